This design comes from an exercise in tuning for a short achievable clock period and few clock cycles on the open sky130 flow, not from production work.
The RTL was checked by simulation tests, not by an equivalence proof against the original design.
Order is by start time. A run may have started before the one above it ended, and the first run may already hold edits.
Some runs may be left out. An edit can pass the tests and still lose a function that they never use.
Power and IR drop assume default switching activity.

==> design.v <==
package rv32i_types;
typedef enum bit [6:0] {
    op_lui   = 7'b0110111,  
    op_auipc = 7'b0010111,  
    op_jal   = 7'b1101111,  
    op_jalr  = 7'b1100111,  
    op_br    = 7'b1100011,  
    op_load  = 7'b0000011,  
    op_store = 7'b0100011,  
    op_imm   = 7'b0010011,  
    op_reg   = 7'b0110011,  
    op_csr   = 7'b1110011   
} rv32i_opcode;
typedef enum bit [2:0] {
    beq  = 3'b000,
    bne  = 3'b001,
    blt  = 3'b100,
    bge  = 3'b101,
    bltu = 3'b110,
    bgeu = 3'b111
} branch_funct3_t;
typedef enum bit [2:0] {
    lb  = 3'b000,
    lh  = 3'b001,
    lw  = 3'b010,
    lbu = 3'b100,
    lhu = 3'b101
} load_funct3_t;
typedef enum bit [2:0] {
    sb = 3'b000,
    sh = 3'b001,
    sw = 3'b010
} store_funct3_t;
typedef enum bit [2:0] {
    add  = 3'b000,  
    sll  = 3'b001,
    slt  = 3'b010,
    sltu = 3'b011,
    axor = 3'b100,
    sr   = 3'b101,  
    aor  = 3'b110,
    aand = 3'b111
} arith_funct3_t;
typedef enum bit [2:0] {
    alu_add = 3'b000,
    alu_sll = 3'b001,
    alu_sra = 3'b010,
    alu_sub = 3'b011,
    alu_xor = 3'b100,
    alu_srl = 3'b101,
    alu_or  = 3'b110,
    alu_and = 3'b111
} alu_ops;
typedef logic [31:0] rv32i_word;
typedef logic [4:0] rv32i_reg;
typedef logic [3:0] rv32i_mem_wmask;
typedef struct packed {
	rv32i_opcode opcode;
	alu_ops aluop;
	logic [2:0] regfilemux_sel;
	logic load_regfile;
	logic alumux1_sel; 
	logic [2:0] alumux2_sel;
	logic cmpmux_sel; 
	logic [1:0] memdatamux_sel;
	branch_funct3_t cmpop;
	rv32i_reg rd;
	logic [1:0] store_op;
	logic load_op;
	logic sign_sel;
	logic jalr_addr_sel;
	logic is_branch;
	logic is_jump;
	logic data_mem_read;
	logic data_mem_write;
	rv32i_reg rs1;
	rv32i_reg rs2;
	logic [7:0] bp_update_index;
} rv32i_control_word;
endpackage : rv32i_types
module register #(parameter width = 32)
(
    input clk,
    input rst,
    input load,
    input [width-1:0] in,
    output logic [width-1:0] out
);
logic [width-1:0] data;
always_ff @(posedge clk)
begin
    if (rst)
    begin
        data <= '0;
    end
    else if (load)
    begin
        data <= in;
    end
end
always_comb
begin
    out = data;
end
endmodule
module pc_register #(parameter width = 32)
(
    input clk,
    input rst,
    input load,
    input [width-1:0] in,
    output logic [width-1:0] out
);
logic [width-1:0] data;
always_ff @(posedge clk)
begin
    if (rst)
    begin
        data <= 32'h00000060;
    end
    else if (load)
    begin
        data <= in;
    end
end
always_comb
begin
    out = data;
end
endmodule
module regfile
(
    input clk,
    input load,
    input [31:0] in,
    input [4:0] src_a, src_b, dest,
    output logic [31:0] reg_a, reg_b
);
logic [31:0] data [32]  ;
always_ff @(posedge clk)
begin
    if (load && dest)
    begin
        data[dest] <= in;
    end
end
always_comb
begin
    reg_a = src_a ? data[src_a] : 0;
    reg_b = src_b ? data[src_b] : 0;
end
endmodule
module mux2 #(parameter width = 32)
(
	input sel,
	input [width-1:0] a, b,
	output logic [width-1:0] f
);
	always_comb
	begin
		if (sel == 0)
			f = a;
		else
			f = b;
	end
endmodule
module mux4 #(parameter width = 32)
(
	input logic [1:0] sel,
	input [width-1:0] a, b, c, d, 
	output logic [width-1:0] f
);
	always_comb
	begin
		if (sel == 0)
			f = a;
		else if (sel == 1)
			f = b;
		else if (sel == 2)
			f = c;
		else 
			f = d;		
	end
endmodule
module mux8 #(parameter width = 32)
(
	input logic [2:0] sel,
	input [width-1:0] a, b, c, d, aa, bb, cc, dd,
	output logic [width-1:0] f
);
	always_comb
	begin
		if (sel == 0)
			f = a;
		else if (sel == 1)
			f = b;
		else if (sel == 2)
			f = c;
		else if (sel == 3)
			f = d;
		else if (sel == 4)
			f = aa;
		else if (sel == 5)
			f = bb;
		else if (sel == 6)
			f = cc;
		else 
			f = dd;
	end
endmodule
import rv32i_types::*;
module alu
(
    input rv32i_types::alu_ops aluop,
    input [31:0] a, b,
    output logic [31:0] f
);
always_comb
begin
    case (aluop)
        alu_add:  f = a + b;
        alu_sll:  f = a << b[4:0];
        alu_sra:  f = $signed(a) >>> b[4:0];
        alu_sub:  f = a - b;
        alu_xor:  f = a ^ b;
        alu_srl:  f = a >> b[4:0];
        alu_or:   f = a | b;
        alu_and:  f = a & b;
    endcase
end
endmodule
import rv32i_types::*;
module cmp
(
	input rv32i_types::rv32i_word rs1,
	input rv32i_types::rv32i_word cmpmux,
	input rv32i_types::branch_funct3_t cmpop,
	output logic br_en
);
logic signed [31:0] rs1_signed;
logic signed [31:0] cmpmux_signed;
assign rs1_signed = $signed(rs1);
assign cmpmux_signed = $signed(cmpmux);
always_comb
begin
	br_en = 0;
	case(cmpop)
		beq: begin
			if (rs1 == cmpmux)
				br_en = 1;
		end
		bne: begin
			if (rs1 != cmpmux)
				br_en = 1;
		end
		blt: begin
			if (rs1_signed < cmpmux_signed)
				br_en = 1;
		end
		bge: begin
			if (rs1_signed >= cmpmux_signed)
				br_en = 1;
		end
		bltu: begin
			if (rs1 < cmpmux)
				br_en = 1;
		end
		bgeu: begin
			if (rs1 >= cmpmux)
				br_en = 1;
		end
	endcase
end
endmodule
import rv32i_types::*;
module forwarding_unit
(
	input rv32i_types::rv32i_reg rs1,
	input rv32i_types::rv32i_reg rs2,
	input rv32i_types::rv32i_reg mem_rd,
	input rv32i_types::rv32i_reg wb_rd,
	input rv32i_types::rv32i_reg decode_rs1,
	input rv32i_types::rv32i_reg decode_rs2,
	input rv32i_types::rv32i_opcode mem_opcode,
	input rv32i_types::rv32i_opcode wb_opcode,
	output logic [1:0] forwardA_sel,
	output logic [1:0] forwardB_sel,
	output logic decode_forwardA_sel,
	output logic decode_forwardB_sel
);
always_comb begin
	forwardA_sel = 2'b00;
	forwardB_sel = 2'b00;
	decode_forwardA_sel = 1'b0;
	decode_forwardB_sel = 1'b0;
	if( (wb_rd != 5'b0) && ((wb_opcode != op_store) && (wb_opcode != op_br)) ) begin
		forwardA_sel[1] = (rs1 == wb_rd);
		forwardB_sel[1] = (rs2 == wb_rd);
		decode_forwardA_sel = (decode_rs1 == wb_rd);
		decode_forwardB_sel = (decode_rs2 == wb_rd);
	end
	if( (mem_rd != 5'b0) && ((mem_opcode != op_store) && (mem_opcode != op_br)) ) begin
		forwardA_sel[0] = (rs1 == mem_rd);
		forwardB_sel[0] = (rs2 == mem_rd);
	end
end
endmodule
import rv32i_types::*;
module load_instr_block
(
	input rv32i_types::rv32i_word wb_mem_rdata,
	input rv32i_types::rv32i_word wb_alu_out,
	input logic wb_sign_sel,
	input logic wb_load_op,
	output rv32i_types::rv32i_word load_data_out
);
rv32i_types::rv32i_word lh_upper, lh_lower, lhu_upper, lhu_lower, lb_0, lb_1, lb_2, lb_3, lbu_0, lbu_1, lbu_2, lbu_3;
rv32i_types::rv32i_word load_half_signed_out, load_byte_signed_out, load_half_unsigned_out, load_byte_unsigned_out, load_signed_out, load_unsigned_out;
assign lh_upper = $signed(wb_mem_rdata[31:16]);
assign lh_lower = $signed(wb_mem_rdata[15:0]);
assign lhu_upper = {16'h0, wb_mem_rdata[31:16]};
assign lhu_lower = {16'h0, wb_mem_rdata[15:0]};	
assign lb_0 = $signed(wb_mem_rdata[7:0]);
assign lb_1 = $signed(wb_mem_rdata[15:8]);
assign lb_2 = $signed(wb_mem_rdata[23:16]);
assign lb_3 = $signed(wb_mem_rdata[31:24]);
assign lbu_0 = {24'h0, wb_mem_rdata[7:0]};
assign lbu_1 = {24'h0, wb_mem_rdata[15:8]};
assign lbu_2 = {24'h0, wb_mem_rdata[23:16]};
assign lbu_3 = {24'h0, wb_mem_rdata[31:24]};
mux2 load_half_signed
(
	.sel(wb_alu_out[1]),
	.a(lh_lower),
	.b(lh_upper),
	.f(load_half_signed_out)
);
mux4 load_byte_signed
(
	.sel(wb_alu_out[1:0]),
	.a(lb_0),
	.b(lb_1),
	.c(lb_2),
	.d(lb_3),
	.f(load_byte_signed_out)
);
mux2 load_half_unsigned
(
	.sel(wb_alu_out[1]),
	.a(lhu_lower),
	.b(lhu_upper),
	.f(load_half_unsigned_out)
);
mux4 load_byte_unsigned
(
	.sel(wb_alu_out[1:0]),
	.a(lbu_0),
	.b(lbu_1),
	.c(lbu_2),
	.d(lbu_3),
	.f(load_byte_unsigned_out)
);
mux2 load_signed
(
	.sel(wb_load_op),
	.a(load_half_signed_out),
	.b(load_byte_signed_out),
	.f(load_signed_out)
);
mux2 load_unsigned
(
	.sel(wb_load_op),
	.a(load_half_unsigned_out),
	.b(load_byte_unsigned_out),
	.f(load_unsigned_out)
);
mux2 load_instr_final
(
	.sel(wb_sign_sel),
	.a(load_signed_out),
	.b(load_unsigned_out),
	.f(load_data_out)
);
endmodule
import rv32i_types::*;
module mem_byte_enable_block
(
	input rv32i_types::rv32i_word mem_alu_out,
	input [1:0] mem_store_op,
	output logic [3:0] mem_byte_enable
);
logic [3:0] store_half_out;
logic [3:0] store_byte_out;
mux2 #(4) store_half
(
	.sel(mem_alu_out[1]),
	.a(4'b0011),
	.b(4'b1100),
	.f(store_half_out)
);
mux4 #(4) store_byte
(
	.sel(mem_alu_out[1:0]),
	.a(4'b0001),
	.b(4'b0010),
	.c(4'b0100),
	.d(4'b1000),
	.f(store_byte_out)
);
mux4 #(4) store_op
(
	.sel(mem_store_op),
	.a(4'b0000),
	.b(store_half_out),
	.c(store_byte_out),
	.d(4'b1111),
	.f(mem_byte_enable)
);
endmodule
import rv32i_types::*;
module control_rom
(
	input rv32i_types::rv32i_opcode opcode,
	input logic [2:0] funct3,
	input logic [6:0] funct7,
	input rv32i_types::rv32i_reg rd,
	input rv32i_types::rv32i_reg rs1,
	input rv32i_types::rv32i_reg rs2,
	input cache_hit,
	input rv32i_types::rv32i_opcode ex_opcode,
	input rv32i_types::rv32i_opcode mem_opcode,
	input rv32i_types::rv32i_reg prev_rd,
	input ex_br_en,
	input old_branch_hazard,
	input [7:0] bp_update_index,
	input [31:0] branch_target,
	input [31:0] id_pc,
	input [31:0] ex_pc,
	output rv32i_types::rv32i_control_word ctrl,
	output logic pipeline_continue ,
	output logic load_use_hazard,
	output logic branch_hazard,
	output logic pc_correction_sel
);
logic output_bubble;
logic [31:0] next_addr;
assign next_addr = ex_pc + 4;
always_comb begin
	output_bubble = 1'b0;
	branch_hazard = 1'b0;
	pc_correction_sel = 1'b0;
	if( ((ex_opcode == op_br) && (ex_br_en == 1'b1)) || (ex_opcode == op_jal) || (ex_opcode == op_jalr) ) begin
		if(id_pc != branch_target) begin
			output_bubble = 1'b1;
			branch_hazard = 1'b1;
		end
	end
	if( (ex_opcode == op_br) && (ex_br_en == 1'b0) ) begin
		if(id_pc != next_addr) begin
			output_bubble = 1'b1;
			branch_hazard = 1'b1;
			pc_correction_sel = 1'b1;
		end	
	end
	if(old_branch_hazard) begin
		output_bubble = 1'b1;
	end
end
always_comb
begin 
	pipeline_continue = cache_hit;
	load_use_hazard = 1'b1;
	ctrl.opcode = opcode;
	ctrl.load_regfile = 1'b0;
	ctrl.aluop = rv32i_types::alu_ops'(funct3);
	ctrl.cmpop = rv32i_types::branch_funct3_t'(funct3);
	ctrl.regfilemux_sel = 3'b0;
	ctrl.rd = rd;
	ctrl.rs1 = rs1;
	ctrl.rs2 = rs2;
	ctrl.alumux1_sel = 1'b0;
	ctrl.alumux2_sel = 3'b0;
	ctrl.cmpmux_sel = 1'b0;
	ctrl.memdatamux_sel = 2'b0;
	ctrl.store_op = 2'b0;
	ctrl.load_op = 1'b0;
	ctrl.sign_sel = 1'b0;
	ctrl.is_jump = 1'b0;
	ctrl.is_branch = 1'b0;
	ctrl.jalr_addr_sel = 1'b0;
	ctrl.data_mem_read = 1'b0;
	ctrl.data_mem_write = 1'b0;
	ctrl.bp_update_index = bp_update_index;
	case(opcode)
		op_lui: begin
			ctrl.regfilemux_sel = 3'b010;  
			ctrl.load_regfile = 1'b1;
		end 
		op_auipc: begin
			ctrl.aluop = alu_add;
			ctrl.alumux1_sel = 1'b1;
			ctrl.alumux2_sel = 3'b1;
			ctrl.load_regfile = 1'b1;  
		end
		op_jal: begin
			ctrl.aluop = alu_add;
			ctrl.is_jump = 1'b1;
			ctrl.alumux1_sel = 1'b1;
			ctrl.alumux2_sel = 3'b100;
			ctrl.regfilemux_sel = 3'b100;
			ctrl.load_regfile = 1'b1;
		end
		op_jalr: begin
			ctrl.aluop = alu_add;
			ctrl.is_jump = 1'b1;
			ctrl.regfilemux_sel = 3'b100;
			ctrl.load_regfile = 1'b1;
			ctrl.jalr_addr_sel = 1'b1;
		end
		op_br: begin
			ctrl.is_branch = 1'b1;
			ctrl.alumux1_sel = 1'b1;
			ctrl.alumux2_sel = 3'b010;
			ctrl.aluop = alu_add;
		end
		op_load: begin
			ctrl.data_mem_read = 1'b1;
			ctrl.aluop = alu_add;
			case(funct3)
				3'b000: begin
					ctrl.load_op = 1'b1; 
					ctrl.sign_sel = 1'b0;
					ctrl.regfilemux_sel = 3'b101;
				end 
				3'b001: begin
					ctrl.load_op = 1'b0;
					ctrl.sign_sel = 1'b0;
					ctrl.regfilemux_sel = 3'b101;
				end
				3'b010: begin
					ctrl.regfilemux_sel = 3'b011;
				end
				3'b100: begin
					ctrl.load_op = 1'b1;
					ctrl.sign_sel = 1'b1;
					ctrl.regfilemux_sel = 3'b101;
				end
				3'b101: begin
					ctrl.load_op = 1'b0;
					ctrl.sign_sel = 1'b1;
					ctrl.regfilemux_sel = 3'b101;
				end
				default: ;  
			endcase
			ctrl.load_regfile = 1'b1;
		end
		op_store: begin
			ctrl.data_mem_write = 1'b1;
			ctrl.aluop = alu_add;
			ctrl.alumux2_sel = 3'b011;
			case(funct3)
				3'b000: begin
					ctrl.memdatamux_sel = 2'b10;
					ctrl.store_op = 2'b10;
				end
				3'b001: begin
					ctrl.memdatamux_sel = 2'b01;
					ctrl.store_op = 2'b01;
				end
				3'b010: begin
					ctrl.store_op = 2'b11;
				end
				default: ;  
			endcase
		end
		op_imm: begin
			ctrl.load_regfile = 1'b1;
			case(funct3)
				3'b010: begin 
					ctrl.cmpop = blt;
					ctrl.cmpmux_sel = 1'b1;
					ctrl.regfilemux_sel = 3'b1;
				end
				3'b011: begin
					ctrl.cmpop = bltu;
					ctrl.cmpmux_sel = 1'b1;
					ctrl.regfilemux_sel = 3'b1;
				end
				3'b101: begin 
					case(funct7)
						7'b0000000: begin 
							ctrl.aluop = alu_srl;
						end
						7'b0100000: begin 
							ctrl.aluop = alu_sra;
						end 
						default:   ;
					endcase
				end
				default: ;   
			endcase
		end
		op_reg: begin
			ctrl.load_regfile = 1'b1;
			ctrl.alumux2_sel = 3'b101;
			case(funct3)
				3'b000: begin
					case(funct7)
						7'b0000000: begin 
							ctrl.aluop = alu_add;
						end 
						7'b0100000: begin 
							ctrl.aluop = alu_sub;
						end
						default:   ;
					endcase
				end 
				3'b010: begin 
					ctrl.cmpop = blt;
					ctrl.regfilemux_sel = 3'b1;
				end 
				3'b011: begin 	
					ctrl.cmpop = bltu;
					ctrl.regfilemux_sel = 3'b1;
				end 
				3'b101: begin 
					case(funct7) 
						7'b0000000: begin 
							ctrl.aluop = alu_srl;
						end 
						7'b0100000: begin
							ctrl.aluop = alu_sra;
						end 
						default:   ;
					endcase 
				end
				default: begin 
					ctrl.aluop = rv32i_types::alu_ops'(funct3);
				end 
			endcase
		end
		op_csr: ;  
		default: begin
			ctrl = 0;
		end 
	endcase
	if( (ex_opcode == op_load) && ((rs1 == prev_rd) || (rs2 == prev_rd)) ) begin
		load_use_hazard = 1'b0;
		ctrl.opcode = op_imm;
		ctrl.load_regfile = 1'b1;
		ctrl.aluop = alu_add;
		ctrl.cmpop = rv32i_types::branch_funct3_t'(3'b011);
		ctrl.regfilemux_sel = 3'b0;
		ctrl.rd = 5'b0;
		ctrl.rs1 = 5'b0;
		ctrl.rs2 = 5'b0;
		ctrl.alumux1_sel = 1'b0;
		ctrl.alumux2_sel = 3'b0;
		ctrl.cmpmux_sel = 1'b0;
		ctrl.memdatamux_sel = 2'b0;
		ctrl.store_op = 2'b0;
		ctrl.load_op = 1'b0;
		ctrl.sign_sel = 1'b0;
		ctrl.is_branch = 1'b0;
		ctrl.is_jump = 1'b0;
		ctrl.jalr_addr_sel = 1'b0;
		ctrl.data_mem_read = 1'b0;
		ctrl.data_mem_write = 1'b0;
	end
	if(output_bubble) begin
		ctrl.opcode = op_imm;
		ctrl.load_regfile = 1'b1;
		ctrl.aluop = alu_add;
		ctrl.cmpop = rv32i_types::branch_funct3_t'(3'b011);
		ctrl.regfilemux_sel = 3'b0;
		ctrl.rd = 5'b0;
		ctrl.rs1 = 5'b0;
		ctrl.rs2 = 5'b0;
		ctrl.alumux1_sel = 1'b0;
		ctrl.alumux2_sel = 3'b0;
		ctrl.cmpmux_sel = 1'b0;
		ctrl.memdatamux_sel = 2'b0;
		ctrl.store_op = 2'b0;
		ctrl.load_op = 1'b0;
		ctrl.sign_sel = 1'b0;
		ctrl.is_branch = 1'b0;
		ctrl.is_jump = 1'b0;
		ctrl.jalr_addr_sel = 1'b0;
		ctrl.data_mem_read = 1'b0;
		ctrl.data_mem_write = 1'b0;
	end
end
endmodule
module IF_ID_reg
(
	input clk,
	input rst,
	input logic load,
	input [31:0] if_pc_out,
	output logic [31:0] id_pc_out
);
register pc_out_reg
(	
	.clk(clk),
	.rst(rst),
	.load(load),
	.in(if_pc_out),
	.out(id_pc_out)
);
endmodule
import rv32i_types::*;
module ID_EX_reg
(
	input clk,
	input rst,
	input logic load,
	input logic hazard,
	input logic branch,
	input rv32i_types::rv32i_word id_pc_out,
	input rv32i_types::rv32i_control_word id_ctrl_word,
	input rv32i_types::rv32i_word id_rs1_out,
	input rv32i_types::rv32i_word id_rs2_out,
	input rv32i_types::rv32i_word id_i_imm,
	input rv32i_types::rv32i_word id_u_imm,
	input rv32i_types::rv32i_word id_b_imm,
	input rv32i_types::rv32i_word id_s_imm,
	input rv32i_types::rv32i_word id_j_imm,
	output rv32i_types::rv32i_word ex_pc_out, 
	output rv32i_types::rv32i_control_word ex_ctrl_word,
	output rv32i_types::rv32i_word ex_rs1_out,
	output rv32i_types::rv32i_word ex_rs2_out,
	output rv32i_types::rv32i_word ex_i_imm,
	output rv32i_types::rv32i_word ex_u_imm,
	output rv32i_types::rv32i_word ex_b_imm,
	output rv32i_types::rv32i_word ex_s_imm,
	output rv32i_types::rv32i_word ex_j_imm
);
logic [31:0] i_imm_out;
logic [31:0] pc_mux_out;
register pc_out_reg
(	
	.clk(clk),
	.rst(rst),
	.load(load),
	.in(pc_mux_out),
	.out(ex_pc_out)
);
register #(56) ctrl_word_reg  
(	
	.clk(clk),
	.rst(rst),
	.load(load),
	.in(id_ctrl_word),
	.out(ex_ctrl_word)
);
register rs1_out_reg
(	
	.clk(clk),
	.rst(rst),
	.load(load),
	.in(id_rs1_out),
	.out(ex_rs1_out)
);
register rs2_out_reg
(	
	.clk(clk),
	.rst(rst),
	.load(load),
	.in(id_rs2_out),
	.out(ex_rs2_out)
);
register i_imm_reg
(	
	.clk(clk),
	.rst(rst),
	.load(load),
	.in(i_imm_out),
	.out(ex_i_imm)
);
register u_imm_reg
(	
	.clk(clk),
	.rst(rst),
	.load(load),
	.in(id_u_imm),
	.out(ex_u_imm)
);
register b_imm_reg
(	
	.clk(clk),
	.rst(rst),
	.load(load),
	.in(id_b_imm),
	.out(ex_b_imm)
);
register s_imm_reg
(	
	.clk(clk),
	.rst(rst),
	.load(load),
	.in(id_s_imm),
	.out(ex_s_imm)
);
register j_imm_reg
(	
	.clk(clk),
	.rst(rst),
	.load(load),
	.in(id_j_imm),
	.out(ex_j_imm)
);
mux2 i_imm_mux
(
	.sel(hazard),
	.a(32'b0),
	.b(id_i_imm),
	.f(i_imm_out)
);
mux2 pc_mux
(
	.sel(~hazard | branch),
	.a(id_pc_out),
	.b(32'b0),
	.f(pc_mux_out)
);
endmodule
import rv32i_types::*;
module EX_MEM_reg
(
	input clk,
	input rst,
	input logic load,
	input rv32i_types::rv32i_word ex_pc_out,
	input rv32i_types::rv32i_control_word ex_ctrl_word,
	input rv32i_types::rv32i_word ex_alu_out,
	input logic ex_br_en,
	input rv32i_types::rv32i_word ex_mem_wdata,
	input rv32i_types::rv32i_word ex_u_imm,
	output rv32i_types::rv32i_word mem_pc_out, 
	output rv32i_types::rv32i_control_word mem_ctrl_word,
	output rv32i_types::rv32i_word mem_alu_out,
	output logic mem_br_en,
	output rv32i_types::rv32i_word mem_mem_wdata,
	output rv32i_types::rv32i_word mem_u_imm
);
register pc_out_reg
(	
	.clk(clk),
	.rst(rst),
	.load(load),
	.in(ex_pc_out),
	.out(mem_pc_out)
);
register #(56) ctrl_word_reg  
(	
	.clk(clk),
	.rst(rst),
	.load(load),
	.in(ex_ctrl_word),
	.out(mem_ctrl_word)
);
register alu_out_reg
(	
	.clk(clk),
	.rst(rst),
	.load(load),
	.in(ex_alu_out),
	.out(mem_alu_out)
);
register #(1) br_en_reg
(	
	.clk(clk),
	.rst(rst),
	.load(load),
	.in(ex_br_en),
	.out(mem_br_en)
);
register mem_wdata_reg
(	
	.clk(clk),
	.rst(rst),
	.load(load),
	.in(ex_mem_wdata),
	.out(mem_mem_wdata)
);
register u_imm_reg
(	
	.clk(clk),
	.rst(rst),
	.load(load),
	.in(ex_u_imm),
	.out(mem_u_imm)
);
endmodule
import rv32i_types::*;
module MEM_WB_reg
(
	input clk,
	input rst,
	input logic load,
	input rv32i_types::rv32i_word mem_pc_out,
	input rv32i_types::rv32i_control_word mem_ctrl_word,
	input rv32i_types::rv32i_word mem_alu_out,
	input logic mem_br_en,
	input rv32i_types::rv32i_word mem_u_imm,
	output rv32i_types::rv32i_word wb_pc_out, 
	output rv32i_types::rv32i_control_word wb_ctrl_word,
	output rv32i_types::rv32i_word wb_alu_out,
	output logic wb_br_en,
	output rv32i_types::rv32i_word wb_u_imm
);
register pc_out_reg
(	
	.clk(clk),
	.rst(rst),
	.load(load),
	.in(mem_pc_out),
	.out(wb_pc_out)
);
register #(56) ctrl_word_reg  
(	
	.clk(clk),
	.rst(rst),
	.load(load),
	.in(mem_ctrl_word),
	.out(wb_ctrl_word)
);
register alu_out_reg
(	
	.clk(clk),
	.rst(rst),
	.load(load),
	.in(mem_alu_out),
	.out(wb_alu_out)
);
register #(1) br_en_reg
(	
	.clk(clk),
	.rst(rst),
	.load(load),
	.in(mem_br_en),
	.out(wb_br_en)
);
register u_imm_reg
(	
	.clk(clk),
	.rst(rst),
	.load(load),
	.in(mem_u_imm),
	.out(wb_u_imm)
);
endmodule
import rv32i_types::*;
module mp3_datapath
(
	input clk,
	input rst,
	input rv32i_types::rv32i_word data_mem_rdata,
	input rv32i_types::rv32i_word instr_mem_rdata,
	input cache_hit,
	output rv32i_types::rv32i_word instr_mem_addr,
	output rv32i_types::rv32i_word data_mem_addr,
	output logic [3:0] data_mem_byte_en,
	output rv32i_types::rv32i_word data_mem_wdata,
	output logic data_mem_read,
	output logic data_mem_write
);
logic pipeline_continue;
rv32i_types::rv32i_word if_pcmux_out;
rv32i_types::rv32i_word if_pc_plus4_out;
logic pcmux_sel;
rv32i_types::rv32i_word if_pc_out;
rv32i_types::rv32i_word jalr_addr_mux_out;
rv32i_types::rv32i_word jalr_target;
rv32i_types::rv32i_control_word id_ctrl_word;
rv32i_types::rv32i_word id_pc_out;
rv32i_types::rv32i_opcode opcode;
logic [2:0] funct3;
logic [6:0] funct7;
rv32i_types::rv32i_reg rs1, rs2, rd;
rv32i_types::rv32i_word id_rs1_out, id_rs2_out;
rv32i_types::rv32i_word id_i_imm,id_u_imm, id_b_imm, id_s_imm, id_j_imm;
rv32i_types::rv32i_word decode_forwardA_out, decode_forwardB_out;
logic decode_forwardA_sel, decode_forwardB_sel;
logic load_use_hazard;
logic branch_hazard;
logic hazard_reg_out;
logic [31:0] instr_reg_out, instr_mux_out;
logic old_branch_hazard;
rv32i_types::rv32i_control_word ex_ctrl_word;
rv32i_types::rv32i_word ex_pc_out;
rv32i_types::rv32i_word ex_rs1_out, ex_rs2_out;
rv32i_types::rv32i_word ex_i_imm,ex_u_imm, ex_b_imm, ex_s_imm, ex_j_imm;
rv32i_types::rv32i_word ex_rs2_half, ex_rs2_byte;
rv32i_types::rv32i_word ex_alumux1_out, ex_alumux2_out;
rv32i_types::rv32i_word ex_forwardA, ex_forwardB;
rv32i_types::rv32i_word ex_cmpmux_out;
rv32i_types::rv32i_word ex_alu_out;
logic ex_br_en;
rv32i_types::rv32i_word ex_mem_wdata;
rv32i_types::rv32i_word wb_forward_out;
rv32i_types::rv32i_control_word mem_ctrl_word;
rv32i_types::rv32i_word mem_pc_out;
rv32i_types::rv32i_word mem_alu_out;
rv32i_types::rv32i_word mem_mem_wdata;
logic mem_br_en;
rv32i_types::rv32i_word mem_u_imm;
rv32i_types::rv32i_word mem_pc_plus_four;
rv32i_types::rv32i_control_word wb_ctrl_word;
rv32i_types::rv32i_word wb_pc_out;
rv32i_types::rv32i_word wb_alu_out;
logic wb_br_en;
rv32i_types::rv32i_word wb_u_imm;
rv32i_types::rv32i_word wb_mem_rdata;
rv32i_types::rv32i_word wb_pc_plus_four;
rv32i_types::rv32i_word wb_load_data_out;
rv32i_types::rv32i_word wb_regfilemux_out;
logic [1:0] forwardA_sel;
logic [1:0] forwardB_sel;
logic [31:0] mem_forward_out;
logic [7:0] bp_read_index;
logic bp_prediction;
logic BTB_match;
logic [31:0] BTB_target;
logic [31:0] BTB_mux_out;
logic pc_correction_sel;
logic [31:0] pc_correction_mux_out;
logic prediction_sel;
logic data_mem_read_temp;
logic data_mem_write_temp;
logic [31:0] data_mem_rdata_temp;
assign instr_mem_addr = BTB_mux_out;
assign opcode = rv32i_types::rv32i_opcode'(instr_mux_out[6:0]);
assign funct3 = instr_mux_out[14:12];
assign funct7 = instr_mux_out[31:25];
assign rs1 = instr_mux_out[19:15];
assign rs2 = instr_mux_out[24:20];
assign rd = instr_mux_out[11:7];
assign id_i_imm = {{21{instr_mux_out[31]}}, instr_mux_out[30:20]};
assign id_s_imm = {{21{instr_mux_out[31]}}, instr_mux_out[30:25], instr_mux_out[11:7]};
assign id_b_imm = {{20{instr_mux_out[31]}}, instr_mux_out[7], instr_mux_out[30:25], instr_mux_out[11:8], 1'b0};
assign id_u_imm = {instr_mux_out[31:12], 12'h000};
assign id_j_imm = {{12{instr_mux_out[31]}}, instr_mux_out[19:12], instr_mux_out[20], instr_mux_out[30:21], 1'b0};
assign wb_mem_rdata = data_mem_rdata_temp;
assign data_mem_read_temp = mem_ctrl_word.data_mem_read;
assign data_mem_write_temp = mem_ctrl_word.data_mem_write;
assign data_mem_addr= mem_alu_out;
assign data_mem_wdata = mem_mem_wdata;
assign if_pc_plus4_out = BTB_mux_out + 4;
assign pcmux_sel = branch_hazard;
assign jalr_target = (ex_alu_out & 32'hfffffffe);
assign ex_rs2_half = {ex_forwardB[15:0], ex_forwardB[15:0]};
assign ex_rs2_byte = {ex_forwardB[7:0], ex_forwardB[7:0], ex_forwardB[7:0], ex_forwardB[7:0]};
assign wb_pc_plus_four = wb_pc_out + 4;
assign mem_pc_plus_four = mem_pc_out + 4;
assign prediction_sel = 1'b0;
pc_register pc
(
	.clk(clk),
	.rst(rst),
	.load(pipeline_continue & load_use_hazard),
	.in(pc_correction_mux_out),
	.out(if_pc_out)
);
mux2 pcmux
(
	.sel(pcmux_sel),
	.a(if_pc_plus4_out),
	.b(jalr_addr_mux_out),
	.f(if_pcmux_out)
);
mux2 jalr_addr_mux 
(
	.sel(ex_ctrl_word.jalr_addr_sel),
	.a(ex_alu_out),
	.b(jalr_target),
	.f(jalr_addr_mux_out)
);
mux2 pc_correction_mux
(
	.sel(pc_correction_sel),
	.a(if_pcmux_out),
	.b(ex_pc_out + 4),
	.f(pc_correction_mux_out)
);
IF_ID_reg IF_ID_reg
(
	.clk(clk),
	.rst(rst),
	.load(pipeline_continue & load_use_hazard),
	.if_pc_out(BTB_mux_out),
	.id_pc_out(id_pc_out)
);
control_rom control_rom
(
	.opcode(opcode),
	.funct3(funct3),
	.funct7(funct7),
	.rd(rd),
	.rs1(rs1),
	.rs2(rs2),
	.cache_hit(cache_hit),
	.ex_opcode(ex_ctrl_word.opcode),
	.mem_opcode(mem_ctrl_word.opcode),
	.prev_rd(ex_ctrl_word.rd),
	.ex_br_en(ex_br_en),
	.old_branch_hazard(old_branch_hazard),
	.bp_update_index(bp_read_index),
	.branch_target(jalr_addr_mux_out),
	.id_pc(id_pc_out),
	.ex_pc(ex_pc_out),
	.ctrl(id_ctrl_word),
	.pipeline_continue(pipeline_continue),
	.load_use_hazard(load_use_hazard),
	.branch_hazard(branch_hazard),
	.pc_correction_sel(pc_correction_sel)
);
regfile regfile
(
	.clk(clk),
	.load(wb_ctrl_word.load_regfile),
	.in(wb_regfilemux_out),
	.src_a(rs1),
	.src_b(rs2),
	.dest(wb_ctrl_word.rd),
	.reg_a(id_rs1_out), 
	.reg_b(id_rs2_out)
);
mux2 decode_forwardA_mux
(
	.sel(decode_forwardA_sel),
	.a(id_rs1_out),
	.b(wb_regfilemux_out),
	.f(decode_forwardA_out)
);
mux2 decode_forwardB_mux
(
	.sel(decode_forwardB_sel),
	.a(id_rs2_out),
	.b(wb_regfilemux_out),
	.f(decode_forwardB_out)
);
register instr_reg
(
	.clk(clk),
	.rst(rst),
	.load(pipeline_continue),
	.in(instr_mem_rdata),
	.out(instr_reg_out)
);
register #(1) hazard_reg
(
	.clk(clk),
	.rst(rst),
	.load(pipeline_continue),
	.in(load_use_hazard),
	.out(hazard_reg_out)
);
mux2 instr_mux
(
	.sel(hazard_reg_out),
	.a(instr_reg_out),
	.b(instr_mem_rdata),
	.f(instr_mux_out)
);
register #(1) br_en_reg
(
	.clk(clk),
	.rst(rst),
	.load(pipeline_continue),
	.in(branch_hazard),
	.out(old_branch_hazard)
);
ID_EX_reg ID_EX_reg
(
	.clk(clk),
	.rst(rst),
	.load(pipeline_continue),
	.hazard(load_use_hazard),
	.branch(branch_hazard),
	.id_pc_out(id_pc_out),
	.id_ctrl_word(id_ctrl_word),
	.id_rs1_out(decode_forwardA_out),
	.id_rs2_out(decode_forwardB_out),
	.id_i_imm(id_i_imm),
	.id_u_imm(id_u_imm),
	.id_b_imm(id_b_imm),
	.id_s_imm(id_s_imm),
	.id_j_imm(id_j_imm),
	.ex_pc_out(ex_pc_out),
	.ex_ctrl_word(ex_ctrl_word),
	.ex_rs1_out(ex_rs1_out),
	.ex_rs2_out(ex_rs2_out),
	.ex_i_imm(ex_i_imm),
	.ex_u_imm(ex_u_imm),
	.ex_b_imm(ex_b_imm),
	.ex_s_imm(ex_s_imm),
	.ex_j_imm(ex_j_imm)
);
mux2 alumux1
(
	.sel(ex_ctrl_word.alumux1_sel),
	.a(ex_forwardA),
	.b(ex_pc_out),
	.f(ex_alumux1_out)
);
mux8 alumux2
(
	.sel(ex_ctrl_word.alumux2_sel),
	.a(ex_i_imm),
	.b(ex_u_imm),
	.c(ex_b_imm),
	.d(ex_s_imm),
	.aa(ex_j_imm),	
	.bb(ex_forwardB),				 
	.cc(32'b0),	 
	.dd(32'b0),	 
	.f(ex_alumux2_out)
);
mux2 cmpmux
(
	.sel(ex_ctrl_word.cmpmux_sel),
	.a(ex_forwardB),
	.b(ex_i_imm),
	.f(ex_cmpmux_out)
);
mux4 memdatamux
(
	.sel(ex_ctrl_word.memdatamux_sel),
	.a(ex_forwardB),
	.b(ex_rs2_half),
	.c(ex_rs2_byte),
	.d(32'b0),		 
	.f(ex_mem_wdata)
);
alu alu 
(
	.aluop(ex_ctrl_word.aluop),
	.a(ex_alumux1_out),
	.b(ex_alumux2_out),
	.f(ex_alu_out)
);
cmp cmp 
(
	.cmpop(ex_ctrl_word.cmpop),
	.rs1(ex_forwardA),
	.cmpmux(ex_cmpmux_out),
	.br_en(ex_br_en)
);
mux4 forwardA_mux
(
	.sel(forwardA_sel),
	.a(ex_rs1_out),
	.b(mem_forward_out),
	.c(wb_regfilemux_out),
	.d(mem_forward_out),
	.f(ex_forwardA)
);
mux4 forwardB_mux
(
	.sel(forwardB_sel),
	.a(ex_rs2_out),
	.b(mem_forward_out),
	.c(wb_regfilemux_out),
	.d(mem_forward_out),
	.f(ex_forwardB)
);
EX_MEM_reg EX_MEM_reg
(
	.clk(clk),
	.rst(rst),
	.load(pipeline_continue),
	.ex_pc_out(ex_pc_out),
	.ex_ctrl_word(ex_ctrl_word),
	.ex_alu_out(jalr_addr_mux_out),
	.ex_br_en(ex_br_en),
	.ex_mem_wdata(ex_mem_wdata),
	.ex_u_imm(ex_u_imm),
	.mem_pc_out(mem_pc_out),
	.mem_ctrl_word(mem_ctrl_word),
	.mem_alu_out(mem_alu_out),
	.mem_br_en(mem_br_en),
	.mem_mem_wdata(mem_mem_wdata),
	.mem_u_imm(mem_u_imm)
);
mem_byte_enable_block mbe_block 
(
	.mem_alu_out(mem_alu_out),
	.mem_store_op(mem_ctrl_word.store_op),
	.mem_byte_enable(data_mem_byte_en)
);
MEM_WB_reg MEM_WB_reg
(
	.clk(clk),
	.rst(rst),
	.load(pipeline_continue),
	.mem_pc_out(mem_pc_out),
	.mem_ctrl_word(mem_ctrl_word),
	.mem_alu_out(mem_alu_out),
	.mem_br_en(mem_br_en),
	.mem_u_imm(mem_u_imm),
	.wb_pc_out(wb_pc_out),
	.wb_ctrl_word(wb_ctrl_word),
	.wb_alu_out(wb_alu_out),
	.wb_br_en(wb_br_en),
	.wb_u_imm(wb_u_imm)
);
mux8 mem_forward_mux
(
	.sel(mem_ctrl_word.regfilemux_sel),
	.a(mem_alu_out),
	.b({31'h0, mem_br_en}),
	.c(mem_u_imm),
	.d(32'b0),
	.aa(mem_pc_plus_four),	
	.bb(32'b0),				 
	.cc(32'b0),	 
	.dd(32'b0),	 
	.f(mem_forward_out)
);
mux8 regfilemux
(
	.sel(wb_ctrl_word.regfilemux_sel),
	.a(wb_alu_out),
	.b({31'h0, wb_br_en}),
	.c(wb_u_imm),
	.d(wb_mem_rdata),
	.aa(wb_pc_plus_four),	
	.bb(wb_load_data_out),				 
	.cc(32'b0),	 
	.dd(32'b0),	 
	.f(wb_regfilemux_out)
);
load_instr_block load_instr_block
(
	.wb_mem_rdata(wb_mem_rdata),
	.wb_alu_out(wb_alu_out),
	.wb_sign_sel(wb_ctrl_word.sign_sel),
	.wb_load_op(wb_ctrl_word.load_op),
	.load_data_out(wb_load_data_out)
);
forwarding_unit forwarding_unit
(
	.rs1(ex_ctrl_word.rs1),
	.rs2(ex_ctrl_word.rs2),
	.mem_rd(mem_ctrl_word.rd),
	.wb_rd(wb_ctrl_word.rd),
	.decode_rs1(rs1),
	.decode_rs2(rs2),
	.mem_opcode(mem_ctrl_word.opcode),
	.wb_opcode(wb_ctrl_word.opcode),
	.forwardA_sel(forwardA_sel),
	.forwardB_sel(forwardB_sel),
	.decode_forwardA_sel(decode_forwardA_sel),
	.decode_forwardB_sel(decode_forwardB_sel)
);
assign bp_read_index = 8'b0;
assign bp_prediction = 1'b0;
assign BTB_match = 1'b0;
assign BTB_target = 32'b0;
mux2 #(32) BTB_mux
(
	.sel(prediction_sel),
	.a(if_pc_out),
	.b(BTB_target),
	.f(BTB_mux_out)
);
assign data_mem_read = data_mem_read_temp;
assign data_mem_write = data_mem_write_temp;
assign data_mem_rdata_temp = data_mem_rdata;
endmodule
==> run.sh <==
#!/bin/bash
# synth_recipe.tcl (not shown) runs the flow's synth.tcl, then flattens the netlist and writes it again
# the make line also repeats each setting of config.mk as NAME=value (left out here)
make -C /OpenROAD-flow-scripts/flow DESIGN_CONFIG=/design/flow/config.mk WORK_HOME=/design/flow/orfs CLKGATE_MAP_FILE= SYNTH_SCRIPT=/design/flow/synth_recipe.tcl finish
==> config.mk <==
export PLATFORM = sky130hd
export DESIGN_NAME = mp3_datapath
export DESIGN_NICKNAME = mp3_datapath
export VERILOG_FILES = /design/flow/design.v
export SDC_FILE = /design/flow/constraint.sdc
export NUM_CORES = 4
export LEC_CHECK = 0
export CAP_MARGIN = 20
export CORE_MARGIN = 2
export CORE_UTILIZATION = 40
export SLEW_MARGIN = 20
==> constraint.sdc <==
create_clock -name core_clock -period 15.0 [get_ports {clk}]
set_input_delay 3.0000 -clock core_clock [delete_from_list [all_inputs] [get_ports {clk}]]
set_output_delay 3.0000 -clock core_clock [all_outputs]
set_load 0.01 [all_outputs]
==> flow_summary.yaml, run 1 <==
run_status:
  outcome: "no timing/DRC/antenna violations"
finish:
  drive_above_1_share_pct: 16.0
  syn2layout_area_growth_pct: 12.9
  seq_area_sq_um: 41100
  final_cells: 11100
  fillCellCount: 20200
  final_common_cell: "edfxtp_1"
  layout.nets: 8247
  final_cell_mix: "1024 x edfxtp_1, 969 x nand2_1, 789 x nor2_1"
  multiInputGateArea_sq_um: 44300
routing:
  final_antenna_net_count: 0
  drtIter0Drc: 11300
  vias: 74800
  totalWireLength_microns: 431000
  drtPass1Iterations: 8
  avgViaCountPerCell: 6.77
  wl_per_cell_microns: 38.9
  drc_errors: 0
place:
  placed_cells: 10700
  placement.io_buffers: 168
  place_ws_ps: 1970
  hpwl_microns: 305000
  place.gp.congestion: 1.10
yosys:
  yosys.area_share.adder_pct: 2.03
  synth-edff-count: 1024
  synth-simple-area-share_pct: 14.1
  yosys_register_bits: 1541
  yosysWarnings: 15
  synth_ff_type: "edfxtp_1"
  netlist_instances: 7996
  synthXorXnorAreaFrac_pct: 1.91
  synth_top_family_by_area: "multiplexers"
  synth_area_leaders: "edfxtp_1 35%, mux4_2 13%, dfxtp_1 12%, mux2i_1 4.4%, nand2_1 4.1%"
  synth-compound-area-share_pct: 13.3
  synth_top_area_share_pct: 35.0
  async_reset_ff_share_pct: 0
  muxShareOfSynthArea_pct: 18.2
  seq_area_frac_synth_pct: 46.8
  avgSynthCellArea_sq_um: 11.0
  synth_area_leader_cell: "edfxtp_1"
  synth_cell_types: 123
  synth_area_sq_um: 87800
die:
  core_area_sq_um: 219000
  die_h_microns: 473
  io_pins: 169
  row_count: 172
  die_x_microns: 473
  design.die.area_sq_um: 223000
  start_util_pct: 40.1
clocking:
  htree_num_levels: 4
  cts_root_buf: "clkbuf_16"
  cts_buffers: 170
  post_cts_resized: 0
  clock_sinks: 1541
  cts_buffer_depth: 3
  post_cts_buffers: 0
  postCtsHoldBufs: 0
  tritoncts: "done"
  clkLatencyLatePin_ps: 860
  clk_pin_slew_ps: 60
timing:
  drv_slew: 0
  max_freq_mhz: 82.3
  tightest_slew_ps: 1250
  finalHoldViolCount: 0
  finalCritPeriodShare_pct: 81.0
  skew_ps: 83.0
  max_slew_margin_pct: 16.0
  min_period_ps: 12150
  setup_viol: 0
  fin_setup_tns_ps: 0
  rsz0062_at_grt: "false"
  finalWorstSetupSlack_ps: 2850
worst_hold_path:
  hp-class: "register to register"
  min_from: "ID_EX_reg.rs2_out_reg.data[17]$_SDFFE_PP0P_"
  hold_end: "ID_EX_reg.rs2_out_reg.data[17]$_SDFFE_PP0P_"
  min_path_cells: 2
global_routing:
  grt_max_degree: 128
  antenna_found_initial: 20
  grt_pass1_wl_microns: 585000
  grt_pass1_vias: 69700
  overflow: 0
  grt_usage_pct: 37.6
setup_path:
  r2r_slack_ps: 4400
  worst_setup_path_end_kind: "register"
  start_kind: "input port"
  cp.required_ps: 15730
  worst-setup-path-type: "input port to register"
  crit_slowest_cell: "o211ai_1"
  setup.worst_path.start: "data_mem_rdata[29]"
  critPathArrivalTime_ps: 12880
  reg2reg_to: "ID_EX_reg.ctrl_word_reg.data[27]$_SDFFE_PP0P_"
  r2r-start: "MEM_WB_reg.ctrl_word_reg.data[44]$_SDFFE_PP0P_"
  r2r_cells: 36
  max_stage_delay_ps: 730
  worstPathMaxFanout: 29
job:
  maxCapViolCount: 0
power_and_ir_drop:
  ir_drop_mv: 0.108
  finalPower_mw: 11.4
  p_leak_nw: 34.7
  p_per_area_nw_per_um2: 115
cell families after synthesis:
family	Yosys count
flip-flops	1541
other	1
AND/OR/NAND/NOR	2736
AO/OA/AOI/OAI	1642
XOR/XNOR	192
buffers and inverters	799
multiplexers	943
adder cells (fa/ha/maj)	142
stage by stage:
| stage | hold WS, ps | util, % | area (sq um) |
|---|---|---|---|
| 2_1_floorplan | 425 | - | 88000 |
| 3_3_place_gp | 467 | 42.7 | 93500 |
| 3_5_place_dp | 475 | 42.7 | 93600 |
| 4_1_cts | 482 | 45.2 | 99100 |
| 5_1_grt | 504 | 45.3 | 99100 |
| 6_report | 484 | 45.3 | 99200 |
cells in the mapped netlist (131+ instances only):
cell and number:
edfxtp_1 1024, nand2_1 969, nor2_1 830, dfxtp_1 517, mux4_2 515, clkbuf_1 411, mux2i_1 383, o21ai_0 266
nand3_1 257, a21oi_1 256, nor3_1 171, inv_1 161, ha_1 141, xnor2_1 131
sequential cells by signal, indices dropped and copies added (netlist names), 21 cells and up:
name and count:
instr_reg.data 32, EX_MEM_reg.alu_out_reg.data 32, EX_MEM_reg.pc_out_reg.data 32, MEM_WB_reg.alu_out_reg.data 32, IF_ID_reg.pc_out_reg.data 32, MEM_WB_reg.pc_out_reg.data 32, EX_MEM_reg.ctrl_word_reg.data 21, regfile.data 1024
ID_EX_reg.rs1_out_reg.data 32, ID_EX_reg.ctrl_word_reg.data 46, pc.data 32, ID_EX_reg.pc_out_reg.data 32, ID_EX_reg.rs2_out_reg.data 32, EX_MEM_reg.mem_wdata_reg.data 32
power by group:
| part | internal (mW) | leakage (nW) | switching, mW |
|---|---|---|---|
| sequential | 4.62 | 14.1 | 0.135 |
| combinational | 0.812 | 17.9 | 1.70 |
| clock | 2.33 | 2.65 | 1.84 |
critical path, delay by kind of cell:
kind            cells  cell delay (ps)
mux                 1              470
fa+ha+maj           1              370
xor+xnor            1              150
simple gates       11             3000
buf+inv             5             1310
compound gates     15             4540
cell type report:
type / count / share of cell area [%]
diodes: 9 / 0.0227
clock buffers: 226 / 4.64
clock inverters: 84 / 0.921
inverters: 169 / 0.642
multi-input cells: 5687 / 44.6
flip-flops and latches: 1541 / 41.5
well taps: 2871 / 3.62
repair buffers: 469 / 4.07
metal layers:
layer | wire (microns) | vias to the layer above | GRT usage [%]
li1 | - | 30700 | -
met1 | 163000 | 38000 | 48.6
met2 | 191000 | 5069 | 57.4
met3 | 44400 | 992 | 8.53
met4 | 32100 | 10 | 23.1
met5 | 64 | - | 0
worst max-delay path by stage:
stage	slack, ps	to
5_1_grt	2200	ID_EX_reg.ctrl_word_reg.data[27]$_SDFFE_PP0P_
2_1_floorplan	4450	pc.data[29]$_SDFFE_PP0P_
6_report	2850	ID_EX_reg.ctrl_word_reg.data[27]$_SDFFE_PP0P_
3_5_place_dp	1970	ID_EX_reg.ctrl_word_reg.data[27]$_SDFFE_PP0P_
3_3_place_gp	1990	ID_EX_reg.ctrl_word_reg.data[36]$_SDFFE_PP0P_
4_1_cts	2820	ID_EX_reg.ctrl_word_reg.data[27]$_SDFFE_PP0P_
Testbench counts, summed over its fixed seeds: cycles 80,177.
==> inputs of run 2 (changes only) <==
--- a/design.v
+++ b/design.v
@@ -950,422 +950,344 @@
 	.out(wb_u_imm)
 );
 endmodule
-import rv32i_types::*;
 module mp3_datapath
 (
 	input clk,
 	input rst,
-	input rv32i_types::rv32i_word data_mem_rdata,
-	input rv32i_types::rv32i_word instr_mem_rdata,
+	input logic [31:0] data_mem_rdata,
+	input logic [31:0] instr_mem_rdata,
 	input cache_hit,
-	output rv32i_types::rv32i_word instr_mem_addr,
-	output rv32i_types::rv32i_word data_mem_addr,
+	output logic [31:0] instr_mem_addr,
+	output logic [31:0] data_mem_addr,
 	output logic [3:0] data_mem_byte_en,
-	output rv32i_types::rv32i_word data_mem_wdata,
+	output logic [31:0] data_mem_wdata,
 	output logic data_mem_read,
 	output logic data_mem_write
 );
-logic pipeline_continue;
-rv32i_types::rv32i_word if_pcmux_out;
-rv32i_types::rv32i_word if_pc_plus4_out;
-logic pcmux_sel;
-rv32i_types::rv32i_word if_pc_out;
-rv32i_types::rv32i_word jalr_addr_mux_out;
-rv32i_types::rv32i_word jalr_target;
-rv32i_types::rv32i_control_word id_ctrl_word;
-rv32i_types::rv32i_word id_pc_out;
-rv32i_types::rv32i_opcode opcode;
-logic [2:0] funct3;
-logic [6:0] funct7;
-rv32i_types::rv32i_reg rs1, rs2, rd;
-rv32i_types::rv32i_word id_rs1_out, id_rs2_out;
-rv32i_types::rv32i_word id_i_imm,id_u_imm, id_b_imm, id_s_imm, id_j_imm;
-rv32i_types::rv32i_word decode_forwardA_out, decode_forwardB_out;
-logic decode_forwardA_sel, decode_forwardB_sel;
-logic load_use_hazard;
-logic branch_hazard;
-logic hazard_reg_out;
-logic [31:0] instr_reg_out, instr_mux_out;
-logic old_branch_hazard;
-rv32i_types::rv32i_control_word ex_ctrl_word;
-rv32i_types::rv32i_word ex_pc_out;
-rv32i_types::rv32i_word ex_rs1_out, ex_rs2_out;
-rv32i_types::rv32i_word ex_i_imm,ex_u_imm, ex_b_imm, ex_s_imm, ex_j_imm;
-rv32i_types::rv32i_word ex_rs2_half, ex_rs2_byte;
-rv32i_types::rv32i_word ex_alumux1_out, ex_alumux2_out;
-rv32i_types::rv32i_word ex_forwardA, ex_forwardB;
-rv32i_types::rv32i_word ex_cmpmux_out;
-rv32i_types::rv32i_word ex_alu_out;
-logic ex_br_en;
-rv32i_types::rv32i_word ex_mem_wdata;
-rv32i_types::rv32i_word wb_forward_out;
-rv32i_types::rv32i_control_word mem_ctrl_word;
-rv32i_types::rv32i_word mem_pc_out;
-rv32i_types::rv32i_word mem_alu_out;
-rv32i_types::rv32i_word mem_mem_wdata;
-logic mem_br_en;
-rv32i_types::rv32i_word mem_u_imm;
-rv32i_types::rv32i_word mem_pc_plus_four;
-rv32i_types::rv32i_control_word wb_ctrl_word;
-rv32i_types::rv32i_word wb_pc_out;
-rv32i_types::rv32i_word wb_alu_out;
-logic wb_br_en;
-rv32i_types::rv32i_word wb_u_imm;
-rv32i_types::rv32i_word wb_mem_rdata;
-rv32i_types::rv32i_word wb_pc_plus_four;
-rv32i_types::rv32i_word wb_load_data_out;
-rv32i_types::rv32i_word wb_regfilemux_out;
-logic [1:0] forwardA_sel;
-logic [1:0] forwardB_sel;
-logic [31:0] mem_forward_out;
-logic [7:0] bp_read_index;
-logic bp_prediction;
-logic BTB_match;
-logic [31:0] BTB_target;
-logic [31:0] BTB_mux_out;
-logic pc_correction_sel;
-logic [31:0] pc_correction_mux_out;
-logic prediction_sel;
-logic data_mem_read_temp;
-logic data_mem_write_temp;
-logic [31:0] data_mem_rdata_temp;
-assign instr_mem_addr = BTB_mux_out;
-assign opcode = rv32i_types::rv32i_opcode'(instr_mux_out[6:0]);
-assign funct3 = instr_mux_out[14:12];
-assign funct7 = instr_mux_out[31:25];
-assign rs1 = instr_mux_out[19:15];
-assign rs2 = instr_mux_out[24:20];
-assign rd = instr_mux_out[11:7];
-assign id_i_imm = {{21{instr_mux_out[31]}}, instr_mux_out[30:20]};
-assign id_s_imm = {{21{instr_mux_out[31]}}, instr_mux_out[30:25], instr_mux_out[11:7]};
-assign id_b_imm = {{20{instr_mux_out[31]}}, instr_mux_out[7], instr_mux_out[30:25], instr_mux_out[11:8], 1'b0};
-assign id_u_imm = {instr_mux_out[31:12], 12'h000};
-assign id_j_imm = {{12{instr_mux_out[31]}}, instr_mux_out[19:12], instr_mux_out[20], instr_mux_out[30:21], 1'b0};
-assign wb_mem_rdata = data_mem_rdata_temp;
-assign data_mem_read_temp = mem_ctrl_word.data_mem_read;
-assign data_mem_write_temp = mem_ctrl_word.data_mem_write;
-assign data_mem_addr= mem_alu_out;
-assign data_mem_wdata = mem_mem_wdata;
-assign if_pc_plus4_out = BTB_mux_out + 4;
-assign pcmux_sel = branch_hazard;
-assign jalr_target = (ex_alu_out & 32'hfffffffe);
-assign ex_rs2_half = {ex_forwardB[15:0], ex_forwardB[15:0]};
-assign ex_rs2_byte = {ex_forwardB[7:0], ex_forwardB[7:0], ex_forwardB[7:0], ex_forwardB[7:0]};
-assign wb_pc_plus_four = wb_pc_out + 4;
-assign mem_pc_plus_four = mem_pc_out + 4;
-assign prediction_sel = 1'b0;
-pc_register pc
-(
-	.clk(clk),
-	.rst(rst),
-	.load(pipeline_continue & load_use_hazard),
-	.in(pc_correction_mux_out),
-	.out(if_pc_out)
-);
-mux2 pcmux
-(
-	.sel(pcmux_sel),
-	.a(if_pc_plus4_out),
-	.b(jalr_addr_mux_out),
-	.f(if_pcmux_out)
-);
-mux2 jalr_addr_mux 
-(
-	.sel(ex_ctrl_word.jalr_addr_sel),
-	.a(ex_alu_out),
-	.b(jalr_target),
-	.f(jalr_addr_mux_out)
-);
-mux2 pc_correction_mux
-(
-	.sel(pc_correction_sel),
-	.a(if_pcmux_out),
-	.b(ex_pc_out + 4),
-	.f(pc_correction_mux_out)
-);
-IF_ID_reg IF_ID_reg
-(
-	.clk(clk),
-	.rst(rst),
-	.load(pipeline_continue & load_use_hazard),
-	.if_pc_out(BTB_mux_out),
-	.id_pc_out(id_pc_out)
-);
-control_rom control_rom
-(
-	.opcode(opcode),
-	.funct3(funct3),
-	.funct7(funct7),
-	.rd(rd),
-	.rs1(rs1),
-	.rs2(rs2),
-	.cache_hit(cache_hit),
-	.ex_opcode(ex_ctrl_word.opcode),
-	.mem_opcode(mem_ctrl_word.opcode),
-	.prev_rd(ex_ctrl_word.rd),
-	.ex_br_en(ex_br_en),
-	.old_branch_hazard(old_branch_hazard),
-	.bp_update_index(bp_read_index),
-	.branch_target(jalr_addr_mux_out),
-	.id_pc(id_pc_out),
-	.ex_pc(ex_pc_out),
-	.ctrl(id_ctrl_word),
-	.pipeline_continue(pipeline_continue),
-	.load_use_hazard(load_use_hazard),
-	.branch_hazard(branch_hazard),
-	.pc_correction_sel(pc_correction_sel)
-);
-regfile regfile
-(
-	.clk(clk),
-	.load(wb_ctrl_word.load_regfile),
-	.in(wb_regfilemux_out),
-	.src_a(rs1),
-	.src_b(rs2),
-	.dest(wb_ctrl_word.rd),
-	.reg_a(id_rs1_out), 
-	.reg_b(id_rs2_out)
-);
-mux2 decode_forwardA_mux
-(
-	.sel(decode_forwardA_sel),
-	.a(id_rs1_out),
-	.b(wb_regfilemux_out),
-	.f(decode_forwardA_out)
-);
-mux2 decode_forwardB_mux
-(
-	.sel(decode_forwardB_sel),
-	.a(id_rs2_out),
-	.b(wb_regfilemux_out),
-	.f(decode_forwardB_out)
-);
-register instr_reg
-(
-	.clk(clk),
-	.rst(rst),
-	.load(pipeline_continue),
-	.in(instr_mem_rdata),
-	.out(instr_reg_out)
-);
-register #(1) hazard_reg
-(
-	.clk(clk),
-	.rst(rst),
-	.load(pipeline_continue),
-	.in(load_use_hazard),
-	.out(hazard_reg_out)
-);
-mux2 instr_mux
-(
-	.sel(hazard_reg_out),
-	.a(instr_reg_out),
-	.b(instr_mem_rdata),
-	.f(instr_mux_out)
-);
-register #(1) br_en_reg
-(
-	.clk(clk),
-	.rst(rst),
-	.load(pipeline_continue),
-	.in(branch_hazard),
-	.out(old_branch_hazard)
-);
-ID_EX_reg ID_EX_reg
-(
-	.clk(clk),
-	.rst(rst),
-	.load(pipeline_continue),
-	.hazard(load_use_hazard),
-	.branch(branch_hazard),
-	.id_pc_out(id_pc_out),
-	.id_ctrl_word(id_ctrl_word),
-	.id_rs1_out(decode_forwardA_out),
-	.id_rs2_out(decode_forwardB_out),
-	.id_i_imm(id_i_imm),
-	.id_u_imm(id_u_imm),
-	.id_b_imm(id_b_imm),
-	.id_s_imm(id_s_imm),
-	.id_j_imm(id_j_imm),
-	.ex_pc_out(ex_pc_out),
-	.ex_ctrl_word(ex_ctrl_word),
-	.ex_rs1_out(ex_rs1_out),
-	.ex_rs2_out(ex_rs2_out),
-	.ex_i_imm(ex_i_imm),
-	.ex_u_imm(ex_u_imm),
-	.ex_b_imm(ex_b_imm),
-	.ex_s_imm(ex_s_imm),
-	.ex_j_imm(ex_j_imm)
-);
-mux2 alumux1
-(
-	.sel(ex_ctrl_word.alumux1_sel),
-	.a(ex_forwardA),
-	.b(ex_pc_out),
-	.f(ex_alumux1_out)
-);
-mux8 alumux2
-(
-	.sel(ex_ctrl_word.alumux2_sel),
-	.a(ex_i_imm),
-	.b(ex_u_imm),
-	.c(ex_b_imm),
-	.d(ex_s_imm),
-	.aa(ex_j_imm),	
-	.bb(ex_forwardB),				 
-	.cc(32'b0),	 
-	.dd(32'b0),	 
-	.f(ex_alumux2_out)
-);
-mux2 cmpmux
-(
-	.sel(ex_ctrl_word.cmpmux_sel),
-	.a(ex_forwardB),
-	.b(ex_i_imm),
-	.f(ex_cmpmux_out)
-);
-mux4 memdatamux
-(
-	.sel(ex_ctrl_word.memdatamux_sel),
-	.a(ex_forwardB),
-	.b(ex_rs2_half),
-	.c(ex_rs2_byte),
-	.d(32'b0),		 
-	.f(ex_mem_wdata)
-);
-alu alu 
-(
-	.aluop(ex_ctrl_word.aluop),
-	.a(ex_alumux1_out),
-	.b(ex_alumux2_out),
-	.f(ex_alu_out)
-);
-cmp cmp 
-(
-	.cmpop(ex_ctrl_word.cmpop),
-	.rs1(ex_forwardA),
-	.cmpmux(ex_cmpmux_out),
-	.br_en(ex_br_en)
-);
-mux4 forwardA_mux
-(
-	.sel(forwardA_sel),
-	.a(ex_rs1_out),
-	.b(mem_forward_out),
-	.c(wb_regfilemux_out),
-	.d(mem_forward_out),
-	.f(ex_forwardA)
-);
-mux4 forwardB_mux
-(
-	.sel(forwardB_sel),
-	.a(ex_rs2_out),
-	.b(mem_forward_out),
-	.c(wb_regfilemux_out),
-	.d(mem_forward_out),
-	.f(ex_forwardB)
-);
-EX_MEM_reg EX_MEM_reg
-(
-	.clk(clk),
-	.rst(rst),
-	.load(pipeline_continue),
-	.ex_pc_out(ex_pc_out),
-	.ex_ctrl_word(ex_ctrl_word),
-	.ex_alu_out(jalr_addr_mux_out),
-	.ex_br_en(ex_br_en),
-	.ex_mem_wdata(ex_mem_wdata),
-	.ex_u_imm(ex_u_imm),
-	.mem_pc_out(mem_pc_out),
-	.mem_ctrl_word(mem_ctrl_word),
-	.mem_alu_out(mem_alu_out),
-	.mem_br_en(mem_br_en),
-	.mem_mem_wdata(mem_mem_wdata),
-	.mem_u_imm(mem_u_imm)
-);
-mem_byte_enable_block mbe_block 
-(
-	.mem_alu_out(mem_alu_out),
-	.mem_store_op(mem_ctrl_word.store_op),
-	.mem_byte_enable(data_mem_byte_en)
-);
-MEM_WB_reg MEM_WB_reg
-(
-	.clk(clk),
-	.rst(rst),
-	.load(pipeline_continue),
-	.mem_pc_out(mem_pc_out),
-	.mem_ctrl_word(mem_ctrl_word),
-	.mem_alu_out(mem_alu_out),
-	.mem_br_en(mem_br_en),
-	.mem_u_imm(mem_u_imm),
-	.wb_pc_out(wb_pc_out),
-	.wb_ctrl_word(wb_ctrl_word),
-	.wb_alu_out(wb_alu_out),
-	.wb_br_en(wb_br_en),
-	.wb_u_imm(wb_u_imm)
-);
-mux8 mem_forward_mux
-(
-	.sel(mem_ctrl_word.regfilemux_sel),
-	.a(mem_alu_out),
-	.b({31'h0, mem_br_en}),
-	.c(mem_u_imm),
-	.d(32'b0),
-	.aa(mem_pc_plus_four),	
-	.bb(32'b0),				 
-	.cc(32'b0),	 
-	.dd(32'b0),	 
-	.f(mem_forward_out)
-);
-mux8 regfilemux
-(
-	.sel(wb_ctrl_word.regfilemux_sel),
-	.a(wb_alu_out),
-	.b({31'h0, wb_br_en}),
-	.c(wb_u_imm),
-	.d(wb_mem_rdata),
-	.aa(wb_pc_plus_four),	
-	.bb(wb_load_data_out),				 
-	.cc(32'b0),	 
-	.dd(32'b0),	 
-	.f(wb_regfilemux_out)
-);
-load_instr_block load_instr_block
-(
-	.wb_mem_rdata(wb_mem_rdata),
-	.wb_alu_out(wb_alu_out),
-	.wb_sign_sel(wb_ctrl_word.sign_sel),
-	.wb_load_op(wb_ctrl_word.load_op),
-	.load_data_out(wb_load_data_out)
-);
-forwarding_unit forwarding_unit
-(
-	.rs1(ex_ctrl_word.rs1),
-	.rs2(ex_ctrl_word.rs2),
-	.mem_rd(mem_ctrl_word.rd),
-	.wb_rd(wb_ctrl_word.rd),
-	.decode_rs1(rs1),
-	.decode_rs2(rs2),
-	.mem_opcode(mem_ctrl_word.opcode),
-	.wb_opcode(wb_ctrl_word.opcode),
-	.forwardA_sel(forwardA_sel),
-	.forwardB_sel(forwardB_sel),
-	.decode_forwardA_sel(decode_forwardA_sel),
-	.decode_forwardB_sel(decode_forwardB_sel)
-);
-assign bp_read_index = 8'b0;
-assign bp_prediction = 1'b0;
-assign BTB_match = 1'b0;
-assign BTB_target = 32'b0;
-mux2 #(32) BTB_mux
-(
-	.sel(prediction_sel),
-	.a(if_pc_out),
-	.b(BTB_target),
-	.f(BTB_mux_out)
-);
-assign data_mem_read = data_mem_read_temp;
-assign data_mem_write = data_mem_write_temp;
-assign data_mem_rdata_temp = data_mem_rdata;
+localparam int BI = 5;               
+localparam int NB = 1 << BI;         
+localparam int TL = BI + 2;          
+localparam int TH = 15;              
+localparam int TW = TH - TL + 1;
+localparam logic [6:0] OP_LUI   = 7'b0110111;
+localparam logic [6:0] OP_AUIPC = 7'b0010111;
+localparam logic [6:0] OP_JAL   = 7'b1101111;
+localparam logic [6:0] OP_JALR  = 7'b1100111;
+localparam logic [6:0] OP_BR    = 7'b1100011;
+localparam logic [6:0] OP_LOAD  = 7'b0000011;
+localparam logic [6:0] OP_STORE = 7'b0100011;
+localparam logic [6:0] OP_IMM   = 7'b0010011;
+localparam logic [6:0] OP_REG   = 7'b0110011;
+logic [31:0] pc_f;
+logic          btb_v   [NB];
+logic [1:0]    btb_ctr [NB];
+logic [TW-1:0] btb_tag [NB];
+logic [31:0]   btb_tgt [NB];
+logic        f2_v;
+logic [31:0] f2_pc, f2_pn;
+logic        f2_hit;
+logic [1:0]  f2_ctr;
+logic        use_ibuf;
+logic [31:0] ibuf;
+logic        d_v;
+logic [31:0] d_ir, d_pc, d_pn;
+logic        d_hit;
+logic [1:0]  d_ctr;
+logic        e_v;
+logic [4:0]  e_rd;
+logic        e_wr, e_load, e_store, e_br, e_jal, e_jalr, e_pre_sel, e_sub, e_sra;
+logic [2:0]  e_f3;
+logic [31:0] e_a, e_b, e_sd, e_pre, e_pc, e_pc4, e_tgt, e_pn;
+logic [2:0]  e_fa, e_fb, e_fs;
+logic        e_eq_tgt, e_eq_pc4;
+logic        e_hit;
+logic [1:0]  e_ctr;
+logic        m_v, m_wr, m_load;
+logic [4:0]  m_rd;
+logic [31:0] m_res;
+logic [2:0]  m_f3;
+logic        w_v, w_wr, w_load;
+logic [4:0]  w_rd;
+logic [31:0] w_res;
+logic [2:0]  w_f3;
+logic [1:0]  w_a;
+logic        w2_we;
+logic [4:0]  w2_rd;
+logic [31:0] w2_res;
+logic          u_we, u_tgt_we, u_valid;
+logic [BI-1:0] u_idx;
+logic [TW-1:0] u_tag;
+logic [31:0]   u_tgt;
+logic [1:0]    u_ctr;
+logic [31:0] rf [32];
+logic [BI-1:0] f_idx;
+logic          f_hit, f_taken;
+logic [31:0]   f_pn;
+logic [1:0]    f_ctr;
+assign instr_mem_addr = pc_f;
+assign f_idx = pc_f[TL-1:2];
+assign f_hit = btb_v[f_idx] && (btb_tag[f_idx] == pc_f[TH:TL]);
+assign f_ctr = btb_ctr[f_idx];
+assign f_taken = f_hit && f_ctr[1];
+assign f_pn = f_taken ? btb_tgt[f_idx] : pc_f + 32'd4;
+logic [31:0] f2_ins;
+assign f2_ins = use_ibuf ? ibuf : instr_mem_rdata;
+logic [6:0]  d_op;
+logic [2:0]  d_f3;
+logic [4:0]  d_rs1, d_rs2, d_rdf;
+logic        d_lui, d_auipc, d_jal, d_jalr, d_br, d_load, d_store, d_imm, d_reg;
+logic        d_use1, d_use2, d_wr;
+logic [31:0] d_iimm, d_simm, d_bimm, d_uimm, d_jimm, d_imm_v;
+logic [31:0] d_tgt, d_pc4, d_pre, d_auipc_v;
+logic [31:0] d_r1, d_r2;
+logic [2:0]  d_fa, d_fb;
+logic        d_hz;
+assign d_op  = d_ir[6:0];
+assign d_f3  = d_ir[14:12];
+assign d_rs1 = d_ir[19:15];
+assign d_rs2 = d_ir[24:20];
+assign d_rdf = d_ir[11:7];
+assign d_lui   = d_op == OP_LUI;
+assign d_auipc = d_op == OP_AUIPC;
+assign d_jal   = d_op == OP_JAL;
+assign d_jalr  = d_op == OP_JALR;
+assign d_br    = d_op == OP_BR;
+assign d_load  = d_op == OP_LOAD;
+assign d_store = d_op == OP_STORE;
+assign d_imm   = d_op == OP_IMM;
+assign d_reg   = d_op == OP_REG;
+assign d_use1 = d_jalr | d_br | d_load | d_store | d_imm | d_reg;
+assign d_use2 = d_br | d_store | d_reg;
+assign d_wr   = (d_rdf != 5'd0) & (d_lui | d_auipc | d_jal | d_jalr | d_load | d_imm | d_reg);
+assign d_iimm = {{21{d_ir[31]}}, d_ir[30:20]};
+assign d_simm = {{21{d_ir[31]}}, d_ir[30:25], d_ir[11:7]};
+assign d_bimm = {{20{d_ir[31]}}, d_ir[7], d_ir[30:25], d_ir[11:8], 1'b0};
+assign d_uimm = {d_ir[31:12], 12'h000};
+assign d_jimm = {{12{d_ir[31]}}, d_ir[19:12], d_ir[20], d_ir[30:21], 1'b0};
+assign d_imm_v = d_store ? d_simm : d_iimm;
+assign d_tgt = d_pc + (d_jal ? d_jimm : d_bimm);
+assign d_pc4 = d_pc + 32'd4;
+assign d_auipc_v = d_pc + d_uimm;
+assign d_pre = d_lui ? d_uimm : (d_auipc ? d_auipc_v : d_pc4);
+assign d_r1 = (d_rs1 == 5'd0) ? 32'd0 : ((w2_we && w2_rd == d_rs1) ? w2_res : rf[d_rs1]);
+assign d_r2 = (d_rs2 == 5'd0) ? 32'd0 : ((w2_we && w2_rd == d_rs2) ? w2_res : rf[d_rs2]);
+function automatic logic [2:0] fwd_sel(input logic [4:0] rs);
+	fwd_sel = 3'b000;
+	if (rs != 5'd0) begin
+		if (e_v && e_wr && e_rd == rs) fwd_sel = 3'b001;
+		else if (m_v && m_wr && m_rd == rs) fwd_sel = 3'b010;
+		else if (w_v && w_wr && w_rd == rs) fwd_sel = 3'b100;
+	end
+endfunction
+assign d_fa = fwd_sel(d_rs1);
+assign d_fb = fwd_sel(d_rs2);
+function automatic logic ld_dep(input logic [4:0] rs);
+	ld_dep = (rs != 5'd0) &&
+	       ((e_v && e_load && e_rd == rs) || (m_v && m_load && m_rd == rs));
+endfunction
+assign d_hz = d_v && ((d_use1 && ld_dep(d_rs1)) || (d_use2 && ld_dep(d_rs2)));
+logic [31:0] x_a, x_b, x_sd;
+logic [31:0] x_sum, x_bn, x_res, x_sll, x_sr;
+logic        x_lt, x_ltu, x_eq, x_cond, x_taken;
+logic        x_jeq, x_mis;
+logic [31:0] x_redir;
+logic [31:0] x_wdata;
+logic [3:0]  x_be;
+function automatic logic [31:0] fwd(input logic [31:0] r, input logic [2:0] s);
+	fwd = s[0] ? m_res : (s[1] ? w_res : (s[2] ? w2_res : r));
+endfunction
+assign x_a  = fwd(e_a, e_fa);
+assign x_b  = fwd(e_b, e_fb);
+assign x_sd = fwd(e_sd, e_fs);
+assign x_bn  = e_sub ? ~x_b : x_b;
+assign x_sum = x_a + x_bn + {31'd0, e_sub};
+assign x_sll = x_a << x_b[4:0];
+logic [31:0] x_sra, x_srl;
+assign x_sra = $signed(x_a) >>> x_b[4:0];
+assign x_srl = x_a >> x_b[4:0];
+assign x_sr  = e_sra ? x_sra : x_srl;
+assign x_eq  = x_a == x_b;
+assign x_lt  = $signed(x_a) < $signed(x_b);
+assign x_ltu = x_a < x_b;
+always_comb begin
+	case (e_f3)
+		3'b000: x_res = x_sum;
+		3'b001: x_res = x_sll;
+		3'b010: x_res = {31'd0, x_lt};
+		3'b011: x_res = {31'd0, x_ltu};
+		3'b100: x_res = x_a ^ x_b;
+		3'b101: x_res = x_sr;
+		3'b110: x_res = x_a | x_b;
+		default: x_res = x_a & x_b;
+	endcase
+	if (e_pre_sel) x_res = e_pre;
+end
+always_comb begin
+	case (e_f3)
+		3'b000: x_cond = x_eq;
+		3'b001: x_cond = ~x_eq;
+		3'b100: x_cond = x_lt;
+		3'b101: x_cond = ~x_lt;
+		3'b110: x_cond = x_ltu;
+		default: x_cond = ~x_ltu;
+	endcase
+end
+logic [31:0] jx, jg;
+logic [31:1] jok;
+assign jx = x_a ^ x_b;
+assign jg = x_a & x_b;
+always_comb begin
+	jok[1] = (jx[1] ^ e_pn[1]) == jg[0];
+	for (int i = 2; i < 32; i++)
+		jok[i] = (jx[i] ^ e_pn[i]) == (jg[i-1] | (jx[i-1] & ~e_pn[i-1]));
+end
+assign x_jeq = &jok;
+assign x_taken = e_jal | e_jalr | (e_br & x_cond);
+assign x_mis = e_v & (e_jalr ? ~x_jeq : (x_taken ? ~e_eq_tgt : ~e_eq_pc4));
+assign x_redir = e_jalr ? {x_sum[31:1], 1'b0} : (x_taken ? e_tgt : e_pc4);
+always_comb begin
+	case (e_f3[1:0])
+		2'b00: begin x_wdata = {4{x_sd[7:0]}};  x_be = 4'b0001 << x_sum[1:0]; end
+		2'b01: begin x_wdata = {2{x_sd[15:0]}}; x_be = x_sum[1] ? 4'b1100 : 4'b0011; end
+		default: begin x_wdata = x_sd;          x_be = 4'b1111; end
+	endcase
+end
+logic [31:0] l_sh, l_val;
+assign l_sh = data_mem_rdata >> {w_a, 3'b000};
+always_comb begin
+	case (w_f3)
+		3'b000: l_val = {{24{l_sh[7]}}, l_sh[7:0]};
+		3'b001: l_val = {{16{l_sh[15]}}, l_sh[15:0]};
+		3'b100: l_val = {24'd0, l_sh[7:0]};
+		3'b101: l_val = {16'd0, l_sh[15:0]};
+		default: l_val = data_mem_rdata;
+	endcase
+end
+logic redirect, stall;
+assign redirect = x_mis;
+assign stall = d_hz;
+always_ff @(posedge clk) begin
+	if (rst) begin
+		pc_f <= 32'h00000060;
+		f2_v <= 1'b0;
+		use_ibuf <= 1'b0;
+		d_v <= 1'b0;
+		e_v <= 1'b0;
+		m_v <= 1'b0;
+		w_v <= 1'b0;
+		w2_we <= 1'b0;
+		u_we <= 1'b0;
+		data_mem_read <= 1'b0;
+		data_mem_write <= 1'b0;
+	end else if (cache_hit) begin
+		if (redirect) begin
+			pc_f <= x_redir;
+			f2_v <= 1'b0;
+			use_ibuf <= 1'b0;
+			d_v <= 1'b0;
+		end else if (stall) begin
+			if (f2_v && !use_ibuf) use_ibuf <= 1'b1;
+		end else begin
+			pc_f <= f_pn;
+			f2_v <= 1'b1;
+			use_ibuf <= 1'b0;
+			d_v <= f2_v;
+		end
+		e_v <= d_v & ~stall & ~redirect;
+		m_v <= e_v;
+		w_v <= m_v;
+		w2_we <= w_v & w_wr;
+		u_we <= e_v & ((e_br | e_jal | e_jalr) ? (x_taken | e_hit) : e_hit);
+		data_mem_read <= e_v & e_load;
+		data_mem_write <= e_v & e_store;
+	end
+end
+always_ff @(posedge clk) begin
+	if (cache_hit) begin
+		if (!redirect && stall) begin
+			if (f2_v && !use_ibuf) ibuf <= instr_mem_rdata;
+		end
+		if (!redirect && !stall) begin
+			f2_pc  <= pc_f;
+			f2_pn  <= f_pn;
+			f2_hit <= f_hit;
+			f2_ctr <= f_ctr;
+			d_ir  <= f2_ins;
+			d_pc  <= f2_pc;
+			d_pn  <= f2_pn;
+			d_hit <= f2_hit;
+			d_ctr <= f2_ctr;
+		end
+		e_rd      <= d_rdf;
+		e_wr      <= d_wr;
+		e_load    <= d_load;
+		e_store   <= d_store;
+		e_br      <= d_br;
+		e_jal     <= d_jal;
+		e_jalr    <= d_jalr;
+		e_pre_sel <= d_lui | d_auipc | d_jal | d_jalr;
+		e_sub     <= d_reg & d_ir[30] & (d_f3 == 3'b000);
+		e_sra     <= d_ir[30];
+		e_f3      <= d_f3;
+		e_a       <= d_r1;
+		e_b       <= d_use2 & ~d_store ? d_r2 : d_imm_v;
+		e_sd      <= d_r2;
+		e_fa      <= d_fa;
+		e_fb      <= (d_use2 & ~d_store) ? d_fb : 3'b000;
+		e_fs      <= d_fb;
+		e_pre     <= d_pre;
+		e_pc      <= d_pc;
+		e_pc4     <= d_pc4;
+		e_tgt     <= d_tgt;
+		e_pn      <= d_pn;
+		e_eq_tgt  <= d_pn == d_tgt;
+		e_eq_pc4  <= d_pn == d_pc4;
+		e_hit     <= d_hit;
+		e_ctr     <= d_ctr;
+		m_wr   <= e_wr;
+		m_load <= e_load;
+		m_rd   <= e_rd;
+		m_res  <= x_res;
+		m_f3   <= e_f3;
+		data_mem_addr    <= x_sum;
+		data_mem_wdata   <= x_wdata;
+		data_mem_byte_en <= x_be;
+		w_wr   <= m_wr;
+		w_load <= m_load;
+		w_rd   <= m_rd;
+		w_res  <= m_res;
+		w_f3   <= m_f3;
+		w_a    <= data_mem_addr[1:0];
+		w2_rd  <= w_rd;
+		w2_res <= w_load ? l_val : w_res;
+		u_idx    <= e_pc[TL-1:2];
+		u_tag    <= e_pc[TH:TL];
+		u_tgt    <= x_redir;
+		u_tgt_we <= x_taken;
+		u_valid  <= e_br | e_jal | e_jalr;
+		if (e_jal | e_jalr)
+			u_ctr <= 2'b11;
+		else if (!e_hit)
+			u_ctr <= 2'b10;
+		else if (x_taken)
+			u_ctr <= (e_ctr == 2'b11) ? 2'b11 : e_ctr + 2'b01;
+		else
+			u_ctr <= (e_ctr == 2'b00) ? 2'b00 : e_ctr - 2'b01;
+	end
+end
+always_ff @(posedge clk) begin
+	if (w2_we) rf[w2_rd] <= w2_res;
+end
+always_ff @(posedge clk) begin
+	if (rst) begin
+		for (int i = 0; i < NB; i++) btb_v[i] <= 1'b0;
+	end else if (u_we) begin
+		btb_ctr[u_idx] <= u_ctr;
+		if (u_tgt_we || !u_valid) begin
+			btb_v[u_idx]   <= u_valid;
+			btb_tag[u_idx] <= u_tag;
+			btb_tgt[u_idx] <= u_tgt;
+		end
+	end
+end
 endmodule
==> run 2 against run 1 <==
- sequential share of layout area is 16 points higher
- synthesized area increased by 66%
- non-clock buffer count is 40 lower
- critical endpoint is now d_ir[30]$_DFFE_PP_
- design area is 67% higher
- via count increased by 14%
- critical path type is now register to register
- worst setup slack better by 3500 ps
- total power is 90% higher
- synthesized cell count increased by 6.5%
- fmax up 41%
- still clean
- sequential power up 120%
- hold slack got worse by 69 ps
- critical path depth decreased by 12
==> flow_summary.yaml, run 2 <==
run_status:
  outcome: "no timing/DRC/antenna violations"
clocking:
  tritoncts: "done"
  cts_root_buf: "clkbuf_16"
  cts_buffer_depth: 4
  post_cts_buffers: 0
  post_cts_resized: 0
  htree_num_levels: 5
  clk_pin_slew_ps: 60
  postCtsHoldBufs: 0
  clkLatencyLatePin_ps: 950
  clock_sinks: 3190
  cts_buffers: 343
routing:
  drtIter0Drc: 11500
  avgViaCountPerCell: 6.17
  totalWireLength_microns: 488000
  drc_errors: 0
  wl_per_cell_microns: 35.2
  final_antenna_net_count: 0
  drtPass1Iterations: 7
  vias: 85400
place:
  place.gp.congestion: 0.999
  hpwl_microns: 306000
  placement.io_buffers: 168
worst_hold_path:
  hold_end: "d_pn[3]$_DFFE_PP_"
  hp-class: "register to register"
  min_path_cells: 0
  min_from: "f2_pn[3]$_DFFE_PP_"
setup_path:
  r2r_cells: 22
  worst_setup_path_end_kind: "register"
  r2r-start: "e_fb[2]$_SDFFCE_PN0P_"
  critPathArrivalTime_ps: 9220
  cp.required_ps: 15580
  worstPathMaxFanout: 90
  reg2reg_to: "d_ir[30]$_DFFE_PP_"
  worst-setup-path-type: "register to register"
  start_kind: "register"
  r2r_slack_ps: 6360
job:
  maxCapViolCount: 0
finish:
  drive_above_1_share_pct: 23.0
  reg_top3: "btb_tgt (1024), rf (1024), btb_tag (288)"
  syn2layout_area_growth_pct: 13.3
  layout.nets: 9036
  final_cell_mix: "3138 x edfxtp_1, 1056 x mux4_2, 540 x nor2_1"
  fillCellCount: 30800
  final_common_cell: "edfxtp_1"
yosys:
  seq_area_frac_synth_pct: 65.4
  synth_area_leaders: "edfxtp_1 65%, mux4_2 16%, mux2i_1 2.5%, nor2_1 1.6%, ha_1 1.5%"
  synth_area_sq_um: 146000
  synth_ff_type: "edfxtp_1"
  yosys_register_bits: 3190
  synth_common_cells: "3138 x edfxtp_1, 1056 x mux4_2, 611 x nor2_1, 375 x a21oi_1, 362 x mux2i_1"
  synth-edff-count: 3138
  netlist_instances: 8517
  avgSynthCellArea_sq_um: 17.1
  synth_area_leader_cell: "edfxtp_1"
  synth_top_area_share_pct: 64.6
  synth_cell_types: 86
  async_reset_ff_share_pct: 0
  yosysMostFrequentCell: "edfxtp_1"
  yosysWarnings: 1
die:
  die_h_microns: 608
  design.die.area_sq_um: 369000
  core_area_sq_um: 363000
  die_x_microns: 608
  row_count: 221
  io_pins: 169
  start_util_pct: 40.2
timing:
  setup_viol: 0
  finalCritPeriodShare_pct: 57.6
  skew_ps: 82.5
  finalHoldViolCount: 0
  hold_slack_ps: 415
  max_slew_margin_pct: 13.9
  min_period_ps: 8640
  drv_slew: 0
  max_freq_mhz: 116
  fin_setup_tns_ps: 0
  tightest_slew_ps: 1280
  rsz0062_at_grt: "false"
global_routing:
  grt_pass1_vias: 85000
  grt_pass1_wl_microns: 675000
  grt_usage_pct: 26.0
  overflow: 0
  grt_max_degree: 119
  antenna_found_initial: 30
power_and_ir_drop:
  p_leak_nw: 53.6
  p_per_area_nw_per_um2: 132
  ir_drop_mv: 0.108
## run 2: final cells by class
| type | count | area (sq um) | share of cell area [%] |
|---|---|---|---|
| multi-input combinational | 4604 | 48300 | 29.3 |
| sequential | 3190 | 95300 | 57.7 |
| clock buffer | 417 | 8990 | 5.44 |
| inverter | 190 | 713 | 0.432 |
| timing repair buffer | 429 | 3860 | 2.34 |
| tap | 4794 | 6000 | 3.63 |
| antenna | 14 | 35.0 | 0.0212 |
| clock inverter | 202 | 1930 | 1.17 |
## run 2: kinds of logic (layout without fill, tap and decap cells)
| kind of cell | Yosys count | count (layout) | share of synthesized area [%] |
|---|---|---|---|
| AO/OA/AOI/OAI | 1138 | 1138 | 4.91 |
| XOR/XNOR | 296 | 296 | 1.80 |
| adder cells (fa/ha/maj) | 211 | 211 | 1.98 |
| buffers and inverters | 723 | 1238 | 1.97 |
| flip-flops | 3190 | 3190 | 65.4 |
| multiplexers | 1507 | 1507 | 19.5 |
| other | 0 | 14 | 0 |
| AND/OR/NAND/NOR | 1452 | 1452 | 4.50 |
## run 2: worst max-delay path: stages (launching register included)
cell and delay (ps):
edfxtp_1 320, buf_4 510, mux2_2 320, o21ai_0 80, o21a_2 220, buf_4 270, inv_1 540, buf_4 500
ha_1 220, nor2_1 40, o21ai_0 290, a21oi_1 150, nor4b_1 400, o21ai_0 230, o31ai_1 350, o31a_2 170
buf_4 450, inv_1 390, nand2_1 150, nand2_1 540, nor2_4 400, buf_4 840, buf_6 700
## run 2: worst max path at each step
stage                               start             endpoint  slack (ps)  depth (start not counted)
global route        e_fb[2]$_SDFFCE_PN0P_    d_ir[4]$_DFFE_PP_        5940                         22
floorplan             w2_res[0]$_DFFE_PP_             register        2380                         21
global placement      w2_res[0]$_DFFE_PP_    d_ir[6]$_DFFE_PP_        6060                         21
CTS                   w2_res[0]$_DFFE_PP_  f2_pn[24]$_DFFE_PP_        5890                         21
finish              e_fb[2]$_SDFFCE_PN0P_   d_ir[30]$_DFFE_PP_        6360                         22
detailed placement    w2_res[0]$_DFFE_PP_  f2_pc[23]$_DFFE_PP_        5850                         21
## run 2: per-layer routing
layer / track usage [%] / vias up / share of wire, %
li1: - / 34800 / -
met1: 33.8 / 45100 / 38
met2: 42.0 / 4527 / 48
met5: 0 / - / 0.012
met4: 13.3 / 10 / 6.0
met3: 4.64 / 965 / 8.5
## run 2: power breakdown
group          internal (mW)  switching, mW
Clock                   4.78           3.57
Sequential              10.2          0.284
Combinational           1.08           1.90
## run 2: metrics by stage
step | cell area [sq um] | setup slack, ps | total power, mW | utilization, % | instances
2_1_floorplan | 146000 | 2380 | 12.2 | - | 8517
3_3_place_gp | 154000 | 6060 | 13.5 | 42.5 | 13200
3_5_place_dp | 154000 | 5850 | 13.5 | 42.5 | 13200
4_1_cts | 165000 | 5890 | 21.8 | 45.5 | 13800
5_1_grt | 165000 | 5940 | 22.4 | 45.5 | 13800
6_report | 165000 | 6360 | 21.8 | 45.6 | 13800
Testbench counts for the RTL of run 2, summed over its fixed seeds: cycles 67,310.
==> inputs of run 3 (changes only) <==
--- a/design.v
+++ b/design.v
@@ -983,15 +983,17 @@
 logic [1:0]    btb_ctr [NB];
 logic [TW-1:0] btb_tag [NB];
 logic [31:0]   btb_tgt [NB];
+logic          btb_ret [NB];
+logic [31:0]   ras;
 logic        f2_v;
 logic [31:0] f2_pc, f2_pn;
-logic        f2_hit;
+logic        f2_hit, f2_tk;
 logic [1:0]  f2_ctr;
 logic        use_ibuf;
 logic [31:0] ibuf;
 logic        d_v;
 logic [31:0] d_ir, d_pc, d_pn;
-logic        d_hit;
+logic        d_hit, d_tk;
 logic [1:0]  d_ctr;
 logic        e_v;
 logic [4:0]  e_rd;
@@ -1000,7 +1002,7 @@
 logic [31:0] e_a, e_b, e_sd, e_pre, e_pc, e_pc4, e_tgt, e_pn;
 logic [2:0]  e_fa, e_fb, e_fs;
 logic        e_eq_tgt, e_eq_pc4;
-logic        e_hit;
+logic        e_hit, e_ret;
 logic [1:0]  e_ctr;
 logic        m_v, m_wr, m_load;
 logic [4:0]  m_rd;
@@ -1014,7 +1016,7 @@
 logic        w2_we;
 logic [4:0]  w2_rd;
 logic [31:0] w2_res;
-logic          u_we, u_tgt_we, u_valid;
+logic          u_we, u_tgt_we, u_valid, u_ret;
 logic [BI-1:0] u_idx;
 logic [TW-1:0] u_tag;
 logic [31:0]   u_tgt;
@@ -1029,7 +1031,7 @@
 assign f_hit = btb_v[f_idx] && (btb_tag[f_idx] == pc_f[TH:TL]);
 assign f_ctr = btb_ctr[f_idx];
 assign f_taken = f_hit && f_ctr[1];
-assign f_pn = f_taken ? btb_tgt[f_idx] : pc_f + 32'd4;
+assign f_pn = f_taken ? (btb_ret[f_idx] ? ras : btb_tgt[f_idx]) : pc_f + 32'd4;
 logic [31:0] f2_ins;
 assign f2_ins = use_ibuf ? ibuf : instr_mem_rdata;
 logic [6:0]  d_op;
@@ -1086,6 +1088,13 @@
 	       ((e_v && e_load && e_rd == rs) || (m_v && m_load && m_rd == rs));
 endfunction
 assign d_hz = d_v && ((d_use1 && ld_dep(d_rs1)) || (d_use2 && ld_dep(d_rs2)));
+logic d_ret;
+assign d_ret = d_jalr && d_rdf == 5'd0 && d_ir[31:20] == 12'd0;
+logic        d_redir;
+logic [31:0] d_rtgt, d_pn2;
+assign d_redir = d_v && !d_tk && (d_jal || (d_br && d_ir[31]) || d_ret);
+assign d_rtgt  = d_ret ? ras : d_tgt;
+assign d_pn2   = d_redir ? d_rtgt : d_pn;
 logic [31:0] x_a, x_b, x_sd;
 logic [31:0] x_sum, x_bn, x_res, x_sll, x_sr;
 logic        x_lt, x_ltu, x_eq, x_cond, x_taken;
@@ -1143,8 +1152,10 @@
 end
 assign x_jeq = &jok;
 assign x_taken = e_jal | e_jalr | (e_br & x_cond);
-assign x_mis = e_v & (e_jalr ? ~x_jeq : (x_taken ? ~e_eq_tgt : ~e_eq_pc4));
-assign x_redir = e_jalr ? {x_sum[31:1], 1'b0} : (x_taken ? e_tgt : e_pc4);
+logic x_mis_j;
+assign x_mis   = e_v & ~e_jalr & (x_taken ? ~e_eq_tgt : ~e_eq_pc4);
+assign x_mis_j = e_v & e_jalr & ~x_jeq;
+assign x_redir = x_taken ? e_tgt : e_pc4;
 always_comb begin
 	case (e_f3[1:0])
 		2'b00: begin x_wdata = {4{x_sd[7:0]}};  x_be = 4'b0001 << x_sum[1:0]; end
@@ -1164,7 +1175,9 @@
 	endcase
 end
 logic redirect, stall;
-assign redirect = x_mis;
+logic pend;
+logic [31:0] p_tgt;
+assign redirect = x_mis | x_mis_j | pend;
 assign stall = d_hz;
 always_ff @(posedge clk) begin
 	if (rst) begin
@@ -1177,16 +1190,24 @@
 		w_v <= 1'b0;
 		w2_we <= 1'b0;
 		u_we <= 1'b0;
+		pend <= 1'b0;
 		data_mem_read <= 1'b0;
 		data_mem_write <= 1'b0;
 	end else if (cache_hit) begin
+		pend <= x_mis_j;
 		if (redirect) begin
-			pc_f <= x_redir;
+			if (pend) pc_f <= p_tgt;
+			else if (x_mis) pc_f <= x_redir;
 			f2_v <= 1'b0;
 			use_ibuf <= 1'b0;
 			d_v <= 1'b0;
 		end else if (stall) begin
 			if (f2_v && !use_ibuf) use_ibuf <= 1'b1;
+		end else if (d_redir) begin
+			pc_f <= d_rtgt;
+			f2_v <= 1'b0;
+			use_ibuf <= 1'b0;
+			d_v <= 1'b0;
 		end else begin
 			pc_f <= f_pn;
 			f2_v <= 1'b1;
@@ -1207,15 +1228,18 @@
 		if (!redirect && stall) begin
 			if (f2_v && !use_ibuf) ibuf <= instr_mem_rdata;
 		end
-		if (!redirect && !stall) begin
+		if (d_v && !stall && (d_jal || d_jalr) && d_rdf != 5'd0) ras <= d_pc4;
+		if (!stall) begin
 			f2_pc  <= pc_f;
 			f2_pn  <= f_pn;
 			f2_hit <= f_hit;
+			f2_tk  <= f_taken;
 			f2_ctr <= f_ctr;
 			d_ir  <= f2_ins;
 			d_pc  <= f2_pc;
 			d_pn  <= f2_pn;
 			d_hit <= f2_hit;
+			d_tk  <= f2_tk;
 			d_ctr <= f2_ctr;
 		end
 		e_rd      <= d_rdf;
@@ -1239,10 +1263,11 @@
 		e_pc      <= d_pc;
 		e_pc4     <= d_pc4;
 		e_tgt     <= d_tgt;
-		e_pn      <= d_pn;
-		e_eq_tgt  <= d_pn == d_tgt;
-		e_eq_pc4  <= d_pn == d_pc4;
+		e_pn      <= d_pn2;
+		e_eq_tgt  <= d_pn2 == d_tgt;
+		e_eq_pc4  <= d_pn2 == d_pc4;
 		e_hit     <= d_hit;
+		e_ret     <= d_ret;
 		e_ctr     <= d_ctr;
 		m_wr   <= e_wr;
 		m_load <= e_load;
@@ -1262,9 +1287,11 @@
 		w2_res <= w_load ? l_val : w_res;
 		u_idx    <= e_pc[TL-1:2];
 		u_tag    <= e_pc[TH:TL];
-		u_tgt    <= x_redir;
+		p_tgt    <= {x_sum[31:1], 1'b0};
+		u_tgt    <= e_jalr ? {x_sum[31:1], 1'b0} : x_redir;
 		u_tgt_we <= x_taken;
 		u_valid  <= e_br | e_jal | e_jalr;
+		u_ret    <= e_ret;
 		if (e_jal | e_jalr)
 			u_ctr <= 2'b11;
 		else if (!e_hit)
@@ -1287,6 +1314,7 @@
 			btb_v[u_idx]   <= u_valid;
 			btb_tag[u_idx] <= u_tag;
 			btb_tgt[u_idx] <= u_tgt;
+			btb_ret[u_idx] <= u_ret;
 		end
 	end
 end
==> flow/run.sh (new file) <==
#!/bin/bash
# Standard ORFS layout; repair_timing aims for setup slack well beyond the
# clock period's needs so the achieved period is pushed down.
set -euo pipefail
bash standard.sh SETUP_SLACK_MARGIN=10.5 finish > flow_make.log 2>&1
==> standard.sh (new file) <==
#!/bin/bash
# synth_recipe.tcl (not shown) runs the flow's synth.tcl, then flattens the netlist and writes it again
# the make line also repeats each setting of config.mk as NAME=value (left out here)
make -C /OpenROAD-flow-scripts/flow DESIGN_CONFIG=/design/flow/config.mk WORK_HOME=/design/flow/orfs CLKGATE_MAP_FILE= SYNTH_SCRIPT=/design/flow/synth_recipe.tcl "${@:-finish}"
--- a/config.mk
+++ b/config.mk
@@ -5,7 +5,8 @@
 export SDC_FILE = /design/flow/constraint.sdc
 export NUM_CORES = 4
 export LEC_CHECK = 0
+export ABC_CLOCK_PERIOD_IN_PS = 4000
 export CAP_MARGIN = 20
 export CORE_MARGIN = 2
-export CORE_UTILIZATION = 40
+export CORE_UTILIZATION = 35
 export SLEW_MARGIN = 20
removed: run.sh
==> run 3 against run 2 <==
- hold slack got worse by 17 ps
- sequential share of layout area decreased by 4.0 points
- sequential cell count is 69 higher
- still clean
- clock-buffer cell count grew 29
- critical path depth rose by 3
- sequential power about the same
- clock power up 2.9%
- largest power group unchanged
- worst setup slack gained 3400 ps
- synthesized area is 3.5% higher
- die area increased by 18%
==> flow_summary.yaml, run 3 <==
run_status:
  outcome: "no timing/DRC/antenna violations"
routing:
  final_antenna_net_count: 0
  totalWireLength_microns: 550000
  avgViaCountPerCell: 6.03
  drtIter0Drc: 13600
  drc_errors: 0
  vias: 95100
  wl_per_cell_microns: 34.9
  drtPass1Iterations: 7
place:
  placement.io_buffers: 168
  place.gp.congestion: 0.978
  placed_cells: 14700
  hpwl_microns: 333000
yosys:
  synth_ff_type: "edfxtp_1"
  synth_area_leaders: "edfxtp_1 64%, mux4_2 16%, mux2i_1 2.5%, nor2_1 1.7%, ha_1 1.5%"
  synth_area_sq_um: 151000
  yosysMostFrequentCell: "edfxtp_1"
  synth_common_cells: "3206 x edfxtp_1, 1061 x mux4_2, 674 x nor2_1, 402 x nand2_1, 375 x mux2i_1"
  synth_top_area_share_pct: 63.8
  yosys_register_bits: 3259
  synth_cell_types: 97
  seq_area_frac_synth_pct: 64.5
  avgSynthCellArea_sq_um: 16.6
  netlist_instances: 9067
  async_reset_ff_share_pct: 0
  yosysWarnings: 1
  synth_area_leader_cell: "edfxtp_1"
  synth-edff-count: 3206
setup_path:
  worstPathMaxFanout: 8
  worst-setup-path-type: "register to register"
  start_kind: "register"
  r2r_slack_ps: 9720
  cp.required_ps: 15820
  r2r_cells: 25
  cp_top_family: "compound AO/OA/AOI/OAI gates"
  cp_common_cell: "buf_12"
  max_stage_delay_ps: 410
  worst_setup_path_end_kind: "register"
  r2r-start: "e_fb[2]$_SDFFCE_PN0P_"
  critPathArrivalTime_ps: 6100
  crit_buf_inv: 7
  crit_slowest_cell: "edfxtp_1"
timing:
  max_freq_mhz: 190
  min_period_ps: 5280
  max_slew_margin_pct: 25.3
  finalHoldViolCount: 0
  setup_viol: 0
  fin_setup_tns_ps: 0
  drv_slew: 0
  tightest_slew_ps: 1090
  skew_ps: 99.6
  finalCritPeriodShare_pct: 35.2
  rsz0062_at_grt: "true"
finish:
  final_cell_mix: "3206 x edfxtp_1, 1061 x mux4_2, 573 x nor2_1"
  final_cells: 15800
  layout.nets: 10000
  syn2layout_area_growth_pct: 20.4
  drive_above_1_share_pct: 31.7
  final_common_cell: "edfxtp_1"
  reg_top3: "btb_tgt (1024), rf (1024), btb_tag (288)"
die:
  die_h_microns: 660
  row_count: 241
  die_x_microns: 660
  core_area_sq_um: 430000
  io_pins: 169
  design.die.area_sq_um: 436000
  start_util_pct: 35.1
clocking:
  cts_buffer_depth: 4
  tritoncts: "done"
  clock_sinks: 3259
  htree_num_levels: 5
  clkLatencyLatePin_ps: 960
  clk_pin_slew_ps: 60
  postCtsHoldBufs: 0
  cts_buffers: 346
  cts_root_buf: "clkbuf_16"
power_and_ir_drop:
  p_per_area_nw_per_um2: 127
  ir_drop_mv: 0.0942
  p_leak_nw: 59.9
job:
  maxCapViolCount: 0
global_routing:
  grt_usage_pct: 24.4
  grt_pass1_wl_microns: 748000
  grt_max_degree: 145
  overflow: 0
  grt_pass1_vias: 93000
  antenna_found_initial: 45
worst_hold_path:
  hp-class: "register to register"
  hold_end: "e_ctr[1]$_DFFE_PP_"
  min_path_cells: 0
  min_from: "d_ctr[1]$_DFFE_PP_"
[run 3: changes by cell type after synthesis, moves of 29 or more]
cell / before / now
a211oi_1: 114 / 143
nor2b_1: 54 / 86
o21ai_0: 252 / 304
nor2_1: 611 / 674
nand2_1: 361 / 402
edfxtp_1: 3138 / 3206
clkbuf_1: 328 / 366
[run 3: through the flow]
stage                     power (mW)  instance area [sq um]  setup slack [ps]  hold slack, ps  utilization (%)
after global placement          13.8                 161000              7890             400             37.4
after global routing            23.6                 182000              9600             418             42.2
after CTS                       22.8                 179000              9810             409             41.6
final                           23.0                 182000              9720             398             42.2
after floorplan                 12.4                 152000              8880             400                -
after detailed placement        13.8                 161000              7690             405             37.4
[run 3: power breakdown]
group	total (mW)	internal, mW	switching, mW
Clock	8.58	4.95	3.63
Sequential	10.7	10.4	0.299
Combinational	3.79	1.54	2.25
Total	23.0	16.9	6.18
[run 3: area by class of cell]
class                      count  area (sq um)
clock buffer                 446          9310
tap                         5710          7140
clock inverter               179          1840
fill                       37700        248000
sequential                  3259         97500
antenna                       20          50.0
timing repair buffer         907         10000
multi-input combinational   5028         54900
timing repair inverter         2          12.5
inverter                     216           867
[run 3: worst max path at each step]
stage                     slack, ps               endpoint             startpoint  depth (start not counted)
after floorplan                8880     d_ctr[0]$_DFFE_PP_              cache_hit                          3
after global placement         7890  pc_f[31]$_SDFFE_PP0P_    w2_res[0]$_DFFE_PP_                         20
after detailed placement       7690  pc_f[31]$_SDFFE_PP0P_    w2_res[0]$_DFFE_PP_                         20
after CTS                      9810  pc_f[28]$_SDFFE_PP0P_  e_fb[2]$_SDFFCE_PN0P_                         27
after global routing           9600  pc_f[14]$_SDFFE_PP0P_  e_fb[2]$_SDFFCE_PN0P_                         27
final                          9720               register  e_fb[2]$_SDFFCE_PN0P_                         25
[run 3: logic make-up (layout without fill, tap and decap cells)]
| group | after synthesis | after routing | synth area share, % |
|---|---|---|---|
| flops | 3259 | 3259 | 64.5 |
| simple gates | 1691 | 1697 | 5.19 |
| mux | 1537 | 1537 | 19.1 |
| compound gates | 1297 | 1297 | 5.54 |
| buf+inv | 786 | 1750 | 2.07 |
| xor+xnor | 286 | 286 | 1.66 |
| fa+ha+maj | 211 | 211 | 1.91 |
| other cells | 0 | 20 | 0 |
[run 3: metal layers]
| metal | global-route usage, % | wire length [microns] | vias to the layer above |
|---|---|---|---|
| li1 | - | - | 37900 |
| met1 | 32.3 | 207000 | 50000 |
| met2 | 38.8 | 254000 | 5923 |
| met3 | 4.41 | 53800 | 1229 |
| met4 | 12.5 | 35300 | 4 |
| met5 | 0 | 22 | - |
[run 3: what timing repair did]
| action | CTS | global route |
|---|---|---|
| hold endpoints to repair | 0 | 0 |
| resized for setup | 1284 | 307 |
| setup endpoints to repair | 1950 | 631 |
| setup buffers | 319 | 89 |
| gates cloned | 41 | 10 |
| pin swaps | 152 | 164 |
Testbench counts for the RTL of run 3, summed over its fixed seeds: cycles 66,023.
==> inputs of run 4 (changes only) <==
--- a/design.v
+++ b/design.v
@@ -982,7 +982,7 @@
 logic          btb_v   [NB];
 logic [1:0]    btb_ctr [NB];
 logic [TW-1:0] btb_tag [NB];
-logic [31:0]   btb_tgt [NB];
+logic [15:2]   btb_tgt [NB];    
 logic          btb_ret [NB];
 logic [31:0]   ras;
 logic        f2_v;
@@ -1019,7 +1019,7 @@
 logic          u_we, u_tgt_we, u_valid, u_ret;
 logic [BI-1:0] u_idx;
 logic [TW-1:0] u_tag;
-logic [31:0]   u_tgt;
+logic [15:2]   u_tgt;
 logic [1:0]    u_ctr;
 logic [31:0] rf [32];
 logic [BI-1:0] f_idx;
@@ -1031,7 +1031,7 @@
 assign f_hit = btb_v[f_idx] && (btb_tag[f_idx] == pc_f[TH:TL]);
 assign f_ctr = btb_ctr[f_idx];
 assign f_taken = f_hit && f_ctr[1];
-assign f_pn = f_taken ? (btb_ret[f_idx] ? ras : btb_tgt[f_idx]) : pc_f + 32'd4;
+assign f_pn = f_taken ? (btb_ret[f_idx] ? ras : {pc_f[31:16], btb_tgt[f_idx], 2'b00}) : pc_f + 32'd4;
 logic [31:0] f2_ins;
 assign f2_ins = use_ibuf ? ibuf : instr_mem_rdata;
 logic [6:0]  d_op;
@@ -1067,19 +1067,37 @@
 assign d_uimm = {d_ir[31:12], 12'h000};
 assign d_jimm = {{12{d_ir[31]}}, d_ir[19:12], d_ir[20], d_ir[30:21], 1'b0};
 assign d_imm_v = d_store ? d_simm : d_iimm;
-assign d_tgt = d_pc + (d_jal ? d_jimm : d_bimm);
+logic [31:0] d_off;
+assign d_off = d_jal ? d_jimm : d_bimm;
+assign d_tgt = d_pc + d_off;
+function automatic logic addeq(input logic [31:0] a, input logic [31:0] b, input logic [31:0] c);
+	logic [31:0] x, g, ok;
+	x = a ^ b;
+	g = a & b;
+	ok[0] = x[0] == c[0];
+	for (int i = 1; i < 32; i++)
+		ok[i] = (x[i] ^ c[i]) == (g[i-1] | (x[i-1] & ~c[i-1]));
+	addeq = &ok;
+endfunction
 assign d_pc4 = d_pc + 32'd4;
 assign d_auipc_v = d_pc + d_uimm;
 assign d_pre = d_lui ? d_uimm : (d_auipc ? d_auipc_v : d_pc4);
-assign d_r1 = (d_rs1 == 5'd0) ? 32'd0 : ((w2_we && w2_rd == d_rs1) ? w2_res : rf[d_rs1]);
-assign d_r2 = (d_rs2 == 5'd0) ? 32'd0 : ((w2_we && w2_rd == d_rs2) ? w2_res : rf[d_rs2]);
+function automatic logic [31:0] dval(input logic [4:0] rs, input logic [31:0] rfv);
+	if (rs == 5'd0) dval = 32'd0;
+	else if (m_v && m_wr && m_rd == rs) dval = m_res;
+	else if (w_v && w_wr && w_rd == rs) dval = w_res;
+	else if (w2_we && w2_rd == rs) dval = w2_res;
+	else dval = rfv;
+endfunction
+logic [31:0] d_rf1, d_rf2;
+assign d_rf1 = rf[d_rs1];
+assign d_rf2 = rf[d_rs2];
+assign d_r1 = dval(d_rs1, d_rf1);
+assign d_r2 = dval(d_rs2, d_rf2);
 function automatic logic [2:0] fwd_sel(input logic [4:0] rs);
-	fwd_sel = 3'b000;
-	if (rs != 5'd0) begin
-		if (e_v && e_wr && e_rd == rs) fwd_sel = 3'b001;
-		else if (m_v && m_wr && m_rd == rs) fwd_sel = 3'b010;
-		else if (w_v && w_wr && w_rd == rs) fwd_sel = 3'b100;
-	end
+	if (rs != 5'd0 && e_v && e_wr && e_rd == rs) fwd_sel = 3'b001;
+	else if (rs != 5'd0 && !(m_v && m_wr && m_rd == rs) && w_v && w_wr && w_load && w_rd == rs) fwd_sel = 3'b010;
+	else fwd_sel = 3'b100;
 endfunction
 assign d_fa = fwd_sel(d_rs1);
 assign d_fb = fwd_sel(d_rs2);
@@ -1099,11 +1117,12 @@
 logic [31:0] x_sum, x_bn, x_res, x_sll, x_sr;
 logic        x_lt, x_ltu, x_eq, x_cond, x_taken;
 logic        x_jeq, x_mis;
+logic        mis_t, mis_n;    
 logic [31:0] x_redir;
 logic [31:0] x_wdata;
 logic [3:0]  x_be;
 function automatic logic [31:0] fwd(input logic [31:0] r, input logic [2:0] s);
-	fwd = s[0] ? m_res : (s[1] ? w_res : (s[2] ? w2_res : r));
+	fwd = ({32{s[0]}} & m_res) | ({32{s[1]}} & w2_res) | ({32{s[2]}} & r);
 endfunction
 assign x_a  = fwd(e_a, e_fa);
 assign x_b  = fwd(e_b, e_fb);
@@ -1153,7 +1172,7 @@
 assign x_jeq = &jok;
 assign x_taken = e_jal | e_jalr | (e_br & x_cond);
 logic x_mis_j;
-assign x_mis   = e_v & ~e_jalr & (x_taken ? ~e_eq_tgt : ~e_eq_pc4);
+assign x_mis   = x_taken ? mis_t : mis_n;
 assign x_mis_j = e_v & e_jalr & ~x_jeq;
 assign x_redir = x_taken ? e_tgt : e_pc4;
 always_comb begin
@@ -1178,6 +1197,18 @@
 logic pend;
 logic [31:0] p_tgt;
 assign redirect = x_mis | x_mis_j | pend;
+logic [31:0] pc_norm, pc_t, pc_n, pc_next;
+always_comb begin
+	if (pend) pc_norm = p_tgt;
+	else if (stall) pc_norm = pc_f;
+	else if (d_redir) pc_norm = d_rtgt;
+	else pc_norm = f_pn;
+end
+assign mis_t = e_v & ~e_jalr & ~e_eq_tgt;
+assign mis_n = e_v & ~e_jalr & ~e_eq_pc4;
+assign pc_t = mis_t ? e_tgt : pc_norm;
+assign pc_n = mis_n ? e_pc4 : pc_norm;
+assign pc_next = x_taken ? pc_t : pc_n;
 assign stall = d_hz;
 always_ff @(posedge clk) begin
 	if (rst) begin
@@ -1195,21 +1226,18 @@
 		data_mem_write <= 1'b0;
 	end else if (cache_hit) begin
 		pend <= x_mis_j;
+		pc_f <= pc_next;
 		if (redirect) begin
-			if (pend) pc_f <= p_tgt;
-			else if (x_mis) pc_f <= x_redir;
 			f2_v <= 1'b0;
 			use_ibuf <= 1'b0;
 			d_v <= 1'b0;
 		end else if (stall) begin
 			if (f2_v && !use_ibuf) use_ibuf <= 1'b1;
 		end else if (d_redir) begin
-			pc_f <= d_rtgt;
 			f2_v <= 1'b0;
 			use_ibuf <= 1'b0;
 			d_v <= 1'b0;
 		end else begin
-			pc_f <= f_pn;
 			f2_v <= 1'b1;
 			use_ibuf <= 1'b0;
 			d_v <= f2_v;
@@ -1225,9 +1253,7 @@
 end
 always_ff @(posedge clk) begin
 	if (cache_hit) begin
-		if (!redirect && stall) begin
-			if (f2_v && !use_ibuf) ibuf <= instr_mem_rdata;
-		end
+		if (stall && f2_v && !use_ibuf) ibuf <= instr_mem_rdata;
 		if (d_v && !stall && (d_jal || d_jalr) && d_rdf != 5'd0) ras <= d_pc4;
 		if (!stall) begin
 			f2_pc  <= pc_f;
@@ -1257,15 +1283,15 @@
 		e_b       <= d_use2 & ~d_store ? d_r2 : d_imm_v;
 		e_sd      <= d_r2;
 		e_fa      <= d_fa;
-		e_fb      <= (d_use2 & ~d_store) ? d_fb : 3'b000;
+		e_fb      <= (d_use2 & ~d_store) ? d_fb : 3'b100;
 		e_fs      <= d_fb;
 		e_pre     <= d_pre;
 		e_pc      <= d_pc;
 		e_pc4     <= d_pc4;
 		e_tgt     <= d_tgt;
 		e_pn      <= d_pn2;
-		e_eq_tgt  <= d_pn2 == d_tgt;
-		e_eq_pc4  <= d_pn2 == d_pc4;
+		e_eq_tgt  <= d_redir | addeq(d_pc, d_off, d_pn);
+		e_eq_pc4  <= d_redir ? (d_off == 32'd4) : addeq(d_pc, 32'd4, d_pn);
 		e_hit     <= d_hit;
 		e_ret     <= d_ret;
 		e_ctr     <= d_ctr;
@@ -1288,7 +1314,7 @@
 		u_idx    <= e_pc[TL-1:2];
 		u_tag    <= e_pc[TH:TL];
 		p_tgt    <= {x_sum[31:1], 1'b0};
-		u_tgt    <= e_jalr ? {x_sum[31:1], 1'b0} : x_redir;
+		u_tgt    <= e_jalr ? x_sum[15:2] : x_redir[15:2];
 		u_tgt_we <= x_taken;
 		u_valid  <= e_br | e_jal | e_jalr;
 		u_ret    <= e_ret;
==> flow/run.sh (replaced) <==
#!/bin/bash
# Standard ORFS layout; repair_timing aims for setup slack well beyond the
# clock period's needs so the achieved period is pushed down.
set -euo pipefail
bash standard.sh SETUP_SLACK_MARGIN=11 finish > flow_make.log 2>&1
==> run 4 against run 3 <==
- total power is 14% lower
- core utilization is 1.1 points higher
- highest routed layer unchanged
- clock skew is 26 ps lower
- via count is 8.5% lower
- wire length is 9.6% lower
- still clean on timing, DRC and antenna
- worst setup slack better by 260 ps
- largest power group unchanged
- sequential share of layout area is 3.6 points lower
- largest cell class unchanged
==> flow_summary.yaml, run 4 <==
run_status:
  outcome: "no timing/DRC/antenna violations"
place:
  hpwl_microns: 301000
  placed_cells: 13000
  dpl_cell_area_sq_um: 138000
  place_ws_ps: 7750
  placement.io_buffers: 168
  place.gp.congestion: 0.994
global_routing:
  grt_pass1_wl_microns: 676000
  grt_pass1_vias: 84300
  grt_max_degree: 84
  antenna_found_initial: 28
  overflow: 0
  grt_usage_pct: 25.7
setup_path:
  cp-endpoint: "d_v$_SDFFE_PP0P_"
  r2r_slack_ps: 9980
  r2r-start: "e_fa[0]$_SDFFCE_PP1P_"
  critPathArrivalTime_ps: 5850
  crit_slowest_cell: "nand4_1"
  cp.required_ps: 15830
  worst-setup-path-type: "register to register"
  crit_buf_inv: 7
  crit_chain: "buf_6 > buf_12 > a222oi_1 > buf_4 > clkinvlp_4 > buf_6 > buf_6 > fa_2 > xnor2_4 > nor4_4 > nand4_1 > nor4_2 > nand4_1 > and3_4 > nor4_4 > buf_4 > nand2_1 > a21oi_1"
  worst_setup_path_end_kind: "register"
  setup.worst_path.start: "e_fa[0]$_SDFFCE_PP1P_"
  reg2reg_to: "d_v$_SDFFE_PP0P_"
  cp_num_cells: 18
  r2r_cells: 18
  max_stage_delay_ps: 520
  start_kind: "register"
  cp_common_cell: "buf_6"
  worstPathMaxFanout: 7
  cp_top_family: "simple AND/OR/NAND/NOR gates"
finish:
  largest-register: "rf"
  largest_register_ffs: 1024
  fin_area_sq_um: 159000
  final_common_cell: "edfxtp_1"
  drive_above_1_share_pct: 34.2
  reg_top3: "rf (1024), btb_tgt (448), btb_tag (288)"
  seq_area_sq_um: 79800
  syn2layout_area_growth_pct: 23.5
  multiInputGateArea_sq_um: 51300
  layout.nets: 9408
  final_cells: 14200
  fillCellCount: 32100
  final_cell_mix: "2612 x edfxtp_1, 860 x mux4_2, 607 x buf_4"
die:
  die_x_microns: 611
  start_util_pct: 35.1
  core_area_sq_um: 368000
  design.die.area_sq_um: 374000
  row_count: 223
  io_pins: 169
  die_h_microns: 611
yosys:
  synth_area_leader_cell: "edfxtp_1"
  async_reset_ff_share_pct: 0
  yosysMostFrequentCell: "edfxtp_1"
  synthXorXnorAreaFrac_pct: 1.91
  yosys_register_bits: 2670
  synth-compound-area-share_pct: 7.05
  synth_area_leaders: "edfxtp_1 61%, mux4_2 15%, mux2i_1 2.5%, ha_1 2.0%, nor2_1 1.5%"
  synth-edff-count: 2612
  synth_top_family_by_area: "multiplexers"
  yosysWarnings: 1
  avgSynthCellArea_sq_um: 15.7
  synth_area_sq_um: 129000
  netlist_instances: 8227
  synth_common_cells: "2612 x edfxtp_1, 860 x mux4_2, 508 x nor2_1, 475 x nand2_1, 370 x clkbuf_1"
  synth-simple-area-share_pct: 5.61
  synth_ff_type: "edfxtp_1"
  muxShareOfSynthArea_pct: 18.4
  synth_top_area_share_pct: 60.7
  seq_area_frac_synth_pct: 61.6
  synth_cell_types: 91
  yosys.area_share.adder_pct: 3.00
routing:
  drtIter0Drc: 13000
  totalWireLength_microns: 497000
  final_antenna_net_count: 0
  drtPass1Iterations: 10
  wl_per_cell_microns: 35.1
  avgViaCountPerCell: 6.15
  vias: 87100
  drc_errors: 0
clocking:
  cts_buffers: 299
  htree_num_levels: 5
  cts_buffer_depth: 4
  clock_sinks: 2670
  clkLatencyLatePin_ps: 940
  tritoncts: "done"
  cts_root_buf: "clkbuf_16"
  postCtsHoldBufs: 0
  clk_pin_slew_ps: 60
timing:
  setup_viol: 0
  min_period_ps: 5020
  drv_slew: 0
  finalHoldViolCount: 0
  finalWorstSetupSlack_ps: 9980
  finalCritPeriodShare_pct: 33.5
  max_slew_margin_pct: 8.70
  fin_setup_tns_ps: 0
  max_freq_mhz: 199
  tightest_slew_ps: 1370
  skew_ps: 73.9
  rsz0062_at_grt: "true"
power_and_ir_drop:
  p_sw_share_pct: 28.2
  p_leak_nw: 53.9
  power_frac_seq_pct: 44.3
  pwr-share-clk_pct: 37.0
  p_per_area_nw_per_um2: 124
  ir_drop_mv: 0.105
  pwr-share-comb_pct: 18.8
  switching_power_mw: 5.55
  p_int_mw: 14.2
job:
  maxCapViolCount: 0
worst_hold_path:
  hp-class: "register to register"
run 4: cell count changes in the layout (fill, tap and decap cells not counted), moves of 29 or more:
cell and delta:
a222oi_1 +91, buf_4 +148, clkbuf_16 -51, edfxtp_1 -594
fa_1 +29, ha_1 +33, mux2_2 +34, mux2i_1 -56
mux4_2 -201, nand2_1 +54, nor2_1 -167, nor2b_1 -44
o21ai_0 -49
run 4: metal layers:
metal	vias to the layer above	GRT usage [%]	share of wire [%]
li1	34800	-	-
met1	45500	34.7	38
met2	5773	40.5	46
met3	992	5.37	11
met4	20	10.4	5.1
met5	-	0.168	0.049
run 4: how the worst min path moves through the flow:
stage | from | endpoint | slack (ps) | cells past startpoint
after global placement | f2_pc[10]$_DFFE_PP_ | d_pc[10]$_DFFE_PP_ | 400 | 0
after detailed placement | f2_pc[17]$_DFFE_PP_ | d_pc[17]$_DFFE_PP_ | 400 | 0
final | f2_pc[29]$_DFFE_PP_ | d_pc[29]$_DFFE_PP_ | 400 | 0
after floorplan | f2_ctr[0]$_DFFE_PP_ | d_ctr[0]$_DFFE_PP_ | 400 | 0
after global routing | f2_pc[29]$_DFFE_PP_ | d_pc[29]$_DFFE_PP_ | 410 | 0
after CTS | e_pc[6]$_DFFE_PP_ | u_idx[4]$_DFFE_PP_ | 410 | 0
run 4: cell families after synthesis:
kind of cell / count (synthesis)
compound gates: 1374
xor+xnor: 281
fa+ha+maj: 272
buf+inv: 784
flops: 2670
mux: 1285
simple gates: 1561
run 4: area by class of cell:
class	count	area share (%)
antenna	13	0.0204
timing repair inverter	3	0.0149
inverter	235	0.603
multi-input combinational	4774	32.2
sequential	2670	50.0
clock inverter	172	1.05
timing repair buffer	1086	7.36
clock buffer	377	4.96
tap	4837	3.79
run 4: stage by stage:
| stage | total power [mW] | utilization, % | hold WS, ps |
|---|---|---|---|
| after floorplan | 10.4 | - | 400 |
| after global placement | 11.7 | 37.5 | 400 |
| after detailed placement | 11.7 | 37.5 | 405 |
| after CTS | 19.5 | 42.5 | 408 |
| after global routing | 20.2 | 43.3 | 409 |
| final | 19.7 | 43.3 | 404 |
run 4: repair_timing:
item | in CTS | in global routing
buffers inserted | 426 | 141
pin swaps | 236 | 174
endpoints found under the hold margin | 0 | 0
endpoints found under the setup margin | 1742 | 492
gates resized for setup | 1330 | 309
cloned | 45 | 13
run 4: power by group through the flow:
stage / Sequential, mW / Combinational (mW) / Clock [mW]
6_report: 8.73 / 3.70 / 7.28
5_1_grt: 8.74 / 3.83 / 7.63
4_1_cts: 8.75 / 3.38 / 7.35
3_5_place_dp: 8.96 / 2.72 / 0
3_3_place_gp: 8.96 / 2.72 / 0
2_1_floorplan: 8.82 / 1.60 / 0
Testbench counts for the RTL of run 4, summed over its fixed seeds: cycles 66,023.
==> inputs of run 5 (changes only) <==
--- a/design.v
+++ b/design.v
@@ -1001,6 +1001,7 @@
 logic [2:0]  e_f3;
 logic [31:0] e_a, e_b, e_sd, e_pre, e_pc, e_pc4, e_tgt, e_pn;
 logic [2:0]  e_fa, e_fb, e_fs;
+logic [8:0]  e_sel9;        
 logic        e_eq_tgt, e_eq_pc4;
 logic        e_hit, e_ret;
 logic [1:0]  e_ctr;
@@ -1101,6 +1102,8 @@
 endfunction
 assign d_fa = fwd_sel(d_rs1);
 assign d_fb = fwd_sel(d_rs2);
+logic [2:0] d_fbx;
+assign d_fbx = (d_use2 & ~d_store) ? d_fb : 3'b100;
 function automatic logic ld_dep(input logic [4:0] rs);
 	ld_dep = (rs != 5'd0) &&
 	       ((e_v && e_load && e_rd == rs) || (m_v && m_load && m_rd == rs));
@@ -1127,16 +1130,34 @@
 assign x_a  = fwd(e_a, e_fa);
 assign x_b  = fwd(e_b, e_fb);
 assign x_sd = fwd(e_sd, e_fs);
-assign x_bn  = e_sub ? ~x_b : x_b;
-assign x_sum = x_a + x_bn + {31'd0, e_sub};
+logic [2:0][31:0] src_a, src_b;
+logic [8:0][31:0] sum9;
+logic [8:0]       eq9, lt9, ltu9;
+assign src_a[0] = m_res;
+assign src_a[1] = w2_res;
+assign src_a[2] = e_a;
+assign src_b[0] = m_res;
+assign src_b[1] = w2_res;
+assign src_b[2] = e_b;
+always_comb begin
+	for (int i = 0; i < 3; i++)
+		for (int j = 0; j < 3; j++) begin
+			sum9[3*i+j] = src_a[i] + (src_b[j] ^ {32{e_sub}}) + {31'd0, e_sub};
+			eq9[3*i+j]  = src_a[i] == src_b[j];
+			lt9[3*i+j]  = $signed(src_a[i]) < $signed(src_b[j]);
+			ltu9[3*i+j] = src_a[i] < src_b[j];
+		end
+	x_sum = 32'd0;
+	for (int k = 0; k < 9; k++) x_sum = x_sum | ({32{e_sel9[k]}} & sum9[k]);
+	x_eq  = |(e_sel9 & eq9);
+	x_lt  = |(e_sel9 & lt9);
+	x_ltu = |(e_sel9 & ltu9);
+end
 assign x_sll = x_a << x_b[4:0];
 logic [31:0] x_sra, x_srl;
 assign x_sra = $signed(x_a) >>> x_b[4:0];
 assign x_srl = x_a >> x_b[4:0];
 assign x_sr  = e_sra ? x_sra : x_srl;
-assign x_eq  = x_a == x_b;
-assign x_lt  = $signed(x_a) < $signed(x_b);
-assign x_ltu = x_a < x_b;
 always_comb begin
 	case (e_f3)
 		3'b000: x_res = x_sum;
@@ -1196,7 +1217,7 @@
 logic redirect, stall;
 logic pend;
 logic [31:0] p_tgt;
-assign redirect = x_mis | x_mis_j | pend;
+assign redirect = x_mis | pend;
 logic [31:0] pc_norm, pc_t, pc_n, pc_next;
 always_comb begin
 	if (pend) pc_norm = p_tgt;
@@ -1204,8 +1225,8 @@
 	else if (d_redir) pc_norm = d_rtgt;
 	else pc_norm = f_pn;
 end
-assign mis_t = e_v & ~e_jalr & ~e_eq_tgt;
-assign mis_n = e_v & ~e_jalr & ~e_eq_pc4;
+assign mis_t = e_v & ~pend & ~e_jalr & ~e_eq_tgt;
+assign mis_n = e_v & ~pend & ~e_jalr & ~e_eq_pc4;
 assign pc_t = mis_t ? e_tgt : pc_norm;
 assign pc_n = mis_n ? e_pc4 : pc_norm;
 assign pc_next = x_taken ? pc_t : pc_n;
@@ -1225,7 +1246,7 @@
 		data_mem_read <= 1'b0;
 		data_mem_write <= 1'b0;
 	end else if (cache_hit) begin
-		pend <= x_mis_j;
+		pend <= x_mis_j & ~pend;
 		pc_f <= pc_next;
 		if (redirect) begin
 			f2_v <= 1'b0;
@@ -1243,12 +1264,12 @@
 			d_v <= f2_v;
 		end
 		e_v <= d_v & ~stall & ~redirect;
-		m_v <= e_v;
+		m_v <= e_v & ~pend;
 		w_v <= m_v;
 		w2_we <= w_v & w_wr;
-		u_we <= e_v & ((e_br | e_jal | e_jalr) ? (x_taken | e_hit) : e_hit);
-		data_mem_read <= e_v & e_load;
-		data_mem_write <= e_v & e_store;
+		u_we <= e_v & ~pend & ((e_br | e_jal | e_jalr) ? (x_taken | e_hit) : e_hit);
+		data_mem_read <= e_v & ~pend & e_load;
+		data_mem_write <= e_v & ~pend & e_store;
 	end
 end
 always_ff @(posedge clk) begin
@@ -1283,7 +1304,10 @@
 		e_b       <= d_use2 & ~d_store ? d_r2 : d_imm_v;
 		e_sd      <= d_r2;
 		e_fa      <= d_fa;
-		e_fb      <= (d_use2 & ~d_store) ? d_fb : 3'b100;
+		e_fb      <= d_fbx;
+		for (int i = 0; i < 3; i++)
+			for (int j = 0; j < 3; j++)
+				e_sel9[3*i+j] <= d_fa[i] & d_fbx[j];
 		e_fs      <= d_fb;
 		e_pre     <= d_pre;
 		e_pc      <= d_pc;
==> run 5 against run 4 <==
- clock skew rose by 27 ps
- still clean
- synthesized area rose by 15%
- clock-buffer cell count fell by 7
- sequential share of layout area fell by 6.8 points
- fmax rose by 3.2%
- critical path type unchanged
- via count rose by 27%
- die area rose by 15%
- wire length rose by 18%
- highest routed layer unchanged
==> flow_summary.yaml, run 5 <==
timing:
  max_freq_mhz: 206
  tightest_slew_ps: 1230
  max_slew_margin_pct: 17.7
  fin_setup_tns_ps: 0
  setup_viol: 0
  drv_slew: 0
  hold_slack_ps: 401
  rsz0062_at_grt: "true"
  skew_ps: 101
  finalCritPeriodShare_pct: 32.4
  finalHoldViolCount: 0
  min_period_ps: 4870
setup_path:
  worst_setup_path_end_kind: "register"
  crit_slowest_cell: "a221o_2"
  worstPathMaxFanout: 5
  cp_top_family: "compound AO/OA/AOI/OAI gates"
  crit_buf_inv: 5
  worst-setup-path-type: "register to register"
  start_kind: "register"
  critPathArrivalTime_ps: 5550
  max_stage_delay_ps: 520
  cp.required_ps: 15680
  crit_chain: "buf_8 > buf_16 > buf_12 > xor2_4 > fa_2 > a211o_1 > a211oi_2 > o32ai_2 > buf_4 > buf_6 > a41oi_4 > o21bai_1 > a21oi_1 > xnor2_1 > a22oi_2 > nand4_1 > a221o_2 > and2_1 > a221o_1"
global_routing:
  grt_max_degree: 103
  grt_usage_pct: 26.4
  grt_pass1_vias: 104000
  antenna_found_initial: 54
  overflow: 0
  grt_pass1_wl_microns: 807000
finish:
  largest_register_ffs: 1024
  fillCellCount: 37700
  multiInputGateArea_sq_um: 71600
  syn2layout_area_growth_pct: 24.6
  seq_area_sq_um: 80000
  largest-register: "rf"
  final_cells: 17900
  final_common_cell: "edfxtp_1"
  fin_area_sq_um: 185000
  layout.nets: 12700
  drive_above_1_share_pct: 30.9
  final_cell_mix: "2621 x edfxtp_1, 849 x mux4_2, 740 x buf_4"
  reg_top3: "rf (1024), btb_tgt (448), btb_tag (288)"
die:
  die_h_microns: 655
  core_area_sq_um: 423000
  die_x_microns: 655
  design.die.area_sq_um: 429000
  row_count: 239
  io_pins: 169
  start_util_pct: 35.1
routing:
  avgViaCountPerCell: 6.19
  drtIter0Drc: 15800
  drc_errors: 0
  vias: 111000
  drtPass1Iterations: 14
  totalWireLength_microns: 589000
  final_antenna_net_count: 0
  wl_per_cell_microns: 33.0
yosys:
  yosysMostFrequentCell: "edfxtp_1"
  avgSynthCellArea_sq_um: 13.5
  synth_common_cells: "2621 x edfxtp_1, 849 x mux4_2, 716 x nor2_1, 705 x a21oi_1, 630 x ha_1"
  synth_cell_types: 97
  yosysWarnings: 1
  synth_area_leader_cell: "edfxtp_1"
  seq_area_frac_synth_pct: 53.8
  synth-edff-count: 2621
  async_reset_ff_share_pct: 0
  netlist_instances: 11000
  synth_area_leaders: "edfxtp_1 53%, mux4_2 13%, ha_1 5.3%, a21oi_1 2.4%, mux2i_1 2.0%"
  synth_ff_type: "edfxtp_1"
  synth_top_area_share_pct: 53.0
  yosys_register_bits: 2679
  synth_area_sq_um: 148000
clocking:
  clkLatencyLatePin_ps: 980
  postCtsHoldBufs: 0
  clk_pin_slew_ps: 70
  clock_sinks: 2679
  htree_num_levels: 5
  cts_buffers: 299
  cts_root_buf: "clkbuf_16"
  tritoncts: "done"
  cts_buffer_depth: 4
job:
  maxCapViolCount: 0
place:
  placement.io_buffers: 168
  hpwl_microns: 371000
  place.gp.congestion: 0.987
  placed_cells: 16500
  dpl_cell_area_sq_um: 159000
power_and_ir_drop:
  ir_drop_mv: 0.117
  p_per_area_nw_per_um2: 117
  p_leak_nw: 64.7
run_status:
  outcome: "no timing/DRC/antenna violations"
worst_hold_path:
  hp-class: "register to register"
==> run 5: cell types whose count changed in the layout (fill, tap and decap cells not counted), sizes merged, moves of 135 or more <==
cell / delta
buf: +252
ha: +421
xnor2: +135
nor2: +208
o21ai: +152
a21oi: +338
inv: +199
==> run 5: final cells by class <==
| cell class | count | area share [%] |
|---|---|---|
| sequential | 2679 | 43.3 |
| multi-input combinational | 7179 | 38.7 |
| timing repair buffer | 1343 | 8.08 |
| clock buffer | 370 | 4.25 |
| tap | 5663 | 3.83 |
| inverter | 434 | 0.950 |
| clock inverter | 158 | 0.837 |
| timing repair inverter | 8 | 0.0670 |
| antenna | 19 | 0.0257 |
==> run 5: per-layer routing <==
layer / up-vias / GRT usage, % / routed length (microns)
met5: - / 0 / 316
met4: 48 / 14.2 / 39800
met3: 1615 / 5.34 / 64200
met2: 7239 / 40.6 / 262000
met1: 56100 / 35.1 / 222000
li1: 45600 / - / -
==> run 5: path summary, 6_finish.rpt <==
path / from / to / slack (ps) / cells after the start
max reg2reg: e_sub$_DFFE_PP_ / u_tgt[14]$_DFFE_PP_ / 10130 / 19
max: e_sub$_DFFE_PP_ / u_tgt[14]$_DFFE_PP_ / 10130 / 19
min reg2reg: f2_pn[13]$_DFFE_PP_ / d_pn[13]$_DFFE_PP_ / 400 / 0
min: f2_pn[13]$_DFFE_PP_ / d_pn[13]$_DFFE_PP_ / 400 / 0
==> run 5: cells by family after synthesis <==
logic type | share of synthesized area, %
flip-flops | 53.8
AO/OA/AOI/OAI | 11.2
multiplexers | 15.7
buffers and inverters | 2.95
adder cells (fa/ha/maj) | 6.25
AND/OR/NAND/NOR | 6.88
XOR/XNOR | 3.24
==> run 5: what timing repair did <==
action	in CTS	in global routing
endpoints found under the setup margin	1601	844
cloned	61	16
resized for setup	1611	488
pin swaps	271	274
setup buffers	531	232
==> run 5: worst reg2reg max path, cell delays in order, from the launching register on <==
cell,delay [ps]
edfxtp_1,430
buf_8,170
buf_16,160
buf_12,130
xor2_4,190
fa_2,380
a211o_1,350
a211oi_2,350
o32ai_2,140
buf_4,180
buf_6,130
a41oi_4,150
o21bai_1,100
a21oi_1,170
xnor2_1,110
a22oi_2,230
nand4_1,210
a221o_2,520
and2_1,200
a221o_1,290
==> run 5: where the power goes <==
group	internal [mW]	switching, mW
clock network	4.09	3.13
logic	2.39	3.23
registers	8.48	0.241
==> run 5: through the flow <==
| step | total power, mW | util (%) | setup slack (ps) |
|---|---|---|---|
| floorplan | 11.7 | - | 8760 |
| global placement | 13.2 | 37.6 | 7350 |
| detailed placement | 13.2 | 37.6 | 7310 |
| CTS | 21.2 | 42.6 | 10220 |
| global route | 22.2 | 43.7 | 10050 |
| finish | 21.6 | 43.7 | 10130 |
Testbench counts for the RTL of run 5, summed over its fixed seeds: cycles 66,023.
==> inputs of run 6 (changes only) <==
--- a/design.v
+++ b/design.v
@@ -1002,6 +1002,8 @@
 logic [31:0] e_a, e_b, e_sd, e_pre, e_pc, e_pc4, e_tgt, e_pn;
 logic [2:0]  e_fa, e_fb, e_fs;
 logic [8:0]  e_sel9;        
+logic [8:0]  e_sela, e_sels;  
+logic [8:0]  e_rs;          
 logic        e_eq_tgt, e_eq_pc4;
 logic        e_hit, e_ret;
 logic [1:0]  e_ctr;
@@ -1017,7 +1019,7 @@
 logic        w2_we;
 logic [4:0]  w2_rd;
 logic [31:0] w2_res;
-logic          u_we, u_tgt_we, u_valid, u_ret;
+logic          u_we, u_tgt_we, u_valid, u_ret, u_jalr;
 logic [BI-1:0] u_idx;
 logic [TW-1:0] u_tag;
 logic [15:2]   u_tgt;
@@ -1103,6 +1105,14 @@
 assign d_fa = fwd_sel(d_rs1);
 assign d_fb = fwd_sel(d_rs2);
 logic [2:0] d_fbx;
+logic       d_sub;
+logic [8:0] d_rs;
+assign d_sub = d_reg & d_ir[30] & (d_f3 == 3'b000);
+always_comb begin
+	d_rs = 9'd0;
+	if (d_lui | d_auipc | d_jal | d_jalr) d_rs[8] = 1'b1;
+	else d_rs[d_f3] = 1'b1;
+end
 assign d_fbx = (d_use2 & ~d_store) ? d_fb : 3'b100;
 function automatic logic ld_dep(input logic [4:0] rs);
 	ld_dep = (rs != 5'd0) &&
@@ -1131,7 +1141,7 @@
 assign x_b  = fwd(e_b, e_fb);
 assign x_sd = fwd(e_sd, e_fs);
 logic [2:0][31:0] src_a, src_b;
-logic [8:0][31:0] sum9;
+logic [8:0][31:0] suma9, sums9;
 logic [8:0]       eq9, lt9, ltu9;
 assign src_a[0] = m_res;
 assign src_a[1] = w2_res;
@@ -1142,13 +1152,14 @@
 always_comb begin
 	for (int i = 0; i < 3; i++)
 		for (int j = 0; j < 3; j++) begin
-			sum9[3*i+j] = src_a[i] + (src_b[j] ^ {32{e_sub}}) + {31'd0, e_sub};
+			suma9[3*i+j] = src_a[i] + src_b[j];
+			sums9[3*i+j] = src_a[i] - src_b[j];
 			eq9[3*i+j]  = src_a[i] == src_b[j];
 			lt9[3*i+j]  = $signed(src_a[i]) < $signed(src_b[j]);
 			ltu9[3*i+j] = src_a[i] < src_b[j];
 		end
 	x_sum = 32'd0;
-	for (int k = 0; k < 9; k++) x_sum = x_sum | ({32{e_sel9[k]}} & sum9[k]);
+	for (int k = 0; k < 9; k++) x_sum = x_sum | ({32{e_sela[k]}} & suma9[k]) | ({32{e_sels[k]}} & sums9[k]);
 	x_eq  = |(e_sel9 & eq9);
 	x_lt  = |(e_sel9 & lt9);
 	x_ltu = |(e_sel9 & ltu9);
@@ -1158,19 +1169,15 @@
 assign x_sra = $signed(x_a) >>> x_b[4:0];
 assign x_srl = x_a >> x_b[4:0];
 assign x_sr  = e_sra ? x_sra : x_srl;
-always_comb begin
-	case (e_f3)
-		3'b000: x_res = x_sum;
-		3'b001: x_res = x_sll;
-		3'b010: x_res = {31'd0, x_lt};
-		3'b011: x_res = {31'd0, x_ltu};
-		3'b100: x_res = x_a ^ x_b;
-		3'b101: x_res = x_sr;
-		3'b110: x_res = x_a | x_b;
-		default: x_res = x_a & x_b;
-	endcase
-	if (e_pre_sel) x_res = e_pre;
-end
+assign x_res = ({32{e_rs[0]}} & x_sum) |
+               ({32{e_rs[1]}} & x_sll) |
+               ({32{e_rs[2]}} & {31'd0, x_lt}) |
+               ({32{e_rs[3]}} & {31'd0, x_ltu}) |
+               ({32{e_rs[4]}} & (x_a ^ x_b)) |
+               ({32{e_rs[5]}} & x_sr) |
+               ({32{e_rs[6]}} & (x_a | x_b)) |
+               ({32{e_rs[7]}} & (x_a & x_b)) |
+               ({32{e_rs[8]}} & e_pre);
 always_comb begin
 	case (e_f3)
 		3'b000: x_cond = x_eq;
@@ -1297,7 +1304,7 @@
 		e_jal     <= d_jal;
 		e_jalr    <= d_jalr;
 		e_pre_sel <= d_lui | d_auipc | d_jal | d_jalr;
-		e_sub     <= d_reg & d_ir[30] & (d_f3 == 3'b000);
+		e_sub     <= d_sub;
 		e_sra     <= d_ir[30];
 		e_f3      <= d_f3;
 		e_a       <= d_r1;
@@ -1306,8 +1313,12 @@
 		e_fa      <= d_fa;
 		e_fb      <= d_fbx;
 		for (int i = 0; i < 3; i++)
-			for (int j = 0; j < 3; j++)
+			for (int j = 0; j < 3; j++) begin
 				e_sel9[3*i+j] <= d_fa[i] & d_fbx[j];
+				e_sela[3*i+j] <= d_fa[i] & d_fbx[j] & ~d_sub;
+				e_sels[3*i+j] <= d_fa[i] & d_fbx[j] & d_sub;
+			end
+		e_rs      <= d_rs;
 		e_fs      <= d_fb;
 		e_pre     <= d_pre;
 		e_pc      <= d_pc;
@@ -1338,7 +1349,8 @@
 		u_idx    <= e_pc[TL-1:2];
 		u_tag    <= e_pc[TH:TL];
 		p_tgt    <= {x_sum[31:1], 1'b0};
-		u_tgt    <= e_jalr ? x_sum[15:2] : x_redir[15:2];
+		u_tgt    <= e_tgt[15:2];
+		u_jalr   <= e_jalr;
 		u_tgt_we <= x_taken;
 		u_valid  <= e_br | e_jal | e_jalr;
 		u_ret    <= e_ret;
@@ -1363,7 +1375,7 @@
 		if (u_tgt_we || !u_valid) begin
 			btb_v[u_idx]   <= u_valid;
 			btb_tag[u_idx] <= u_tag;
-			btb_tgt[u_idx] <= u_tgt;
+			btb_tgt[u_idx] <= u_jalr ? p_tgt[15:2] : u_tgt;
 			btb_ret[u_idx] <= u_ret;
 		end
 	end
--- a/config.mk
+++ b/config.mk
@@ -9,4 +9,5 @@
 export CAP_MARGIN = 20
 export CORE_MARGIN = 2
 export CORE_UTILIZATION = 35
+export CTS_CLUSTER_SIZE = 30
 export SLEW_MARGIN = 20
==> run 6 against run 5 <==
- clock power increased by 2%
- sequential cell count increased by 24
- critical path depth decreased by 1
- fmax decreased by 0.54%
- largest power group unchanged
==> flow_summary.yaml, run 6 <==
clocking:
  cts_root_buf: "clkbuf_16"
  clkLatencyLatePin_ps: 1000
  postCtsHoldBufs: 0
  cts_buffers: 302
  tritoncts: "done"
  clock_sinks: 2703
  htree_num_levels: 5
  clk_pin_slew_ps: 60
  cts_buffer_depth: 4
setup_path:
  start_kind: "register"
  r2r_cells: 18
  worst_setup_path_end_kind: "register"
  cp-endpoint: "pc_f[23]$_SDFFE_PP0P_"
  worstPathMaxFanout: 6
  reg2reg_to: "pc_f[23]$_SDFFE_PP0P_"
  cp.required_ps: 15800
  critPathArrivalTime_ps: 5690
  r2r_slack_ps: 10110
  worst-setup-path-type: "register to register"
finish:
  final_cell_mix: "2645 x edfxtp_1, 886 x mux4_2, 779 x nor2_1"
  layout.nets: 12900
  reg_top3: "rf (1024), btb_tgt (448), btb_tag (288)"
  syn2layout_area_growth_pct: 22.9
  final_core_util_pct: 43.1
  largest_register_ffs: 1024
  fillCellCount: 38600
  final_common_cell: "edfxtp_1"
  fin_area_sq_um: 184000
  largest-register: "rf"
  drive_above_1_share_pct: 29.8
yosys:
  synth_common_cells: "2645 x edfxtp_1, 907 x nor2_1, 886 x mux4_2, 757 x a21oi_1, 660 x nand2_1"
  synth_area_sq_um: 150000
  synth_top_family_by_area: "multiplexers"
  synthXorXnorAreaFrac_pct: 3.21
  async_reset_ff_share_pct: 0
  synth_area_leader_cell: "edfxtp_1"
  synth_top_area_share_pct: 53.0
  synth-simple-area-share_pct: 7.73
  muxShareOfSynthArea_pct: 15.3
  yosysMostFrequentCell: "edfxtp_1"
  seq_area_frac_synth_pct: 53.8
  netlist_instances: 11300
  avgSynthCellArea_sq_um: 13.2
  synth_ff_type: "edfxtp_1"
  yosys_register_bits: 2703
  synth_cell_types: 83
  synth-compound-area-share_pct: 11.2
  yosysWarnings: 1
  synth-edff-count: 2645
  synth_area_leaders: "edfxtp_1 53%, mux4_2 13%, ha_1 4.7%, a21oi_1 2.5%, nor2_1 2.3%"
  yosys.area_share.adder_pct: 5.68
timing:
  drv_slew: 0
  finalHoldViolCount: 0
  rsz0062_at_grt: "true"
  max_slew_margin_pct: 15.6
  min_period_ps: 4890
  skew_ps: 110
  hold_slack_ps: 373
  finalCritPeriodShare_pct: 32.6
  tightest_slew_ps: 1260
  fin_setup_tns_ps: 0
  max_freq_mhz: 204
  setup_viol: 0
global_routing:
  grt_pass1_vias: 106000
  overflow: 0
  grt_max_degree: 74
  antenna_found_initial: 37
  grt_pass1_wl_microns: 837000
  grt_usage_pct: 27.2
die:
  start_util_pct: 35.1
  row_count: 240
  die_x_microns: 658
  die_h_microns: 658
  io_pins: 169
  design.die.area_sq_um: 434000
  core_area_sq_um: 427000
routing:
  drtIter0Drc: 16700
  totalWireLength_microns: 614000
  final_antenna_net_count: 0
  drtPass1Iterations: 11
  drc_errors: 0
  wl_per_cell_microns: 33.9
  vias: 112000
  avgViaCountPerCell: 6.20
place:
  hpwl_microns: 399000
  placement.io_buffers: 168
  place.gp.congestion: 1.02
  dpl_cell_area_sq_um: 160000
job:
  maxCapViolCount: 0
power_and_ir_drop:
  p_per_area_nw_per_um2: 116
  p_leak_nw: 63.3
  finalPower_mw: 21.4
  ir_drop_mv: 0.112
worst_hold_path:
  hp-class: "register to register"
run_status:
  outcome: "no timing/DRC/antenna violations"
==> run 6: cell types whose count changed after synthesis, moves of 57 or more <==
| cell | before | now |
|---|---|---|
| nor2_1 | 716 | 907 |
| mux2i_1 | 296 | 184 |
| clkbuf_1 | 498 | 560 |
| xor2_1 | 239 | 174 |
| a21o_1 | 180 | 119 |
| ha_1 | 630 | 561 |
| xnor2_1 | 310 | 376 |
| o21bai_1 | 51 | 108 |
| nand2_1 | 580 | 660 |
==> run 6: worst min-delay path by stage <==
stage / start / slack [ps] / endpoint / depth (start not counted)
floorplan: f2_ctr[0]$_DFFE_PP_ / 400 / d_ctr[0]$_DFFE_PP_ / 0
global placement: f2_pc[11]$_DFFE_PP_ / 400 / d_pc[11]$_DFFE_PP_ / 0
detailed placement: f2_pc[10]$_DFFE_PP_ / 400 / d_pc[10]$_DFFE_PP_ / 0
CTS: f2_pc[12]$_DFFE_PP_ / 370 / d_pc[12]$_DFFE_PP_ / 0
global route: e_pc[6]$_DFFE_PP_ / 390 / u_idx[4]$_DFFE_PP_ / 0
finish: f2_pc[12]$_DFFE_PP_ / 370 / d_pc[12]$_DFFE_PP_ / 0
==> run 6: timing repair <==
item                       4_1_cts  5_1_grt
pin swaps                      294      256
cloned                          45       11
buffers inserted               497      194
gates resized for setup       1725      453
setup endpoints to repair     1718      565
==> run 6: kinds of logic (layout without fill, tap and decap cells) <==
group / count (synthesis) / count (layout)
flops: 2703 / 2703
compound gates: 2546 / 2546
simple gates: 2507 / 2511
buf+inv: 1210 / 2266
mux: 1177 / 1177
fa+ha+maj: 636 / 636
xor+xnor: 550 / 550
other cells: 0 / 13
==> run 6: through the flow <==
| stage | setup WS, ps | std cells |
|---|---|---|
| after floorplan | 8920 | 11300 |
| after global placement | 8150 | 16800 |
| after detailed placement | 8100 | 16800 |
| after CTS | 10160 | 17900 |
| after global routing | 10040 | 18100 |
| final | 10110 | 18100 |
==> run 6: per-layer routing <==
metal | part of all wire, % | wire length, microns | global-route usage (%)
met1 | 38 | 233000 | 35.7
met2 | 44 | 272000 | 41.7
met3 | 10 | 62100 | 5.42
met4 | 7.6 | 46500 | 16.4
met5 | 0.022 | 132 | 0
==> run 6: final cells by class <==
| type | count | area (sq um) | share of cell area (%) |
|---|---|---|---|
| multi-input cells | 7420 | 71600 | 38.9 |
| flip-flops and latches | 2703 | 80800 | 43.8 |
| clock inverters | 162 | 1580 | 0.859 |
| diodes | 13 | 32.5 | 0.0177 |
| clock buffers | 375 | 7980 | 4.33 |
| repair inverters | 1 | 7.51 | 0.00408 |
| inverters | 484 | 1880 | 1.02 |
| well taps | 5687 | 7120 | 3.86 |
| repair buffers | 1244 | 13200 | 7.17 |
==> run 6: power breakdown <==
group / internal [mW] / total [mW] / switching [mW]
Sequential: 8.53 / 8.74 / 0.208
Clock: 4.16 / 7.33 / 3.17
Combinational: 2.13 / 5.31 / 3.18
Total: 14.8 / 21.4 / 6.56
==> run 6: worst max-delay path, stage by stage (launching register included) <==
cell       delay [ps]
dfxtp_4           460
buf_12            140
buf_16            120
mux4_2            500
mux4_2            480
nand2b_4          150
mux4_2            540
a21oi_2           130
or4b_4            480
or3_4             380
buf_6             160
clkbuf_16         160
buf_4             140
nor3_4            150
a21oi_4            50
o32ai_2           200
a311o_1           170
a21oi_2            60
o31a_1            260
Testbench counts for the RTL of run 6, summed over its fixed seeds: cycles 66,023.
==> inputs of run 7 (changes only) <==
--- a/design.v
+++ b/design.v
@@ -967,7 +967,7 @@
 localparam int BI = 5;               
 localparam int NB = 1 << BI;         
 localparam int TL = BI + 2;          
-localparam int TH = 15;              
+localparam int TH = 10;              
 localparam int TW = TH - TL + 1;
 localparam logic [6:0] OP_LUI   = 7'b0110111;
 localparam logic [6:0] OP_AUIPC = 7'b0010111;
@@ -1034,7 +1034,10 @@
 assign f_hit = btb_v[f_idx] && (btb_tag[f_idx] == pc_f[TH:TL]);
 assign f_ctr = btb_ctr[f_idx];
 assign f_taken = f_hit && f_ctr[1];
-assign f_pn = f_taken ? (btb_ret[f_idx] ? ras : {pc_f[31:16], btb_tgt[f_idx], 2'b00}) : pc_f + 32'd4;
+logic [31:0]   f_btb, f_pc4;
+assign f_btb = btb_ret[f_idx] ? ras : {pc_f[31:16], btb_tgt[f_idx], 2'b00};
+assign f_pc4 = pc_f + 32'd4;
+assign f_pn = f_taken ? f_btb : f_pc4;
 logic [31:0] f2_ins;
 assign f2_ins = use_ibuf ? ibuf : instr_mem_rdata;
 logic [6:0]  d_op;
@@ -1226,12 +1229,16 @@
 logic [31:0] p_tgt;
 assign redirect = x_mis | pend;
 logic [31:0] pc_norm, pc_t, pc_n, pc_next;
+logic [31:0] pc_other;
+logic        f_use;
 always_comb begin
-	if (pend) pc_norm = p_tgt;
-	else if (stall) pc_norm = pc_f;
-	else if (d_redir) pc_norm = d_rtgt;
-	else pc_norm = f_pn;
+	if (pend) pc_other = p_tgt;
+	else if (stall) pc_other = pc_f;
+	else if (d_redir) pc_other = d_rtgt;
+	else pc_other = f_pc4;
 end
+assign f_use = f_taken & ~pend & ~stall & ~d_redir;
+assign pc_norm = f_use ? f_btb : pc_other;
 assign mis_t = e_v & ~pend & ~e_jalr & ~e_eq_tgt;
 assign mis_n = e_v & ~pend & ~e_jalr & ~e_eq_pc4;
 assign pc_t = mis_t ? e_tgt : pc_norm;
@@ -1252,6 +1259,9 @@
 		pend <= 1'b0;
 		data_mem_read <= 1'b0;
 		data_mem_write <= 1'b0;
+		data_mem_addr <= 32'd0;
+		data_mem_wdata <= 32'd0;
+		data_mem_byte_en <= 4'd0;
 	end else if (cache_hit) begin
 		pend <= x_mis_j & ~pend;
 		pc_f <= pc_next;
@@ -1277,6 +1287,9 @@
 		u_we <= e_v & ~pend & ((e_br | e_jal | e_jalr) ? (x_taken | e_hit) : e_hit);
 		data_mem_read <= e_v & ~pend & e_load;
 		data_mem_write <= e_v & ~pend & e_store;
+		data_mem_addr    <= x_sum;
+		data_mem_wdata   <= x_wdata;
+		data_mem_byte_en <= x_be;
 	end
 end
 always_ff @(posedge clk) begin
@@ -1335,9 +1348,6 @@
 		m_rd   <= e_rd;
 		m_res  <= x_res;
 		m_f3   <= e_f3;
-		data_mem_addr    <= x_sum;
-		data_mem_wdata   <= x_wdata;
-		data_mem_byte_en <= x_be;
 		w_wr   <= m_wr;
 		w_load <= m_load;
 		w_rd   <= m_rd;
--- a/config.mk
+++ b/config.mk
@@ -9,5 +9,4 @@
 export CAP_MARGIN = 20
 export CORE_MARGIN = 2
 export CORE_UTILIZATION = 35
-export CTS_CLUSTER_SIZE = 30
 export SLEW_MARGIN = 20
==> run 7 against run 6 <==
- critical path depth grew 3
- via count grew 2.6%
- register-to-register slack lost 120 ps
- synthesized cell count grew 2.1%
- clock skew shrank 50 ps
- sequential cell count shrank 139
- hold slack gained 29 ps
- wire length grew 8.6%
- largest power group unchanged
- cell count grew 0.40%
- synthesized area shrank 2.2%
- die area shrank 2.1%
- total power shrank 0.45%
==> flow_summary.yaml, run 7 <==
yosys:
  synth_ff_type: "edfxtp_1"
  async_reset_ff_share_pct: 0
  synth_cell_types: 98
  synth_area_sq_um: 147000
  avgSynthCellArea_sq_um: 12.7
  synth-edff-count: 2438
  yosysWarnings: 1
  netlist_instances: 11600
  synth_top_area_share_pct: 49.9
  synth_area_leaders: "edfxtp_1 50%, mux4_2 13%, ha_1 4.8%, nor2_1 2.5%, a21oi_1 2.5%"
  yosysMostFrequentCell: "edfxtp_1"
  seq_area_frac_synth_pct: 51.6
  yosys_register_bits: 2564
  synth_common_cells: "2438 x edfxtp_1, 992 x nor2_1, 844 x mux4_2, 733 x a21oi_1, 695 x nand2_1"
  synth_area_leader_cell: "edfxtp_1"
clocking:
  cts_buffer_depth: 4
  clk_pin_slew_ps: 80
  cts_root_buf: "clkbuf_16"
  clock_sinks: 2564
  cts_buffers: 288
  htree_num_levels: 5
  postCtsHoldBufs: 0
  clkLatencyLatePin_ps: 960
  tritoncts: "done"
timing:
  finalCritPeriodShare_pct: 33.4
  drv_slew: 0
  min_period_ps: 5010
  setup_viol: 0
  hold_slack_ps: 402
  skew_ps: 60.4
  rsz0062_at_grt: "true"
  max_freq_mhz: 200
  tightest_slew_ps: 1210
  finalHoldViolCount: 0
  fin_setup_tns_ps: 0
  max_slew_margin_pct: 19.6
place:
  placement.io_buffers: 168
  placed_cells: 16800
  place.gp.congestion: 1.02
  hpwl_microns: 444000
finish:
  final_cell_mix: "2438 x edfxtp_1, 871 x nor2_1, 844 x mux4_2"
  final_common_cell: "edfxtp_1"
  drive_above_1_share_pct: 30.2
  largest-register: "rf"
  syn2layout_area_growth_pct: 24.5
  largest_register_ffs: 1024
  reg_top3: "rf (1024), btb_tgt (448), btb_tag (128)"
  final_cells: 18200
  layout.nets: 13100
global_routing:
  antenna_found_initial: 45
  grt_max_degree: 127
  grt_pass1_wl_microns: 900000
  grt_usage_pct: 30.2
  grt_pass1_vias: 109000
  overflow: 0
routing:
  totalWireLength_microns: 667000
  vias: 115000
  drtPass1Iterations: 10
  drc_errors: 0
  drtIter0Drc: 17100
  avgViaCountPerCell: 6.34
  final_antenna_net_count: 0
  wl_per_cell_microns: 36.7
die:
  core_area_sq_um: 417000
  io_pins: 169
  row_count: 237
  die_h_microns: 651
  die_x_microns: 651
  start_util_pct: 35.2
  design.die.area_sq_um: 424000
power_and_ir_drop:
  p_leak_nw: 63.1
  finalPower_mw: 21.3
  ir_drop_mv: 0.129
  p_per_area_nw_per_um2: 117
job:
  maxCapViolCount: 0
worst_hold_path:
  hp-class: "register to register"
setup_path:
  worstPathMaxFanout: 13
  cp.required_ps: 15800
  worst_setup_path_end_kind: "register"
  critPathArrivalTime_ps: 5810
  start_kind: "register"
  worst-setup-path-type: "register to register"
run_status:
  outcome: "no timing/DRC/antenna violations"
run 7: cell count changes after synthesis, moves of 25 or more:
cell	change
nor2_1	+85
edfxtp_1	-207
nand2_1	+35
o21ai_0	+75
dfxtp_1	+68
clkbuf_1	+38
mux4_2	-42
or3_1	+25
run 7: cell type report:
class,instances,area (sq um)
Sequential cell,2564,76100
Inverter,508,2010
Antenna cell,22,55.1
Tap cell,5497,6880
Fill cell,37700,234000
Clock inverter,150,1630
Timing Repair Buffer,1307,14800
Clock buffer,363,7770
Timing Repair inverter,4,31.3
Multi-Input combinational cell,7747,73300
run 7: report_power, final:
group          total (mW)  internal [mW]  switching, mW
clock network        7.22           4.13           3.09
logic                5.80           2.27           3.53
registers            8.27           8.07          0.196
run 7: worst max-delay path: stages (launching register included):
cell and delay (ps):
edfxtp_1 330, buf_4 240, inv_1 130, ha_4 400
nand2_1 210, nor4_4 500, nand4_1 420, o41ai_2 130
buf_4 220, or4_1 140, a21oi_2 60, mux2i_1 160
o32a_1 380, buf_4 150, nand4_4 210, buf_6 140
buf_6 90, o21ai_4 80, buf_12 170, clkbuf_16 170
o22a_1 210, a32o_1 280
run 7: path summary, 6_finish.rpt:
check                startpoint                 to  slack, ps  cells past startpoint
max          m_res[9]$_DFFE_PP_           register       9990                     21
min          f2_pn[6]$_DFFE_PP_  d_pn[6]$_DFFE_PP_        400                      0
max reg2reg  m_res[9]$_DFFE_PP_           register       9990                     21
min reg2reg  f2_pn[6]$_DFFE_PP_  d_pn[6]$_DFFE_PP_        400                      0
run 7: stage by stage:
| step | util (%) | cell area, sq um | setup WS, ps |
|---|---|---|---|
| 6_report | 43.8 | 183000 | 9990 |
| 5_1_grt | 43.8 | 182000 | 9900 |
| 4_1_cts | 42.7 | 178000 | 10170 |
| 3_5_place_dp | 37.6 | 157000 | 7980 |
| 3_3_place_gp | 37.6 | 157000 | 8040 |
| 2_1_floorplan | - | 148000 | 8620 |
run 7: cells by family (layout without fill, tap and decap cells):
kind of cell / count (synthesis) / count (layout) / share of synthesized area, %
fa+ha+maj: 638 / 638 / 5.82
simple gates: 2703 / 2724 / 8.57
compound gates: 2702 / 2703 / 12.3
xor+xnor: 533 / 533 / 3.18
other cells: 0 / 22 / 0
flops: 2564 / 2564 / 51.6
buf+inv: 1283 / 2332 / 3.36
mux: 1149 / 1149 / 15.1
run 7: routing by layer:
metal	GRT usage, %	part of all wire (%)	up-vias
met1	40.1	38	58800
met4	18.0	7.5	40
met2	45.6	44	7555
li1	-	-	46900
met3	6.08	11	1705
met5	0	0.064	-
run 7: what timing repair did:
| action | CTS | global route |
|---|---|---|
| buffers inserted | 500 | 206 |
| gates resized for setup | 1838 | 396 |
| endpoints found under the hold margin | 0 | 0 |
| pin swaps | 264 | 224 |
| setup endpoints to repair | 1540 | 525 |
| gates cloned | 83 | 23 |
Testbench counts for the RTL of run 7, summed over its fixed seeds: cycles 66,023.
==> inputs of run 8 (changes only) <==
--- a/design.v
+++ b/design.v
@@ -1031,9 +1031,15 @@
 logic [1:0]    f_ctr;
 assign instr_mem_addr = pc_f;
 assign f_idx = pc_f[TL-1:2];
-assign f_hit = btb_v[f_idx] && (btb_tag[f_idx] == pc_f[TH:TL]);
+logic [NB-1:0] f_hitv, f_tkv;
+always_comb
+	for (int i = 0; i < NB; i++) begin
+		f_hitv[i] = btb_v[i] && (btb_tag[i] == pc_f[TH:TL]);
+		f_tkv[i]  = f_hitv[i] && btb_ctr[i][1];
+	end
+assign f_hit = f_hitv[f_idx];
 assign f_ctr = btb_ctr[f_idx];
-assign f_taken = f_hit && f_ctr[1];
+assign f_taken = f_tkv[f_idx];
 logic [31:0]   f_btb, f_pc4;
 assign f_btb = btb_ret[f_idx] ? ras : {pc_f[31:16], btb_tgt[f_idx], 2'b00};
 assign f_pc4 = pc_f + 32'd4;
==> run 8 against run 7 <==
- core utilization is 0.23 points lower
- hold slack worse by 28 ps
- sequential power is 4.8% higher
- die area is 0.23% lower
- combinational power is about 40% higher
- largest power group unchanged
- synthesized cell count is 0.35% higher
- sequential cell count stayed put
- first-iteration DRC count is 1.7% higher
- clock-buffer cell count is 11 higher
==> flow_summary.yaml, run 8 <==
timing:
  max_freq_mhz: 207
  skew_ps: 88.9
  finalCritPeriodShare_pct: 32.2
  finalHoldViolCount: 0
  max_slew_margin_pct: 20.1
  drv_slew: 0
  rsz0062_at_grt: "true"
  fin_setup_tns_ps: 0
  min_period_ps: 4830
  tightest_slew_ps: 1190
  hold_slack_ps: 373
  setup_viol: 0
place:
  hpwl_microns: 420000
  dpl_cell_area_sq_um: 156000
  placement.io_buffers: 168
  place.gp.congestion: 1.04
yosys:
  synth_common_cells: "2438 x edfxtp_1, 1005 x nor2_1, 813 x mux4_2, 757 x a21oi_1, 718 x nand2_1"
  async_reset_ff_share_pct: 0
  synth_top_area_share_pct: 50.0
  synth_area_sq_um: 146000
  yosys_register_bits: 2564
  avgSynthCellArea_sq_um: 12.6
  seq_area_frac_synth_pct: 51.8
  synth_cell_types: 95
  synth_ff_type: "edfxtp_1"
  synth-edff-count: 2438
  synth_area_leaders: "edfxtp_1 50%, mux4_2 13%, ha_1 4.8%, a21oi_1 2.6%, nor2_1 2.6%"
  yosysWarnings: 1
  netlist_instances: 11600
  synth_area_leader_cell: "edfxtp_1"
  yosysMostFrequentCell: "edfxtp_1"
power_and_ir_drop:
  pwr-share-clk_pct: 29.6
  switching_power_mw: 8.25
  power_frac_seq_pct: 36.3
  ir_drop_mv: 0.112
  p_per_area_nw_per_um2: 132
  p_int_mw: 15.6
  p_sw_share_pct: 34.5
  pwr-share-comb_pct: 34.1
  p_leak_nw: 62.6
setup_path:
  max_stage_delay_ps: 450
  worst_setup_path_end_kind: "register"
  worst-setup-path-type: "register to register"
  start_kind: "register"
  r2r_slack_ps: 10170
  cp_common_cell: "buf_4"
  crit_chain: "buf_6 > inv_6 > ha_4 > inv_2 > fa_2 > a21oi_4 > o211ai_1 > buf_4 > a211oi_2 > buf_4 > o21ai_4 > a221o_2 > a31o_4 > xor2_4 > a211oi_4 > o2111ai_2 > nor4_2 > o21ai_1 > nand2b_4 > a221o_1"
  crit_slowest_cell: "a221o_2"
  cp_top_family: "compound AO/OA/AOI/OAI gates"
  worstPathMaxFanout: 4
  cp.required_ps: 15670
  critPathArrivalTime_ps: 5510
  crit_buf_inv: 5
die:
  row_count: 237
  design.die.area_sq_um: 423000
  die_x_microns: 651
  start_util_pct: 35.1
  core_area_sq_um: 416000
  die_h_microns: 651
  io_pins: 169
routing:
  drtIter0Drc: 17400
  vias: 114000
  totalWireLength_microns: 626000
  wl_per_cell_microns: 34.5
  final_antenna_net_count: 0
  drtPass1Iterations: 7
  avgViaCountPerCell: 6.28
  drc_errors: 0
finish:
  fillCellCount: 37800
  final_cell_mix: "2438 x edfxtp_1, 888 x nor2_1, 813 x mux4_2"
  largest_register_ffs: 1024
  layout.nets: 13100
  fin_area_sq_um: 181000
  drive_above_1_share_pct: 30.1
  final_common_cell: "edfxtp_1"
  largest-register: "rf"
  reg_top3: "rf (1024), btb_tgt (448), btb_tag (128)"
  syn2layout_area_growth_pct: 23.9
  seq_area_sq_um: 76100
  multiInputGateArea_sq_um: 73700
job:
  maxCapViolCount: 0
clocking:
  htree_num_levels: 5
  cts_buffer_depth: 4
  cts_root_buf: "clkbuf_16"
  clock_sinks: 2564
  clkLatencyLatePin_ps: 990
  tritoncts: "done"
  cts_buffers: 287
  clk_pin_slew_ps: 60
worst_hold_path:
  hp-class: "register to register"
run_status:
  outcome: "no timing/DRC/antenna violations"
global_routing:
  grt_usage_pct: 28.2
  overflow: 0
  grt_pass1_vias: 107000
  antenna_found_initial: 39
  grt_max_degree: 81
  grt_pass1_wl_microns: 852000
-- run 8: cell count changes after synthesis, sizes merged, moves of 23 or more --
cell / previous run / this run
o21ai: 519 / 495
nor4: 61 / 85
mux2i: 206 / 169
xnor2: 377 / 414
a21oi: 735 / 758
buf: 177 / 207
nand2: 695 / 718
xor2: 156 / 261
a211oi: 236 / 262
clkbuf: 598 / 575
mux4: 844 / 813
-- run 8: final timing paths --
| kind | depth (start not counted) | from | to |
|---|---|---|---|
| max reg2reg | 20 | e_a[0]$_SDFFCE_PP0P_ | m_res[28]$_DFFE_PP_ |
| min | 0 | f2_pc[28]$_DFFE_PP_ | d_pc[28]$_DFFE_PP_ |
| min reg2reg | 0 | f2_pc[28]$_DFFE_PP_ | d_pc[28]$_DFFE_PP_ |
| max | 20 | e_a[0]$_SDFFCE_PP0P_ | m_res[28]$_DFFE_PP_ |
-- run 8: per-stage QoR --
step	worst slack (ps)	util, %	std cells	power [mW]
finish	10170	43.5	18100	23.9
global route	10120	43.5	18100	24.5
CTS	10280	42.3	17900	23.3
detailed placement	8160	37.5	16800	15.4
global placement	8060	37.5	16800	15.4
floorplan	10230	-	11600	12.9
-- run 8: logic make-up (layout without fill, tap and decap cells) --
kind of cell	after synthesis	in the layout	synth area share, %
AND/OR/NAND/NOR	2731	2746	8.59
AO/OA/AOI/OAI	2639	2639	12.0
flip-flops	2564	2564	51.8
buffers and inverters	1283	2272	3.35
multiplexers	1085	1085	14.5
XOR/XNOR	675	675	4.04
adder cells (fa/ha/maj)	636	636	5.82
other	0	11	0
-- run 8: timing repair --
item                        CTS  global route
buffers inserted            475           226
pin swaps                   277           270
cloned                       44            23
setup endpoints to repair  1589           759
resized for setup          1887           560
hold buffers                  0             0
-- run 8: metal layers --
layer / up-vias / global-route usage (%) / part of all wire (%)
li1: 46600 / - / -
met1: 58100 / 38.7 / 39
met2: 7631 / 42.0 / 43
met3: 1448 / 5.79 / 11
met4: 26 / 15.3 / 6.9
met5: - / 0 / 0.023
-- run 8: power by group through the flow --
stage | Sequential [mW] | Combinational [mW] | Clock, mW
2_1_floorplan | 8.69 | 4.22 | 0
6_report | 8.67 | 8.14 | 7.07
5_1_grt | 8.69 | 8.45 | 7.39
3_3_place_gp | 8.93 | 6.50 | 0
4_1_cts | 8.68 | 7.51 | 7.13
3_5_place_dp | 8.94 | 6.48 | 0
-- run 8: area by class of cell --
class / count / area share [%]
flip-flops and latches: 2564 / 42.0
multi-input cells: 7781 / 40.7
repair buffers: 1248 / 7.38
clock buffers: 374 / 4.25
well taps: 5497 / 3.79
inverters: 501 / 1.09
clock inverters: 147 / 0.835
diodes: 11 / 0.0152
repair inverters: 2 / 0.0110
Testbench counts for the RTL of run 8, summed over its fixed seeds: cycles 66,023.
==> inputs of run 9 (changes only) <==
--- a/design.v
+++ b/design.v
@@ -1149,6 +1149,34 @@
 assign x_a  = fwd(e_a, e_fa);
 assign x_b  = fwd(e_b, e_fb);
 assign x_sd = fwd(e_sd, e_fs);
+function automatic logic [31:0] ks_sum(input logic [31:0] a, input logic [31:0] b, input logic cin);
+	logic [31:0] p, g, gg, pp;
+	p = a ^ b;
+	g = a & b;
+	gg = g;
+	pp = p;
+	gg[0] = g[0] | (p[0] & cin);
+	for (int k = 0; k < 5; k++)
+		for (int i = 31; i >= (1 << k); i--) begin
+			gg[i] = gg[i] | (pp[i] & gg[i - (1 << k)]);
+			pp[i] = pp[i] & pp[i - (1 << k)];
+		end
+	ks_sum = p ^ {gg[30:0], cin};
+endfunction
+function automatic logic ks_geu(input logic [31:0] a, input logic [31:0] b);
+	logic [31:0] p, g, gg, pp;
+	p = ~(a ^ b);
+	g = a & ~b;
+	gg = g;
+	pp = p;
+	gg[0] = g[0] | p[0];
+	for (int k = 0; k < 5; k++)
+		for (int i = 31; i >= (1 << k); i--) begin
+			gg[i] = gg[i] | (pp[i] & gg[i - (1 << k)]);
+			pp[i] = pp[i] & pp[i - (1 << k)];
+		end
+	ks_geu = gg[31];
+endfunction
 logic [2:0][31:0] src_a, src_b;
 logic [8:0][31:0] suma9, sums9;
 logic [8:0]       eq9, lt9, ltu9;
@@ -1161,11 +1189,11 @@
 always_comb begin
 	for (int i = 0; i < 3; i++)
 		for (int j = 0; j < 3; j++) begin
-			suma9[3*i+j] = src_a[i] + src_b[j];
-			sums9[3*i+j] = src_a[i] - src_b[j];
+			suma9[3*i+j] = ks_sum(src_a[i], src_b[j], 1'b0);
+			sums9[3*i+j] = ks_sum(src_a[i], ~src_b[j], 1'b1);
 			eq9[3*i+j]  = src_a[i] == src_b[j];
-			lt9[3*i+j]  = $signed(src_a[i]) < $signed(src_b[j]);
-			ltu9[3*i+j] = src_a[i] < src_b[j];
+			ltu9[3*i+j] = ~ks_geu(src_a[i], src_b[j]);
+			lt9[3*i+j]  = ltu9[3*i+j] ^ src_a[i][31] ^ src_b[j][31];
 		end
 	x_sum = 32'd0;
 	for (int k = 0; k < 9; k++) x_sum = x_sum | ({32{e_sela[k]}} & suma9[k]) | ({32{e_sels[k]}} & sums9[k]);
==> run 9 against run 8 <==
- worst setup slack worse by 300 ps
- register-to-register slack worse by 300 ps
- critical path depth is 3 lower
- die area is 0.13% lower
==> flow_summary.yaml, run 9 <==
finish:
  fin_area_sq_um: 182000
  final_cell_mix: "2438 x edfxtp_1, 910 x nor2_1, 815 x mux4_2"
  layout.nets: 13100
  syn2layout_area_growth_pct: 24.4
  drive_above_1_share_pct: 30.3
  multiInputGateArea_sq_um: 72900
  fillCellCount: 37900
  largest_register_ffs: 1024
  largest-register: "rf"
  final_common_cell: "edfxtp_1"
  seq_area_sq_um: 76100
  reg_top3: "rf (1024), btb_tgt (448), btb_tag (128)"
  final_cells: 18200
die:
  design.die.area_sq_um: 423000
  row_count: 237
  die_x_microns: 650
  start_util_pct: 35.1
  io_pins: 169
  die_h_microns: 650
  core_area_sq_um: 416000
power_and_ir_drop:
  pwr-share-comb_pct: 27.6
  p_sw_share_pct: 32.2
  ir_drop_mv: 0.0975
  switching_power_mw: 6.94
  finalPower_mw: 21.5
  p_int_mw: 14.6
  power_frac_seq_pct: 38.8
  p_per_area_nw_per_um2: 118
  p_leak_nw: 63.0
  pwr-share-clk_pct: 33.5
place:
  placement.io_buffers: 168
  place_ws_ps: 7800
  place.gp.congestion: 1.03
  placed_cells: 16800
  dpl_cell_area_sq_um: 156000
  hpwl_microns: 419000
setup_path:
  r2r-start: "e_b[19]$_DFFE_PP_"
  start_kind: "register"
  worst_setup_path_end_kind: "register"
  r2r_slack_ps: 9870
  r2r_cells: 17
  critPathArrivalTime_ps: 5970
  cp.required_ps: 15840
  worstPathMaxFanout: 10
  worst-setup-path-type: "register to register"
  reg2reg_to: "pc_f[0]$_SDFFE_PP0P_"
global_routing:
  grt_max_degree: 85
  grt_pass1_wl_microns: 863000
  overflow: 0
  antenna_found_initial: 50
  grt_pass1_vias: 107000
  grt_usage_pct: 28.9
routing:
  totalWireLength_microns: 638000
  drtPass1Iterations: 14
  final_antenna_net_count: 0
  drtIter0Drc: 18600
  wl_per_cell_microns: 35.2
  drc_errors: 0
  vias: 114000
  avgViaCountPerCell: 6.29
yosys:
  synth_area_sq_um: 146000
  yosysWarnings: 1
  synth_top_area_share_pct: 50.1
  netlist_instances: 11600
  synth_area_leader_cell: "edfxtp_1"
  synth_area_leaders: "edfxtp_1 50%, mux4_2 13%, ha_1 4.9%, xnor2_1 2.8%, a21oi_1 2.8%"
  synth_common_cells: "2438 x edfxtp_1, 1011 x nor2_1, 822 x a21oi_1, 815 x mux4_2, 648 x nand2_1"
  yosys_register_bits: 2564
  synth-edff-count: 2438
  avgSynthCellArea_sq_um: 12.6
  synth_ff_type: "edfxtp_1"
  synth_cell_types: 101
  yosysMostFrequentCell: "edfxtp_1"
  async_reset_ff_share_pct: 0
  seq_area_frac_synth_pct: 51.8
timing:
  max_slew_margin_pct: 14.6
  fin_setup_tns_ps: 0
  drv_slew: 0
  setup_viol: 0
  skew_ps: 91.0
  max_freq_mhz: 195
  min_period_ps: 5130
  finalWorstSetupSlack_ps: 9870
  finalCritPeriodShare_pct: 34.2
  tightest_slew_ps: 1270
  rsz0062_at_grt: "true"
  finalHoldViolCount: 0
run_status:
  outcome: "no timing/DRC/antenna violations"
clocking:
  clk_pin_slew_ps: 60
  clock_sinks: 2564
  cts_root_buf: "clkbuf_16"
  clkLatencyLatePin_ps: 970
  tritoncts: "done"
  cts_buffers: 289
  cts_buffer_depth: 4
  htree_num_levels: 5
worst_hold_path:
  hp-class: "register to register"
  min_from: "f2_pc[0]$_DFFE_PP_"
  min_path_cells: 0
  hold_end: "d_pc[0]$_DFFE_PP_"
job:
  maxCapViolCount: 0
[run 9: cell count changes after synthesis, sizes merged, moves of 16 or more]
cell | before | now
a211oi | 262 | 246
a21oi | 758 | 823
a221oi | 77 | 56
nand2 | 718 | 648
nand4 | 103 | 86
o211ai | 72 | 101
o21bai | 86 | 102
o221ai | 56 | 27
xnor2 | 414 | 471
xor2 | 261 | 210
[run 9: layer usage]
| layer | part of all wire (%) | vias to the layer above | global-route usage, % |
|---|---|---|---|
| li1 | - | 46600 | - |
| met1 | 39 | 58100 | 39.5 |
| met2 | 42 | 7885 | 42.3 |
| met3 | 12 | 1596 | 7.00 |
| met4 | 6.8 | 16 | 15.5 |
| met5 | 0.017 | - | 0 |
[run 9: worst max-delay path by stage]
| stage | startpoint | to | slack [ps] |
|---|---|---|---|
| floorplan | cache_hit | d_ctr[0]$_DFFE_PP_ | 8630 |
| global placement | w2_res[28]$_DFFE_PP_ | pc_f[25]$_SDFFE_PP0P_ | 7860 |
| detailed placement | w2_res[31]$_DFFE_PP_ | register | 7800 |
| CTS | m_res[16]$_DFFE_PP_ | m_res[29]$_DFFE_PP_ | 10020 |
| global route | w2_res[0]$_DFFE_PP_ | pc_f[29]$_SDFFE_PP0P_ | 9880 |
| finish | e_b[19]$_DFFE_PP_ | pc_f[0]$_SDFFE_PP0P_ | 9870 |
[run 9: critical path: stages (launching register included)]
cell,delay [ps]
edfxtp_1,520
inv_1,170
ha_1,600
nand4_1,510
inv_1,210
o22ai_1,90
o21ba_4,280
a221oi_4,110
a2111oi_4,510
mux2i_2,190
a211o_4,370
a2111oi_4,290
buf_4,210
buf_12,170
o2bb2ai_4,280
nor2b_4,240
nor3_1,50
a31o_2,260
[run 9: kinds of logic (layout without fill, tap and decap cells)]
family                     count (synthesis)  after routing  synth area share (%)
AOI/OAI and AO/OA                       2684           2685                  12.1
and+or+nand+nor                         2621           2638                  8.23
DFF                                     2564           2564                  51.8
buffers and inverters                   1293           2344                  3.42
muxes                                   1078           1078                  14.4
xor gates and xnor gates                 681            681                  4.08
adders and majority gates                645            645                  5.91
other                                      0             18                     0
[run 9: layout make-up]
cell class,count,area share (%)
timing repair buffer,1315,7.94
multi-input combinational,7727,40.1
antenna,18,0.0248
clock buffer,373,4.31
sequential,2564,41.8
tap,5497,3.78
inverter,509,1.12
clock inverter,145,0.881
timing repair inverter,2,0.0179
[run 9: power by group through the flow]
stage	combinational, mW	clock (mW)	sequential [mW]
after floorplan	2.95	0	8.44
after global placement	4.67	0	8.54
after detailed placement	4.65	0	8.55
after CTS	5.44	7.26	8.37
after global routing	6.18	7.53	8.37
final	5.95	7.22	8.36
[run 9: timing repair]
| item | 4_1_cts | 5_1_grt |
|---|---|---|
| endpoints found under the hold margin | 0 | 0 |
| buffers inserted | 536 | 233 |
| gates resized for setup | 1925 | 486 |
| hold buffers | 0 | 0 |
| gates cloned | 60 | 25 |
| endpoints found under the setup margin | 1583 | 676 |
| pin swaps | 288 | 224 |
[run 9: metrics by stage]
stage	hold slack, ps	utilization [%]
after floorplan	400	-
after global placement	400	37.4
after detailed placement	405	37.4
after CTS	391	42.5
after global routing	384	43.7
final	385	43.7
Testbench counts for the RTL of run 9, summed over its fixed seeds: cycles 66,023.
==> inputs of run 10 (changes only) <==
--- a/design.v
+++ b/design.v
@@ -1261,8 +1261,8 @@
 logic redirect, stall;
 logic pend;
 logic [31:0] p_tgt;
-assign redirect = x_mis | pend;
-logic [31:0] pc_norm, pc_t, pc_n, pc_next;
+assign redirect = pend;
+logic [31:0] pc_norm, pc_next;
 logic [31:0] pc_other;
 logic        f_use;
 always_comb begin
@@ -1275,9 +1275,7 @@
 assign pc_norm = f_use ? f_btb : pc_other;
 assign mis_t = e_v & ~pend & ~e_jalr & ~e_eq_tgt;
 assign mis_n = e_v & ~pend & ~e_jalr & ~e_eq_pc4;
-assign pc_t = mis_t ? e_tgt : pc_norm;
-assign pc_n = mis_n ? e_pc4 : pc_norm;
-assign pc_next = x_taken ? pc_t : pc_n;
+assign pc_next = pc_norm;
 assign stall = d_hz;
 always_ff @(posedge clk) begin
 	if (rst) begin
@@ -1297,7 +1295,7 @@
 		data_mem_wdata <= 32'd0;
 		data_mem_byte_en <= 4'd0;
 	end else if (cache_hit) begin
-		pend <= x_mis_j & ~pend;
+		pend <= (x_mis | x_mis_j) & ~pend;
 		pc_f <= pc_next;
 		if (redirect) begin
 			f2_v <= 1'b0;
@@ -1392,7 +1390,7 @@
 		w2_res <= w_load ? l_val : w_res;
 		u_idx    <= e_pc[TL-1:2];
 		u_tag    <= e_pc[TH:TL];
-		p_tgt    <= {x_sum[31:1], 1'b0};
+		p_tgt    <= e_jalr ? {x_sum[31:1], 1'b0} : x_redir;
 		u_tgt    <= e_tgt[15:2];
 		u_jalr   <= e_jalr;
 		u_tgt_we <= x_taken;
==> run 10 against run 9 <==
- global-route usage fell by 1.3 points
- sequential cell count rose by 1
- cell count fell by 1.4%
- largest cell class unchanged
==> flow_summary.yaml, run 10 <==
run_status:
  outcome: "no timing/DRC/antenna violations"
die:
  core_area_sq_um: 416000
  die_x_microns: 650
  row_count: 237
  io_pins: 169
  die_h_microns: 650
  design.die.area_sq_um: 422000
  start_util_pct: 35.1
yosys:
  avgSynthCellArea_sq_um: 12.7
  synth_top_family_by_area: "multiplexers"
  muxShareOfSynthArea_pct: 14.4
  synth_area_leader_cell: "edfxtp_1"
  synth-simple-area-share_pct: 8.08
  yosysMostFrequentCell: "edfxtp_1"
  netlist_instances: 11500
  synth-edff-count: 2439
  synth_ff_type: "edfxtp_1"
  synth-compound-area-share_pct: 12.4
  yosys.area_share.adder_pct: 5.92
  yosys_register_bits: 2565
  synth_cell_types: 108
  async_reset_ff_share_pct: 0
  synthXorXnorAreaFrac_pct: 3.96
  synth_top_area_share_pct: 50.2
  synth_common_cells: "2439 x edfxtp_1, 974 x nor2_1, 811 x mux4_2, 764 x a21oi_1, 615 x nand2_1"
  seq_area_frac_synth_pct: 51.9
  yosysWarnings: 1
  synth_area_sq_um: 146000
  synth_area_leaders: "edfxtp_1 50%, mux4_2 13%, ha_1 4.9%, xnor2_1 2.7%, a21oi_1 2.6%"
finish:
  drive_above_1_share_pct: 28.1
  fillCellCount: 37800
  seq_area_sq_um: 76100
  largest_register_ffs: 1024
  multiInputGateArea_sq_um: 71300
  final_common_cell: "edfxtp_1"
  final_cell_mix: "2439 x edfxtp_1, 857 x nor2_1, 811 x mux4_2"
  reg_top3: "rf (1024), btb_tgt (448), btb_tag (128)"
  largest-register: "rf"
  layout.nets: 12900
  syn2layout_area_growth_pct: 21.8
setup_path:
  worst-setup-path-type: "register to register"
  setup.worst_path.start: "w2_res[0]$_DFFE_PP_"
  crit_chain: "buf_8 > inv_6 > ha_4 > inv_4 > fa_2 > a21o_1 > a221o_1 > a211o_1 > a221o_2 > a21oi_4 > xnor2_1 > o221a_1 > o2111a_1 > o211ai_1 > buf_4 > mux2i_1 > o21a_2 > buf_12 > nor2_4 > buf_12 > a221o_1"
  cp_top_family: "compound AO/OA/AOI/OAI gates"
  cp.required_ps: 15660
  r2r_cells: 21
  cp_num_cells: 21
  reg2reg_to: "p_tgt[2]$_DFFE_PP_"
  r2r-start: "w2_res[0]$_DFFE_PP_"
  crit_buf_inv: 6
  max_stage_delay_ps: 450
  crit_slowest_cell: "a221o_2"
  r2r_slack_ps: 9870
  start_kind: "register"
  cp-endpoint: "p_tgt[2]$_DFFE_PP_"
  critPathArrivalTime_ps: 5790
  worst_setup_path_end_kind: "register"
  worstPathMaxFanout: 7
power_and_ir_drop:
  pwr-share-clk_pct: 33.7
  power_frac_seq_pct: 39.2
  finalPower_mw: 21.4
  p_per_area_nw_per_um2: 120
  switching_power_mw: 6.81
  ir_drop_mv: 0.172
  pwr-share-comb_pct: 27.2
  p_int_mw: 14.6
  p_leak_nw: 61.7
  p_sw_share_pct: 31.8
place:
  hpwl_microns: 405000
  placement.io_buffers: 168
  place.gp.congestion: 1.02
global_routing:
  grt_pass1_vias: 105000
  grt_max_degree: 72
  antenna_found_initial: 33
  grt_usage_pct: 27.6
  use_met3_pct: 4.85
  gr-usage-met1_pct: 36.2
  grt_pass1_wl_microns: 830000
  met2_usage_pct: 42.5
  overflow: 0
  grt_busiest_layer: "met2"
timing:
  fin_setup_tns_ps: 0
  skew_ps: 105
  max_freq_mhz: 195
  rsz0062_at_grt: "true"
  tightest_slew_ps: 1250
  min_period_ps: 5130
  setup_viol: 0
  finalCritPeriodShare_pct: 34.2
  finalHoldViolCount: 0
  max_slew_margin_pct: 16.5
  drv_slew: 0
clocking:
  tritoncts: "done"
  clkLatencyLatePin_ps: 960
  clk_pin_slew_ps: 60
  cts_buffers: 283
  htree_num_levels: 5
  cts_root_buf: "clkbuf_16"
  cts_buffer_depth: 4
  clock_sinks: 2565
  postCtsHoldBufs: 0
worst_hold_path:
  min_path_cells: 0
  hp-class: "register to register"
routing:
  drtIter0Drc: 15700
  vias: 111000
  final_antenna_net_count: 0
  drc_errors: 0
  avgViaCountPerCell: 6.21
  wl_per_cell_microns: 34.0
  drtPass1Iterations: 9
  totalWireLength_microns: 608000
job:
  maxCapViolCount: 0
==> run 10: power by group through the flow <==
stage | Sequential (mW) | Clock (mW) | Combinational [mW]
2_1_floorplan | 8.46 | 0 | 3.00
3_3_place_gp | 8.58 | 0 | 4.73
3_5_place_dp | 8.58 | 0 | 4.71
4_1_cts | 8.38 | 7.27 | 5.41
5_1_grt | 8.38 | 7.53 | 6.04
6_report | 8.38 | 7.20 | 5.81
==> run 10: timing repair <==
| action | CTS | global route |
|---|---|---|
| pin swaps | 275 | 198 |
| gates cloned | 40 | 11 |
| resized for setup | 1589 | 376 |
| setup endpoints to repair | 1428 | 645 |
| buffers inserted | 425 | 189 |
==> run 10: per-stage QoR <==
step                      instances  hold slack (ps)  cell area [sq um]  setup slack (ps)  utilization [%]
after floorplan               11500              400             147000              8750                -
after global placement        16700              401             156000              8100             37.4
after detailed placement      16700              405             156000              8050             37.4
after CTS                     17700              407             174000              9920             41.9
after global routing          17900              416             178000              9840             42.7
final                         17900              407             178000              9870             42.7
==> run 10: how the worst min path moves through the flow <==
stage,start,to
CTS,f2_pn[18]$_DFFE_PP_,d_pn[18]$_DFFE_PP_
global placement,f2_pc[28]$_DFFE_PP_,d_pc[28]$_DFFE_PP_
floorplan,f2_ctr[0]$_DFFE_PP_,d_ctr[0]$_DFFE_PP_
finish,f2_pn[18]$_DFFE_PP_,d_pn[18]$_DFFE_PP_
detailed placement,f2_hit$_DFFE_PP_,d_hit$_DFFE_PP_
global route,f2_pc[1]$_DFFE_PP_,d_pc[1]$_DFFE_PP_
==> run 10: worst reg2reg max path, delay by kind of cell, from the launching register on <==
kind                       cells  cell delay (ps)
DFF                            1              440
muxes                          1              200
xor gates and xnor gates       1              140
and+or+nand+nor                1              100
buffers and inverters          6              850
AOI/OAI and AO/OA             10             2700
adders and majority gates      2              490
==> run 10: cell type report <==
type	instances	share of cell area, %
inverters	503	1.11
multi-input cells	7634	40.1
clock inverters	169	1.14
diodes	22	0.0310
flip-flops and latches	2565	42.8
repair buffers	1156	6.77
repair inverters	1	0.00422
well taps	5497	3.87
clock buffers	343	4.16
==> run 10: routing by layer <==
metal  part of all wire [%]  vias up
li1                       -    46000
met1                     38    56600
met2                     44     6879
met3                    9.6     1477
met4                    7.7        8
met5                 0.0084        -
==> run 10: kinds of logic after synthesis <==
kind of cell / count (synthesis)
DFF: 2565
AOI/OAI and AO/OA: 2686
muxes: 1069
and+or+nand+nor: 2558
xor gates and xnor gates: 661
buffers and inverters: 1277
adders and majority gates: 646
Testbench counts for the RTL of run 10, summed over its fixed seeds: cycles 66,805.
==> inputs of run 11 (changes only) <==
--- a/design.v
+++ b/design.v
@@ -1004,6 +1004,7 @@
 logic [8:0]  e_sel9;        
 logic [8:0]  e_sela, e_sels;  
 logic [8:0]  e_rs;          
+logic [8:0]  e_rsa, e_rss;   
 logic        e_eq_tgt, e_eq_pc4;
 logic        e_hit, e_ret;
 logic [1:0]  e_ctr;
@@ -1206,7 +1207,12 @@
 assign x_sra = $signed(x_a) >>> x_b[4:0];
 assign x_srl = x_a >> x_b[4:0];
 assign x_sr  = e_sra ? x_sra : x_srl;
-assign x_res = ({32{e_rs[0]}} & x_sum) |
+logic [31:0] x_addres;
+always_comb begin
+	x_addres = 32'd0;
+	for (int k = 0; k < 9; k++) x_addres = x_addres | ({32{e_rsa[k]}} & suma9[k]) | ({32{e_rss[k]}} & sums9[k]);
+end
+assign x_res = x_addres |
                ({32{e_rs[1]}} & x_sll) |
                ({32{e_rs[2]}} & {31'd0, x_lt}) |
                ({32{e_rs[3]}} & {31'd0, x_ltu}) |
@@ -1261,8 +1267,8 @@
 logic redirect, stall;
 logic pend;
 logic [31:0] p_tgt;
-assign redirect = pend;
-logic [31:0] pc_norm, pc_next;
+assign redirect = x_mis | pend;
+logic [31:0] pc_norm, pc_t, pc_n, pc_next;
 logic [31:0] pc_other;
 logic        f_use;
 always_comb begin
@@ -1275,7 +1281,9 @@
 assign pc_norm = f_use ? f_btb : pc_other;
 assign mis_t = e_v & ~pend & ~e_jalr & ~e_eq_tgt;
 assign mis_n = e_v & ~pend & ~e_jalr & ~e_eq_pc4;
-assign pc_next = pc_norm;
+assign pc_t = mis_t ? e_tgt : pc_norm;
+assign pc_n = mis_n ? e_pc4 : pc_norm;
+assign pc_next = x_taken ? pc_t : pc_n;
 assign stall = d_hz;
 always_ff @(posedge clk) begin
 	if (rst) begin
@@ -1295,7 +1303,7 @@
 		data_mem_wdata <= 32'd0;
 		data_mem_byte_en <= 4'd0;
 	end else if (cache_hit) begin
-		pend <= (x_mis | x_mis_j) & ~pend;
+		pend <= x_mis_j & ~pend;
 		pc_f <= pc_next;
 		if (redirect) begin
 			f2_v <= 1'b0;
@@ -1327,7 +1335,7 @@
 always_ff @(posedge clk) begin
 	if (cache_hit) begin
 		if (stall && f2_v && !use_ibuf) ibuf <= instr_mem_rdata;
-		if (d_v && !stall && (d_jal || d_jalr) && d_rdf != 5'd0) ras <= d_pc4;
+		if (d_v && (d_jal || d_jalr) && d_rdf != 5'd0) ras <= d_pc4;
 		if (!stall) begin
 			f2_pc  <= pc_f;
 			f2_pn  <= f_pn;
@@ -1362,6 +1370,8 @@
 				e_sel9[3*i+j] <= d_fa[i] & d_fbx[j];
 				e_sela[3*i+j] <= d_fa[i] & d_fbx[j] & ~d_sub;
 				e_sels[3*i+j] <= d_fa[i] & d_fbx[j] & d_sub;
+				e_rsa[3*i+j]  <= d_fa[i] & d_fbx[j] & ~d_sub & d_rs[0];
+				e_rss[3*i+j]  <= d_fa[i] & d_fbx[j] & d_sub & d_rs[0];
 			end
 		e_rs      <= d_rs;
 		e_fs      <= d_fb;
@@ -1390,7 +1400,7 @@
 		w2_res <= w_load ? l_val : w_res;
 		u_idx    <= e_pc[TL-1:2];
 		u_tag    <= e_pc[TH:TL];
-		p_tgt    <= e_jalr ? {x_sum[31:1], 1'b0} : x_redir;
+		p_tgt    <= {x_sum[31:1], 1'b0};
 		u_tgt    <= e_tgt[15:2];
 		u_jalr   <= e_jalr;
 		u_tgt_we <= x_taken;
--- a/config.mk
+++ b/config.mk
@@ -5,7 +5,7 @@
 export SDC_FILE = /design/flow/constraint.sdc
 export NUM_CORES = 4
 export LEC_CHECK = 0
-export ABC_CLOCK_PERIOD_IN_PS = 4000
+export ABC_CLOCK_PERIOD_IN_PS = 1500
 export CAP_MARGIN = 20
 export CORE_MARGIN = 2
 export CORE_UTILIZATION = 35
==> run 11 against run 10 <==
- still clean on timing, DRC and antenna
- fmax grew 0.19%
- sequential power about the same
- clock power rose by 0.7%
- sequential cell count up 14
- sequential share of layout area is 1.8 points lower
- core utilization rose by 0.64 points
- critical path depth decreased by 5
- synthesized area rose by 3.4%
- clock-buffer cell count increased by 21
==> flow_summary.yaml, run 11 <==
setup_path:
  critPathArrivalTime_ps: 5940
  r2r_slack_ps: 9880
  cp.required_ps: 15820
  cp-endpoint: "pc_f[28]$_SDFFE_PP0P_"
  reg2reg_to: "pc_f[28]$_SDFFE_PP0P_"
  crit_slowest_cell: "ha_1"
  r2r-start: "e_a[28]$_SDFFCE_PP0P_"
  max_stage_delay_ps: 630
  cp_num_cells: 16
  worst-setup-path-type: "register to register"
  cp_top_family: "simple AND/OR/NAND/NOR gates"
  worstPathMaxFanout: 10
  start_kind: "register"
  crit_chain: "ha_1 > nand4_1 > nor2_1 > and4_1 > and3_1 > a31oi_1 > and3b_1 > mux2_2 > o32a_1 > nand2_4 > and2_4 > inv_16 > mux2i_4 > buf_6 > or3_1 > a211oi_2"
  worst_setup_path_end_kind: "register"
  setup.worst_path.start: "e_a[28]$_SDFFCE_PP0P_"
  r2r_cells: 16
  crit_buf_inv: 2
yosys:
  synth_cell_types: 97
  synth_ff_type: "edfxtp_1"
  muxShareOfSynthArea_pct: 14.4
  synth_area_leaders: "edfxtp_1 49%, mux4_2 12%, ha_1 4.7%, xnor2_1 2.8%, nor2_1 2.5%"
  synth_common_cells: "2453 x edfxtp_1, 1017 x nor2_1, 811 x mux4_2, 760 x a21oi_1, 702 x clkbuf_1"
  synth-compound-area-share_pct: 13.3
  synthXorXnorAreaFrac_pct: 4.14
  synth-simple-area-share_pct: 8.41
  netlist_instances: 12200
  synth_top_family_by_area: "multiplexers"
  async_reset_ff_share_pct: 0
  seq_area_frac_synth_pct: 50.5
  synth_top_area_share_pct: 48.8
  yosys.area_share.adder_pct: 5.72
  yosysMostFrequentCell: "edfxtp_1"
  avgSynthCellArea_sq_um: 12.4
  yosys_register_bits: 2579
  synth-edff-count: 2453
  synth_area_leader_cell: "edfxtp_1"
  synth_area_sq_um: 151000
  yosysWarnings: 1
routing:
  wl_per_cell_microns: 37.6
  drc_errors: 0
  final_antenna_net_count: 0
  avgViaCountPerCell: 6.45
  totalWireLength_microns: 710000
  vias: 122000
  drtPass1Iterations: 9
  drtIter0Drc: 20200
place:
  hpwl_microns: 478000
  place.gp.congestion: 1.05
  placement.io_buffers: 168
  placed_cells: 17600
  place_ws_ps: 7490
finish:
  syn2layout_area_growth_pct: 23.6
  final_core_util_pct: 43.4
  reg_top3: "rf (1024), btb_tgt (448), btb_tag (128)"
  largest-register: "rf"
  largest_register_ffs: 1024
  final_cells: 18900
  fillCellCount: 39500
  final_common_cell: "edfxtp_1"
  layout.nets: 13600
  drive_above_1_share_pct: 29.6
  final_cell_mix: "2453 x edfxtp_1, 888 x nor2_1, 811 x mux4_2"
global_routing:
  grt_pass1_wl_microns: 948000
  antenna_found_initial: 63
  grt_usage_pct: 31.2
  grt_max_degree: 155
  overflow: 0
  grt_pass1_vias: 114000
timing:
  finalWorstSetupSlack_ps: 9880
  rsz0062_at_grt: "true"
  finalCritPeriodShare_pct: 34.1
  setup_viol: 0
  drv_slew: 0
  max_freq_mhz: 195
  max_slew_margin_pct: 7.91
  fin_setup_tns_ps: 0
  min_period_ps: 5120
  skew_ps: 61.9
  tightest_slew_ps: 1380
  finalHoldViolCount: 0
job:
  maxCapViolCount: 0
die:
  design.die.area_sq_um: 436000
  die_h_microns: 661
  row_count: 241
  io_pins: 169
  core_area_sq_um: 430000
  die_x_microns: 661
  start_util_pct: 35.1
worst_hold_path:
  min_from: "m_f3[2]$_DFFE_PP_"
  hp-class: "register to register"
power_and_ir_drop:
  p_per_area_nw_per_um2: 114
  finalPower_mw: 21.3
  p_leak_nw: 64.3
  ir_drop_mv: 0.104
clocking:
  cts_root_buf: "clkbuf_16"
  clock_sinks: 2579
  clkLatencyLatePin_ps: 950
  cts_buffer_depth: 4
  htree_num_levels: 5
  cts_buffers: 290
  tritoncts: "done"
  clk_pin_slew_ps: 60
run_status:
  outcome: "no timing/DRC/antenna violations"
run 11: cell count changes after synthesis, sizes merged, moves of 37 or more:
cell	change
o21ai	+79
nor2	+43
a221oi	+67
inv	+37
mux2i	+41
xnor2	+40
a211oi	-50
o21bai	+37
nand2	+78
clkbuf	+133
run 11: layout make-up:
| type | instances | area [sq um] | share of cell area, % |
|---|---|---|---|
| diodes | 40 | 100 | 0.0537 |
| clock buffers | 364 | 7770 | 4.17 |
| clock inverters | 162 | 1680 | 0.900 |
| inverters | 546 | 2150 | 1.15 |
| multi-input cells | 8203 | 77300 | 41.4 |
| flip-flops and latches | 2579 | 76500 | 41.0 |
| well taps | 5710 | 7140 | 3.83 |
| repair buffers | 1261 | 13700 | 7.34 |
| repair inverters | 9 | 145 | 0.0778 |
run 11: metrics by stage:
| step | hold slack (ps) | cell area, sq um |
|---|---|---|
| 5_1_grt | 414 | 186000 |
| 4_1_cts | 407 | 181000 |
| 2_1_floorplan | 400 | 152000 |
| 3_3_place_gp | 400 | 161000 |
| 3_5_place_dp | 405 | 161000 |
| 6_report | 410 | 186000 |
run 11: cells by family after synthesis:
kind of cell,after synthesis
adders and majority gates,645
muxes,1137
and+or+nand+nor,2750
AOI/OAI and AO/OA,2946
xor gates and xnor gates,714
DFF,2579
buffers and inverters,1431
run 11: routing by layer:
layer  part of all wire [%]  vias up  global-route usage, %
met5                  0.018        -                      0
met2                     42     8806                   45.3
met4                    6.9       16                   17.3
met1                     39    62200                   42.3
li1                       -    48900                      -
met3                     12     1828                   8.18
run 11: worst min path at each step:
stage	to	slack (ps)	cells past startpoint
2_1_floorplan	d_ctr[0]$_DFFE_PP_	400	0
3_3_place_gp	d_pn[2]$_DFFE_PP_	400	0
3_5_place_dp	d_pc[24]$_DFFE_PP_	400	0
4_1_cts	w_f3[2]$_DFFE_PP_	410	0
5_1_grt	w_f3[0]$_DFFE_PP_	410	0
6_report	w_f3[2]$_DFFE_PP_	410	0
run 11: repair_timing:
action,4_1_cts,5_1_grt
setup buffers,429,202
pin swaps,260,279
gates resized for setup,1856,557
hold buffers,0,0
setup endpoints to repair,1358,613
gates cloned,59,23
run 11: where the power goes:
| group | total (mW) | switching [mW] | leakage, nW | internal [mW] |
|---|---|---|---|---|
| registers | 8.38 | 0.245 | 23.4 | 8.14 |
| logic | 5.71 | 3.52 | 36.3 | 2.18 |
| clock network | 7.25 | 3.13 | 4.59 | 4.12 |
Testbench counts for the RTL of run 11, summed over its fixed seeds: cycles 66,023.
==> inputs of run 12 (changes only) <==
--- a/design.v
+++ b/design.v
@@ -1333,7 +1333,36 @@
 	end
 end
 always_ff @(posedge clk) begin
-	if (cache_hit) begin
+	if (rst) begin
+		e_a <= '0;
+		e_b <= '0;
+		e_sd <= '0;
+		e_pre <= '0;
+		e_tgt <= '0;
+		e_pc4 <= '0;
+		e_pn <= '0;
+		e_fa <= '0;
+		e_fb <= '0;
+		e_fs <= '0;
+		e_sel9 <= '0;
+		e_sela <= '0;
+		e_sels <= '0;
+		e_rs <= '0;
+		e_rsa <= '0;
+		e_rss <= '0;
+		e_f3 <= '0;
+		e_sub <= '0;
+		e_sra <= '0;
+		e_eq_tgt <= '0;
+		e_eq_pc4 <= '0;
+		e_jalr <= '0;
+		e_jal <= '0;
+		e_br <= '0;
+		m_res <= '0;
+		w_res <= '0;
+		w2_res <= '0;
+		d_ir <= '0;
+	end else if (cache_hit) begin
 		if (stall && f2_v && !use_ibuf) ibuf <= instr_mem_rdata;
 		if (d_v && (d_jal || d_jalr) && d_rdf != 5'd0) ras <= d_pc4;
 		if (!stall) begin
--- a/config.mk
+++ b/config.mk
@@ -5,7 +5,7 @@
 export SDC_FILE = /design/flow/constraint.sdc
 export NUM_CORES = 4
 export LEC_CHECK = 0
-export ABC_CLOCK_PERIOD_IN_PS = 1500
+export ABC_CLOCK_PERIOD_IN_PS = 4000
 export CAP_MARGIN = 20
 export CORE_MARGIN = 2
 export CORE_UTILIZATION = 35
==> run 12 against run 11 <==
- sequential share of layout area fell by 3.0 points
- critical path depth fell by 1
- cell count rose by 4.8%
- sequential power fell by 2.9%
- clock-buffer cell count rose by 16
- total power fell by 1.7%
- first-iteration DRC count rose by 13%
- synthesized cell count rose by 6.0%
- synthesized area rose by 0.14%
- register-to-register slack improved by 80 ps
- non-clock buffer count rose by 268
- largest power group unchanged
- clock skew rose by 38 ps
==> flow_summary.yaml, run 12 <==
run_status:
  outcome: "no timing/DRC/antenna violations"
power_and_ir_drop:
  p_sw_share_pct: 32.6
  pwr-share-comb_pct: 27.1
  p_int_mw: 14.2
  pwr-share-clk_pct: 34.1
  ir_drop_mv: 0.110
  power_frac_seq_pct: 38.8
  p_per_area_nw_per_um2: 110
  switching_power_mw: 6.83
  p_leak_nw: 67.8
routing:
  drtPass1Iterations: 13
  avgViaCountPerCell: 6.57
  vias: 130000
  final_antenna_net_count: 0
  totalWireLength_microns: 759000
  drc_errors: 0
  wl_per_cell_microns: 38.4
  drtIter0Drc: 22800
setup_path:
  start_kind: "register"
  setup.worst_path.start: "m_res[6]$_SDFFE_PP0P_"
  r2r-start: "m_res[6]$_SDFFE_PP0P_"
  critPathArrivalTime_ps: 5820
  worstPathMaxFanout: 7
  worst-setup-path-type: "register to register"
  worst_setup_path_end_kind: "register"
  cp.required_ps: 15780
  r2r_slack_ps: 9960
timing:
  min_period_ps: 5040
  finalHoldViolCount: 0
  tightest_slew_ps: 1410
  rsz0062_at_grt: "true"
  max_freq_mhz: 198
  setup_viol: 0
  skew_ps: 100
  max_slew_margin_pct: 5.82
  drv_slew: 0
  finalWorstSetupSlack_ps: 9960
  fin_setup_tns_ps: 0
  finalCritPeriodShare_pct: 33.6
  hold_slack_ps: 402
place:
  hpwl_microns: 487000
  place_ws_ps: 7930
  placed_cells: 18200
  place.gp.congestion: 1.09
  placement.io_buffers: 168
die:
  row_count: 241
  core_area_sq_um: 430000
  die_x_microns: 661
  io_pins: 169
  design.die.area_sq_um: 437000
  die_h_microns: 661
  start_util_pct: 35.1
clocking:
  clock_sinks: 2579
  cts_buffer_depth: 4
  clk_pin_slew_ps: 60
  cts_buffers: 284
  postCtsHoldBufs: 0
  htree_num_levels: 5
  tritoncts: "done"
  cts_root_buf: "clkbuf_16"
  clkLatencyLatePin_ps: 1000
yosys:
  synth_cell_types: 114
  synth_top_area_share_pct: 40.5
  netlist_instances: 12900
  seq_area_frac_synth_pct: 47.6
  yosysWarnings: 1
  synth_area_sq_um: 151000
  yosysMostFrequentCell: "edfxtp_1"
  synth_common_cells: "2036 x edfxtp_1, 1003 x nor2_1, 945 x nand2_1, 815 x mux4_2, 759 x clkbuf_1"
  synth_area_leaders: "edfxtp_1 40%, mux4_2 12%, dfxtp_1 7.2%, ha_1 4.7%, xnor2_1 2.6%"
  synth-edff-count: 2036
  yosys_register_bits: 2579
  avgSynthCellArea_sq_um: 11.7
  async_reset_ff_share_pct: 0
  synth_area_leader_cell: "edfxtp_1"
  synth_ff_type: "edfxtp_1"
finish:
  fillCellCount: 39000
  largest-register: "rf"
  largest_register_ffs: 1024
  final_core_util_pct: 44.4
  final_common_cell: "edfxtp_1"
  final_cell_mix: "2036 x edfxtp_1, 954 x buf_4, 884 x nand2_1"
  final_cells: 19800
  layout.nets: 14500
  drive_above_1_share_pct: 30.8
  reg_top3: "rf (1024), btb_tgt (448), btb_tag (128)"
  syn2layout_area_growth_pct: 26.3
worst_hold_path:
  hp-class: "register to register"
  min_from: "f2_ctr[1]$_DFFE_PP_"
global_routing:
  grt_usage_pct: 33.0
  antenna_found_initial: 47
  grt_max_degree: 102
  grt_pass1_vias: 120000
  grt_pass1_wl_microns: 1000000
  overflow: 0
job:
  maxCapViolCount: 0
## run 12: metal layers
layer	routed length (microns)	up-vias	track usage [%]	share of wire [%]
met5	771	-	0.787	0.10
met4	64600	38	21.9	8.5
met3	103000	2493	10.1	14
met2	311000	10400	46.8	41
met1	279000	65400	43.1	37
li1	-	51600	-	-
## run 12: cell type report
class | count | area (sq um) | share of cell area, %
Multi-Input combinational cell | 8884 | 83000 | 43.5
Sequential cell | 2579 | 72600 | 38.1
Timing Repair Buffer | 1529 | 16600 | 8.71
Clock buffer | 380 | 7770 | 4.07
Tap cell | 5710 | 7140 | 3.74
Inverter | 517 | 2100 | 1.10
Clock inverter | 139 | 1530 | 0.803
Antenna cell | 34 | 85.1 | 0.0446
Timing Repair inverter | 1 | 8.76 | 0.00459
## run 12: worst max-delay path: stages (launching register included)
cell,delay [ps]
dfxtp_2,340
buf_12,150
buf_4,130
a222oi_1,1090
buf_4,330
mux2i_1,130
mux2i_2,310
mux2i_1,180
mux2i_4,330
nand2_1,240
a31oi_4,350
o2111ai_4,190
a311oi_4,330
nand4b_1,290
nor4b_2,300
a221oi_1,110
## run 12: power by group through the flow
stage,registers [mW],clock network [mW],logic (mW)
5_1_grt,8.14,7.47,5.80
2_1_floorplan,8.16,0,2.68
4_1_cts,8.13,7.20,5.14
6_report,8.14,7.16,5.68
3_5_place_dp,8.33,0,4.23
3_3_place_gp,8.33,0,4.25
## run 12: what timing repair did
| action | CTS | global route |
|---|---|---|
| endpoints found under the setup margin | 1652 | 641 |
| gates resized for setup | 2284 | 675 |
| pin swaps | 390 | 324 |
| buffers inserted | 634 | 246 |
| cloned | 85 | 31 |
## run 12: through the flow
stage                     instance area [sq um]  power [mW]
after CTS                                185000        20.5
after global routing                     191000        21.4
after global placement                   161000        12.6
final                                    191000        21.0
after floorplan                          153000        10.8
after detailed placement                 161000        12.6
## run 12: logic make-up (layout without fill, tap and decap cells)
group | Yosys count | in the layout | share of synthesized area [%]
buffers and inverters | 1510 | 2566 | 3.83
AO/OA/AOI/OAI | 3116 | 3116 | 14.1
AND/OR/NAND/NOR | 3161 | 3195 | 9.71
other | 0 | 34 | 0
adder cells (fa/ha/maj) | 645 | 645 | 5.71
multiplexers | 1242 | 1242 | 15.0
flip-flops | 2579 | 2579 | 47.6
XOR/XNOR | 686 | 686 | 3.98
## run 12: path summary, 6_finish.rpt
kind / endpoint / depth (start not counted)
setup reg to reg: m_res[31]$_SDFFE_PP0P_ / 15
hold reg to reg: d_ctr[1]$_DFFE_PP_ / 0
hold / removal: d_ctr[1]$_DFFE_PP_ / 0
setup / recovery: m_res[31]$_SDFFE_PP0P_ / 15
Testbench counts for the RTL of run 12, summed over its fixed seeds: cycles 66,023.
==> inputs of run 13 (changes only) <==
--- a/design.v
+++ b/design.v
@@ -1358,7 +1358,6 @@
 		e_jalr <= '0;
 		e_jal <= '0;
 		e_br <= '0;
-		m_res <= '0;
 		w_res <= '0;
 		w2_res <= '0;
 		d_ir <= '0;
==> run 13 against run 12 <==
- still clean
- via count is 3.0% lower
- non-clock buffer count decreased by 264
- sequential share of layout area increased by 1.1 points
- hold slack better by 8.9 ps
- critical path type unchanged
- global-route usage shrank 0.94 points
- sequential power is 0.9% lower
- register-to-register slack improved by 90 ps
- sequential cell count stayed put
- total power fell by 6.4%
- clock power rose by 1%
==> flow_summary.yaml, run 13 <==
yosys:
  synth_cell_types: 122
  netlist_instances: 12900
  synth_top_family_by_area: "multiplexers"
  synth-compound-area-share_pct: 14.2
  yosysWarnings: 1
  synth_area_leaders: "edfxtp_1 41%, mux4_2 12%, dfxtp_1 6.8%, ha_1 4.7%, xnor2_1 2.7%"
  yosys.area_share.adder_pct: 5.71
  synth_top_area_share_pct: 41.0
  yosysMostFrequentCell: "edfxtp_1"
  synth_common_cells: "2068 x edfxtp_1, 1018 x nor2_1, 988 x nand2_1, 812 x mux4_2, 711 x a21oi_1"
  yosys_register_bits: 2579
  synth-edff-count: 2068
  synth_area_sq_um: 151000
  async_reset_ff_share_pct: 0
  synth_area_leader_cell: "edfxtp_1"
  seq_area_frac_synth_pct: 47.8
  avgSynthCellArea_sq_um: 11.7
  synth-simple-area-share_pct: 9.40
  synth_ff_type: "edfxtp_1"
  muxShareOfSynthArea_pct: 14.9
  synthXorXnorAreaFrac_pct: 4.11
routing:
  drc_errors: 0
  final_antenna_net_count: 0
  avgViaCountPerCell: 6.47
  drtPass1Iterations: 13
  vias: 126000
  totalWireLength_microns: 732000
  drtIter0Drc: 20700
  wl_per_cell_microns: 37.6
timing:
  min_period_ps: 4950
  finalWorstSetupSlack_ps: 10050
  drv_slew: 0
  fin_setup_tns_ps: 0
  rsz0062_at_grt: "true"
  max_slew_margin_pct: 7.77
  tightest_slew_ps: 1380
  finalCritPeriodShare_pct: 33.0
  skew_ps: 94.3
  finalHoldViolCount: 0
  max_freq_mhz: 202
  setup_viol: 0
  hold_slack_ps: 411
worst_hold_path:
  hp-class: "register to register"
global_routing:
  gr-usage-met1_pct: 41.8
  grt_pass1_wl_microns: 979000
  antenna_found_initial: 72
  use_met3_pct: 8.60
  grt_busiest_layer: "met2"
  met2_usage_pct: 46.2
  grt_max_degree: 113
  grt_pass1_vias: 117000
  grt_usage_pct: 32.0
  overflow: 0
power_and_ir_drop:
  p_per_area_nw_per_um2: 106
  p_leak_nw: 65.7
  finalPower_mw: 19.6
  ir_drop_mv: 0.100
place:
  place_ws_ps: 8320
  placed_cells: 18200
  placement.io_buffers: 168
  hpwl_microns: 488000
  place.gp.congestion: 1.06
clocking:
  postCtsHoldBufs: 0
  cts_buffers: 291
  clk_pin_slew_ps: 60
  clkLatencyLatePin_ps: 960
  clock_sinks: 2579
  cts_buffer_depth: 4
  htree_num_levels: 5
  cts_root_buf: "clkbuf_16"
  tritoncts: "done"
die:
  die_h_microns: 662
  design.die.area_sq_um: 438000
  core_area_sq_um: 431000
  die_x_microns: 662
  start_util_pct: 35.1
  io_pins: 169
  row_count: 241
setup_path:
  cp.required_ps: 15860
  crit_buf_inv: 9
  crit_chain: "buf_6 > clkinvlp_4 > buf_4 > buf_4 > ha_4 > inv_1 > o21ai_1 > a221oi_1 > o21ai_2 > inv_1 > a31oi_1 > nand3_4 > o311ai_4 > o21ai_4 > buf_12 > buf_12 > a21oi_4 > buf_6 > nor3_2 > o41ai_2"
  crit_slowest_cell: "o311ai_4"
  max_stage_delay_ps: 470
  worstPathMaxFanout: 11
  cp_top_family: "compound AO/OA/AOI/OAI gates"
  worst-setup-path-type: "register to register"
  worst_setup_path_end_kind: "register"
  critPathArrivalTime_ps: 5810
  start_kind: "register"
job:
  maxCapViolCount: 0
finish:
  multiInputGateArea_sq_um: 80300
  final_cell_mix: "2068 x edfxtp_1, 959 x nand2_1, 909 x nor2_1"
  largest-register: "rf"
  syn2layout_area_growth_pct: 22.9
  final_common_cell: "edfxtp_1"
  fillCellCount: 39300
  layout.nets: 14200
  largest_register_ffs: 1024
  seq_area_sq_um: 72900
  drive_above_1_share_pct: 27.7
  reg_top3: "rf (1024), btb_tgt (448), btb_tag (128)"
  final_cells: 19500
run_status:
  outcome: "no timing/DRC/antenna violations"
run 13: power breakdown:
group          total, mW  switching [mW]  internal (mW)
logic               4.31            2.71           1.61
registers           8.07           0.219           7.85
clock network       7.26            3.15           4.11
run 13: through the flow:
step	utilization [%]	cell area (sq um)
after floorplan	-	153000
after global placement	37.3	161000
after detailed placement	37.3	161000
after CTS	42.1	181000
after global routing	43.2	186000
final	43.2	186000
run 13: layout make-up:
type                       count  share of cell area [%]
antenna                       34                  0.0457
clock buffer                 356                    4.21
clock inverter               167                   0.904
inverter                     523                    1.12
multi-input combinational   8866                    43.2
sequential                  2579                    39.2
tap                         5710                    3.84
timing repair buffer        1265                    7.53
timing repair inverter         4                  0.0188
run 13: worst register-to-register path, cell delays in order (launching register included):
cell and delay [ps]:
dfxtp_1 320, buf_6 250, clkinvlp_4 130, buf_4 200, buf_4 150, ha_4 360
inv_1 140, o21ai_1 320, a221oi_1 180, o21ai_2 300, inv_1 220, a31oi_1 320
nand3_4 300, o311ai_4 490, o21ai_4 90, buf_12 190, buf_12 150, a21oi_4 310
buf_6 220, nor3_2 80, o41ai_2 210
run 13: cell families after synthesis:
logic type,Yosys count
adders and majority gates,646
buffers and inverters,1497
DFF,2579
AOI/OAI and AO/OA,3137
muxes,1234
xor gates and xnor gates,711
and+or+nand+nor,3119
run 13: per-layer routing:
layer / part of all wire [%] / vias up
met3: 12 / 2291
met1: 38 / 63400
met4: 8.6 / 68
met5: 0.063 / -
li1: - / 51000
met2: 42 / 9357
run 13: worst paths after layout:
kind                            to                 start  depth (start not counted)  slack (ps)
min reg2reg     d_pc[16]$_DFFE_PP_   f2_pc[16]$_DFFE_PP_                          0         410
max          pc_f[13]$_SDFFE_PP0P_  e_b[26]$_SDFFE_PP0P_                         20       10050
min             d_pc[16]$_DFFE_PP_   f2_pc[16]$_DFFE_PP_                          0         410
max reg2reg  pc_f[13]$_SDFFE_PP0P_  e_b[26]$_SDFFE_PP0P_                         20       10050
run 13: what timing repair did:
action                                  4_1_cts  5_1_grt
hold endpoints to repair                      0        0
pin swaps                                   301      320
gates resized for setup                    1786      575
setup buffers                               455      190
endpoints found under the setup margin     1549      648
gates cloned                                 60       17
Testbench counts for the RTL of run 13, summed over its fixed seeds: cycles 66,023.
==> inputs of run 14 (changes only) <==
--- a/design.v
+++ b/design.v
@@ -1004,7 +1004,6 @@
 logic [8:0]  e_sel9;        
 logic [8:0]  e_sela, e_sels;  
 logic [8:0]  e_rs;          
-logic [8:0]  e_rsa, e_rss;   
 logic        e_eq_tgt, e_eq_pc4;
 logic        e_hit, e_ret;
 logic [1:0]  e_ctr;
@@ -1150,34 +1149,6 @@
 assign x_a  = fwd(e_a, e_fa);
 assign x_b  = fwd(e_b, e_fb);
 assign x_sd = fwd(e_sd, e_fs);
-function automatic logic [31:0] ks_sum(input logic [31:0] a, input logic [31:0] b, input logic cin);
-	logic [31:0] p, g, gg, pp;
-	p = a ^ b;
-	g = a & b;
-	gg = g;
-	pp = p;
-	gg[0] = g[0] | (p[0] & cin);
-	for (int k = 0; k < 5; k++)
-		for (int i = 31; i >= (1 << k); i--) begin
-			gg[i] = gg[i] | (pp[i] & gg[i - (1 << k)]);
-			pp[i] = pp[i] & pp[i - (1 << k)];
-		end
-	ks_sum = p ^ {gg[30:0], cin};
-endfunction
-function automatic logic ks_geu(input logic [31:0] a, input logic [31:0] b);
-	logic [31:0] p, g, gg, pp;
-	p = ~(a ^ b);
-	g = a & ~b;
-	gg = g;
-	pp = p;
-	gg[0] = g[0] | p[0];
-	for (int k = 0; k < 5; k++)
-		for (int i = 31; i >= (1 << k); i--) begin
-			gg[i] = gg[i] | (pp[i] & gg[i - (1 << k)]);
-			pp[i] = pp[i] & pp[i - (1 << k)];
-		end
-	ks_geu = gg[31];
-endfunction
 logic [2:0][31:0] src_a, src_b;
 logic [8:0][31:0] suma9, sums9;
 logic [8:0]       eq9, lt9, ltu9;
@@ -1190,11 +1161,11 @@
 always_comb begin
 	for (int i = 0; i < 3; i++)
 		for (int j = 0; j < 3; j++) begin
-			suma9[3*i+j] = ks_sum(src_a[i], src_b[j], 1'b0);
-			sums9[3*i+j] = ks_sum(src_a[i], ~src_b[j], 1'b1);
+			suma9[3*i+j] = src_a[i] + src_b[j];
+			sums9[3*i+j] = src_a[i] - src_b[j];
 			eq9[3*i+j]  = src_a[i] == src_b[j];
-			ltu9[3*i+j] = ~ks_geu(src_a[i], src_b[j]);
-			lt9[3*i+j]  = ltu9[3*i+j] ^ src_a[i][31] ^ src_b[j][31];
+			lt9[3*i+j]  = $signed(src_a[i]) < $signed(src_b[j]);
+			ltu9[3*i+j] = src_a[i] < src_b[j];
 		end
 	x_sum = 32'd0;
 	for (int k = 0; k < 9; k++) x_sum = x_sum | ({32{e_sela[k]}} & suma9[k]) | ({32{e_sels[k]}} & sums9[k]);
@@ -1207,12 +1178,7 @@
 assign x_sra = $signed(x_a) >>> x_b[4:0];
 assign x_srl = x_a >> x_b[4:0];
 assign x_sr  = e_sra ? x_sra : x_srl;
-logic [31:0] x_addres;
-always_comb begin
-	x_addres = 32'd0;
-	for (int k = 0; k < 9; k++) x_addres = x_addres | ({32{e_rsa[k]}} & suma9[k]) | ({32{e_rss[k]}} & sums9[k]);
-end
-assign x_res = x_addres |
+assign x_res = ({32{e_rs[0]}} & x_sum) |
                ({32{e_rs[1]}} & x_sll) |
                ({32{e_rs[2]}} & {31'd0, x_lt}) |
                ({32{e_rs[3]}} & {31'd0, x_ltu}) |
@@ -1348,8 +1314,6 @@
 		e_sela <= '0;
 		e_sels <= '0;
 		e_rs <= '0;
-		e_rsa <= '0;
-		e_rss <= '0;
 		e_f3 <= '0;
 		e_sub <= '0;
 		e_sra <= '0;
@@ -1398,8 +1362,6 @@
 				e_sel9[3*i+j] <= d_fa[i] & d_fbx[j];
 				e_sela[3*i+j] <= d_fa[i] & d_fbx[j] & ~d_sub;
 				e_sels[3*i+j] <= d_fa[i] & d_fbx[j] & d_sub;
-				e_rsa[3*i+j]  <= d_fa[i] & d_fbx[j] & ~d_sub & d_rs[0];
-				e_rss[3*i+j]  <= d_fa[i] & d_fbx[j] & d_sub & d_rs[0];
 			end
 		e_rs      <= d_rs;
 		e_fs      <= d_fb;
==> run 14 against run 13 <==
- sequential power decreased by 0.5%
- register-to-register slack barely moved
- worst setup slack worse by 4.2 ps
- hold slack lost 9.5 ps
- clock power about the same
- synthesized area down 3.0%
- via count down 4.3%
- global-route usage is 0.10 points lower
- clock skew increased by 20 ps
- design area fell by 2.6%
==> flow_summary.yaml, run 14 <==
setup_path:
  cp_top_family: "compound AO/OA/AOI/OAI gates"
  cp.required_ps: 15900
  crit_slowest_cell: "or4_1"
  max_stage_delay_ps: 470
  start_kind: "register"
  r2r_slack_ps: 10050
  cp_num_cells: 22
  r2r_cells: 22
  cp_common_cell: "o211ai_1"
  worstPathMaxFanout: 9
  crit_chain: "buf_6 > buf_6 > ha_4 > inv_2 > fa_2 > a211oi_2 > o211ai_1 > buf_4 > nand2_4 > o21ai_4 > buf_8 > a21oi_4 > o211ai_1 > and3_1 > a31oi_4 > xnor2_4 > o211ai_1 > clkbuf_16 > o41ai_4 > buf_12 > or4_1 > a21oi_1"
  reg2reg_to: "e_v$_SDFFE_PP0P_"
  critPathArrivalTime_ps: 5850
  worst_setup_path_end_kind: "register"
  r2r-start: "m_res[0]$_DFFE_PP_"
  crit_buf_inv: 7
  worst-setup-path-type: "register to register"
place:
  hpwl_microns: 470000
  placement.io_buffers: 168
  place.gp.congestion: 1.07
power_and_ir_drop:
  p_int_mw: 13.5
  p_sw_share_pct: 30.0
  finalPower_mw: 19.2
  pwr-share-comb_pct: 20.3
  switching_power_mw: 5.75
  p_per_area_nw_per_um2: 106
  pwr-share-clk_pct: 37.9
  power_frac_seq_pct: 41.8
  ir_drop_mv: 0.0985
  p_leak_nw: 63.4
timing:
  fin_setup_tns_ps: 0
  min_period_ps: 4950
  tightest_slew_ps: 1280
  finalCritPeriodShare_pct: 33.0
  skew_ps: 115
  max_freq_mhz: 202
  finalHoldViolCount: 0
  max_slew_margin_pct: 14.7
  drv_slew: 0
  rsz0062_at_grt: "true"
  setup_viol: 0
routing:
  final_antenna_net_count: 0
  avgViaCountPerCell: 6.40
  vias: 121000
  drtPass1Iterations: 10
  drc_errors: 0
  drtIter0Drc: 19200
  wl_per_cell_microns: 37.3
  totalWireLength_microns: 702000
clocking:
  postCtsHoldBufs: 0
  clock_sinks: 2564
  cts_root_buf: "clkbuf_16"
  tritoncts: "done"
  clk_pin_slew_ps: 60
  htree_num_levels: 5
  clkLatencyLatePin_ps: 990
  cts_buffers: 291
  cts_buffer_depth: 4
yosys:
  yosys_register_bits: 2564
  synth_top_area_share_pct: 42.3
  synth_top_family_by_area: "multiplexers"
  synthXorXnorAreaFrac_pct: 4.11
  muxShareOfSynthArea_pct: 14.5
  seq_area_frac_synth_pct: 49.0
  synth-compound-area-share_pct: 13.4
  synth_area_leaders: "edfxtp_1 42%, mux4_2 13%, dfxtp_1 6.8%, ha_1 4.8%, xnor2_1 2.7%"
  synth_ff_type: "edfxtp_1"
  synth-simple-area-share_pct: 9.39
  avgSynthCellArea_sq_um: 11.8
  synth_area_sq_um: 147000
  synth_common_cells: "2068 x edfxtp_1, 1047 x nor2_1, 1015 x nand2_1, 818 x mux4_2, 746 x a21oi_1"
  netlist_instances: 12500
  async_reset_ff_share_pct: 0
  synth-edff-count: 2068
  yosysMostFrequentCell: "edfxtp_1"
  yosys.area_share.adder_pct: 5.81
  synth_cell_types: 106
  synth_area_leader_cell: "edfxtp_1"
  yosysWarnings: 1
global_routing:
  grt_pass1_wl_microns: 949000
  grt_max_degree: 139
  grt_pass1_vias: 113000
  overflow: 0
  grt_usage_pct: 31.9
  antenna_found_initial: 52
job:
  maxCapViolCount: 0
die:
  die_x_microns: 652
  row_count: 237
  start_util_pct: 35.2
  core_area_sq_um: 417000
  die_h_microns: 652
  design.die.area_sq_um: 425000
  io_pins: 169
finish:
  layout.nets: 13800
  largest-register: "rf"
  syn2layout_area_growth_pct: 23.4
  reg_top3: "rf (1024), btb_tgt (448), btb_tag (128)"
  largest_register_ffs: 1024
  drive_above_1_share_pct: 28.6
  final_cell_mix: "2068 x edfxtp_1, 971 x nand2_1, 917 x nor2_1"
  final_common_cell: "edfxtp_1"
run_status:
  outcome: "no timing/DRC/antenna violations"
worst_hold_path:
  hold_end: "d_pn[22]$_DFFE_PP_"
  min_from: "f2_pn[22]$_DFFE_PP_"
  hp-class: "register to register"
  min_path_cells: 0
## run 14: cell count changes after synthesis, sizes merged, moves of 30 or more
| cell | change |
|---|---|
| mux2i | -95 |
| buf | -86 |
| nand3 | -71 |
| a222oi | -50 |
| nor4 | +45 |
| a22oi | -44 |
| o21ai | +40 |
| a221oi | -37 |
| clkbuf | +37 |
| mux2 | -36 |
| a22o | -35 |
| a21oi | +32 |
| nor2 | +30 |
## run 14: per-layer routing
| metal | part of all wire (%) | global-route usage, % | wire length [microns] |
|---|---|---|---|
| met5 | 0.022 | 0.0113 | 156 |
| met4 | 7.9 | 20.7 | 55800 |
| met3 | 12 | 8.13 | 85300 |
| met2 | 42 | 46.2 | 295000 |
| met1 | 38 | 42.4 | 267000 |
## run 14: power by group through the flow
| stage | Combinational, mW | Sequential [mW] | Clock, mW |
|---|---|---|---|
| finish | 3.89 | 8.03 | 7.29 |
| global route | 4.00 | 8.03 | 7.61 |
| CTS | 3.61 | 8.02 | 7.33 |
| detailed placement | 2.98 | 8.24 | 0 |
| global placement | 3.00 | 8.23 | 0 |
| floorplan | 1.89 | 8.07 | 0 |
## run 14: area by class of cell
type	instances	area, sq um
Fill cell	38200	236000
Multi-Input combinational cell	8513	77200
Sequential cell	2564	72700
Timing Repair Buffer	1224	13000
Clock buffer	370	7890
Tap cell	5497	6880
Inverter	495	1960
Clock inverter	153	1570
Antenna cell	34	85.1
Timing Repair inverter	3	26.3
## run 14: worst max path at each step
| stage | slack [ps] | endpoint | from |
|---|---|---|---|
| final | 10050 | e_v$_SDFFE_PP0P_ | m_res[0]$_DFFE_PP_ |
| after global routing | 10030 | f2_v$_SDFFE_PP0P_ | e_a[0]$_SDFFE_PP0P_ |
| after CTS | 10120 | pc_f[28]$_SDFFE_PP0P_ | w2_res[29]$_SDFFE_PP0P_ |
| after detailed placement | 7330 | p_tgt[14]$_DFFE_PP_ | cache_hit |
| after global placement | 7450 | p_tgt[22]$_DFFE_PP_ | cache_hit |
| after floorplan | 7720 | d_ctr[0]$_DFFE_PP_ | rst |
## run 14: logic make-up (layout without fill, tap and decap cells)
family | after synthesis | count (layout)
fa+ha+maj | 638 | 638
flops | 2564 | 2564
xor+xnor | 689 | 689
other cells | 0 | 34
mux | 1109 | 1109
buf+inv | 1420 | 2245
compound gates | 2987 | 2987
simple gates | 3070 | 3090
## run 14: metrics by stage
| step | hold slack [ps] | setup slack (ps) | area (sq um) | utilization (%) | cells |
|---|---|---|---|---|---|
| after floorplan | 400 | 7720 | 148000 | - | 12500 |
| after global placement | 401 | 7450 | 156000 | 37.4 | 17600 |
| after detailed placement | 405 | 7330 | 156000 | 37.4 | 17600 |
| after CTS | 412 | 10120 | 178000 | 42.7 | 18700 |
| after global routing | 414 | 10030 | 181000 | 43.4 | 18800 |
| final | 401 | 10050 | 181000 | 43.5 | 18900 |
## run 14: repair_timing
item                                    4_1_cts  5_1_grt
hold endpoints to repair                      0        0
endpoints found under the setup margin     1629      619
resized for setup                          2132      400
gates cloned                                 53        7
setup buffers                               548      129
pin swaps                                   325      205
Testbench counts for the RTL of run 14, summed over its fixed seeds: cycles 66,023.

## static timing again, ports no longer ideal
Ports are ideal in the flow. The routed layouts listed here were re-timed in OpenROAD. Step 1 (the two cells are an assumption about what drives the block):
set clk [get_ports {clk}]
set_driving_cell -lib_cell sky130_fd_sc_hd__clkbuf_16 $clk
set_driving_cell -lib_cell sky130_fd_sc_hd__buf_2 [delete_from_list [all_inputs] $clk]
Step 2 times the ports against the registers' clock, not the clock port: input delays grow and output delays shrink by t, the midpoint of the rising clock arrivals with the driver on. Slacks: ideal / step 1 / step 2; pairs: ideal / step 1.
run | t (ns) | setup WS [ns] | worst register clock-pin slew, ns
run 1 | 0.915 | 2.851 / 2.919 / 2.004 | 0.07 / 0.07
run 2 | 1.015 | 6.361 / 6.361 / 6.361 | 0.07 / 0.07
run 3 | 1.020 | 9.723 / 9.723 / 9.409 | 0.07 / 0.07
run 4 | 1.004 | 9.980 / 9.980 / 9.390 | 0.07 / 0.07
run 5 | 1.040 | 10.135 / 10.135 / 9.680 | 0.07 / 0.07
run 6 | 1.057 | 10.108 / 10.108 / 9.418 | 0.07 / 0.07
run 7 | 1.034 | 9.989 / 9.989 / 9.827 | 0.08 / 0.08
run 8 | 1.041 | 10.169 / 10.169 / 9.836 | 0.07 / 0.07
run 9 | 1.041 | 9.869 / 9.869 / 9.224 | 0.08 / 0.08
run 10 | 1.010 | 9.871 / 9.871 / 9.490 | 0.07 / 0.07
run 11 | 1.033 | 9.881 / 9.881 / 9.631 | 0.07 / 0.07
run 12 | 1.062 | 9.962 / 9.927 / 8.864 | 0.07 / 0.07
run 13 | 1.034 | 10.049 / 10.049 / 9.766 | 0.08 / 0.08
run 14 | 1.071 | 10.045 / 10.045 / 9.183 | 0.08 / 0.08
After both steps every run listed still meets setup and hold. For run 12, which loses most, drivers alone change the setup slack by -0.035 ns; drivers and shift together by -1.098 ns.
